What follows belongs to an exercise in optimizing a design on an open flow for small area and a short achievable clock period; a production flow would make more cautious choices.
RTL that was checked went through simulation tests only; none was proved equivalent to the original.
Order is by start time. A run may have started before the one above it ended, and the first run may already hold edits.
The series may have gaps, and a smaller design here may also do less where the tests do not look.
For runs 8, 12 and 20, only the layout was checked, not whether the RTL still works.
Power and IR drop assume default switching activity.

==> design.v <==
`timescale 1ns / 1ps
module apb_master #(parameter DATA_WIDTH = 32, parameter ADDR_WIDTH = 32) (
		output 					PSEL,
		output 					PENABLE,
		output  [ADDR_WIDTH-1:0] PADDR,
		output  [DATA_WIDTH-1:0]	PWRDATA,
		output  					PWRITE,
		output  [DATA_WIDTH-1:0]	PRDATA_o,
		input  [DATA_WIDTH-1:0]	PRDATA,
		input  [DATA_WIDTH-1:0] data_i,
		input  [ADDR_WIDTH-1:0]	addr_i,
		input 					PCLK,
		input 					PRESETn,
		input 					PREADY,
		input 					evnt_trig_i,
		input 					pwrite_i
);
parameter IDLE = 2'd0;
parameter SETUP = 2'd1;
parameter ACCESS = 2'd2;
reg [1:0]	state, next_state;
always@(posedge PCLK) begin
	if(!PRESETn)
		state <= IDLE ;
	else
		state <= next_state ;
end
always@(*) begin
	case(state)
		IDLE : begin
			if (evnt_trig_i)
				next_state <= SETUP ;
			else 
				next_state <= IDLE;
		end
		SETUP : next_state <= ACCESS;
		ACCESS : begin
			if(PREADY)
				next_state <= IDLE ;
			else 
				next_state <= ACCESS ;
		end
		default : next_state <= IDLE ;
	endcase
end
assign PSEL = PRESETn ? (state != IDLE) : 1'b0;
assign PENABLE = (state == ACCESS) ;
assign PWRITE = pwrite_i;
assign PWRDATA = data_i;
assign PADDR = addr_i;
assign PRDATA_o = PRDATA;
endmodule
`timescale 1ns / 1ps
module APB_slave #( parameter DATA_WIDTH = 32, parameter ADDR_WIDTH = 32)(
    output  reg [DATA_WIDTH-1:0] PRDATA,
    output                       PREADY_o,
    input                    PREADY,
    input   [DATA_WIDTH-1:0] PWRDATA, 
    input   [ADDR_WIDTH-1:0] PADDR,
    input                    PCLK,
    input                    PRESETn,
    input                    PWRITE,
    input                    PENABLE,
    input                    PSEL
    );
    parameter  IDLE   = 2'd0, SETUP = 2'd1, ACCESS =2'd2;
    reg [DATA_WIDTH-1:0]    APB_MEM [ADDR_WIDTH-1:0];
    reg [1:0] prsnt_state , next_state ;
    always@(posedge PCLK , negedge PRESETn) begin   
        if(!PRESETn)
            prsnt_state <= IDLE ;
        else 
            prsnt_state <= next_state ;
    end
   always@(* ) begin
        next_state <= prsnt_state;
        case (prsnt_state)
            IDLE : begin
                if(PSEL )
                    next_state <= SETUP;        
                else 
                    next_state <= IDLE;
            end
            SETUP : begin
                if(PENABLE)
                    next_state <= ACCESS;
                else 
                    next_state <= IDLE;
            end
            ACCESS : begin
                if(PREADY) begin
                    if(!PSEL) 
                        next_state <= IDLE ;
                    else
                        next_state <= SETUP ;
                end
                else 
                    next_state <= ACCESS;
            end
            default : next_state <= IDLE;
        endcase
   end
   always@(*) begin
         if(!PRESETn)
            PRDATA = 32'd0;
         else begin
            if((next_state == ACCESS) && !PWRITE && (PADDR < ADDR_WIDTH))
                PRDATA = APB_MEM[PADDR];
            else 
                PRDATA = 32'd0;    
         end
   end
   always@(posedge PCLK) begin
         if((next_state == ACCESS) && PWRITE && (PADDR < ADDR_WIDTH))
            APB_MEM[PADDR] <= PWRDATA ;
   end
   assign PREADY_o = PREADY ;
endmodule
`timescale 1ns / 1ps
module apb_top #(parameter DATA_WIDTH = 32 , parameter ADDR_WIDTH = 32) (
		output [DATA_WIDTH-1:0]	PRDATA_o,
		input 					PCLK_i,
		input 					PRESETn_i,
		input [DATA_WIDTH-1:0]	PWRDATA_i,
		input [ADDR_WIDTH-1:0]	PADDR_i,
		input 					PWRITE_i,
		input 					PREADY_i,
		input 					EVENT_i
);
	wire [DATA_WIDTH-1:0]	p_rd_intr, pwrdata_intr, paddr_intr;
	wire 					p_ready_intr, psel_intr, pena_intr, pwrite_intr;				
	apb_master  #(.DATA_WIDTH(DATA_WIDTH), .ADDR_WIDTH(ADDR_WIDTH))  master_inst(
		.PCLK(PCLK_i),
		.PRESETn(PRESETn_i),
		.evnt_trig_i(EVENT_i),
		.data_i(PWRDATA_i),
		.addr_i(PADDR_i),
		.pwrite_i(PWRITE_i),
		.PRDATA(p_rd_intr),
		.PREADY(p_ready_intr),
		.PSEL(psel_intr),
		.PENABLE(pena_intr),
		.PADDR(paddr_intr),
		.PWRDATA(pwrdata_intr),
		.PWRITE(pwrite_intr),
		.PRDATA_o(PRDATA_o)
	);
	APB_slave #(.DATA_WIDTH(DATA_WIDTH), .ADDR_WIDTH(ADDR_WIDTH)) slave_inst(
		.PREADY(PREADY_i),
		.PWRDATA(pwrdata_intr), 
		.PADDR(paddr_intr),
		.PCLK(PCLK_i),
		.PRESETn(PRESETn_i),
		.PWRITE(pwrite_intr),
		.PENABLE(pena_intr),
		.PSEL(psel_intr),
		.PRDATA(p_rd_intr),
		.PREADY_o(p_ready_intr)
	);
endmodule
==> run.sh <==
#!/bin/bash
# synth_recipe.tcl (not shown) runs the flow's synth.tcl, then flattens the netlist and writes it again
# the make line also repeats each setting of config.mk as NAME=value (left out here)
make -C /OpenROAD-flow-scripts/flow DESIGN_CONFIG=/design/flow/config.mk WORK_HOME=/design/flow/orfs CLKGATE_MAP_FILE= SYNTH_SCRIPT=/design/flow/synth_recipe.tcl finish
==> config.mk <==
export PLATFORM = sky130hd
export DESIGN_NAME = apb_top
export DESIGN_NICKNAME = apb_top
export VERILOG_FILES = /design/flow/design.v
export SDC_FILE = /design/flow/constraint.sdc
export NUM_CORES = 4
export LEC_CHECK = 0
export CAP_MARGIN = 20
export CORE_MARGIN = 2
export CORE_UTILIZATION = 40
export SLEW_MARGIN = 20
==> constraint.sdc <==
create_clock -name core_clock -period 6.0 [get_ports {PCLK_i}]
set_input_delay 1.2000 -clock core_clock [delete_from_list [all_inputs] [get_ports {PCLK_i}]]
set_output_delay 1.2000 -clock core_clock [all_outputs]
set_load 0.01 [all_outputs]
==> impl_metrics.env, run 1 <==
export IMPL_nets=2125
export IMPL_ir_worst_vdd_uv=234
export IMPL_routed_via_density=5.75
export IMPL_die_x_um=320
export IMPL_dpl_worst_slack_ns=0.254
export IMPL_holdCritPathClass="reg2reg"
export IMPL_cts_num_sinks=1028
export IMPL_ff2ff_setup_slack_ns=3.47
export IMPL_drc=0
export IMPL_post_route_cells_drive_above_1_share_pct=22.4
export IMPL_initial_core_util_pct=40.5
export IMPL_setup_tns_ns=0
export IMPL_startpoint_type="input pin"
export IMPL_yosys_most_used_dff="edfxtp_1"
export IMPL_grt_pass1_vias=19700
export IMPL_antenna_found_initial=8
export IMPL_cts_buffers=95
export IMPL_synth_top_area_share_pct=77.0
export IMPL_yosysSeqAreaShare_pct=77.2
export IMPL_hold_buffers=0
export IMPL_max_slew_margin_pct=28.3
export IMPL_grt_ovfl_total=0
export IMPL_status="timing/DRC/antenna clean"
export IMPL_fin_cells=3419
export IMPL_synth_area_mm2=0.0399
export IMPL_cts_setup_buffers=0
export IMPL_clk_latency_ns=0.66
export IMPL_vias=19700
export IMPL_syn2layout_area_growth_pct=14.6
export IMPL_critPathArrivalTime_ns=4.62
export IMPL_worstHoldStart="slave_inst.prsnt_state[0]$_DFF_PN0_"
export IMPL_synth_async_reset_ratio_pct=0.195
export IMPL_die_area_mm2=0.102
export IMPL_yosys_top_cells_count="edfxtp_1, mux2i_1, a22oi_1, mux4_2, buf_2"
export IMPL_synth_area_leaders="edfxtp_1, mux2i_1, mux4_2, a22oi_1, nor4_2"
export IMPL_finalWorstSetupSlack_ns=0.177
export IMPL_dr_pass1_iters=6
export IMPL_groute_usage_overall_pct=19.0
export IMPL_critical_path_slowest_cell="a2111oi_2"
export IMPL_clock_root_buffer="clkbuf_16"
export IMPL_yosysMostFrequentCell="edfxtp_1"
export IMPL_antenna_left=0
export IMPL_crit_family="buffers and inverters"
export IMPL_clk_pin_slew_ns=0.07
export IMPL_drt_wl_total_um=97800
export IMPL_p_leak_nw=14.8
export IMPL_worstHoldPathCells=1
export IMPL_synth_edf_count=1024
export IMPL_port_buffers=100
export IMPL_whs_endpoint="slave_inst.prsnt_state[0]$_DFF_PN0_"
export IMPL_power_mw=14.5
export IMPL_rows=115
export IMPL_synth_nets=1943
export IMPL_crit_type="in2out"
export IMPL_ios=101
export IMPL_end_kind="output port"
export IMPL_dp_hpwl_um=55800
export IMPL_fin_util_pct=46.4
export IMPL_r2r_end="slave_inst.APB_MEM[7][12]$_DFFE_PP_"
export IMPL_rsz0062_at_grt="false"
export IMPL_drtIter0Drc=1937
export IMPL_gp_congestion=0.809
export IMPL_ys_warn_count=2
export IMPL_routedWlPerCell_um=28.6
export IMPL_slew_violations=0
export IMPL_power_density_mw_per_mm2=317
export IMPL_worst_pin_slew_ns=1.07
export IMPL_path_buf_inv=4
export IMPL_r2r_start="slave_inst.prsnt_state[1]$_DFF_PN0_"
export IMPL_h_tree_depth=3
export IMPL_fin_crit_ns=5.82
export IMPL_tritoncts="built"
export IMPL_clock_fmax_mhz=172
export IMPL_grt_pass1_wl_um=141000
export IMPL_cts_buffer_depth=3
export IMPL_crit_required_ns=4.80
export IMPL_hold_viol_final=0
export IMPL_yosysTopAreaCell="edfxtp_1"
export IMPL_finalCritPeriodShare_pct=97.1
export IMPL_syn_inst=1874
export IMPL_path_max_fanout=32
export IMPL_placed_cells=3246
export IMPL_maxCapViolations=0
export IMPL_rr_worst_depth=5
export IMPL_grt_max_degree=76
export IMPL_clock_skew_final_ns=0.0201
export IMPL_cts_resized=0
export IMPL_setup_viol=0
export IMPL_worst_path_largest_cell_delay_ns=0.70
export IMPL_synth_area_per_cell_um2=21.3
export IMPL_crit_chain="clkdlybuf4s50_1 -> buf_4 -> and4b_2 -> a22oi_4 -> o211ai_2 -> a2111oi_2 -> buf_4 -> clkdlybuf4s50_1"
export IMPL_fin_hold_ws_ns=0.471
export IMPL_synth_seq_cells=1028
export IMPL_insertedDiodeCount=0
export IMPL_die_h_um=320
export IMPL_placed_area_mm2=0.0428
export IMPL_stdcell_area_mm2=0.0458
export IMPL_core_mm2=0.0987
export IMPL_ys_types=47
==> final cells by class <==
type / instances / area (um2)
Fill cell: 8179 / 52900
Sequential cell: 1028 / 30800
Inverter: 1 / 3.75
Timing Repair Buffer: 202 / 1730
Clock buffer: 110 / 2480
Tap cell: 1287 / 1610
Multi-Input combinational cell: 728 / 8500
Clock inverter: 63 / 604
==> routing by layer <==
metal / up-vias / share of wire, % / track usage (%)
li1: 8328 / - / -
met2: 681 / 49 / 31.2
met1: 10500 / 43 / 26.4
met5: - / 0.074 / 0
met3: 118 / 6.4 / 3.13
met4: 12 / 1.7 / 4.79
==> state kept, by name (all words and copies together), names as in the netlist <==
name and count:
slave_inst.prsnt_state 2, master_inst.state 2, slave_inst.APB_MEM 1024
==> layout by cell type (no fill, tap or decap), types with 20 or more instances in the layout <==
| master | Yosys | layout |
|---|---|---|
| nor4_2 | 36 | 59 |
| buf_2 | 53 | 30 |
| clkinv_1 | 0 | 23 |
| clkdlybuf4s50_1 | 0 | 68 |
| buf_4 | 24 | 93 |
| edfxtp_1 | 1024 | 1024 |
| clkbuf_16 | 0 | 97 |
| mux4_2 | 109 | 109 |
| mux2i_1 | 263 | 263 |
| o22ai_1 | 50 | 50 |
| nand4_1 | 33 | 33 |
| a22oi_1 | 127 | 127 |
| clkinv_2 | 0 | 20 |
==> cell families after synthesis <==
kind of cell / after synthesis / synth area share [%]
DFF: 1028 / 77.2
muxes: 388 / 13.8
AOI/OAI and AO/OA: 194 / 3.72
and+or+nand+nor: 146 / 3.12
buffers and inverters: 118 / 2.14
==> worst max path at each step <==
stage | slack [ns] | cells after the start | end | start
6_report | 0.18 | 8 | PRDATA_o[30] | PADDR_i[2]
5_1_grt | 0.13 | 8 | PRDATA_o[30] | PADDR_i[2]
4_1_cts | 0.24 | 8 | PRDATA_o[24] | PADDR_i[3]
3_5_place_dp | 0.25 | 8 | PRDATA_o[30] | PADDR_i[2]
3_3_place_gp | 0.28 | 8 | PRDATA_o[30] | PADDR_i[2]
2_1_floorplan | 0.33 | 6 | slave_inst.APB_MEM[21][0]$_DFFE_PP_ | PADDR_i[1]
==> report_power, final <==
group	switching, mW	internal, mW
sequential	0.00125	7.89
combinational	0.363	0.208
clock	2.59	3.43
total	2.96	11.5
==> inputs of run 2 (changes only) <==
==> design.v (replaced) <==
module apb_master (
    input  wire PCLK,
    input  wire PRESETn,
    input  wire evnt_trig_i,
    input  wire PREADY,
    output wire m_setup,
    output wire m_access
);
    localparam [1:0] IDLE = 2'd0, SETUP = 2'd1, ACCESS = 2'd2;
    reg [1:0] state;
    reg [1:0] next_state;
    always @(*) begin
        case (state)
            IDLE:    next_state = evnt_trig_i ? SETUP : IDLE;
            SETUP:   next_state = ACCESS;
            ACCESS:  next_state = PREADY ? IDLE : ACCESS;
            default: next_state = IDLE;
        endcase
    end
    always @(posedge PCLK) begin
        if (!PRESETn) state <= IDLE;
        else          state <= next_state;
    end
    assign m_setup  = (state == SETUP);
    assign m_access = (state == ACCESS);
endmodule
module regbit (
    input  wire clk,
    input  wire we,
    input  wire hold,
    input  wire d,
    output reg  q
);
    always @(posedge clk)
        q <= (we & d) | (hold & q);
endmodule
module rd_and_or3 (
    input  wire [2:0] d,
    input  wire [2:0] s,
    output wire       y_n
);
    assign y_n = ~|(d & s);
endmodule
module rd_and_or2 (
    input  wire [1:0] d,
    input  wire [1:0] s,
    output wire       y_n
);
    assign y_n = ~|(d & s);
endmodule
module rd_bit (
    input  wire [31:0] d,
    input  wire [31:0] s,
    output wire        y
);
    wire [10:0] part_n;
    genvar g;
    generate
        for (g = 0; g < 10; g = g + 1) begin : g_part
            rd_and_or3 u_part (.d(d[3*g+2:3*g]), .s(s[3*g+2:3*g]), .y_n(part_n[g]));
        end
    endgenerate
    rd_and_or2 u_last (.d(d[31:30]), .s(s[31:30]), .y_n(part_n[10]));
    assign y = ~&part_n;
endmodule
module APB_slave (
    input  wire        PCLK,
    input  wire        PRESETn,
    input  wire        PREADY,
    input  wire        PWRITE,
    input  wire [31:0] PADDR,
    input  wire [31:0] PWRDATA,
    input  wire        m_setup,
    input  wire        m_access,
    output wire [31:0] PRDATA
);
    localparam [1:0] IDLE = 2'd0, SETUP = 2'd1, ACCESS = 2'd2;
    reg [1:0] state;
    reg [1:0] next_state;
    wire psel    = PRESETn & (m_setup | m_access);
    wire penable = m_access;
    always @(*) begin
        case (state)
            IDLE:    next_state = psel ? SETUP : IDLE;
            SETUP:   next_state = penable ? ACCESS : IDLE;
            ACCESS:  next_state = PREADY ? (psel ? SETUP : IDLE) : ACCESS;
            default: next_state = IDLE;
        endcase
    end
    always @(posedge PCLK or negedge PRESETn) begin
        if (!PRESETn) state <= IDLE;
        else          state <= next_state;
    end
    wire in_mem = PRESETn & (next_state == ACCESS) & ~|PADDR[31:5];
    wire rd_en  = in_mem & ~PWRITE;
    wire wr_en  = in_mem & PWRITE;
    wire [31:0] word_hit;
    genvar i, b;
    generate
        for (i = 0; i < 32; i = i + 1) begin : g_word_hit
            assign word_hit[i] = (PADDR[4:0] == i);
        end
    endgenerate
    wire [31:0] rd_sel = word_hit & {32{rd_en}};
    wire [31:0] wr_sel = word_hit & {32{wr_en}};
    wire [31:0] keep   = ~wr_sel;
    wire [31:0] bit_col [0:31];
    generate
        for (i = 0; i < 32; i = i + 1) begin : g_word
            for (b = 0; b < 32; b = b + 1) begin : g_bit
                regbit u_bit (.clk(PCLK), .we(wr_sel[i]), .hold(keep[i]),
                              .d(PWRDATA[b]), .q(bit_col[b][i]));
            end
        end
        for (b = 0; b < 32; b = b + 1) begin : g_rd
            rd_bit u_rd (.d(bit_col[b]), .s(rd_sel), .y(PRDATA[b]));
        end
    endgenerate
endmodule
module apb_top #(parameter DATA_WIDTH = 32, parameter ADDR_WIDTH = 32) (
    output [DATA_WIDTH-1:0] PRDATA_o,
    input                   PCLK_i,
    input                   PRESETn_i,
    input  [DATA_WIDTH-1:0] PWRDATA_i,
    input  [ADDR_WIDTH-1:0] PADDR_i,
    input                   PWRITE_i,
    input                   PREADY_i,
    input                   EVENT_i
);
    wire m_setup, m_access;
    apb_master master_inst (
        .PCLK(PCLK_i), .PRESETn(PRESETn_i), .evnt_trig_i(EVENT_i),
        .PREADY(PREADY_i), .m_setup(m_setup), .m_access(m_access)
    );
    APB_slave slave_inst (
        .PCLK(PCLK_i), .PRESETn(PRESETn_i), .PREADY(PREADY_i),
        .PWRITE(PWRITE_i), .PADDR(PADDR_i), .PWRDATA(PWRDATA_i),
        .m_setup(m_setup), .m_access(m_access), .PRDATA(PRDATA_o)
    );
endmodule
--- a/config.mk
+++ b/config.mk
@@ -9,3 +9,4 @@
 export CORE_MARGIN = 2
 export CORE_UTILIZATION = 40
 export SLEW_MARGIN = 20
+export SYNTH_HIERARCHICAL = 1
==> run 2 against run 1 <==
The layout now fails its checks (negative setup slack). Global-route usage is 11 points higher. Non-clock buffer count is 236 higher. Worst setup slack worse by 0.28 ns. Total power fell by 3.5%. Critical path depth increased by 2. Largest cell class unchanged. Final area is 0.80% lower.
==> impl_metrics.env, run 2 <==
export IMPL_post_route_cells_drive_above_1_share_pct=19.2
export IMPL_so_faults="negative setup slack"
export IMPL_yosysSeqAreaShare_pct=58.8
export IMPL_placed_cells=4210
export IMPL_grt_ovfl_total=0
export IMPL_setup_viol=5
export IMPL_synth_area_leaders="dfxtp_1, a22o_1, a222oi_1, nor4_1, nand4_1"
export IMPL_fin_hold_ws_ns=0.469
export IMPL_fin_util_pct=52.3
export IMPL_top_register="slave_inst.g_word.g_bit.u_bit.q"
export IMPL_most_common_layout_cells="dfxtp_1, a22o_1, a222oi_1"
export IMPL_dpl_worst_slack_ns=-0.232
export IMPL_gp_congestion=0.866
export IMPL_drtIter0Drc=5875
export IMPL_synth_top_area_share_pct=58.7
export IMPL_drt_wl_total_um=143000
export IMPL_switching_power_mw=3.02
export IMPL_yosysMostFrequentCell="dfxtp_1"
export IMPL_end_kind="output port"
export IMPL_biggestRegsByFlops="slave_inst.g_word.g_bit.u_bit.q: 1024 flops, master_inst.state: 2 flops, slave_inst.state: 2 flops"
export IMPL_h_tree_depth=3
export IMPL_syn_inst=2705
export IMPL_busiest_layer="met2"
export IMPL_grtUsageMet2_pct=46.0
export IMPL_yosys_top_cells_count="dfxtp_1, a22o_1, a222oi_1, nor4_1, nand4_1"
export IMPL_synth_area_mm2=0.0350
export IMPL_largest_reg_flops=1024
export IMPL_slew_violations=0
export IMPL_hold_viol_final=0
export IMPL_ys_types=28
export IMPL_fin_cells=4465
export IMPL_layout_commonest_cell="dfxtp_1"
export IMPL_ios=101
export IMPL_clock_root_buffer="clkbuf_16"
export IMPL_tritoncts="built"
export IMPL_clock_fmax_mhz=164
export IMPL_combPwrFrac_pct=2.0
export IMPL_synth_nets=2774
export IMPL_clk_latency_ns=0.71
export IMPL_seq_power_share_pct=48.8
export IMPL_fillers=7335
export IMPL_synth_async_reset_ratio_pct=0.195
export IMPL_finalWorstSetupSlack_ns=-0.105
export IMPL_dp_hpwl_um=81300
export IMPL_die_area_mm2=0.0899
export IMPL_drc=0
export IMPL_holdCritPathClass="reg2reg"
export IMPL_dr_pass1_iters=13
export IMPL_synth_area_per_cell_um2=12.9
export IMPL_yosys_most_used_dff="dfxtp_1"
export IMPL_routed_via_density=7.10
export IMPL_clk_pin_slew_ns=0.06
export IMPL_maxCapViolations=0
export IMPL_ys_warn_count=9
export IMPL_crit_type="in2out"
export IMPL_startpoint_type="input pin"
export IMPL_initial_core_util_pct=40.3
export IMPL_clock_skew_final_ns=0.0257
export IMPL_ff2ff_setup_slack_ns=2.45
export IMPL_path_max_fanout=19
export IMPL_max_slew_margin_pct=26.4
export IMPL_core_mm2=0.0868
export IMPL_grtUsageMet1_pct=39.3
export IMPL_p_clk_share_pct=49.2
export IMPL_cts_buffers=106
export IMPL_grt_pass1_vias=30600
export IMPL_synth_seq_cells=1028
export IMPL_hold_buffers=0
export IMPL_grt_max_degree=53
export IMPL_power_density_mw_per_mm2=308
export IMPL_finalCritPeriodShare_pct=102
export IMPL_critPathArrivalTime_ns=4.90
export IMPL_synth_edf_count=0
export IMPL_yosysTopAreaCell="dfxtp_1"
export IMPL_ir_worst_vdd_uv=247
export IMPL_routedWlPerCell_um=32.1
export IMPL_vias=31700
export IMPL_nets=3290
export IMPL_grt_pass1_wl_um=204000
export IMPL_setup_tns_ns=-0.316
export IMPL_syn2layout_area_growth_pct=29.7
export IMPL_crit_required_ns=4.80
export IMPL_cts_buffer_depth=3
export IMPL_worst_pin_slew_ns=1.10
export IMPL_fin_crit_ns=6.10
export IMPL_rows=108
export IMPL_switching_share_pct=21.6
export IMPL_antenna_found_initial=4
export IMPL_cts_num_sinks=1028
export IMPL_die_h_um=300
export IMPL_die_x_um=300
export IMPL_antenna_left=0
export IMPL_groute_usage_overall_pct=29.7
export IMPL_status="failed layout checks"
export IMPL_grt_util_met3_pct=6.69
export IMPL_rsz0062_at_grt="true"
export IMPL_p_leak_nw=17.8
export IMPL_port_buffers=100
export IMPL_internal_power_mw=11.0
## run 2: cell count changes after synthesis, sizes merged, moves of 31 or more
| cell | delta |
|---|---|
| buf | -90 |
| dfxtp | +1024 |
| nand3 | +34 |
| a222oi | +320 |
| a22o | +1024 |
| edfxtp | -1024 |
| a22oi | -97 |
| or4 | +35 |
| mux2i | -263 |
| nand4 | +33 |
| o22ai | -62 |
| mux4 | -125 |
| or3 | +31 |
## run 2: area by class of cell
cell class                      instances  area [um2]  share of cell area (%)
Multi-Input combinational cell       1647       15100                    33.2
Sequential cell                      1028       20600                    45.4
Antenna cell                            1        2.50                 0.00551
Tap cell                             1155        1450                    3.18
Clock buffer                          151        3100                    6.84
Clock inverter                         45         552                    1.22
Timing Repair Buffer                  438        4650                    10.2
## run 2: critical path, stage by stage
cell and delay (ns):
clkdlybuf4s50_1 0.40, or4_1 0.50, a2111o_2 0.61, clkbuf_16 0.27
nor4_4 0.36, buf_12 0.22, a222oi_1 0.12, nand4_1 0.43
or3_1 0.21, clkdlybuf4s50_1 0.54
## run 2: through the flow
step | total power [mW] | cell area, um2
after floorplan | 7.01 | 35200
after global placement | 7.25 | 40800
after detailed placement | 7.25 | 40800
after CTS | 14.0 | 44600
after global routing | 14.3 | 45400
final | 14.0 | 45400
## run 2: modules after synthesis, one instance, submodules excluded, excerpt
module	area [um2]	flip-flops and latches	times used
APB_slave	1080	2	1
apb_master	78.8	2	1
rd_and_or2	12.5	0	32
rd_and_or3	10.0	0	320
rd_bit	23.8	0	32
regbit	28.8	1	1024
## run 2: power by group through the flow
| stage | combinational (mW) | sequential (mW) | clock, mW |
|---|---|---|---|
| after floorplan | 0.0305 | 6.98 | 0 |
| after global placement | 0.268 | 6.98 | 0 |
| after detailed placement | 0.274 | 6.98 | 0 |
| after CTS | 0.276 | 6.83 | 6.92 |
| after global routing | 0.293 | 6.82 | 7.22 |
| final | 0.284 | 6.83 | 6.88 |
## run 2: final timing paths
| path | start | end | depth (start not counted) |
|---|---|---|---|
| setup / recovery | PADDR_i[19] | PRDATA_o[4] | 10 |
| hold / removal | slave_inst.state[0]$_DFF_PN0_ | slave_inst.state[0]$_DFF_PN0_ | 1 |
| setup reg to reg | slave_inst.state[0]$_DFF_PN0_ | slave_inst.g_word[14].g_bit[9].u_bit.q$_DFF_P_ | 8 |
| hold reg to reg | slave_inst.state[0]$_DFF_PN0_ | slave_inst.state[0]$_DFF_PN0_ | 1 |
| max in group asynchronous | PRESETn_i | slave_inst.state[0]$_DFF_PN0_ | 2 |
| min in group asynchronous | PRESETn_i | slave_inst.state[1]$_DFF_PN0_ | 2 |
## run 2: cell families after synthesis
| family | count (synthesis) | synth area share [%] |
|---|---|---|
| AO/OA/AOI/OAI | 1378 | 36.0 |
| flip-flops | 1028 | 58.8 |
| AND/OR/NAND/NOR | 269 | 4.72 |
| buffers and inverters | 30 | 0.465 |
## run 2: routing by layer
metal	wire length, um	vias up
li1	-	13100
met1	57400	16000
met2	63800	2206
met3	15600	337
met4	6400	0
met5	0	-
## run 2: what timing repair did
item | in CTS | in global routing
buffers inserted | 5 | 36
resized for setup | 12 | 52
cloned | 2 | 15
endpoints found under the setup margin | 32 | 32
pin swaps | 10 | 29
==> inputs of run 3 (changes only) <==
--- a/config.mk
+++ b/config.mk
@@ -8,5 +8,6 @@
 export CAP_MARGIN = 20
 export CORE_MARGIN = 2
 export CORE_UTILIZATION = 40
+export SETUP_SLACK_MARGIN = 2.5
 export SLEW_MARGIN = 20
 export SYNTH_HIERARCHICAL = 1
==> run 3 against run 2 <==
Now clean on timing, DRC and antenna. Routed wire length rose by 5.3%. Highest routed layer is now met5. Final area rose by 5.5%. Die area did not move. Hold slack got worse by 0.0039 ns. Critical path depth rose by 7. Maximum frequency rose by 8.8%. Total power fell by 2.2%. Combinational power barely moved. Sequential power barely moved. Via count rose by 4.6%. Clock skew fell by 0.0027 ns. Cell count rose by 3.8%.
==> impl_metrics.env, run 3 <==
export IMPL_synth_seq_cells=1028
export IMPL_startpoint_type="input pin"
export IMPL_fin_hold_ws_ns=0.465
export IMPL_synth_top_area_share_pct=58.7
export IMPL_syn2layout_area_growth_pct=36.9
export IMPL_top_register="slave_inst.g_word.g_bit.u_bit.q"
export IMPL_clock_fmax_mhz=178
export IMPL_die_x_um=300
export IMPL_biggestRegsByFlops="slave_inst.g_word.g_bit.u_bit.q: 1024 flops, master_inst.state: 2 flops, slave_inst.state: 2 flops"
export IMPL_yosysMostFrequentCell="dfxtp_1"
export IMPL_tritoncts="built"
export IMPL_die_h_um=300
export IMPL_routedWlPerCell_um=32.5
export IMPL_grt_pass1_vias=31500
export IMPL_fillers=7152
export IMPL_core_mm2=0.0868
export IMPL_yosys_most_used_dff="dfxtp_1"
export IMPL_rsz0062_at_grt="true"
export IMPL_finalCritPeriodShare_pct=93.5
export IMPL_dr_pass1_iters=14
export IMPL_synth_edf_count=0
export IMPL_syn_inst=2705
export IMPL_drtIter0Drc=5918
export IMPL_fin_crit_ns=5.61
export IMPL_post_route_cells_drive_above_1_share_pct=25.5
export IMPL_antenna_found_initial=3
export IMPL_placed_area_mm2=0.0413
export IMPL_ir_worst_vdd_uv=252
export IMPL_critPathLaunch="PADDR_i[30]"
export IMPL_yosysTopAreaCell="dfxtp_1"
export IMPL_slew_violations=0
export IMPL_grt_max_degree=33
export IMPL_synth_area_mm2=0.0350
export IMPL_clock_root_buffer="clkbuf_16"
export IMPL_initial_core_util_pct=40.3
export IMPL_critPathArrivalTime_ns=4.41
export IMPL_vias=33200
export IMPL_synth_area_leaders="dfxtp_1, a22o_1, a222oi_1, nor4_1, nand4_1"
export IMPL_clk_latency_ns=0.68
export IMPL_critical_path_slowest_cell="a2111o_2"
export IMPL_max_slew_margin_pct=44.9
export IMPL_layout_commonest_cell="dfxtp_1"
export IMPL_ys_warn_count=9
export IMPL_rr_worst_depth=12
export IMPL_rows=108
export IMPL_port_buffers=100
export IMPL_path_buf_inv=11
export IMPL_crit_type="in2out"
export IMPL_grt_pass1_wl_um=211000
export IMPL_ys_types=28
export IMPL_largest_reg_flops=1024
export IMPL_h_tree_depth=3
export IMPL_cts_buffers=104
export IMPL_routed_via_density=7.15
export IMPL_nets=3467
export IMPL_power_density_mw_per_mm2=286
export IMPL_yosys_top_cells_count="dfxtp_1, a22o_1, a222oi_1, nor4_1, nand4_1"
export IMPL_status="timing/DRC/antenna clean"
export IMPL_drt_wl_total_um=151000
export IMPL_dp_hpwl_um=83300
export IMPL_clock_skew_final_ns=0.0230
export IMPL_ff2ff_setup_slack_ns=2.53
export IMPL_drc=0
export IMPL_ios=101
export IMPL_worst_path_largest_cell_delay_ns=0.54
export IMPL_r2r_start="slave_inst.state[0]$_DFF_PN0_"
export IMPL_stdcell_area_mm2=0.0479
export IMPL_synth_area_per_cell_um2=12.9
export IMPL_yosysSeqAreaShare_pct=58.8
export IMPL_synth_nets=2774
export IMPL_synth_async_reset_ratio_pct=0.195
export IMPL_cts_num_sinks=1028
export IMPL_crit_chain="clkbuf_2 -> or4_1 -> a2111o_2 -> buf_12 -> buf_12 -> buf_12 -> nor4_4 -> buf_4 -> buf_6 -> buf_6 -> buf_16 -> a222oi_1 -> buf_4 -> nand4_1 -> buf_4 -> or3_4 -> buf_6"
export IMPL_fin_util_pct=55.2
export IMPL_power_mw=13.7
export IMPL_holdCritPathClass="in2async"
export IMPL_maxCapViolations=0
export IMPL_r2r_end="slave_inst.g_word[30].g_bit[16].u_bit.q$_DFF_P_"
export IMPL_grt_ovfl_total=0
export IMPL_crit_family="buffers and inverters"
export IMPL_hold_viol_final=0
export IMPL_groute_usage_overall_pct=31.0
export IMPL_end_kind="output port"
export IMPL_p_leak_nw=18.8
export IMPL_cts_buffer_depth=3
export IMPL_clk_pin_slew_ns=0.06
export IMPL_setup_viol=0
export IMPL_path_max_fanout=8
export IMPL_crit_required_ns=4.80
export IMPL_die_area_mm2=0.0899
export IMPL_gp_congestion=0.865
export IMPL_worst_pin_slew_ns=0.827
export IMPL_antenna_left=0
export IMPL_most_common_layout_cells="dfxtp_1, a22o_1, a222oi_1"
-- run 3: final cells by class --
type | count | area, um2 | share of cell area (%)
multi-input combinational | 1648 | 15300 | 31.9
clock buffer | 155 | 3100 | 6.47
clock inverter | 33 | 362 | 0.755
tap | 1155 | 1450 | 3.02
antenna | 1 | 2.50 | 0.00522
timing repair buffer | 616 | 7120 | 14.9
sequential | 1028 | 20600 | 43.0
-- run 3: worst max-delay path by stage --
stage / depth (start not counted) / to
floorplan: 8 / PRDATA_o[0]
global route: 17 / PRDATA_o[6]
detailed placement: 12 / PRDATA_o[30]
finish: 17 / PRDATA_o[6]
CTS: 13 / PRDATA_o[9]
global placement: 12 / PRDATA_o[30]
-- run 3: modules after synthesis, one instance, submodules excluded, a selection --
module | cells | copies in the design | cell area [um2] | flops+latches
rd_bit | 4 | 32 | 23.8 | 0
apb_master | 8 | 1 | 78.8 | 2
rd_and_or2 | 1 | 32 | 12.5 | 0
APB_slave | 169 | 1 | 1080 | 2
rd_and_or3 | 1 | 320 | 10.0 | 0
regbit | 2 | 1024 | 28.8 | 1
-- run 3: logic make-up after synthesis --
family	after synthesis	share of synthesized area [%]
AO/OA/AOI/OAI	1378	36.0
flip-flops	1028	58.8
AND/OR/NAND/NOR	269	4.72
buffers and inverters	30	0.465
-- run 3: stage by stage --
step / setup TNS [ns] / setup slack (ns) / instances
global placement: -3.76 / -0.226 / 4254
finish: 0 / 0.390 / 4636
floorplan: 0 / 0.425 / 2705
global route: 0 / 0.400 / 4635
detailed placement: -4.23 / -0.246 / 4254
CTS: 0 / 0.300 / 4567
-- run 3: where the power goes --
group	leakage, nW	internal (mW)	switching [mW]
Clock	1.70	3.82	2.76
Sequential	8.29	6.83	0.00118
Combinational	8.77	0.0701	0.214
Total	18.8	10.7	2.97
-- run 3: per-layer routing --
| layer | GRT usage (%) | up-vias | routed length, um |
|---|---|---|---|
| met2 | 47.5 | 2419 | 67100 |
| met3 | 6.41 | 417 | 16500 |
| met1 | 41.2 | 16800 | 59300 |
| li1 | - | 13500 | - |
| met4 | 16.1 | 2 | 7930 |
| met5 | 0 | - | 8 |
-- run 3: worst min-delay path: stages --
cell	delay, ns
buf_6	0.07
buf_4	0.09
buf_4	0.12
-- run 3: timing repair --
item,CTS,global route
gates cloned,21,22
gates resized for setup,338,129
pin swaps,89,107
endpoints found under the setup margin,992,480
hold buffers,0,0
buffers inserted,104,46
==> inputs of run 4 (changes only) <==
--- a/design.v
+++ b/design.v
@@ -48,9 +48,17 @@
 );
     assign y_n = ~|(d & s);
 endmodule
+module rd_out (
+    input  wire [10:0] part_n,
+    input  wire        en,
+    output wire        y
+);
+    assign y = en & ~&part_n;
+endmodule
 module rd_bit (
     input  wire [31:0] d,
     input  wire [31:0] s,
+    input  wire        en,
     output wire        y
 );
     wire [10:0] part_n;
@@ -61,7 +69,21 @@
         end
     endgenerate
     rd_and_or2 u_last (.d(d[31:30]), .s(s[31:30]), .y_n(part_n[10]));
-    assign y = ~&part_n;
+    rd_out u_out (.part_n(part_n), .en(en), .y(y));
+endmodule
+module line_and (
+    input  wire a,
+    input  wire b,
+    output wire y
+);
+    assign y = a & b;
+endmodule
+module line_nand (
+    input  wire a,
+    input  wire b,
+    output wire y
+);
+    assign y = ~(a & b);
 endmodule
 module APB_slave (
     input  wire        PCLK,
@@ -91,19 +113,30 @@
         if (!PRESETn) state <= IDLE;
         else          state <= next_state;
     end
-    wire in_mem = PRESETn & (next_state == ACCESS) & ~|PADDR[31:5];
+    wire in_mem = (next_state == ACCESS) & ~|PADDR[31:5];
     wire rd_en  = in_mem & ~PWRITE;
     wire wr_en  = in_mem & PWRITE;
-    wire [31:0] word_hit;
+    wire [3:0] lo;
+    wire [7:0] hi;
+    wire [7:0] hi_wr;
     genvar i, b;
     generate
-        for (i = 0; i < 32; i = i + 1) begin : g_word_hit
-            assign word_hit[i] = (PADDR[4:0] == i);
+        for (i = 0; i < 4; i = i + 1) begin : g_lo
+            assign lo[i] = (PADDR[1:0] == i);
+        end
+        for (i = 0; i < 8; i = i + 1) begin : g_hi
+            assign hi[i]    = (PADDR[4:2] == i);
+            assign hi_wr[i] = hi[i] & wr_en;
         end
     endgenerate
-    wire [31:0] rd_sel = word_hit & {32{rd_en}};
-    wire [31:0] wr_sel = word_hit & {32{wr_en}};
-    wire [31:0] keep   = ~wr_sel;
+    wire [31:0] rd_sel, wr_sel, keep;
+    generate
+        for (i = 0; i < 32; i = i + 1) begin : g_line
+            line_and  u_rs (.a(lo[i%4]), .b(hi[i/4]),    .y(rd_sel[i]));
+            line_and  u_ws (.a(lo[i%4]), .b(hi_wr[i/4]), .y(wr_sel[i]));
+            line_nand u_kp (.a(lo[i%4]), .b(hi_wr[i/4]), .y(keep[i]));
+        end
+    endgenerate
     wire [31:0] bit_col [0:31];
     generate
         for (i = 0; i < 32; i = i + 1) begin : g_word
@@ -113,7 +146,7 @@
             end
         end
         for (b = 0; b < 32; b = b + 1) begin : g_rd
-            rd_bit u_rd (.d(bit_col[b]), .s(rd_sel), .y(PRDATA[b]));
+            rd_bit u_rd (.d(bit_col[b]), .s(rd_sel), .en(rd_en), .y(PRDATA[b]));
         end
     endgenerate
 endmodule
==> flow/run.sh (new file) <==
#!/bin/bash
# Standard synthesis, then the standard ORFS layout with free cell sizing
# (no footprint matching) and plain buffers on the ports.
set -euo pipefail
bash standard.sh synth > synth.log 2>&1
bash standard.sh MATCH_CELL_FOOTPRINT=0 \
  "BUFFER_PORTS_ARGS=-buffer_cell sky130_fd_sc_hd__buf_2" \
  finish > layout.log 2>&1
==> standard.sh (new file) <==
#!/bin/bash
# synth_recipe.tcl (not shown) runs the flow's synth.tcl, then flattens the netlist and writes it again
# the make line also repeats each setting of config.mk as NAME=value (left out here)
make -C /OpenROAD-flow-scripts/flow DESIGN_CONFIG=/design/flow/config.mk WORK_HOME=/design/flow/orfs CLKGATE_MAP_FILE= SYNTH_SCRIPT=/design/flow/synth_recipe.tcl "${@:-finish}"
removed: run.sh
==> run 4 against run 3 <==
Cell count down 6.6%. Routed wire length down 4.7%. Still clean. Area after synthesis down 0.51%.
==> impl_metrics.env, run 4 <==
export IMPL_synth_area_leaders="dfxtp_1, a22o_1, a222oi_1, and2_1, nand4_1"
export IMPL_antenna_found_initial=4
export IMPL_clock_skew_final_ns=0.0261
export IMPL_yosysTopAreaCell="dfxtp_1"
export IMPL_drt_wl_total_um=144000
export IMPL_synth_nets=2747
export IMPL_dpl_worst_slack_ns=0.806
export IMPL_synth_area_mm2=0.0348
export IMPL_worst_path_largest_cell_delay_ns=0.54
export IMPL_largest_reg_flops=1024
export IMPL_die_x_um=299
export IMPL_ios=101
export IMPL_fin_cells=4329
export IMPL_initial_core_util_pct=40.3
export IMPL_crit_type="in2out"
export IMPL_slew_violations=0
export IMPL_crit_required_ns=4.80
export IMPL_path_buf_inv=5
export IMPL_stdcell_area_mm2=0.0429
export IMPL_die_h_um=299
export IMPL_rows=108
export IMPL_setup_tns_ns=0
export IMPL_drc=0
export IMPL_dp_hpwl_um=77900
export IMPL_yosys_top_cells_count="dfxtp_1, a22o_1, a222oi_1, and2_1, nand4_1"
export IMPL_setup_viol=0
export IMPL_cts_num_sinks=1028
export IMPL_groute_usage_overall_pct=30.4
export IMPL_clk_latency_ns=0.68
export IMPL_rr_worst_depth=7
export IMPL_port_buffers=100
export IMPL_holdCritPathClass="in2async"
export IMPL_status="timing/DRC/antenna clean"
export IMPL_tritoncts="built"
export IMPL_synth_async_reset_ratio_pct=0.195
export IMPL_synth_edf_count=0
export IMPL_top_register="slave_inst.g_word.g_bit.u_bit.q"
export IMPL_cts_buffer_depth=3
export IMPL_placed_cells=4043
export IMPL_critical_path_slowest_cell="a222oi_1"
export IMPL_core_mm2=0.0865
export IMPL_synth_seq_cells=1028
export IMPL_yosysMostFrequentCell="dfxtp_1"
export IMPL_syn2layout_area_growth_pct=23.3
export IMPL_ys_types=27
export IMPL_hold_viol_final=0
export IMPL_placed_area_mm2=0.0377
export IMPL_finalWorstSetupSlack_ns=1.22
export IMPL_finalCritPeriodShare_pct=79.7
export IMPL_drtIter0Drc=5461
export IMPL_cts_buffers=104
export IMPL_path_max_fanout=5
export IMPL_grt_pass1_vias=30200
export IMPL_path_depth=10
export IMPL_syn_inst=2678
export IMPL_max_slew_margin_pct=38.8
export IMPL_power_density_mw_per_mm2=325
export IMPL_crit_family="compound AO/OA/AOI/OAI gates"
export IMPL_most_common_layout_cells="dfxtp_1, a22o_1, a222oi_1"
export IMPL_synth_area_per_cell_um2=13.0
export IMPL_fin_util_pct=49.6
export IMPL_dr_pass1_iters=11
export IMPL_antenna_left=0
export IMPL_rsz0062_at_grt="true"
export IMPL_routedWlPerCell_um=33.2
export IMPL_gp_congestion=0.819
export IMPL_clk_pin_slew_ns=0.06
export IMPL_die_area_mm2=0.0894
export IMPL_busiest_layer="met2"
export IMPL_grtUsageMet2_pct=45.2
export IMPL_routed_via_density=7.19
export IMPL_grtUsageMet1_pct=41.7
export IMPL_grt_pass1_wl_um=206000
export IMPL_end_kind="output port"
export IMPL_crit_chain="buf_12 -> nor2b_4 -> buf_6 -> and2_4 -> buf_6 -> buf_6 -> a222oi_1 -> nand4_1 -> o31a_1 -> buf_2"
export IMPL_synth_top_area_share_pct=59.0
export IMPL_startpoint_type="input pin"
export IMPL_fin_crit_ns=4.78
export IMPL_ir_worst_vdd_uv=270
export IMPL_cpMostUsedCell="buf_6"
export IMPL_p_leak_nw=16.5
export IMPL_h_tree_depth=3
export IMPL_clock_fmax_mhz=209
export IMPL_nets=3156
export IMPL_grt_max_degree=33
export IMPL_grt_ovfl_total=0
export IMPL_biggestRegsByFlops="slave_inst.g_word.g_bit.u_bit.q: 1024 flops, master_inst.state: 2 flops, slave_inst.state: 2 flops"
export IMPL_clock_root_buffer="clkbuf_16"
export IMPL_grt_util_met3_pct=7.09
export IMPL_vias=31100
export IMPL_critPathArrivalTime_ns=3.58
export IMPL_worst_pin_slew_ns=0.918
export IMPL_post_route_cells_drive_above_1_share_pct=18.3
export IMPL_ys_warn_count=9
export IMPL_maxCapViolations=0
export IMPL_fillers=7503
export IMPL_layout_commonest_cell="dfxtp_1"
export IMPL_yosys_most_used_dff="dfxtp_1"
export IMPL_yosysSeqAreaShare_pct=59.1
run 4: worst paths after layout:
kind	end	slack (ns)	start
min	slave_inst.state[1]$_DFF_PN0_	0.31	PRESETn_i
min in group core_clock	slave_inst.state[0]$_DFF_PN0_	0.47	slave_inst.state[0]$_DFF_PN0_
max	PRDATA_o[6]	1.22	PADDR_i[1]
min reg2reg	slave_inst.state[0]$_DFF_PN0_	0.47	slave_inst.state[0]$_DFF_PN0_
max reg2reg	slave_inst.g_word[13].g_bit[25].u_bit.q$_DFF_P_	2.88	slave_inst.state[0]$_DFF_PN0_
max in group asynchronous	slave_inst.state[0]$_DFF_PN0_	5.57	PRESETn_i
run 4: cell type report:
type	instances	area, um2	area share (%)
timing repair buffer	298	2660	6.20
tap	1155	1450	3.37
multi-input combinational	1654	14600	34.1
inverter	1	8.76	0.0204
antenna	2	5.00	0.0117
clock inverter	24	399	0.930
clock buffer	167	3170	7.39
sequential	1028	20600	48.0
run 4: per-module statistics from Yosys (local to each module, per instance), a selection:
module | copies in the design | area, um2
rd_and_or2 | 32 | 12.5
apb_master | 1 | 78.8
line_nand | 32 | 3.75
line_and | 64 | 6.26
rd_and_or3 | 320 | 10.0
rd_out | 32 | 26.3
APB_slave | 1 | 305
regbit | 1024 | 28.8
run 4: per-stage QoR:
step | hold WS (ns) | total power, mW
after floorplan | 0.427 | 7.03
after global placement | 0.444 | 7.24
after detailed placement | 0.452 | 7.25
after CTS | 0.289 | 14.0
after global routing | 0.301 | 14.3
final | 0.314 | 13.9
run 4: cell families after synthesis:
logic type             count (synthesis)  synth area share (%)
and+or+nand+nor                      238                  3.85
buffers and inverters                  2                0.0431
AOI/OAI and AO/OA                   1410                  37.0
DFF                                 1028                  59.1
run 4: layer usage:
metal / vias to the layer above / part of all wire [%]
met1: 15800 / 40
met5: - / 0.044
li1: 12700 / -
met2: 2303 / 43
met3: 341 / 12
met4: 4 / 4.9
run 4: repair_timing:
item | in CTS | in global routing
resized for setup | 174 | 39
endpoints found under the hold margin | 0 | 0
gates cloned | 22 | 4
pin swaps | 111 | 53
setup endpoints to repair | 486 | 757
hold buffers | 0 | 0
setup buffers | 56 | 11
run 4: worst register-to-register path: stages, from the launching register on:
cell	delay, ns
dfrtp_1	0.39
or3b_1	0.38
a2111o_2	0.55
buf_4	0.24
nor4_4	0.42
buf_4	0.29
and2_4	0.52
a22o_1	0.27
run 4: power by group:
group | total, mW | internal, mW | switching (mW) | leakage [nW]
sequential | 6.83 | 6.83 | 0.00121 | 8.29
combinational | 0.341 | 0.0809 | 0.260 | 6.50
clock | 6.78 | 4.00 | 2.78 | 1.75
==> inputs of run 5 (changes only) <==
--- a/config.mk
+++ b/config.mk
@@ -7,7 +7,8 @@
 export LEC_CHECK = 0
 export CAP_MARGIN = 20
 export CORE_MARGIN = 2
-export CORE_UTILIZATION = 40
+export CORE_UTILIZATION = 65
+export PLACE_DENSITY = 0.72
 export SETUP_SLACK_MARGIN = 2.5
 export SLEW_MARGIN = 20
 export SYNTH_HIERARCHICAL = 1
==> run 5 against run 4 <==
First-iteration DRC count up 30%. Worst setup slack got worse by 0.017 ns. Critical path depth down 1. Sequential share of layout area grew 1.5 points. Combinational power shrank 6.2%. Cell count decreased by 12%. Die area is 38% lower. Final area decreased by 3.1%. Critical path type unchanged. Clock skew is 0.0076 ns lower. Critical endpoint is now PRDATA_o[3]. Total power decreased by 3.4%.
==> impl_metrics.env, run 5 <==
export IMPL_status="timing/DRC/antenna clean"
export IMPL_worst_path_largest_cell_delay_ns=0.72
export IMPL_stdcell_area_mm2=0.0416
export IMPL_post_route_cells_drive_above_1_share_pct=17.1
export IMPL_fin_crit_ns=4.80
export IMPL_grt_pass1_vias=30500
export IMPL_cts_num_sinks=1028
export IMPL_dp_hpwl_um=68900
export IMPL_crit_type="in2out"
export IMPL_clock_root_buffer="clkbuf_16"
export IMPL_finalWorstSetupSlack_ns=1.20
export IMPL_die_h_um=235
export IMPL_p_leak_nw=16.2
export IMPL_gp_congestion=0.921
export IMPL_hold_viol_final=0
export IMPL_initial_core_util_pct=66.0
export IMPL_rsz0062_at_grt="true"
export IMPL_clk_latency_ns=0.65
export IMPL_end_kind="output port"
export IMPL_top_register="slave_inst.g_word.g_bit.u_bit.q"
export IMPL_synth_top_area_share_pct=59.0
export IMPL_fillers=3265
export IMPL_placed_cells=3547
export IMPL_ys_warn_count=9
export IMPL_drt_wl_total_um=136000
export IMPL_combPwrFrac_pct=2.4
export IMPL_cts_buffers=99
export IMPL_ys_types=27
export IMPL_antenna_found_initial=2
export IMPL_nets=3114
export IMPL_finalCritPeriodShare_pct=80.0
export IMPL_yosysTopAreaCell="dfxtp_1"
export IMPL_met2RoutedLength_um=56300
export IMPL_maxCapViolations=0
export IMPL_largest_reg_flops=1024
export IMPL_grt_ovfl_total=0
export IMPL_ios=101
export IMPL_drc=0
export IMPL_critical_path_slowest_cell="a222oi_1"
export IMPL_power_density_mw_per_mm2=324
export IMPL_port_buffers=100
export IMPL_groute_usage_overall_pct=45.6
export IMPL_vias=32000
export IMPL_critPathArrivalTime_ns=3.60
export IMPL_holdCritPathClass="in2async"
export IMPL_core_mm2=0.0528
export IMPL_die_area_mm2=0.0554
export IMPL_synth_area_per_cell_um2=13.0
export IMPL_internal_power_mw=10.6
export IMPL_yosys_most_used_dff="dfxtp_1"
export IMPL_clock_skew_final_ns=0.0185
export IMPL_layout_commonest_cell="dfxtp_1"
export IMPL_tritoncts="built"
export IMPL_clock_fmax_mhz=208
export IMPL_synth_seq_cells=1028
export IMPL_max_slew_margin_pct=39.8
export IMPL_h_tree_depth=3
export IMPL_wl_met1_um=47600
export IMPL_setup_viol=0
export IMPL_yosysSeqAreaShare_pct=59.1
export IMPL_clk_pin_slew_ns=0.06
export IMPL_setup_tns_ns=0
export IMPL_antenna_left=0
export IMPL_die_x_um=235
export IMPL_worst_pin_slew_ns=0.902
export IMPL_placed_area_mm2=0.0369
export IMPL_crit_required_ns=4.80
export IMPL_critPathLaunch="PADDR_i[4]"
export IMPL_grt_pass1_wl_um=193000
export IMPL_cts_buffer_depth=3
export IMPL_slew_violations=0
export IMPL_fin_cells=3815
export IMPL_rows=84
export IMPL_yosys_top_cells_count="dfxtp_1, a22o_1, a222oi_1, and2_1, nand4_1"
export IMPL_switching_power_mw=2.90
export IMPL_startpoint_type="input pin"
export IMPL_yosysMostFrequentCell="dfxtp_1"
export IMPL_cpMostUsedCell="buf_2"
export IMPL_synth_area_leaders="dfxtp_1, a22o_1, a222oi_1, and2_1, nand4_1"
export IMPL_routedWlPerCell_um=35.7
export IMPL_syn_inst=2678
export IMPL_switching_share_pct=21.5
export IMPL_synth_area_mm2=0.0348
export IMPL_grt_max_degree=33
export IMPL_r2r_start="slave_inst.state[0]$_DFF_PN0_"
export IMPL_wl_met3_um=22800
export IMPL_syn2layout_area_growth_pct=19.4
export IMPL_p_clk_share_pct=47.0
export IMPL_synth_nets=2747
export IMPL_drtIter0Drc=7106
export IMPL_synth_edf_count=0
export IMPL_hold_buffers=0
export IMPL_dr_pass1_iters=13
export IMPL_path_max_fanout=6
export IMPL_biggestRegsByFlops="slave_inst.g_word.g_bit.u_bit.q: 1024 flops, master_inst.state: 2 flops, slave_inst.state: 2 flops"
export IMPL_most_common_layout_cells="dfxtp_1, a22o_1, a222oi_1"
export IMPL_dpl_worst_slack_ns=0.908
export IMPL_crit_chain="buf_2 -> inv_4 -> nor2_1 -> and2_4 -> buf_12 -> a222oi_1 -> nand4_1 -> o31a_1 -> buf_2"
export IMPL_synth_async_reset_ratio_pct=0.195
export IMPL_ir_worst_vdd_uv=265
export IMPL_top_layer="met5"
export IMPL_routed_via_density=8.39
export IMPL_seq_power_share_pct=50.6
run 5: layer usage:
metal / vias up / GRT usage [%]
li1: 12600 / -
met1: 15500 / 59.5
met2: 3211 / 64.9
met3: 662 / 15.3
met4: 4 / 29.1
met5: - / 0
run 5: modules after synthesis, one instance, submodules excluded, excerpt:
module / cells inside / times used / area (um2)
APB_slave: 46 / 1 / 305
apb_master: 8 / 1 / 78.8
line_and: 1 / 64 / 6.26
line_nand: 1 / 32 / 3.75
rd_and_or2: 1 / 32 / 12.5
rd_and_or3: 1 / 320 / 10.0
rd_out: 4 / 32 / 26.3
regbit: 2 / 1024 / 28.8
run 5: area by class of cell:
type	instances	area, um2	area share [%]
antenna	2	5.00	0.0120
tap	688	861	2.07
timing repair buffer	262	2250	5.40
inverter	1	6.26	0.0150
multi-input combinational	1653	14600	35.1
clock inverter	40	440	1.06
clock buffer	141	2840	6.83
sequential	1028	20600	49.5
run 5: critical path, delay by kind of cell:
| kind | cells | cell delay (ns) |
|---|---|---|
| AO/OA/AOI/OAI | 2 | 1.10 |
| buffers and inverters | 4 | 0.56 |
| AND/OR/NAND/NOR | 3 | 0.74 |
run 5: path summary, 6_finish.rpt:
| check | endpoint | slack, ns | depth (start not counted) |
|---|---|---|---|
| max | PRDATA_o[3] | 1.20 | 9 |
| min | slave_inst.state[1]$_DFF_PN0_ | 0.33 | 1 |
| max reg2reg | slave_inst.g_word[16].g_bit[23].u_bit.q$_DFF_P_ | 2.64 | 7 |
| min reg2reg | slave_inst.g_word[12].g_bit[18].u_bit.q$_DFF_P_ | 0.47 | 1 |
| max in group asynchronous | slave_inst.state[0]$_DFF_PN0_ | 5.55 | 1 |
| min in group core_clock | slave_inst.g_word[12].g_bit[18].u_bit.q$_DFF_P_ | 0.47 | 1 |
run 5: cell families after synthesis:
logic type / after synthesis / share of synthesized area [%]
and+or+nand+nor: 238 / 3.85
AOI/OAI and AO/OA: 1410 / 37.0
buffers and inverters: 2 / 0.0431
DFF: 1028 / 59.1
run 5: through the flow:
stage | utilization, % | power [mW] | hold WS [ns]
after floorplan | - | 7.03 | 0.427
after global placement | 69.8 | 7.22 | 0.442
after detailed placement | 69.9 | 7.23 | 0.452
after CTS | 77.4 | 13.4 | 0.322
after global routing | 78.8 | 13.7 | 0.324
final | 78.8 | 13.5 | 0.334
run 5: power groups by stage:
stage | combinational (mW) | sequential (mW) | clock, mW
after detailed placement | 0.246 | 6.98 | 0
after CTS | 0.273 | 6.83 | 6.31
final | 0.320 | 6.83 | 6.33
after global placement | 0.237 | 6.98 | 0
after floorplan | 0.0487 | 6.98 | 0
after global routing | 0.320 | 6.82 | 6.58
run 5: repair_timing:
action	4_1_cts	5_1_grt
endpoints found under the setup margin	433	541
setup buffers	25	38
pin swaps	60	61
gates resized for setup	113	72
endpoints found under the hold margin	0	0
cloned	13	9
==> inputs of run 6 (changes only) <==
==> flow/run.sh (replaced) <==
#!/bin/bash
# Standard synthesis, then the standard ORFS layout with free cell sizing
# (no footprint matching), plain buffers on the ports, and a clock tree of
# mid-size buffers without dummy loads.
set -euo pipefail
bash standard.sh synth > synth.log 2>&1
bash standard.sh MATCH_CELL_FOOTPRINT=0 \
  "BUFFER_PORTS_ARGS=-buffer_cell sky130_fd_sc_hd__buf_2" \
  "CTS_ARGS=-sink_clustering_enable -repair_clock_nets -dont_use_dummy_load -buf_list {sky130_fd_sc_hd__clkbuf_4 sky130_fd_sc_hd__clkbuf_8} -sink_clustering_size 16 -sink_clustering_max_diameter 50" \
  finish > layout.log 2>&1
--- a/config.mk
+++ b/config.mk
@@ -7,8 +7,7 @@
 export LEC_CHECK = 0
 export CAP_MARGIN = 20
 export CORE_MARGIN = 2
-export CORE_UTILIZATION = 65
-export PLACE_DENSITY = 0.72
+export CORE_UTILIZATION = 40
 export SETUP_SLACK_MARGIN = 2.5
 export SLEW_MARGIN = 20
 export SYNTH_HIERARCHICAL = 1
==> run 6 against run 5 <==
First-iteration DRC count decreased by 22%. Cell count up 12%. Critical path depth up 1. Hold slack got worse by 0.097 ns. Non-clock buffer count grew 60.
==> impl_metrics.env, run 6 <==
export IMPL_clock_root_buffer="clkbuf_8"
export IMPL_clk_latency_ns=0.78
export IMPL_internal_power_mw=8.37
export IMPL_hold_buffers=0
export IMPL_cts_buffers=99
export IMPL_ys_types=27
export IMPL_drc=0
export IMPL_maxCapViolations=0
export IMPL_p_clk_share_pct=34.2
export IMPL_biggestRegsByFlops="slave_inst.g_word.g_bit.u_bit.q: 1024 flops, master_inst.state: 2 flops, slave_inst.state: 2 flops"
export IMPL_top_register="slave_inst.g_word.g_bit.u_bit.q"
export IMPL_regArea_mm2=0.0206
export IMPL_switching_power_mw=2.53
export IMPL_crit_type="in2out"
export IMPL_yosysSeqAreaShare_pct=59.1
export IMPL_cts_buffer_depth=3
export IMPL_ir_worst_vdd_uv=171
export IMPL_path_max_fanout=5
export IMPL_seq_power_share_pct=62.5
export IMPL_antenna_found_initial=3
export IMPL_dr_pass1_iters=10
export IMPL_yosysTopAreaCell="dfxtp_1"
export IMPL_finalWorstSetupSlack_ns=1.26
export IMPL_die_h_um=299
export IMPL_status="timing/DRC/antenna clean"
export IMPL_rows=108
export IMPL_most_common_layout_cells="dfxtp_1, a22o_1, a222oi_1"
export IMPL_groute_usage_overall_pct=30.1
export IMPL_h_tree_depth=3
export IMPL_drtIter0Drc=5537
export IMPL_vias=31000
export IMPL_tritoncts="built"
export IMPL_layout_commonest_cell="dfxtp_1"
export IMPL_synth_area_mm2=0.0348
export IMPL_setup_tns_ns=0
export IMPL_worst_pin_slew_ns=0.949
export IMPL_dp_hpwl_um=77900
export IMPL_drt_wl_total_um=143000
export IMPL_syn2layout_area_growth_pct=17.9
export IMPL_multi_input_area_mm2=0.0146
export IMPL_port_buffers=100
export IMPL_clk_pin_slew_ns=0.10
export IMPL_max_slew_margin_pct=36.7
export IMPL_holdCritPathClass="in2async"
export IMPL_p_leak_nw=15.6
export IMPL_clock_skew_final_ns=0.0766
export IMPL_cts_num_sinks=1028
export IMPL_routedWlPerCell_um=33.6
export IMPL_die_area_mm2=0.0894
export IMPL_power_mw=10.9
export IMPL_synth_nets=2747
export IMPL_grt_pass1_vias=30000
export IMPL_routed_via_density=7.28
export IMPL_hold_viol_final=0
export IMPL_largest_reg_flops=1024
export IMPL_nets=3174
export IMPL_setup_viol=0
export IMPL_fin_util_pct=47.5
export IMPL_synth_async_reset_ratio_pct=0.195
export IMPL_fin_hold_ws_ns=0.237
export IMPL_end_kind="output port"
export IMPL_slew_violations=0
export IMPL_synth_seq_cells=1028
export IMPL_startpoint_type="input pin"
export IMPL_ios=101
export IMPL_synth_area_per_cell_um2=13.0
export IMPL_critPathArrivalTime_ns=3.54
export IMPL_synth_edf_count=0
export IMPL_ff2ff_setup_slack_ns=2.72
export IMPL_yosys_most_used_dff="dfxtp_1"
export IMPL_fillers=7686
export IMPL_power_density_mw_per_mm2=266
export IMPL_dpl_worst_slack_ns=0.806
export IMPL_crit_required_ns=4.80
export IMPL_grt_ovfl_total=0
export IMPL_grt_max_degree=33
export IMPL_antenna_left=0
export IMPL_grt_pass1_wl_um=204000
export IMPL_finalCritPeriodShare_pct=79.0
export IMPL_core_mm2=0.0865
export IMPL_combPwrFrac_pct=3.3
export IMPL_gp_congestion=0.819
export IMPL_ys_warn_count=9
export IMPL_synth_top_area_share_pct=59.0
export IMPL_switching_share_pct=23.2
export IMPL_initial_core_util_pct=40.3
export IMPL_post_route_cells_drive_above_1_share_pct=17.8
export IMPL_yosys_top_cells_count="dfxtp_1, a22o_1, a222oi_1, and2_1, nand4_1"
export IMPL_fin_crit_ns=4.74
export IMPL_synth_area_leaders="dfxtp_1, a22o_1, a222oi_1, and2_1, nand4_1"
export IMPL_clock_fmax_mhz=211
export IMPL_rsz0062_at_grt="true"
export IMPL_yosysMostFrequentCell="dfxtp_1"
export IMPL_syn_inst=2678
export IMPL_die_x_um=299
[run 6: cell type report]
cell class / instances / share of cell area (%)
sequential: 1028 / 50.1
multi-input combinational: 1653 / 35.6
timing repair buffer: 322 / 7.36
tap: 1155 / 3.52
clock buffer: 99 / 3.32
inverter: 1 / 0.0213
antenna: 2 / 0.0122
[run 6: cells by family (layout without fill, tap and decap cells)]
logic type | count (synthesis) | after routing | share of synthesized area, %
and+or+nand+nor | 238 | 243 | 3.85
AOI/OAI and AO/OA | 1410 | 1410 | 37.0
buffers and inverters | 2 | 422 | 0.0431
other | 0 | 2 | 0
DFF | 1028 | 1028 | 59.1
[run 6: worst max-delay path: stages]
cell and delay, ns:
buf_12 0.12, nor2b_4 0.12, buf_6 0.12, and2_4 0.20
buf_6 0.13, buf_6 0.11, a222oi_1 0.48, nand4_1 0.46
o31a_1 0.43, buf_2 0.16
[run 6: per-stage QoR]
step,std cells,cell area (um2)
floorplan,2678,34900
global placement,4043,37700
detailed placement,4043,37700
CTS,4224,40400
global route,4259,41100
finish,4260,41100
[run 6: worst paths after layout]
check | start | to | depth (start not counted)
min in group core_clock | slave_inst.g_word[23].g_bit[2].u_bit.q$_DFF_P_ | slave_inst.g_word[23].g_bit[2].u_bit.q$_DFF_P_ | 1
worst min-delay path | PRESETn_i | slave_inst.state[1]$_DFF_PN0_ | 1
worst max-delay path | PADDR_i[1] | PRDATA_o[6] | 10
worst max register to register | slave_inst.state[0]$_DFF_PN0_ | slave_inst.g_word[19].g_bit[20].u_bit.q$_DFF_P_ | 7
max in group asynchronous | PRESETn_i | slave_inst.state[0]$_DFF_PN0_ | 1
worst min register to register | slave_inst.g_word[23].g_bit[2].u_bit.q$_DFF_P_ | slave_inst.g_word[23].g_bit[2].u_bit.q$_DFF_P_ | 1
[run 6: repair_timing]
action | CTS | global route
endpoints found under the setup margin | 391 | 379
gates resized for setup | 183 | 70
gates cloned | 15 | 12
pin swaps | 118 | 80
buffers inserted | 67 | 22
[run 6: power by group through the flow]
stage          clock, mW  combinational, mW  sequential [mW]
2_1_floorplan          0             0.0487             6.98
3_3_place_gp           0              0.260             6.98
3_5_place_dp           0              0.268             6.98
4_1_cts             3.75              0.321             6.82
5_1_grt             4.03              0.361             6.82
6_report            3.73              0.355             6.82
[run 6: Yosys stat by module, one instance, submodules excluded, a selection]
| module | flip-flops and latches | area, um2 |
|---|---|---|
| APB_slave | 2 | 305 |
| apb_master | 2 | 78.8 |
| regbit | 1 | 28.8 |
| rd_out | 0 | 26.3 |
| rd_and_or2 | 0 | 12.5 |
| rd_and_or3 | 0 | 10.0 |
| line_and | 0 | 6.26 |
| line_nand | 0 | 3.75 |
[run 6: per-layer routing]
layer	global-route usage [%]	part of all wire [%]	wire length [um]	up-vias
met2	44.7	43	61700	2201
li1	-	-	-	12600
met5	0	0.018	26	-
met1	40.8	40	57400	15800
met3	8.15	12	17200	379
met4	13.7	4.8	6890	4
==> inputs of run 7 (changes only) <==
--- a/design.v
+++ b/design.v
@@ -34,56 +34,80 @@
     always @(posedge clk)
         q <= (we & d) | (hold & q);
 endmodule
-module rd_and_or3 (
-    input  wire [2:0] d,
-    input  wire [2:0] s,
-    output wire       y_n
+module rd_and_or8 (
+    input  wire [7:0] d,
+    input  wire [7:0] s,
+    output wire       y
 );
-    assign y_n = ~|(d & s);
+    assign y = |(d & s);
 endmodule
-module rd_and_or2 (
-    input  wire [1:0] d,
-    input  wire [1:0] s,
-    output wire       y_n
+module rd_or2_n (
+    input  wire a,
+    input  wire b,
+    output wire y_n
 );
-    assign y_n = ~|(d & s);
+    assign y_n = ~(a | b);
 endmodule
 module rd_out (
-    input  wire [10:0] part_n,
-    input  wire        en,
-    output wire        y
+    input  wire a_n,
+    input  wire b_n,
+    input  wire en_n,
+    output wire y
 );
-    assign y = en & ~&part_n;
+    assign y = ~((a_n & b_n) | en_n);
 endmodule
 module rd_bit (
     input  wire [31:0] d,
     input  wire [31:0] s,
-    input  wire        en,
+    input  wire        en_n,
     output wire        y
 );
-    wire [10:0] part_n;
+    wire [3:0] part;
+    wire [1:0] half_n;
     genvar g;
     generate
-        for (g = 0; g < 10; g = g + 1) begin : g_part
-            rd_and_or3 u_part (.d(d[3*g+2:3*g]), .s(s[3*g+2:3*g]), .y_n(part_n[g]));
+        for (g = 0; g < 4; g = g + 1) begin : g_part
+            rd_and_or8 u_part (.d(d[8*g+7:8*g]), .s(s[8*g+7:8*g]), .y(part[g]));
+        end
+        for (g = 0; g < 2; g = g + 1) begin : g_half
+            rd_or2_n u_half (.a(part[2*g]), .b(part[2*g+1]), .y_n(half_n[g]));
         end
     endgenerate
-    rd_and_or2 u_last (.d(d[31:30]), .s(s[31:30]), .y_n(part_n[10]));
-    rd_out u_out (.part_n(part_n), .en(en), .y(y));
+    rd_out u_out (.a_n(half_n[0]), .b_n(half_n[1]), .en_n(en_n), .y(y));
 endmodule
-module line_and (
-    input  wire a,
-    input  wire b,
+module predec2_n (
+    input  wire [1:0] a,
+    output wire [3:0] y_n
+);
+    assign y_n[0] = ~(~a[1] & ~a[0]);
+    assign y_n[1] = ~(~a[1] &  a[0]);
+    assign y_n[2] = ~( a[1] & ~a[0]);
+    assign y_n[3] = ~( a[1] &  a[0]);
+endmodule
+module predec3_n (
+    input  wire [2:0] a,
+    output wire [7:0] y_n
+);
+    genvar k;
+    generate
+        for (k = 0; k < 8; k = k + 1) begin : g_k
+            assign y_n[k] = ~(a == k);
+        end
+    endgenerate
+endmodule
+module line_nor (
+    input  wire a_n,
+    input  wire b_n,
     output wire y
 );
-    assign y = a & b;
+    assign y = ~(a_n | b_n);
 endmodule
-module line_nand (
-    input  wire a,
-    input  wire b,
+module line_or (
+    input  wire a_n,
+    input  wire b_n,
     output wire y
 );
-    assign y = ~(a & b);
+    assign y = a_n | b_n;
 endmodule
 module APB_slave (
     input  wire        PCLK,
@@ -113,28 +137,21 @@
         if (!PRESETn) state <= IDLE;
         else          state <= next_state;
     end
-    wire in_mem = (next_state == ACCESS) & ~|PADDR[31:5];
-    wire rd_en  = in_mem & ~PWRITE;
-    wire wr_en  = in_mem & PWRITE;
-    wire [3:0] lo;
-    wire [7:0] hi;
-    wire [7:0] hi_wr;
+    wire in_mem  = (next_state == ACCESS) & ~|PADDR[31:5];
+    wire rd_en_n = ~(in_mem & ~PWRITE);
+    wire wr_en   = in_mem & PWRITE;
+    wire [3:0] lo_n;
+    wire [7:0] hi_n;
+    wire [7:0] hi_wr_n = hi_n | {8{~wr_en}};
+    predec2_n u_pd_lo (.a(PADDR[1:0]), .y_n(lo_n));
+    predec3_n u_pd_hi (.a(PADDR[4:2]), .y_n(hi_n));
+    wire [31:0] rd_sel, wr_sel, keep;
     genvar i, b;
     generate
-        for (i = 0; i < 4; i = i + 1) begin : g_lo
-            assign lo[i] = (PADDR[1:0] == i);
-        end
-        for (i = 0; i < 8; i = i + 1) begin : g_hi
-            assign hi[i]    = (PADDR[4:2] == i);
-            assign hi_wr[i] = hi[i] & wr_en;
-        end
-    endgenerate
-    wire [31:0] rd_sel, wr_sel, keep;
-    generate
         for (i = 0; i < 32; i = i + 1) begin : g_line
-            line_and  u_rs (.a(lo[i%4]), .b(hi[i/4]),    .y(rd_sel[i]));
-            line_and  u_ws (.a(lo[i%4]), .b(hi_wr[i/4]), .y(wr_sel[i]));
-            line_nand u_kp (.a(lo[i%4]), .b(hi_wr[i/4]), .y(keep[i]));
+            line_nor u_rs (.a_n(lo_n[i%4]), .b_n(hi_n[i/4]),    .y(rd_sel[i]));
+            line_nor u_ws (.a_n(lo_n[i%4]), .b_n(hi_wr_n[i/4]), .y(wr_sel[i]));
+            line_or  u_kp (.a_n(lo_n[i%4]), .b_n(hi_wr_n[i/4]), .y(keep[i]));
         end
     endgenerate
     wire [31:0] bit_col [0:31];
@@ -146,7 +163,7 @@
             end
         end
         for (b = 0; b < 32; b = b + 1) begin : g_rd
-            rd_bit u_rd (.d(bit_col[b]), .s(rd_sel), .en(rd_en), .y(PRDATA[b]));
+            rd_bit u_rd (.d(bit_col[b]), .s(rd_sel), .en_n(rd_en_n), .y(PRDATA[b]));
         end
     endgenerate
 endmodule
--- a/config.mk
+++ b/config.mk
@@ -7,7 +7,8 @@
 export LEC_CHECK = 0
 export CAP_MARGIN = 20
 export CORE_MARGIN = 2
-export CORE_UTILIZATION = 40
+export CORE_UTILIZATION = 55
+export PLACE_DENSITY = 0.65
 export SETUP_SLACK_MARGIN = 2.5
 export SLEW_MARGIN = 20
 export SYNTH_HIERARCHICAL = 1
==> run 7 against run 6 <==
Critical endpoint is now PRDATA_o[16]. Critical path type unchanged. Worst setup slack gained 0.29 ns. Critical path depth unchanged. Register-to-register slack improved by 0.03 ns. Clock-buffer cell count down 7. Still clean. First-iteration DRC count decreased by 25%. Via count increased by 0.19%.
==> impl_metrics.env, run 7 <==
export IMPL_synth_edf_count=0
export IMPL_synth_area_mm2=0.0355
export IMPL_ir_worst_vdd_uv=184
export IMPL_clock_root_buffer="clkbuf_8"
export IMPL_power_mw=10.8
export IMPL_synth_area_leaders="dfxtp_1, a22o_1, a22oi_1, nand4_1, nor2_1"
export IMPL_worst_pin_slew_ns=1.01
export IMPL_yosysSeqAreaShare_pct=58.0
export IMPL_vias=31100
export IMPL_endpoint="PRDATA_o[16]"
export IMPL_synth_area_per_cell_um2=12.1
export IMPL_synth_async_reset_ratio_pct=0.195
export IMPL_synthMuxAreaShare_pct=0
export IMPL_path_max_fanout=8
export IMPL_end_kind="output port"
export IMPL_yosysMostFrequentCell="dfxtp_1"
export IMPL_syn2layout_area_growth_pct=15.7
export IMPL_layout_commonest_cell="dfxtp_1"
export IMPL_biggestRegsByFlops="slave_inst.g_word.g_bit.u_bit.q: 1024 flops, master_inst.state: 2 flops, slave_inst.state: 2 flops"
export IMPL_dp_hpwl_um=71400
export IMPL_die_h_um=258
export IMPL_yosys_top_cells_count="dfxtp_1, a22o_1, a22oi_1, nand4_1, nor2_1"
export IMPL_ff2ff_setup_slack_ns=2.75
export IMPL_r2r_start="master_inst.state[1]$_SDFF_PN0_"
export IMPL_rsz0062_at_grt="true"
export IMPL_grt_max_degree=33
export IMPL_clk_pin_slew_ns=0.09
export IMPL_max_slew_margin_pct=32.4
export IMPL_status="timing/DRC/antenna clean"
export IMPL_drc=0
export IMPL_cts_buffer_depth=3
export IMPL_critPathArrivalTime_ns=3.25
export IMPL_fillers=5014
export IMPL_cts_num_sinks=1028
export IMPL_gp_congestion=0.861
export IMPL_holdCritPathClass="in2async"
export IMPL_initial_core_util_pct=55.4
export IMPL_clock_fmax_mhz=225
export IMPL_power_density_mw_per_mm2=262
export IMPL_startpoint_type="input pin"
export IMPL_most_common_layout_cells="dfxtp_1, a22o_1, a22oi_1"
export IMPL_synth_compound_area_share_pct=37.0
export IMPL_fin_crit_ns=4.45
export IMPL_antenna_left=0
export IMPL_setup_tns_ns=0
export IMPL_routedWlPerCell_um=32.7
export IMPL_synthXorXnorAreaFrac_pct=0
export IMPL_port_buffers=100
export IMPL_dr_pass1_iters=6
export IMPL_routed_via_density=7.50
export IMPL_ios=101
export IMPL_groute_usage_overall_pct=39.0
export IMPL_rows=93
export IMPL_maxCapViolations=0
export IMPL_yosys_most_used_dff="dfxtp_1"
export IMPL_drt_wl_total_um=135000
export IMPL_largest_reg_flops=1024
export IMPL_fin_hold_ws_ns=0.240
export IMPL_drtIter0Drc=4159
export IMPL_grt_ovfl_total=0
export IMPL_top_register="slave_inst.g_word.g_bit.u_bit.q"
export IMPL_nets=3352
export IMPL_crit_required_ns=4.80
export IMPL_clock_skew_final_ns=0.0898
export IMPL_antenna_found_initial=10
export IMPL_syn_inst=2929
export IMPL_h_tree_depth=3
export IMPL_finalCritPeriodShare_pct=74.1
export IMPL_die_area_mm2=0.0666
export IMPL_crit_type="in2out"
export IMPL_synthAdderAreaFrac_pct=0
export IMPL_hold_viol_final=0
export IMPL_rr_worst_depth=7
export IMPL_die_x_um=258
export IMPL_clk_latency_ns=0.74
export IMPL_grt_pass1_wl_um=196000
export IMPL_hold_buffers=0
export IMPL_ys_types=31
export IMPL_slew_violations=0
export IMPL_synth_top_family_by_area="compound AO/OA/AOI/OAI gates"
export IMPL_cts_buffers=92
export IMPL_synth_simple_gate_area_share_pct=4.98
export IMPL_p_leak_nw=15.1
export IMPL_ys_warn_count=9
export IMPL_core_mm2=0.0641
export IMPL_synth_seq_cells=1028
export IMPL_yosysTopAreaCell="dfxtp_1"
export IMPL_r2r_end="slave_inst.g_word[3].g_bit[4].u_bit.q$_DFF_P_"
export IMPL_grt_pass1_vias=29700
export IMPL_critPathLaunch="PADDR_i[3]"
export IMPL_synth_nets=2998
export IMPL_tritoncts="built"
export IMPL_post_route_cells_drive_above_1_share_pct=16.5
export IMPL_setup_viol=0
export IMPL_synth_top_area_share_pct=57.9
==> run 7: report_power, final <==
part	internal [mW]	switching, mW	total, mW	leakage [nW]
sequential	6.82	0.00124	6.82	8.29
combinational	0.0787	0.266	0.344	6.15
clock	1.37	2.23	3.59	0.661
total	8.26	2.50	10.8	15.1
==> run 7: worst max-delay path: stages <==
cell	delay, ns
buf_6	0.11
or3b_4	0.38
nor2_4	0.12
buf_12	0.16
clkbuf_16	0.17
a22oi_1	0.20
nand4_1	0.34
nor2_4	0.31
a21oi_2	0.07
buf_2	0.17
==> run 7: Yosys stat by module, one instance, submodules excluded, a selection <==
module | copies in the design | flip-flops and latches
predec3_n | 1 | 0
rd_and_or8 | 128 | 0
regbit | 1024 | 1
predec2_n | 1 | 0
line_or | 32 | 0
line_nor | 64 | 0
rd_or2_n | 64 | 0
==> run 7: cell families after synthesis <==
group / Yosys count
buffers and inverters: 4
DFF: 1028
and+or+nand+nor: 326
AOI/OAI and AO/OA: 1571
==> run 7: layout make-up <==
class / count / area [um2] / share of cell area, %
well taps: 855 / 1070 / 2.60
repair buffers: 262 / 2540 / 6.19
flip-flops and latches: 1028 / 20600 / 50.1
inverters: 1 / 3.75 / 0.00914
clock buffers: 92 / 1270 / 3.08
diodes: 4 / 10.0 / 0.0244
multi-input cells: 1898 / 15600 / 38.0
==> run 7: metrics by stage <==
step | utilization, % | cell area, um2 | setup slack, ns | std cells
after global routing | 64.1 | 41100 | 1.57 | 4140
after detailed placement | 59.2 | 38000 | 0.970 | 3981
after CTS | 63.6 | 40800 | 1.66 | 4124
after floorplan | - | 35600 | 1.56 | 2929
after global placement | 59.2 | 38000 | 1.00 | 3981
final | 64.1 | 41100 | 1.55 | 4140
==> run 7: what timing repair did <==
action	in CTS	in global routing
gates resized for setup	214	38
gates cloned	20	1
endpoints found under the hold margin	0	0
pin swaps	118	31
setup buffers	31	11
setup endpoints to repair	32	32
==> run 7: worst min-delay path by stage <==
stage / to / slack, ns / start
floorplan: slave_inst.state[0]$_DFF_PN0_ / 0.42 / slave_inst.state[0]$_DFF_PN0_
global placement: slave_inst.state[0]$_DFF_PN0_ / 0.44 / slave_inst.state[0]$_DFF_PN0_
detailed placement: slave_inst.state[0]$_DFF_PN0_ / 0.45 / slave_inst.state[0]$_DFF_PN0_
CTS: slave_inst.state[0]$_DFF_PN0_ / 0.21 / PRESETn_i
global route: slave_inst.state[0]$_DFF_PN0_ / 0.22 / PRESETn_i
finish: slave_inst.state[0]$_DFF_PN0_ / 0.24 / PRESETn_i
==> run 7: routing by layer <==
| metal | up-vias | GRT usage, % | share of wire [%] |
|---|---|---|---|
| met5 | - | 0 | 0.031 |
| met4 | 6 | 20.3 | 5.0 |
| met3 | 345 | 11.7 | 13 |
| met2 | 2078 | 55.9 | 42 |
| met1 | 15700 | 53.1 | 40 |
| li1 | 13000 | - | - |
==> inputs of run 8 (changes only) <==
--- a/design.v
+++ b/design.v
@@ -75,25 +75,37 @@
     endgenerate
     rd_out u_out (.a_n(half_n[0]), .b_n(half_n[1]), .en_n(en_n), .y(y));
 endmodule
-module predec2_n (
-    input  wire [1:0] a,
-    output wire [3:0] y_n
-);
-    assign y_n[0] = ~(~a[1] & ~a[0]);
-    assign y_n[1] = ~(~a[1] &  a[0]);
-    assign y_n[2] = ~( a[1] & ~a[0]);
-    assign y_n[3] = ~( a[1] &  a[0]);
-endmodule
-module predec3_n (
-    input  wire [2:0] a,
-    output wire [7:0] y_n
-);
-    genvar k;
-    generate
-        for (k = 0; k < 8; k = k + 1) begin : g_k
-            assign y_n[k] = ~(a == k);
-        end
-    endgenerate
+module inv_cell (
+    input  wire a,
+    output wire y
+);
+    assign y = ~a;
+endmodule
+module nand2_cell (
+    input  wire a,
+    input  wire b,
+    output wire y
+);
+    assign y = ~(a & b);
+endmodule
+module nand3_cell (
+    input  wire a,
+    input  wire b,
+    input  wire c,
+    output wire y
+);
+    assign y = ~(a & b & c);
+endmodule
+module rd_en_gen (
+    input  wire [26:0] addr_hi,
+    input  wire        pwrite,
+    input  wire        pready,
+    input  wire        s_access,
+    input  wire        s_setup_m_access,
+    output wire        en_n
+);
+    wire access = s_setup_m_access | (s_access & ~pready);
+    assign en_n = ~(access & ~|addr_hi & ~pwrite);
 endmodule
 module line_nor (
     input  wire a_n,
@@ -138,15 +150,36 @@
         else          state <= next_state;
     end
     wire in_mem  = (next_state == ACCESS) & ~|PADDR[31:5];
-    wire rd_en_n = ~(in_mem & ~PWRITE);
     wire wr_en   = in_mem & PWRITE;
+    wire [1:0] rd_en_n;
+    genvar i, b;
+    generate
+        for (i = 0; i < 2; i = i + 1) begin : g_en
+            rd_en_gen u_en (.addr_hi(PADDR[31:5]), .pwrite(PWRITE), .pready(PREADY),
+                            .s_access(state == ACCESS),
+                            .s_setup_m_access((state == SETUP) & penable),
+                            .en_n(rd_en_n[i]));
+        end
+    endgenerate
+    wire [4:0] a_n;
     wire [3:0] lo_n;
     wire [7:0] hi_n;
+    generate
+        for (i = 0; i < 5; i = i + 1) begin : g_inv
+            inv_cell u_inv (.a(PADDR[i]), .y(a_n[i]));
+        end
+        for (i = 0; i < 4; i = i + 1) begin : g_lo
+            nand2_cell u_lo (.a(i[0] ? PADDR[0] : a_n[0]),
+                             .b(i[1] ? PADDR[1] : a_n[1]), .y(lo_n[i]));
+        end
+        for (i = 0; i < 8; i = i + 1) begin : g_hi
+            nand3_cell u_hi (.a(i[0] ? PADDR[2] : a_n[2]),
+                             .b(i[1] ? PADDR[3] : a_n[3]),
+                             .c(i[2] ? PADDR[4] : a_n[4]), .y(hi_n[i]));
+        end
+    endgenerate
     wire [7:0] hi_wr_n = hi_n | {8{~wr_en}};
-    predec2_n u_pd_lo (.a(PADDR[1:0]), .y_n(lo_n));
-    predec3_n u_pd_hi (.a(PADDR[4:2]), .y_n(hi_n));
     wire [31:0] rd_sel, wr_sel, keep;
-    genvar i, b;
     generate
         for (i = 0; i < 32; i = i + 1) begin : g_line
             line_nor u_rs (.a_n(lo_n[i%4]), .b_n(hi_n[i/4]),    .y(rd_sel[i]));
@@ -163,7 +196,7 @@
             end
         end
         for (b = 0; b < 32; b = b + 1) begin : g_rd
-            rd_bit u_rd (.d(bit_col[b]), .s(rd_sel), .en_n(rd_en_n), .y(PRDATA[b]));
+            rd_bit u_rd (.d(bit_col[b]), .s(rd_sel), .en_n(rd_en_n[b/16]), .y(PRDATA[b]));
         end
     endgenerate
 endmodule
==> run 8 against run 7 <==
Non-clock buffer count is 118 higher. Routed wire length is 3.9% higher. Sequential cell count stayed put. Cell count is 3.9% higher. First-iteration DRC count is 4.8% higher. Sequential power hardly changed. Maximum frequency is 1.1% lower. Clock power hardly changed. Sequential share of layout area is 2.5 points lower. Total power is 0.66% higher. Area after synthesis is 0.31% higher. Highest routed layer unchanged.
==> impl_metrics.env, run 8 <==
export IMPL_cpMostUsedCell="buf_12"
export IMPL_yosys_most_used_dff="dfxtp_1"
export IMPL_grt_max_degree=33
export IMPL_fin_util_pct=67.3
export IMPL_dpl_worst_slack_ns=0.849
export IMPL_dp_hpwl_um=76000
export IMPL_holdCritPathClass="in2async"
export IMPL_multi_input_area_mm2=0.0167
export IMPL_ff2ff_setup_slack_ns=3.03
export IMPL_worst_pin_slew_ns=1.06
export IMPL_fin_hold_ws_ns=0.276
export IMPL_path_max_fanout=8
export IMPL_ys_warn_count=9
export IMPL_h_tree_depth=3
export IMPL_cts_num_sinks=1028
export IMPL_synth_area_per_cell_um2=12.1
export IMPL_setup_tns_ns=0
export IMPL_yosys_top_cells_count="dfxtp_1, a22o_1, a22oi_1, nand4_1, nor2_1"
export IMPL_synth_area_mm2=0.0356
export IMPL_synth_async_reset_ratio_pct=0.195
export IMPL_die_h_um=258
export IMPL_yosysMostFrequentCell="dfxtp_1"
export IMPL_crit_type="in2out"
export IMPL_yosysSeqAreaShare_pct=57.8
export IMPL_biggestRegsByFlops="slave_inst.g_word.g_bit.u_bit.q: 1024 flops, master_inst.state: 2 flops, slave_inst.state: 2 flops"
export IMPL_dr_pass1_iters=8
export IMPL_critical_path_slowest_cell="nand4_1"
export IMPL_layout_commonest_cell="dfxtp_1"
export IMPL_finalWorstSetupSlack_ns=1.50
export IMPL_ios=101
export IMPL_regArea_mm2=0.0206
export IMPL_rows=93
export IMPL_rsz0062_at_grt="true"
export IMPL_fin_crit_ns=4.50
export IMPL_antenna_left=0
export IMPL_ys_types=26
export IMPL_cts_buffer_depth=3
export IMPL_top_register="slave_inst.g_word.g_bit.u_bit.q"
export IMPL_crit_family="buffers and inverters"
export IMPL_finalCritPeriodShare_pct=74.9
export IMPL_drtIter0Drc=4359
export IMPL_synth_nets=3024
export IMPL_post_route_cells_drive_above_1_share_pct=22.9
export IMPL_critPathArrivalTime_ns=3.30
export IMPL_die_area_mm2=0.0668
export IMPL_grt_pass1_vias=31300
export IMPL_clk_latency_ns=0.71
export IMPL_most_common_layout_cells="dfxtp_1, a22o_1, a22oi_1"
export IMPL_slew_violations=0
export IMPL_synth_area_leaders="dfxtp_1, a22o_1, a22oi_1, nand4_1, nor2_1"
export IMPL_power_mw=10.8
export IMPL_antenna_found_initial=2
export IMPL_crit_required_ns=4.80
export IMPL_clk_pin_slew_ns=0.09
export IMPL_die_x_um=258
export IMPL_setup_viol=0
export IMPL_syn2layout_area_growth_pct=21.4
export IMPL_largest_reg_flops=1024
export IMPL_drc=0
export IMPL_port_buffers=100
export IMPL_max_slew_margin_pct=29.5
export IMPL_gp_congestion=0.887
export IMPL_ir_worst_vdd_uv=215
export IMPL_synth_seq_cells=1028
export IMPL_cts_buffers=92
export IMPL_startpoint_type="input pin"
export IMPL_clock_fmax_mhz=222
export IMPL_grt_pass1_wl_um=205000
export IMPL_worst_path_largest_cell_delay_ns=0.32
export IMPL_clock_skew_final_ns=0.0467
export IMPL_groute_usage_overall_pct=40.8
export IMPL_synth_top_area_share_pct=57.7
export IMPL_synth_edf_count=0
export IMPL_syn_inst=2955
export IMPL_drt_wl_total_um=141000
export IMPL_fillers=4911
export IMPL_grt_ovfl_total=0
export IMPL_yosysTopAreaCell="dfxtp_1"
export IMPL_clock_root_buffer="clkbuf_8"
export IMPL_routedWlPerCell_um=32.7
export IMPL_maxCapViolations=0
export IMPL_nets=3515
export IMPL_initial_core_util_pct=55.4
export IMPL_status="timing/DRC/antenna clean"
export IMPL_p_leak_nw=15.9
export IMPL_routed_via_density=7.51
export IMPL_path_buf_inv=7
export IMPL_hold_viol_final=0
export IMPL_end_kind="output port"
export IMPL_core_mm2=0.0642
export IMPL_crit_chain="buf_12 -> clkinvlp_4 -> nand3_4 -> buf_6 -> nor2_4 -> buf_12 -> buf_12 -> buf_6 -> a22oi_2 -> nand4_1 -> nor2_1 -> a21oi_2 -> buf_2"
export IMPL_tritoncts="built"
export IMPL_vias=32300
export IMPL_power_density_mw_per_mm2=250
[run 8: cell count changes after synthesis, moves of 5 or more]
| cell | before | now |
|---|---|---|
| nand3_1 | 1 | 8 |
| nor4_1 | 4 | 15 |
| nand4b_1 | 8 | 0 |
| nand2_1 | 2 | 7 |
| inv_1 | 1 | 7 |
| or3_1 | 1 | 8 |
[run 8: timing repair]
item | 4_1_cts | 5_1_grt
hold buffers | 0 | 0
resized for setup | 309 | 61
cloned | 22 | 0
pin swaps | 191 | 92
buffers inserted | 133 | 18
setup endpoints to repair | 32 | 32
[run 8: final cells by class]
class	instances	area share [%]
sequential	1028	47.6
multi-input combinational	1937	38.5
timing repair buffer	380	8.34
clock buffer	92	2.93
tap	855	2.47
inverter	7	0.104
antenna	1	0.00579
[run 8: metrics by stage]
stage / instance area [um2] / cells
2_1_floorplan: 36000 / 2955
3_3_place_gp: 38600 / 4034
3_5_place_dp: 38600 / 4034
4_1_cts: 42800 / 4281
5_1_grt: 43200 / 4300
6_report: 43200 / 4300
[run 8: report_power, final]
group	internal, mW	total [mW]	switching (mW)
Combinational	0.114	0.432	0.318
Sequential	6.82	6.82	0.00141
Clock	1.37	3.58	2.21
[run 8: cell families (layout without fill, tap and decap cells)]
logic type,after synthesis,in the layout,share of synthesized area [%]
other,0,1,0
flip-flops,1028,1028,57.8
buffers and inverters,7,479,0.0738
AND/OR/NAND/NOR,348,365,5.25
AO/OA/AOI/OAI,1572,1572,36.9
[run 8: Yosys stat by module, one instance, submodules excluded, a selection]
| module | times used | cell area [um2] | flip-flops and latches | cells inside |
|---|---|---|---|---|
| nand3_cell | 8 | 5.00 | 0 | 1 |
| rd_out | 32 | 8.76 | 0 | 1 |
| inv_cell | 5 | 3.75 | 0 | 1 |
| APB_slave | 1 | 243 | 2 | 26 |
| nand2_cell | 4 | 3.75 | 0 | 1 |
| rd_en_gen | 2 | 71.3 | 0 | 12 |
| line_or | 32 | 6.26 | 0 | 1 |
| line_nor | 64 | 3.75 | 0 | 1 |
| rd_or2_n | 64 | 3.75 | 0 | 1 |
| apb_master | 1 | 78.8 | 2 | 8 |
| rd_and_or8 | 128 | 36.3 | 0 | 5 |
| regbit | 1024 | 28.8 | 1 | 2 |
[run 8: worst register-to-register path: stages (launching register included)]
cell,delay [ns]
dfxtp_1,0.39
nor2b_1,0.18
and3b_1,0.25
o2111ai_2,0.46
or3_1,0.68
or2_1,0.29
buf_4,0.29
a22o_1,0.30
[run 8: final timing paths]
check                                                                      end                                           from  cells after the start
worst max-delay path                                              PRDATA_o[23]                                     PADDR_i[4]                     13
worst min-delay path                             slave_inst.state[0]$_DFF_PN0_                                      PRESETn_i                      1
worst max register to register  slave_inst.g_word[3].g_bit[13].u_bit.q$_DFF_P_                master_inst.state[1]$_SDFF_PN0_                      7
worst min register to register   slave_inst.g_word[5].g_bit[7].u_bit.q$_DFF_P_  slave_inst.g_word[5].g_bit[7].u_bit.q$_DFF_P_                      1
max in group asynchronous                        slave_inst.state[1]$_DFF_PN0_                                      PRESETn_i                      1
min in group core_clock          slave_inst.g_word[5].g_bit[7].u_bit.q$_DFF_P_  slave_inst.g_word[5].g_bit[7].u_bit.q$_DFF_P_                      1
[run 8: per-layer routing]
layer | part of all wire, % | GRT usage [%] | up-vias
met4 | 4.5 | 18.6 | 2
met2 | 42 | 58.7 | 2211
met5 | 0.0078 | 0 | -
met1 | 40 | 55.6 | 16400
li1 | - | - | 13400
met3 | 13 | 13.6 | 317
==> inputs of run 9 (changes only) <==
==> design.v: back to that of run 7 <==
--- a/config.mk
+++ b/config.mk
@@ -9,6 +9,6 @@
 export CORE_MARGIN = 2
 export CORE_UTILIZATION = 55
 export PLACE_DENSITY = 0.65
-export SETUP_SLACK_MARGIN = 2.5
+export SETUP_SLACK_MARGIN = 1.8
 export SLEW_MARGIN = 20
 export SYNTH_HIERARCHICAL = 1
==> run 9 against run 8 <==
Still clean on timing, DRC and antenna. Global-route usage down 2.0 points. Clock-buffer cell count is the same. Die area fell by 0.31%. Clock power barely moved. Critical path depth decreased by 3.
==> impl_metrics.env, run 9 <==
export IMPL_initial_core_util_pct=55.4
export IMPL_post_route_cells_drive_above_1_share_pct=16.5
export IMPL_end_kind="output port"
export IMPL_stdcell_area_mm2=0.0410
export IMPL_layout_commonest_cell="dfxtp_1"
export IMPL_die_x_um=258
export IMPL_setup_viol=0
export IMPL_port_buffers=100
export IMPL_syn_inst=2929
export IMPL_cpMostUsedCell="nor2_4"
export IMPL_r2r_end="slave_inst.g_word[3].g_bit[4].u_bit.q$_DFF_P_"
export IMPL_ys_types=31
export IMPL_crit_chain="buf_6 -> or3b_4 -> nor2_4 -> buf_12 -> clkbuf_16 -> a22oi_1 -> nand4_1 -> nor2_4 -> a21oi_2 -> buf_2"
export IMPL_clock_fmax_mhz=224
export IMPL_p_leak_nw=15.0
export IMPL_nets=3345
export IMPL_ys_warn_count=9
export IMPL_multi_input_area_mm2=0.0156
export IMPL_yosys_top_cells_count="dfxtp_1, a22o_1, a22oi_1, nand4_1, nor2_1"
export IMPL_startpoint_type="input pin"
export IMPL_top_register="slave_inst.g_word.g_bit.u_bit.q"
export IMPL_setup_tns_ns=0
export IMPL_worst_pin_slew_ns=1.01
export IMPL_critical_path_slowest_cell="or3b_4"
export IMPL_hold_viol_final=0
export IMPL_drc=0
export IMPL_crit_required_ns=4.80
export IMPL_synthMuxAreaShare_pct=0
export IMPL_rows=93
export IMPL_h_tree_depth=3
export IMPL_synth_edf_count=0
export IMPL_cts_num_sinks=1028
export IMPL_fin_crit_ns=4.47
export IMPL_groute_usage_overall_pct=38.9
export IMPL_synth_top_family_by_area="compound AO/OA/AOI/OAI gates"
export IMPL_path_max_fanout=8
export IMPL_clk_pin_slew_ns=0.09
export IMPL_drtIter0Drc=4070
export IMPL_ff2ff_setup_slack_ns=2.72
export IMPL_maxCapViolations=0
export IMPL_yosysSeqAreaShare_pct=58.0
export IMPL_clock_skew_final_ns=0.0884
export IMPL_placed_cells=3981
export IMPL_power_mw=10.8
export IMPL_fin_cells=4134
export IMPL_drt_wl_total_um=135000
export IMPL_synth_simple_gate_area_share_pct=4.98
export IMPL_path_buf_inv=4
export IMPL_power_density_mw_per_mm2=262
export IMPL_dp_hpwl_um=71400
export IMPL_synth_compound_area_share_pct=37.0
export IMPL_synth_area_leaders="dfxtp_1, a22o_1, a22oi_1, nand4_1, nor2_1"
export IMPL_slew_violations=0
export IMPL_hold_buffers=0
export IMPL_synth_async_reset_ratio_pct=0.195
export IMPL_clock_root_buffer="clkbuf_8"
export IMPL_status="timing/DRC/antenna clean"
export IMPL_die_area_mm2=0.0666
export IMPL_regArea_mm2=0.0206
export IMPL_synthAdderAreaFrac_pct=0
export IMPL_synth_top_area_share_pct=57.9
export IMPL_crit_family="simple AND/OR/NAND/NOR gates"
export IMPL_yosysMostFrequentCell="dfxtp_1"
export IMPL_critPathLaunch="PADDR_i[3]"
export IMPL_routed_via_density=7.49
export IMPL_holdCritPathClass="in2async"
export IMPL_synthXorXnorAreaFrac_pct=0
export IMPL_syn2layout_area_growth_pct=15.5
export IMPL_critPathArrivalTime_ns=3.27
export IMPL_yosys_most_used_dff="dfxtp_1"
export IMPL_ir_worst_vdd_uv=183
export IMPL_biggestRegsByFlops="slave_inst.g_word.g_bit.u_bit.q: 1024 flops, master_inst.state: 2 flops, slave_inst.state: 2 flops"
export IMPL_routedWlPerCell_um=32.7
export IMPL_largest_reg_flops=1024
export IMPL_cts_buffers=92
export IMPL_crit_type="in2out"
export IMPL_ios=101
export IMPL_most_common_layout_cells="dfxtp_1, a22o_1, a22oi_1"
export IMPL_core_mm2=0.0641
export IMPL_grt_max_degree=33
export IMPL_antenna_left=0
export IMPL_die_h_um=258
export IMPL_finalCritPeriodShare_pct=74.4
export IMPL_antenna_found_initial=10
export IMPL_placed_area_mm2=0.0380
export IMPL_synth_nets=2998
export IMPL_gp_congestion=0.861
export IMPL_synth_seq_cells=1028
export IMPL_grt_pass1_vias=29600
export IMPL_yosysTopAreaCell="dfxtp_1"
export IMPL_r2r_start="master_inst.state[1]$_SDFF_PN0_"
export IMPL_synth_area_per_cell_um2=12.1
export IMPL_tritoncts="built"
export IMPL_clk_latency_ns=0.74
export IMPL_path_depth=10
export IMPL_dr_pass1_iters=6
export IMPL_max_slew_margin_pct=32.6
export IMPL_worst_path_largest_cell_delay_ns=0.39
export IMPL_cts_buffer_depth=3
export IMPL_fillers=5011
export IMPL_grt_ovfl_total=0
export IMPL_grt_pass1_wl_um=195000
export IMPL_rr_worst_depth=7
export IMPL_synth_area_mm2=0.0355
export IMPL_rsz0062_at_grt="true"
export IMPL_vias=31000
==> run 9: changes by cell type after synthesis, moves of 3 or more <==
cell / before / now
inv_1: 7 / 1
nor4_1: 15 / 4
nand3b_1: 0 / 4
or4_1: 4 / 0
nand3_1: 8 / 1
nand4b_1: 0 / 8
or3b_1: 0 / 3
nand2_1: 7 / 2
or3_1: 8 / 1
nand4_1: 131 / 128
==> run 9: cell type report <==
| class | instances | share of cell area (%) |
|---|---|---|
| diodes | 5 | 0.0305 |
| clock buffers | 92 | 3.09 |
| inverters | 1 | 0.00915 |
| multi-input cells | 1898 | 38.1 |
| flip-flops and latches | 1028 | 50.2 |
| well taps | 855 | 2.61 |
| repair buffers | 255 | 5.95 |
==> run 9: routing by layer <==
metal | wire length (um) | vias to the layer above | track usage (%) | share of wire [%]
met5 | 57 | - | 0 | 0.042
met4 | 6990 | 8 | 20.2 | 5.2
met3 | 17500 | 343 | 11.9 | 13
met2 | 56500 | 2021 | 55.8 | 42
met1 | 54100 | 15600 | 52.7 | 40
li1 | - | 13000 | - | -
==> run 9: per-stage QoR <==
step / utilization, % / worst slack, ns / hold slack (ns)
finish: 64.0 / 1.53 / 0.240
global route: 64.0 / 1.57 / 0.208
CTS: 63.5 / 1.66 / 0.209
detailed placement: 59.2 / 0.970 / 0.446
global placement: 59.2 / 1.00 / 0.440
floorplan: - / 1.56 / 0.423
==> run 9: logic make-up (layout without fill, tap and decap cells) <==
group | count (synthesis) | in the layout
AO/OA/AOI/OAI | 1571 | 1571
flip-flops | 1028 | 1028
AND/OR/NAND/NOR | 326 | 327
buffers and inverters | 4 | 348
other | 0 | 5
==> run 9: worst max path at each step <==
| stage | end |
|---|---|
| after floorplan | PRDATA_o[0] |
| after global placement | PRDATA_o[8] |
| after detailed placement | PRDATA_o[8] |
| after CTS | PRDATA_o[1] |
| after global routing | PRDATA_o[13] |
| final | PRDATA_o[14] |
==> run 9: modules after synthesis, one instance, submodules excluded, a selection <==
module,cells inside,cell area [um2]
rd_or2_n,1,3.75
APB_slave,29,265
line_nor,1,3.75
regbit,2,28.8
apb_master,8,78.8
line_or,1,6.26
predec3_n,8,60.1
rd_out,1,8.76
rd_and_or8,5,36.3
predec2_n,4,22.5
==> run 9: timing repair <==
action | in CTS | in global routing
buffers inserted | 28 | 7
setup endpoints to repair | 32 | 32
hold endpoints to repair | 0 | 0
pin swaps | 111 | 57
resized for setup | 208 | 49
cloned | 18 | 3
==> run 9: power by group <==
group	switching, mW	internal, mW
logic	0.266	0.0772
clock network	2.23	1.37
registers	0.00125	6.82
==> inputs of run 10 (changes only) <==
--- a/config.mk
+++ b/config.mk
@@ -9,6 +9,7 @@
 export CORE_MARGIN = 2
 export CORE_UTILIZATION = 55
 export PLACE_DENSITY = 0.65
-export SETUP_SLACK_MARGIN = 1.8
+export SETUP_SLACK_MARGIN = 1.5
 export SLEW_MARGIN = 20
 export SYNTH_HIERARCHICAL = 1
+export TNS_END_PERCENT = 5
==> run 10 against run 9 <==
Still clean. Sequential power hardly changed. Utilization is 1.7 points lower. First-iteration DRC count is 1.3% lower. Hold slack better by 0.050 ns. Critical path type unchanged. Critical endpoint is now PRDATA_o[13].
==> impl_metrics.env, run 10 <==
export IMPL_yosysMostFrequentCell="dfxtp_1"
export IMPL_drt_wl_total_um=130000
export IMPL_ios=101
export IMPL_rsz0062_at_grt="true"
export IMPL_top_register="slave_inst.g_word.g_bit.u_bit.q"
export IMPL_clock_skew_final_ns=0.0379
export IMPL_power_mw=10.7
export IMPL_drc=0
export IMPL_syn2layout_area_growth_pct=12.5
export IMPL_rr_worst_depth=7
export IMPL_setup_tns_ns=0
export IMPL_max_slew_margin_pct=33.5
export IMPL_p_leak_nw=14.7
export IMPL_ys_types=31
export IMPL_ff2ff_setup_slack_ns=2.73
export IMPL_post_route_cells_drive_above_1_share_pct=14.4
export IMPL_yosys_most_used_dff="dfxtp_1"
export IMPL_gp_congestion=0.856
export IMPL_antenna_left=0
export IMPL_yosys_top_cells_count="dfxtp_1, a22o_1, a22oi_1, nand4_1, nor2_1"
export IMPL_p_clk_share_pct=33.4
export IMPL_routed_via_density=7.43
export IMPL_crit_family="simple AND/OR/NAND/NOR gates"
export IMPL_placed_area_mm2=0.0381
export IMPL_cpMostUsedCell="buf_2"
export IMPL_routedWlPerCell_um=31.5
export IMPL_path_max_fanout=32
export IMPL_synth_top_area_share_pct=57.9
export IMPL_startpoint_type="input pin"
export IMPL_clock_fmax_mhz=218
export IMPL_worst_path_largest_cell_delay_ns=0.41
export IMPL_clk_pin_slew_ns=0.08
export IMPL_grt_pass1_vias=29500
export IMPL_cts_buffer_depth=3
export IMPL_slew_violations=0
export IMPL_fin_util_pct=62.3
export IMPL_core_mm2=0.0641
export IMPL_switching_power_mw=2.44
export IMPL_groute_usage_overall_pct=37.7
export IMPL_clock_root_buffer="clkbuf_8"
export IMPL_grt_ovfl_total=0
export IMPL_fin_crit_ns=4.58
export IMPL_synth_nets=2998
export IMPL_vias=30600
export IMPL_ys_warn_count=9
export IMPL_critical_path_slowest_cell="nand4_1"
export IMPL_holdCritPathClass="in2async"
export IMPL_internal_power_mw=8.27
export IMPL_biggestRegsByFlops="slave_inst.g_word.g_bit.u_bit.q: 1024 flops, master_inst.state: 2 flops, slave_inst.state: 2 flops"
export IMPL_end_kind="output port"
export IMPL_finalWorstSetupSlack_ns=1.42
export IMPL_worst_pin_slew_ns=0.997
export IMPL_finalCritPeriodShare_pct=76.4
export IMPL_critPathArrivalTime_ns=3.38
export IMPL_syn_inst=2929
export IMPL_synth_edf_count=0
export IMPL_synth_async_reset_ratio_pct=0.195
export IMPL_h_tree_depth=3
export IMPL_die_h_um=258
export IMPL_die_x_um=258
export IMPL_largest_reg_flops=1024
export IMPL_cts_num_sinks=1028
export IMPL_r2r_start="master_inst.state[1]$_SDFF_PN0_"
export IMPL_stdcell_area_mm2=0.0399
export IMPL_yosysSeqAreaShare_pct=58.0
export IMPL_layout_commonest_cell="dfxtp_1"
export IMPL_critPathLaunch="PADDR_i[1]"
export IMPL_grt_pass1_wl_um=190000
export IMPL_synth_area_mm2=0.0355
export IMPL_drtIter0Drc=4018
export IMPL_r2r_end="slave_inst.g_word[24].g_bit[19].u_bit.q$_DFF_P_"
export IMPL_dpl_worst_slack_ns=0.868
export IMPL_most_common_layout_cells="dfxtp_1, a22o_1, a22oi_1"
export IMPL_switching_share_pct=22.8
export IMPL_synth_area_per_cell_um2=12.1
export IMPL_nets=3329
export IMPL_synth_seq_cells=1028
export IMPL_hold_viol_final=0
export IMPL_antenna_found_initial=8
export IMPL_synth_area_leaders="dfxtp_1, a22o_1, a22oi_1, nand4_1, nor2_1"
export IMPL_crit_chain="buf_2 -> nand2b_2 -> buf_12 -> nor2_2 -> buf_4 -> a22oi_1 -> nand4_1 -> nor2_1 -> a21oi_2 -> buf_2"
export IMPL_ir_worst_vdd_uv=197
export IMPL_crit_required_ns=4.80
export IMPL_tritoncts="built"
export IMPL_fillers=5204
export IMPL_die_area_mm2=0.0666
export IMPL_cts_buffers=94
export IMPL_port_buffers=100
export IMPL_initial_core_util_pct=55.4
export IMPL_hold_buffers=0
export IMPL_status="timing/DRC/antenna clean"
export IMPL_dr_pass1_iters=6
export IMPL_maxCapViolations=0
export IMPL_crit_type="in2out"
export IMPL_dp_hpwl_um=72100
export IMPL_combPwrFrac_pct=2.9
export IMPL_path_buf_inv=4
export IMPL_yosysTopAreaCell="dfxtp_1"
export IMPL_rows=93
export IMPL_setup_viol=0
export IMPL_grt_max_degree=33
export IMPL_power_density_mw_per_mm2=268
export IMPL_seq_power_share_pct=63.7
export IMPL_clk_latency_ns=0.70
[run 10: routing by layer]
metal / GRT usage, % / share of wire, %
met5: 0 / 0.041
met4: 16.6 / 4.7
met3: 10.4 / 12
met2: 55.1 / 42
met1: 52.1 / 41
[run 10: worst max-delay path by stage]
stage | end | slack, ns | cells after the start
after floorplan | PRDATA_o[0] | 1.53 | 6
after global placement | PRDATA_o[6] | 0.86 | 9
after detailed placement | PRDATA_o[6] | 0.87 | 9
after CTS | PRDATA_o[9] | 1.46 | 9
after global routing | PRDATA_o[0] | 1.41 | 10
final | PRDATA_o[13] | 1.42 | 10
[run 10: what timing repair did]
action,CTS,global route
endpoints found under the setup margin,32,32
gates resized for setup,51,26
pin swaps,10,14
setup buffers,12,15
cloned,0,0
[run 10: area by class of cell]
class | instances | area (um2) | area share (%)
multi-input combinational | 1897 | 15200 | 38.1
tap | 855 | 1070 | 2.68
timing repair buffer | 238 | 1730 | 4.34
clock buffer | 94 | 1290 | 3.24
antenna | 3 | 7.51 | 0.0188
sequential | 1028 | 20600 | 51.6
inverter | 1 | 3.75 | 0.00940
[run 10: modules after synthesis, one instance, submodules excluded, a selection]
module      cell area [um2]  flops+latches  cells
line_nor               3.75              0      1
predec2_n              22.5              0      4
apb_master             78.8              2      8
APB_slave               265              2     29
predec3_n              60.1              0      8
regbit                 28.8              1      2
line_or                6.26              0      1
rd_out                 8.76              0      1
rd_or2_n               3.75              0      1
rd_and_or8             36.3              0      5
[run 10: kinds of logic after synthesis]
group / count (synthesis) / synth area share (%)
flip-flops: 1028 / 58.0
buffers and inverters: 4 / 0.0740
AO/OA/AOI/OAI: 1571 / 37.0
AND/OR/NAND/NOR: 326 / 4.98
[run 10: through the flow]
step                      std cells  hold WS [ns]
after global placement         3992         0.437
after global routing           4115         0.248
after CTS                      4098         0.239
after floorplan                2929         0.423
final                          4116         0.290
after detailed placement       3992         0.453
[run 10: worst reg2reg max path: stages, from the launching register on]
cell and delay (ns):
dfxtp_1 0.38, nor2b_1 0.18, and3b_1 0.19, o2111a_1 0.56, nand4b_1 0.47, nor2_2 0.79
buf_4 0.44, a22o_1 0.21
[run 10: power groups by stage]
stage	Combinational (mW)	Clock, mW	Sequential [mW]
final	0.308	3.58	6.82
after global routing	0.313	3.86	6.82
after CTS	0.284	3.61	6.82
after detailed placement	0.273	0	6.98
after global placement	0.266	0	6.98
after floorplan	0.0481	0	6.98
==> inputs of run 11 (changes only) <==
==> config.mk (replaced) <==
export PLATFORM = sky130hd
export DESIGN_NAME = apb_top
export DESIGN_NICKNAME = apb_top
export VERILOG_FILES = /design/flow/design.v
export SDC_FILE = /design/flow/constraint.sdc
export NUM_CORES = 4
export LEC_CHECK = 0
export CAP_MARGIN = 5
export CORE_MARGIN = 2
export CORE_UTILIZATION = 55
export PLACE_DENSITY = 0.65
export SETUP_SLACK_MARGIN = 1.5
export SLEW_MARGIN = 5
export SYNTH_HIERARCHICAL = 1
==> run 11 against run 10 <==
Still clean. Hold slack worse by 0.0042 ns. Via count down 0.20%. Routed wire length up 0.28%. Worst setup slack better by 0.12 ns. Die area unchanged. Largest cell class unchanged. Highest routed layer unchanged.
==> impl_metrics.env, run 11 <==
export IMPL_clk_pin_slew_ns=0.08
export IMPL_cts_buffers=94
export IMPL_slew_violations=0
export IMPL_routedWlPerCell_um=31.5
export IMPL_antenna_found_initial=8
export IMPL_max_slew_margin_pct=33.3
export IMPL_fin_crit_ns=4.47
export IMPL_die_x_um=258
export IMPL_hold_viol_final=0
export IMPL_grt_max_degree=33
export IMPL_critPathArrivalTime_ns=3.27
export IMPL_antenna_left=0
export IMPL_die_h_um=258
export IMPL_initial_core_util_pct=55.4
export IMPL_crit_required_ns=4.80
export IMPL_rows=93
export IMPL_h_tree_depth=3
export IMPL_rsz0062_at_grt="false"
export IMPL_clk_latency_ns=0.70
export IMPL_core_mm2=0.0641
export IMPL_synth_async_reset_ratio_pct=0.195
export IMPL_biggestRegsByFlops="slave_inst.g_word.g_bit.u_bit.q: 1024 flops, master_inst.state: 2 flops, slave_inst.state: 2 flops"
export IMPL_synth_area_leaders="dfxtp_1, a22o_1, a22oi_1, nand4_1, nor2_1"
export IMPL_synth_edf_count=0
export IMPL_clock_skew_final_ns=0.0372
export IMPL_layout_commonest_cell="dfxtp_1"
export IMPL_yosys_most_used_dff="dfxtp_1"
export IMPL_setup_tns_ns=0
export IMPL_largest_reg_flops=1024
export IMPL_ys_types=31
export IMPL_groute_usage_overall_pct=37.7
export IMPL_tritoncts="built"
export IMPL_crit_type="in2out"
export IMPL_cpMostUsedCell="buf_2"
export IMPL_vias=30500
export IMPL_grt_ovfl_total=0
export IMPL_yosysMostFrequentCell="dfxtp_1"
export IMPL_setup_viol=0
export IMPL_cts_buffer_depth=3
export IMPL_yosys_top_cells_count="dfxtp_1, a22o_1, a22oi_1, nand4_1, nor2_1"
export IMPL_synth_nets=2998
export IMPL_fin_hold_ws_ns=0.286
export IMPL_ys_warn_count=9
export IMPL_ios=101
export IMPL_worst_path_largest_cell_delay_ns=0.44
export IMPL_cts_num_sinks=1028
export IMPL_nets=3335
export IMPL_port_buffers=100
export IMPL_synth_area_mm2=0.0355
export IMPL_status="timing/DRC/antenna clean"
export IMPL_post_route_cells_drive_above_1_share_pct=14.6
export IMPL_dp_hpwl_um=72100
export IMPL_ir_worst_vdd_uv=196
export IMPL_power_density_mw_per_mm2=267
export IMPL_p_leak_nw=14.8
export IMPL_drt_wl_total_um=130000
export IMPL_top_register="slave_inst.g_word.g_bit.u_bit.q"
export IMPL_path_max_fanout=32
export IMPL_finalCritPeriodShare_pct=74.5
export IMPL_worst_pin_slew_ns=1.00
export IMPL_gp_congestion=0.856
export IMPL_most_common_layout_cells="dfxtp_1, a22o_1, a22oi_1"
export IMPL_grt_pass1_vias=29500
export IMPL_yosysTopAreaCell="dfxtp_1"
export IMPL_synth_area_per_cell_um2=12.1
export IMPL_end_kind="output port"
export IMPL_clock_fmax_mhz=224
export IMPL_clock_root_buffer="clkbuf_8"
export IMPL_synth_top_area_share_pct=57.9
export IMPL_critical_path_slowest_cell="nand4_1"
export IMPL_synth_seq_cells=1028
export IMPL_syn2layout_area_growth_pct=12.9
export IMPL_grt_pass1_wl_um=190000
export IMPL_dr_pass1_iters=6
export IMPL_crit_chain="buf_2 -> nand2b_4 -> buf_12 -> nor2_2 -> buf_8 -> a22oi_1 -> nand4_1 -> nor2_4 -> a21oi_2 -> buf_2"
export IMPL_drc=0
export IMPL_maxCapViolations=0
export IMPL_syn_inst=2929
export IMPL_startpoint_type="input pin"
export IMPL_die_area_mm2=0.0666
export IMPL_routed_via_density=7.40
export IMPL_drtIter0Drc=3991
export IMPL_holdCritPathClass="in2async"
export IMPL_yosysSeqAreaShare_pct=58.0
run 11: worst paths after layout:
check | from | to | slack (ns) | cells after the start
max in group asynchronous | PRESETn_i | slave_inst.state[0]$_DFF_PN0_ | 5.59 | 1
min | PRESETn_i | slave_inst.state[1]$_DFF_PN0_ | 0.29 | 1
min reg2reg | slave_inst.state[0]$_DFF_PN0_ | slave_inst.state[0]$_DFF_PN0_ | 0.47 | 1
max reg2reg | master_inst.state[1]$_SDFF_PN0_ | slave_inst.g_word[24].g_bit[19].u_bit.q$_DFF_P_ | 2.75 | 7
min in group core_clock | slave_inst.state[0]$_DFF_PN0_ | slave_inst.state[0]$_DFF_PN0_ | 0.47 | 1
max | PADDR_i[1] | PRDATA_o[1] | 1.53 | 10
run 11: worst max-delay path, delay by kind of cell:
kind | cells | cell delay (ns)
AO/OA/AOI/OAI | 2 | 0.34
buffers and inverters | 4 | 0.68
AND/OR/NAND/NOR | 4 | 1.01
run 11: modules after synthesis (local to each module, per instance), a selection:
module      flip-flops and latches  times used
rd_or2_n                         0          64
line_or                          0          32
APB_slave                        2           1
regbit                           1        1024
rd_out                           0          32
line_nor                         0          64
predec2_n                        0           1
rd_and_or8                       0         128
run 11: cell families (layout without fill, tap and decap cells):
family	Yosys count	in the layout	synth area share (%)
flops	1028	1028	58.0
other cells	0	3	0
simple gates	326	326	4.98
compound gates	1571	1571	37.0
buf+inv	4	339	0.0740
run 11: where the power goes:
group	internal [mW]	switching [mW]	leakage [nW]	total (mW)
logic	0.0622	0.252	5.83	0.314
clock network	1.39	2.19	0.676	3.58
registers	6.82	0.00119	8.29	6.82
total	8.28	2.44	14.8	10.7
run 11: final cells by class:
type | instances | area (um2)
inverter | 1 | 3.75
timing repair buffer | 244 | 1870
clock buffer | 94 | 1290
tap | 855 | 1070
antenna | 3 | 7.51
fill | 5183 | 24000
multi-input combinational | 1897 | 15200
sequential | 1028 | 20600
run 11: per-stage QoR:
stage	power [mW]	instances	area (um2)	setup WS (ns)	utilization, %
2_1_floorplan	7.03	2929	35500	1.53	-
3_3_place_gp	7.24	3992	38100	0.861	59.4
3_5_place_dp	7.25	3992	38100	0.868	59.4
4_1_cts	10.7	4101	39700	1.50	62.0
5_1_grt	11.0	4121	40100	1.50	62.5
6_report	10.7	4122	40100	1.53	62.5
run 11: repair_timing:
item,in CTS,in global routing
cloned,0,2
buffers inserted,15,16
pin swaps,13,18
setup endpoints to repair,32,29
hold buffers,0,0
resized for setup,60,39
run 11: layer usage:
| layer | track usage, % | up-vias | wire, um |
|---|---|---|---|
| met1 | 52.0 | 15500 | 53600 |
| met5 | 0 | - | 72 |
| li1 | - | 12900 | - |
| met3 | 10.6 | 296 | 15600 |
| met4 | 16.7 | 12 | 5850 |
| met2 | 55.1 | 1818 | 54900 |
==> inputs of run 12 (changes only) <==
--- a/design.v
+++ b/design.v
@@ -94,6 +94,17 @@
             assign y_n[k] = ~(a == k);
         end
     endgenerate
+endmodule
+module rd_en_gen (
+    input  wire [26:0] addr_hi,
+    input  wire        pwrite,
+    input  wire        pready,
+    input  wire        s_access,
+    input  wire        s_setup_m_access,
+    output wire        en_n
+);
+    wire access = s_setup_m_access | (s_access & ~pready);
+    assign en_n = ~(access & ~|addr_hi & ~pwrite);
 endmodule
 module line_nor (
     input  wire a_n,
@@ -138,18 +149,27 @@
         else          state <= next_state;
     end
     wire in_mem  = (next_state == ACCESS) & ~|PADDR[31:5];
-    wire rd_en_n = ~(in_mem & ~PWRITE);
     wire wr_en   = in_mem & PWRITE;
     wire [3:0] lo_n;
     wire [7:0] hi_n;
     wire [7:0] hi_wr_n = hi_n | {8{~wr_en}};
     predec2_n u_pd_lo (.a(PADDR[1:0]), .y_n(lo_n));
     predec3_n u_pd_hi (.a(PADDR[4:2]), .y_n(hi_n));
-    wire [31:0] rd_sel, wr_sel, keep;
+    wire [31:0] rd_sel [0:1];
+    wire [1:0]  rd_en_n;
+    wire [31:0] wr_sel, keep;
     genvar i, b;
     generate
+        for (i = 0; i < 2; i = i + 1) begin : g_bank
+            rd_en_gen u_en (.addr_hi(PADDR[31:5]), .pwrite(PWRITE), .pready(PREADY),
+                            .s_access(state == ACCESS),
+                            .s_setup_m_access((state == SETUP) & penable),
+                            .en_n(rd_en_n[i]));
+            for (b = 0; b < 32; b = b + 1) begin : g_rs
+                line_nor u_rs (.a_n(lo_n[b%4]), .b_n(hi_n[b/4]), .y(rd_sel[i][b]));
+            end
+        end
         for (i = 0; i < 32; i = i + 1) begin : g_line
-            line_nor u_rs (.a_n(lo_n[i%4]), .b_n(hi_n[i/4]),    .y(rd_sel[i]));
             line_nor u_ws (.a_n(lo_n[i%4]), .b_n(hi_wr_n[i/4]), .y(wr_sel[i]));
             line_or  u_kp (.a_n(lo_n[i%4]), .b_n(hi_wr_n[i/4]), .y(keep[i]));
         end
@@ -163,7 +183,7 @@
             end
         end
         for (b = 0; b < 32; b = b + 1) begin : g_rd
-            rd_bit u_rd (.d(bit_col[b]), .s(rd_sel), .en_n(rd_en_n), .y(PRDATA[b]));
+            rd_bit u_rd (.d(bit_col[b]), .s(rd_sel[b/16]), .en_n(rd_en_n[b/16]), .y(PRDATA[b]));
         end
     endgenerate
 endmodule
--- a/config.mk
+++ b/config.mk
@@ -5,10 +5,10 @@
 export SDC_FILE = /design/flow/constraint.sdc
 export NUM_CORES = 4
 export LEC_CHECK = 0
-export CAP_MARGIN = 5
+export CAP_MARGIN = 20
 export CORE_MARGIN = 2
 export CORE_UTILIZATION = 55
 export PLACE_DENSITY = 0.65
 export SETUP_SLACK_MARGIN = 1.5
-export SLEW_MARGIN = 5
+export SLEW_MARGIN = 20
 export SYNTH_HIERARCHICAL = 1
==> run 12 against run 11 <==
Still clean. Sequential power barely moved. Clock power increased by 2%. Combinational power grew 12%. Utilization up 0.19 points. Maximum frequency fell by 2.3%. Sequential share of layout area decreased by 0.34 points. Routed wire length increased by 5.6%. Die area rose by 0.66%. Clock-buffer cell count up 1. Non-clock buffer count up 13. Sequential cell count stayed put. Largest power group unchanged.
==> impl_metrics.env, run 12 <==
export IMPL_largest_reg_flops=1024
export IMPL_finalWorstSetupSlack_ns=1.43
export IMPL_path_max_fanout=11
export IMPL_critical_path_slowest_cell="nand4_1"
export IMPL_hold_viol_final=0
export IMPL_drc=0
export IMPL_finalCritPeriodShare_pct=76.2
export IMPL_rr_worst_depth=7
export IMPL_slew_violations=0
export IMPL_vias=31400
export IMPL_setup_tns_ns=0
export IMPL_max_slew_margin_pct=28.0
export IMPL_routed_via_density=7.49
export IMPL_r2r_start="master_inst.state[1]$_SDFF_PN0_"
export IMPL_die_area_mm2=0.0670
export IMPL_post_route_cells_drive_above_1_share_pct=14.3
export IMPL_ff2ff_setup_slack_ns=2.39
export IMPL_dr_pass1_iters=6
export IMPL_synth_edf_count=0
export IMPL_grt_max_degree=33
export IMPL_worst_path_largest_cell_delay_ns=0.49
export IMPL_ys_warn_count=9
export IMPL_layout_commonest_cell="dfxtp_1"
export IMPL_synth_area_mm2=0.0357
export IMPL_fin_crit_ns=4.57
export IMPL_initial_core_util_pct=55.5
export IMPL_die_x_um=259
export IMPL_h_tree_depth=3
export IMPL_drt_wl_total_um=137000
export IMPL_startpoint_type="input pin"
export IMPL_crit_type="in2out"
export IMPL_routedWlPerCell_um=32.7
export IMPL_synth_area_per_cell_um2=12.0
export IMPL_cpMostUsedCell="buf_4"
export IMPL_holdCritPathClass="in2async"
export IMPL_clock_root_buffer="clkbuf_8"
export IMPL_port_buffers=100
export IMPL_ys_types=29
export IMPL_top_register="slave_inst.g_word.g_bit.u_bit.q"
export IMPL_dp_hpwl_um=83500
export IMPL_busiest_layer="met2"
export IMPL_rsz0062_at_grt="true"
export IMPL_path_depth=10
export IMPL_r2r_end="slave_inst.g_word[28].g_bit[26].u_bit.q$_DFF_P_"
export IMPL_power_mw=10.8
export IMPL_fillers=5151
export IMPL_crit_required_ns=4.80
export IMPL_grtUsageMet1_pct=54.7
export IMPL_hold_buffers=0
export IMPL_tritoncts="built"
export IMPL_cts_num_sinks=1028
export IMPL_yosys_top_cells_count="dfxtp_1, a22o_1, a22oi_1, nor2_1, nand4_1"
export IMPL_crit_family="simple AND/OR/NAND/NOR gates"
export IMPL_grtUsageMet2_pct=57.0
export IMPL_syn_inst=2982
export IMPL_power_density_mw_per_mm2=268
export IMPL_rows=93
export IMPL_syn2layout_area_growth_pct=12.9
export IMPL_path_buf_inv=4
export IMPL_yosys_most_used_dff="dfxtp_1"
export IMPL_p_leak_nw=14.9
export IMPL_end_kind="output port"
export IMPL_synth_seq_cells=1028
export IMPL_die_h_um=259
export IMPL_multi_input_area_mm2=0.0155
export IMPL_setup_viol=0
export IMPL_groute_usage_overall_pct=39.5
export IMPL_cts_buffer_depth=3
export IMPL_synth_nets=3051
export IMPL_crit_chain="buf_4 -> nand2b_4 -> buf_12 -> nor2_1 -> buf_4 -> a22oi_1 -> nand4_1 -> nor2_2 -> a21oi_2 -> buf_2"
export IMPL_critPathArrivalTime_ns=3.37
export IMPL_clk_latency_ns=0.74
export IMPL_ios=101
export IMPL_nets=3405
export IMPL_clk_pin_slew_ns=0.05
export IMPL_synth_area_leaders="dfxtp_1, a22o_1, a22oi_1, nand4_1, nor2_1"
export IMPL_grt_pass1_wl_um=199000
export IMPL_biggestRegsByFlops="slave_inst.g_word.g_bit.u_bit.q: 1024 flops, master_inst.state: 2 flops, slave_inst.state: 2 flops"
export IMPL_worst_pin_slew_ns=1.08
export IMPL_yosysMostFrequentCell="dfxtp_1"
export IMPL_dpl_worst_slack_ns=0.846
export IMPL_clock_skew_final_ns=0.0460
export IMPL_synth_top_area_share_pct=57.5
export IMPL_most_common_layout_cells="dfxtp_1, a22o_1, a22oi_1"
export IMPL_maxCapViolations=0
export IMPL_cts_buffers=95
export IMPL_ir_worst_vdd_uv=228
export IMPL_synth_async_reset_ratio_pct=0.195
export IMPL_clock_fmax_mhz=219
export IMPL_yosysTopAreaCell="dfxtp_1"
export IMPL_antenna_found_initial=8
export IMPL_drtIter0Drc=4138
export IMPL_gp_congestion=0.942
export IMPL_yosysSeqAreaShare_pct=57.6
export IMPL_grt_ovfl_total=0
export IMPL_antenna_left=0
export IMPL_core_mm2=0.0643
export IMPL_status="timing/DRC/antenna clean"
export IMPL_regArea_mm2=0.0206
export IMPL_grt_util_met3_pct=11.2
export IMPL_grt_pass1_vias=29900
[run 12: changes by cell type in the layout (fill, tap and decap cells not counted), moves of 3 or more]
cell      previous run  this run
buf_12              13         9
buf_4              109       135
buf_8                4         0
nand4_1            128       131
nand4b_1             8         0
nor2_1              39        88
nor2_2              73        55
nor4_1               4        15
or3_1                0         8
or4_1                0         3
[run 12: area by class of cell]
cell class                 instances  share of cell area, %
sequential                      1028                   51.0
multi-input combinational       1952                   38.4
clock buffer                      95                   3.24
antenna                            3                 0.0186
timing repair buffer             257                   4.66
tap                              855                   2.65
inverter                           2                 0.0186
[run 12: worst register-to-register path, stage by stage (launching register included)]
cell	delay (ns)
dfxtp_1	0.37
nor2b_1	0.17
and3b_1	0.26
o2111ai_2	0.56
or3_1	0.71
nor2_2	0.85
buf_4	0.42
a22o_1	0.18
[run 12: cell families after synthesis]
family          after synthesis  synth area share [%]
buf+inv                       2                0.0210
simple gates                380                  5.65
compound gates             1572                  36.7
flops                      1028                  57.6
[run 12: power by group]
group          switching, mW  total [mW]  internal [mW]
clock network           2.24        3.65           1.41
logic                  0.284       0.353         0.0687
registers            0.00134        6.82           6.82
total                   2.52        10.8           8.30
[run 12: timing repair]
item,in CTS,in global routing
endpoints found under the setup margin,32,32
buffers inserted,15,3
pin swaps,16,21
resized for setup,66,39
hold endpoints to repair,0,0
cloned,2,0
[run 12: worst max path at each step]
| stage | start | to |
|---|---|---|
| 2_1_floorplan | PADDR_i[1] | PRDATA_o[0] |
| 3_3_place_gp | PADDR_i[1] | PRDATA_o[16] |
| 3_5_place_dp | PADDR_i[3] | PRDATA_o[16] |
| 4_1_cts | PADDR_i[0] | PRDATA_o[15] |
| 5_1_grt | PADDR_i[2] | PRDATA_o[6] |
| 6_report | PADDR_i[1] | PRDATA_o[3] |
[run 12: modules after synthesis, one instance, submodules excluded, excerpt]
module      times used  flip-flops and latches  area [um2]  cells
APB_slave            1                       2         243     26
apb_master           1                       2        78.8      8
line_nor            96                       0        3.75      1
line_or             32                       0        6.26      1
predec2_n            1                       0        22.5      4
predec3_n            1                       0        60.1      8
rd_and_or8         128                       0        36.3      5
rd_en_gen            2                       0        71.3     12
rd_or2_n            64                       0        3.75      1
rd_out              32                       0        8.76      1
regbit            1024                       1        28.8      2
[run 12: per-stage QoR]
step	hold slack [ns]	instances	cell area (um2)	util (%)
5_1_grt	0.279	4191	40400	62.7
3_5_place_dp	0.453	4074	38400	59.7
3_3_place_gp	0.450	4074	38400	59.7
2_1_floorplan	0.435	2982	35700	-
4_1_cts	0.263	4186	40200	62.4
6_report	0.303	4192	40400	62.7
[run 12: per-layer routing]
layer | vias up | wire length (um)
li1 | 13200 | -
met4 | 8 | 7070
met1 | 15800 | 55500
met5 | - | 40
met3 | 374 | 16900
met2 | 2037 | 57700
==> inputs of run 13 (changes only) <==
--- a/design.v
+++ b/design.v
@@ -95,17 +95,6 @@
         end
     endgenerate
 endmodule
-module rd_en_gen (
-    input  wire [26:0] addr_hi,
-    input  wire        pwrite,
-    input  wire        pready,
-    input  wire        s_access,
-    input  wire        s_setup_m_access,
-    output wire        en_n
-);
-    wire access = s_setup_m_access | (s_access & ~pready);
-    assign en_n = ~(access & ~|addr_hi & ~pwrite);
-endmodule
 module line_nor (
     input  wire a_n,
     input  wire b_n,
@@ -149,27 +138,18 @@
         else          state <= next_state;
     end
     wire in_mem  = (next_state == ACCESS) & ~|PADDR[31:5];
+    wire rd_en_n = ~(in_mem & ~PWRITE);
     wire wr_en   = in_mem & PWRITE;
     wire [3:0] lo_n;
     wire [7:0] hi_n;
     wire [7:0] hi_wr_n = hi_n | {8{~wr_en}};
     predec2_n u_pd_lo (.a(PADDR[1:0]), .y_n(lo_n));
     predec3_n u_pd_hi (.a(PADDR[4:2]), .y_n(hi_n));
-    wire [31:0] rd_sel [0:1];
-    wire [1:0]  rd_en_n;
-    wire [31:0] wr_sel, keep;
+    wire [31:0] rd_sel, wr_sel, keep;
     genvar i, b;
     generate
-        for (i = 0; i < 2; i = i + 1) begin : g_bank
-            rd_en_gen u_en (.addr_hi(PADDR[31:5]), .pwrite(PWRITE), .pready(PREADY),
-                            .s_access(state == ACCESS),
-                            .s_setup_m_access((state == SETUP) & penable),
-                            .en_n(rd_en_n[i]));
-            for (b = 0; b < 32; b = b + 1) begin : g_rs
-                line_nor u_rs (.a_n(lo_n[b%4]), .b_n(hi_n[b/4]), .y(rd_sel[i][b]));
-            end
-        end
         for (i = 0; i < 32; i = i + 1) begin : g_line
+            line_nor u_rs (.a_n(lo_n[i%4]), .b_n(hi_n[i/4]),    .y(rd_sel[i]));
             line_nor u_ws (.a_n(lo_n[i%4]), .b_n(hi_wr_n[i/4]), .y(wr_sel[i]));
             line_or  u_kp (.a_n(lo_n[i%4]), .b_n(hi_wr_n[i/4]), .y(keep[i]));
         end
@@ -183,7 +163,7 @@
             end
         end
         for (b = 0; b < 32; b = b + 1) begin : g_rd
-            rd_bit u_rd (.d(bit_col[b]), .s(rd_sel[b/16]), .en_n(rd_en_n[b/16]), .y(PRDATA[b]));
+            rd_bit u_rd (.d(bit_col[b]), .s(rd_sel), .en_n(rd_en_n), .y(PRDATA[b]));
         end
     endgenerate
 endmodule
--- a/config.mk
+++ b/config.mk
@@ -8,6 +8,7 @@
 export CAP_MARGIN = 20
 export CORE_MARGIN = 2
 export CORE_UTILIZATION = 55
+export GPL_TIMING_DRIVEN = 0
 export PLACE_DENSITY = 0.65
 export SETUP_SLACK_MARGIN = 1.5
 export SLEW_MARGIN = 20
==> run 13 against run 12 <==
Non-clock buffer count up 25. Clock power about the same. Via count up 0.60%. Synthesized cell count down 1.8%. Critical path type unchanged. Combinational power down 1%. Area after synthesis down 0.67%. Clock skew up 0.0085 ns. Critical endpoint is now PRDATA_o[23].
==> impl_metrics.env, run 13 <==
export IMPL_status="timing/DRC/antenna clean"
export IMPL_drtIter0Drc=4470
export IMPL_synth_nets=2998
export IMPL_clock_root_buffer="clkbuf_8"
export IMPL_drt_wl_total_um=138000
export IMPL_yosys_top_cells_count="dfxtp_1, a22o_1, a22oi_1, nand4_1, nor2_1"
export IMPL_core_mm2=0.0641
export IMPL_routedWlPerCell_um=33.2
export IMPL_placed_cells=3982
export IMPL_grt_pass1_vias=30900
export IMPL_dr_pass1_iters=8
export IMPL_drc=0
export IMPL_rows=93
export IMPL_synth_area_per_cell_um2=12.1
export IMPL_synth_async_reset_ratio_pct=0.195
export IMPL_holdCritPathClass="in2async"
export IMPL_routed_via_density=7.58
export IMPL_critPathArrivalTime_ns=3.37
export IMPL_ios=101
export IMPL_ir_worst_vdd_uv=179
export IMPL_finalWorstSetupSlack_ns=1.43
export IMPL_finalCritPeriodShare_pct=76.2
export IMPL_clk_latency_ns=0.77
export IMPL_die_x_um=258
export IMPL_top_register="slave_inst.g_word.g_bit.u_bit.q"
export IMPL_dpl_worst_slack_ns=0.837
export IMPL_worst_pin_slew_ns=0.945
export IMPL_rsz0062_at_grt="true"
export IMPL_initial_core_util_pct=55.4
export IMPL_crit_chain="buf_4 -> nand2b_4 -> buf_4 -> nor2_4 -> buf_4 -> a22oi_1 -> nand4_1 -> nor2_1 -> a21oi_2 -> buf_2"
export IMPL_fin_hold_ws_ns=0.257
export IMPL_power_density_mw_per_mm2=254
export IMPL_clock_skew_final_ns=0.0545
export IMPL_yosysMostFrequentCell="dfxtp_1"
export IMPL_multi_input_area_mm2=0.0155
export IMPL_max_slew_margin_pct=37.0
export IMPL_antenna_found_initial=11
export IMPL_synth_seq_cells=1028
export IMPL_crit_type="in2out"
export IMPL_startpoint_type="input pin"
export IMPL_nets=3379
export IMPL_setup_viol=0
export IMPL_post_route_cells_drive_above_1_share_pct=16.4
export IMPL_path_buf_inv=4
export IMPL_critical_path_slowest_cell="nor2_1"
export IMPL_port_buffers=99
export IMPL_antenna_left=0
export IMPL_crit_family="simple AND/OR/NAND/NOR gates"
export IMPL_syn2layout_area_growth_pct=19.8
export IMPL_stdcell_area_mm2=0.0425
export IMPL_vias=31600
export IMPL_layout_commonest_cell="dfxtp_1"
export IMPL_cts_buffers=95
export IMPL_path_max_fanout=14
export IMPL_clock_fmax_mhz=219
export IMPL_gp_congestion=0.863
export IMPL_cpMostUsedCell="buf_4"
export IMPL_regArea_mm2=0.0206
export IMPL_crit_required_ns=4.80
export IMPL_slew_violations=0
export IMPL_tritoncts="built"
export IMPL_groute_usage_overall_pct=39.5
export IMPL_ys_types=31
export IMPL_fin_crit_ns=4.57
export IMPL_biggestRegsByFlops="slave_inst.g_word.g_bit.u_bit.q: 1024 flops, master_inst.state: 2 flops, slave_inst.state: 2 flops"
export IMPL_h_tree_depth=3
export IMPL_yosys_most_used_dff="dfxtp_1"
export IMPL_synth_area_mm2=0.0355
export IMPL_grt_ovfl_total=0
export IMPL_synth_top_area_share_pct=57.9
export IMPL_syn_inst=2929
export IMPL_maxCapViolations=0
export IMPL_most_common_layout_cells="dfxtp_1, a22o_1, a22oi_1"
export IMPL_cts_buffer_depth=3
export IMPL_worst_path_largest_cell_delay_ns=0.54
export IMPL_placed_area_mm2=0.0401
export IMPL_grt_max_degree=33
export IMPL_setup_tns_ns=0
export IMPL_hold_viol_final=0
export IMPL_yosysSeqAreaShare_pct=58.0
export IMPL_largest_reg_flops=1024
export IMPL_clk_pin_slew_ns=0.10
export IMPL_ys_warn_count=9
export IMPL_fillers=4707
export IMPL_end_kind="output port"
export IMPL_die_h_um=258
export IMPL_dp_hpwl_um=83400
export IMPL_fin_cells=4171
export IMPL_synth_area_leaders="dfxtp_1, a22o_1, a22oi_1, nand4_1, nor2_1"
export IMPL_synth_edf_count=0
export IMPL_cts_num_sinks=1028
export IMPL_die_area_mm2=0.0666
export IMPL_grt_pass1_wl_um=198000
export IMPL_yosysTopAreaCell="dfxtp_1"
export IMPL_p_leak_nw=15.7
run 13: cell types whose count changed after synthesis, moves of 2 or more:
cell	change
nor2_1	-33
nor4_1	-11
nand4b_1	+8
or3_1	-8
or4_1	-4
nand4_1	-3
a21oi_1	-2
nand2_1	-2
nor2b_1	-2
nor4b_1	-2
run 13: layout make-up:
type / instances / area share [%]
Timing Repair Buffer: 279 / 9.34
Multi-Input combinational cell: 1902 / 36.5
Antenna cell: 8 / 0.0471
Clock buffer: 95 / 3.08
Buffer: 3 / 0.0530
Tap cell: 855 / 2.52
Sequential cell: 1028 / 48.4
Inverter: 1 / 0.00883
run 13: cells by family (layout without fill, tap and decap cells):
kind of cell	Yosys count	after routing	share of synthesized area [%]
other	0	8	0
DFF	1028	1028	58.0
AOI/OAI and AO/OA	1571	1571	37.0
and+or+nand+nor	326	331	4.98
buffers and inverters	4	378	0.0740
run 13: worst paths after layout:
path	start	to	slack [ns]	cells after the start
worst max-delay path	PADDR_i[1]	PRDATA_o[23]	1.43	10
max in group asynchronous	PRESETn_i	slave_inst.state[1]$_DFF_PN0_	5.60	1
worst max register to register	master_inst.state[1]$_SDFF_PN0_	slave_inst.g_word[10].g_bit[31].u_bit.q$_DFF_P_	2.63	8
worst min register to register	slave_inst.state[0]$_DFF_PN0_	slave_inst.state[0]$_DFF_PN0_	0.47	1
worst min-delay path	PRESETn_i	slave_inst.state[0]$_DFF_PN0_	0.26	1
min in group core_clock	slave_inst.state[0]$_DFF_PN0_	slave_inst.state[0]$_DFF_PN0_	0.47	1
run 13: worst reg2reg max path, stage by stage, from the launching register on:
cell and delay (ns):
dfxtp_1 0.38, nor2b_1 0.19, and3b_1 0.20, o2111a_1 0.39, buf_6 0.21, nand4b_1 0.62
or2_2 0.80, buf_16 0.26, a22o_1 0.21
run 13: power by group:
| part | internal (mW) | total [mW] | switching, mW |
|---|---|---|---|
| clock network | 1.41 | 3.65 | 2.24 |
| logic | 0.0789 | 0.348 | 0.269 |
| registers | 6.82 | 6.82 | 0.00111 |
| total | 8.31 | 10.8 | 2.51 |
run 13: modules after synthesis (local to each module, per instance), excerpt:
module | cells inside | flip-flops and latches
APB_slave | 29 | 2
regbit | 2 | 1
predec2_n | 4 | 0
rd_out | 1 | 0
predec3_n | 8 | 0
rd_and_or8 | 5 | 0
run 13: repair_timing:
action | in CTS | in global routing
cloned | 3 | 2
setup buffers | 62 | 19
hold endpoints to repair | 0 | 0
endpoints found under the setup margin | 32 | 31
pin swaps | 32 | 12
hold buffers | 0 | 0
resized for setup | 24 | 18
run 13: stage by stage:
step	util [%]	total power, mW
2_1_floorplan	-	7.03
3_3_place_gp	57.8	7.22
3_5_place_dp	62.6	7.27
4_1_cts	65.9	10.8
5_1_grt	66.3	11.1
6_report	66.3	10.8
run 13: metal layers:
| layer | part of all wire, % | global-route usage, % | vias up |
|---|---|---|---|
| met5 | 0.035 | 0 | - |
| met4 | 5.6 | 22.0 | 8 |
| met3 | 14 | 14.2 | 468 |
| met2 | 42 | 57.1 | 2359 |
| met1 | 38 | 51.2 | 15700 |
| li1 | - | - | 13100 |
==> inputs of run 14 (changes only) <==
--- a/config.mk
+++ b/config.mk
@@ -8,7 +8,6 @@
 export CAP_MARGIN = 20
 export CORE_MARGIN = 2
 export CORE_UTILIZATION = 55
-export GPL_TIMING_DRIVEN = 0
 export PLACE_DENSITY = 0.65
 export SETUP_SLACK_MARGIN = 1.5
 export SLEW_MARGIN = 20
==> run 14 against run 13 <==
Critical path depth is the same. Critical endpoint is now PRDATA_o[1]. Maximum frequency grew 2.3%. Still clean. Worst setup slack gained 0.10 ns. Combinational power shrank 9.8%. Critical path type unchanged. Sequential power is essentially flat. Routed wire length shrank 6.1%. Global-route usage shrank 1.8 points. First-iteration DRC count shrank 11%.
==> impl_metrics.env, run 14 <==
export IMPL_die_area_mm2=0.0666
export IMPL_most_common_layout_cells="dfxtp_1, a22o_1, a22oi_1"
export IMPL_ys_types=31
export IMPL_synth_area_leaders="dfxtp_1, a22o_1, a22oi_1, nand4_1, nor2_1"
export IMPL_synth_async_reset_ratio_pct=0.195
export IMPL_gp_congestion=0.856
export IMPL_synth_nets=2998
export IMPL_nets=3335
export IMPL_ff2ff_setup_slack_ns=2.75
export IMPL_h_tree_depth=3
export IMPL_rows=93
export IMPL_ys_warn_count=9
export IMPL_yosysSeqAreaShare_pct=58.0
export IMPL_fin_util_pct=62.5
export IMPL_port_buffers=100
export IMPL_fin_cells=4122
export IMPL_top_register="slave_inst.g_word.g_bit.u_bit.q"
export IMPL_worst_path_largest_cell_delay_ns=0.44
export IMPL_ir_worst_vdd_uv=196
export IMPL_die_x_um=258
export IMPL_grt_pass1_vias=29500
export IMPL_cts_buffer_depth=3
export IMPL_rr_worst_depth=7
export IMPL_crit_type="in2out"
export IMPL_fillers=5183
export IMPL_power_mw=10.7
export IMPL_path_max_fanout=32
export IMPL_rsz0062_at_grt="false"
export IMPL_clk_pin_slew_ns=0.08
export IMPL_syn_inst=2929
export IMPL_startpoint_type="input pin"
export IMPL_routedWlPerCell_um=31.5
export IMPL_power_density_mw_per_mm2=267
export IMPL_drc=0
export IMPL_layout_commonest_cell="dfxtp_1"
export IMPL_cpMostUsedCell="buf_2"
export IMPL_clk_latency_ns=0.70
export IMPL_vias=30500
export IMPL_end_kind="output port"
export IMPL_maxCapViolations=0
export IMPL_critPathArrivalTime_ns=3.27
export IMPL_yosysTopAreaCell="dfxtp_1"
export IMPL_hold_viol_final=0
export IMPL_yosysMostFrequentCell="dfxtp_1"
export IMPL_synth_area_per_cell_um2=12.1
export IMPL_finalCritPeriodShare_pct=74.5
export IMPL_largest_reg_flops=1024
export IMPL_synth_top_area_share_pct=57.9
export IMPL_yosys_most_used_dff="dfxtp_1"
export IMPL_regArea_mm2=0.0206
export IMPL_core_mm2=0.0641
export IMPL_groute_usage_overall_pct=37.7
export IMPL_yosys_top_cells_count="dfxtp_1, a22o_1, a22oi_1, nand4_1, nor2_1"
export IMPL_antenna_left=0
export IMPL_fin_crit_ns=4.47
export IMPL_synth_area_mm2=0.0355
export IMPL_crit_required_ns=4.80
export IMPL_die_h_um=258
export IMPL_grt_pass1_wl_um=190000
export IMPL_setup_viol=0
export IMPL_clock_root_buffer="clkbuf_8"
export IMPL_cts_num_sinks=1028
export IMPL_setup_tns_ns=0
export IMPL_grt_ovfl_total=0
export IMPL_clock_fmax_mhz=224
export IMPL_tritoncts="built"
export IMPL_ios=101
export IMPL_initial_core_util_pct=55.4
export IMPL_grt_max_degree=33
export IMPL_multi_input_area_mm2=0.0152
export IMPL_clock_skew_final_ns=0.0372
export IMPL_max_slew_margin_pct=33.3
export IMPL_synth_edf_count=0
export IMPL_dp_hpwl_um=72100
export IMPL_crit_chain="buf_2 -> nand2b_4 -> buf_12 -> nor2_2 -> buf_8 -> a22oi_1 -> nand4_1 -> nor2_4 -> a21oi_2 -> buf_2"
export IMPL_syn2layout_area_growth_pct=12.9
export IMPL_placed_cells=3992
export IMPL_antenna_found_initial=8
export IMPL_r2r_end="slave_inst.g_word[24].g_bit[19].u_bit.q$_DFF_P_"
export IMPL_p_leak_nw=14.8
export IMPL_synth_seq_cells=1028
export IMPL_critical_path_slowest_cell="nand4_1"
export IMPL_cts_buffers=94
export IMPL_dr_pass1_iters=6
export IMPL_drt_wl_total_um=130000
export IMPL_drtIter0Drc=3991
export IMPL_hold_buffers=0
export IMPL_holdCritPathClass="in2async"
export IMPL_biggestRegsByFlops="slave_inst.g_word.g_bit.u_bit.q: 1024 flops, master_inst.state: 2 flops, slave_inst.state: 2 flops"
export IMPL_worst_pin_slew_ns=1.00
export IMPL_routed_via_density=7.40
export IMPL_slew_violations=0
export IMPL_post_route_cells_drive_above_1_share_pct=14.6
export IMPL_status="timing/DRC/antenna clean"
export IMPL_r2r_start="master_inst.state[1]$_SDFF_PN0_"
run 14: cells by family (layout without fill, tap and decap cells):
| family | after synthesis | count (layout) | synth area share [%] |
|---|---|---|---|
| AOI/OAI and AO/OA | 1571 | 1571 | 37.0 |
| DFF | 1028 | 1028 | 58.0 |
| and+or+nand+nor | 326 | 326 | 4.98 |
| buffers and inverters | 4 | 339 | 0.0740 |
| other | 0 | 3 | 0 |
run 14: per-stage QoR:
step / area [um2] / setup slack [ns] / hold slack [ns]
2_1_floorplan: 35500 / 1.53 / 0.423
3_3_place_gp: 38100 / 0.861 / 0.437
3_5_place_dp: 38100 / 0.868 / 0.453
4_1_cts: 39700 / 1.50 / 0.239
5_1_grt: 40100 / 1.50 / 0.248
6_report: 40100 / 1.53 / 0.286
run 14: worst max-delay path by stage:
| stage | from | end | cells past startpoint |
|---|---|---|---|
| floorplan | PADDR_i[1] | PRDATA_o[0] | 6 |
| global placement | PADDR_i[2] | PRDATA_o[6] | 9 |
| detailed placement | PADDR_i[2] | PRDATA_o[6] | 9 |
| CTS | PADDR_i[4] | PRDATA_o[4] | 9 |
| global route | PADDR_i[0] | PRDATA_o[0] | 11 |
| finish | PADDR_i[1] | PRDATA_o[1] | 10 |
run 14: critical path: cells and delay by family:
kind / cells / cell delay (ns)
AND/OR/NAND/NOR: 4 / 1.01
AO/OA/AOI/OAI: 2 / 0.34
buffers and inverters: 4 / 0.68
run 14: where the power goes:
group / leakage [nW] / total (mW) / internal [mW] / switching (mW)
clock: 0.676 / 3.58 / 1.39 / 2.19
sequential: 8.29 / 6.82 / 6.82 / 0.00119
combinational: 5.83 / 0.314 / 0.0622 / 0.252
total: 14.8 / 10.7 / 8.28 / 2.44
run 14: metal layers:
layer / vias up / global-route usage, % / routed length [um]
li1: 12900 / - / -
met1: 15500 / 52.0 / 53600
met2: 1818 / 55.1 / 54900
met3: 296 / 10.6 / 15600
met4: 12 / 16.7 / 5850
met5: - / 0 / 72
run 14: final cells by class:
cell class	instances	area share (%)
repair buffers	244	4.68
inverters	1	0.00936
flip-flops and latches	1028	51.4
diodes	3	0.0187
clock buffers	94	3.23
multi-input cells	1897	38.0
well taps	855	2.67
run 14: modules after synthesis, one instance, submodules excluded, a selection:
module	area (um2)	times used	flops+latches	cells
line_nor	3.75	64	0	1
regbit	28.8	1024	1	2
line_or	6.26	32	0	1
apb_master	78.8	1	2	8
predec3_n	60.1	1	0	8
rd_or2_n	3.75	64	0	1
APB_slave	265	1	2	29
rd_and_or8	36.3	128	0	5
run 14: what timing repair did:
action / CTS / global route
cloned: 0 / 2
buffers inserted: 15 / 16
setup endpoints to repair: 32 / 29
pin swaps: 13 / 18
gates resized for setup: 60 / 39
endpoints found under the hold margin: 0 / 0
==> inputs of run 15 (changes only) <==
--- a/config.mk
+++ b/config.mk
@@ -7,8 +7,8 @@
 export LEC_CHECK = 0
 export CAP_MARGIN = 20
 export CORE_MARGIN = 2
-export CORE_UTILIZATION = 55
-export PLACE_DENSITY = 0.65
+export CORE_UTILIZATION = 62
+export PLACE_DENSITY = 0.72
 export SETUP_SLACK_MARGIN = 1.5
 export SLEW_MARGIN = 20
 export SYNTH_HIERARCHICAL = 1
==> run 15 against run 14 <==
Still clean. Register-to-register slack lost 0.45 ns. Global-route usage grew 4.4 points. Final area shrank 1.1%. Sequential power is essentially flat. Sequential share of layout area grew 0.55 points. Synthesized cell count is the same. Routed wire length shrank 0.39%. Maximum frequency shrank 1.3%. Die area shrank 11%. Non-clock buffer count shrank 14. Critical endpoint is now PRDATA_o[31].
==> impl_metrics.env, run 15 <==
export IMPL_critPathArrivalTime_ns=3.33
export IMPL_synth_async_reset_ratio_pct=0.195
export IMPL_antenna_found_initial=12
export IMPL_hold_viol_final=0
export IMPL_critPathLaunch="PADDR_i[1]"
export IMPL_path_depth=9
export IMPL_rows=87
export IMPL_path_max_fanout=32
export IMPL_clock_fmax_mhz=221
export IMPL_top_register="slave_inst.g_word.g_bit.u_bit.q"
export IMPL_grt_ovfl_total=0
export IMPL_port_buffers=100
export IMPL_core_mm2=0.0565
export IMPL_rsz0062_at_grt="true"
export IMPL_max_slew_margin_pct=27.5
export IMPL_gp_congestion=0.885
export IMPL_groute_usage_overall_pct=42.1
export IMPL_synth_area_per_cell_um2=12.1
export IMPL_power_density_mw_per_mm2=266
export IMPL_finalCritPeriodShare_pct=75.5
export IMPL_path_buf_inv=3
export IMPL_status="timing/DRC/antenna clean"
export IMPL_die_x_um=243
export IMPL_yosysTopAreaCell="dfxtp_1"
export IMPL_fin_crit_ns=4.53
export IMPL_fin_hold_ws_ns=0.297
export IMPL_crit_type="in2out"
export IMPL_tritoncts="built"
export IMPL_ff2ff_setup_slack_ns=2.30
export IMPL_r2r_end="slave_inst.g_word[5].g_bit[8].u_bit.q$_DFF_P_"
export IMPL_cts_num_sinks=1028
export IMPL_dp_hpwl_um=72400
export IMPL_layout_commonest_cell="dfxtp_1"
export IMPL_drtIter0Drc=4399
export IMPL_grt_pass1_wl_um=190000
export IMPL_maxCapViolations=0
export IMPL_synth_top_area_share_pct=57.9
export IMPL_grt_max_degree=33
export IMPL_crit_family="simple AND/OR/NAND/NOR gates"
export IMPL_syn2layout_area_growth_pct=11.7
export IMPL_biggestRegsByFlops="slave_inst.g_word.g_bit.u_bit.q: 1024 flops, master_inst.state: 2 flops, slave_inst.state: 2 flops"
export IMPL_syn_inst=2929
export IMPL_yosysMostFrequentCell="dfxtp_1"
export IMPL_clock_skew_final_ns=0.0388
export IMPL_synth_area_mm2=0.0355
export IMPL_clk_latency_ns=0.72
export IMPL_worst_pin_slew_ns=1.09
export IMPL_startpoint_type="input pin"
export IMPL_yosys_top_cells_count="dfxtp_1, a22o_1, a22oi_1, nand4_1, nor2_1"
export IMPL_die_h_um=243
export IMPL_slew_violations=0
export IMPL_antenna_left=0
export IMPL_h_tree_depth=3
export IMPL_fillers=4139
export IMPL_r2r_start="master_inst.state[1]$_SDFF_PN0_"
export IMPL_ir_worst_vdd_uv=234
export IMPL_crit_chain="buf_2 -> nand2b_4 -> nor2_2 -> buf_4 -> a22oi_1 -> nand4_1 -> nor2_1 -> a21oi_2 -> buf_2"
export IMPL_cts_buffer_depth=3
export IMPL_ys_types=31
export IMPL_routed_via_density=7.73
export IMPL_drt_wl_total_um=129000
export IMPL_routedWlPerCell_um=32.3
export IMPL_drc=0
export IMPL_synth_seq_cells=1028
export IMPL_clk_pin_slew_ns=0.08
export IMPL_cts_buffers=85
export IMPL_yosysSeqAreaShare_pct=58.0
export IMPL_yosys_most_used_dff="dfxtp_1"
export IMPL_setup_viol=0
export IMPL_ios=101
export IMPL_cpMostUsedCell="buf_2"
export IMPL_crit_required_ns=4.80
export IMPL_most_common_layout_cells="dfxtp_1, a22o_1, a22oi_1"
export IMPL_grt_pass1_vias=30000
export IMPL_vias=31000
export IMPL_endpoint="PRDATA_o[31]"
export IMPL_holdCritPathClass="in2async"
export IMPL_placed_area_mm2=0.0379
export IMPL_synth_nets=2998
export IMPL_initial_core_util_pct=62.8
export IMPL_dr_pass1_iters=8
export IMPL_hold_buffers=0
export IMPL_stdcell_area_mm2=0.0397
export IMPL_die_area_mm2=0.0592
export IMPL_clock_root_buffer="clkbuf_8"
export IMPL_post_route_cells_drive_above_1_share_pct=13.8
export IMPL_p_leak_nw=14.6
export IMPL_end_kind="output port"
export IMPL_worst_path_largest_cell_delay_ns=0.44
export IMPL_largest_reg_flops=1024
export IMPL_power_mw=10.6
export IMPL_synth_area_leaders="dfxtp_1, a22o_1, a22oi_1, nand4_1, nor2_1"
export IMPL_rr_worst_depth=7
export IMPL_synth_edf_count=0
export IMPL_critical_path_slowest_cell="nor2_1"
export IMPL_ys_warn_count=9
export IMPL_nets=3314
export IMPL_setup_tns_ns=0
-- run 15: cell counts after synthesis --
Identical to the previous run, type by type.
-- run 15: cell families (layout without fill, tap and decap cells) --
| family | count (synthesis) | count (layout) | synth area share, % |
|---|---|---|---|
| compound gates | 1571 | 1571 | 37.0 |
| flops | 1028 | 1028 | 58.0 |
| simple gates | 326 | 328 | 4.98 |
| buf+inv | 4 | 316 | 0.0740 |
| other cells | 0 | 6 | 0 |
-- run 15: repair_timing --
item                                    in CTS  in global routing
resized for setup                           39                 54
setup buffers                               17                  6
pin swaps                                   10                 18
endpoints found under the setup margin      32                 32
gates cloned                                 2                  3
-- run 15: report_power, final --
group / internal (mW) / switching [mW] / total [mW]
logic: 0.0596 / 0.250 / 0.310
registers: 6.82 / 0.00131 / 6.82
clock network: 1.27 / 2.17 / 3.44
total: 8.15 / 2.42 / 10.6
-- run 15: how the worst min path moves through the flow --
stage / end / depth (start not counted) / from
finish: slave_inst.state[0]$_DFF_PN0_ / 1 / PRESETn_i
global route: slave_inst.state[0]$_DFF_PN0_ / 1 / PRESETn_i
global placement: slave_inst.state[0]$_DFF_PN0_ / 1 / slave_inst.state[0]$_DFF_PN0_
detailed placement: slave_inst.g_word[31].g_bit[16].u_bit.q$_DFF_P_ / 1 / slave_inst.g_word[31].g_bit[16].u_bit.q$_DFF_P_
floorplan: slave_inst.state[0]$_DFF_PN0_ / 1 / slave_inst.state[0]$_DFF_PN0_
CTS: slave_inst.state[0]$_DFF_PN0_ / 1 / PRESETn_i
-- run 15: Yosys stat by module (local to each module, per instance), a selection --
module      cells  flip-flops and latches
APB_slave      29                       2
apb_master      8                       2
line_nor        1                       0
line_or         1                       0
predec2_n       4                       0
predec3_n       8                       0
rd_and_or8      5                       0
rd_or2_n        1                       0
rd_out          1                       0
regbit          2                       1
-- run 15: final cells by class --
class                   count  area (um2)  share of cell area, %
clock buffers              85        1170                   2.95
repair buffers            230        1740                   4.39
multi-input cells        1899       15200                   38.3
diodes                      6        15.0                 0.0379
flip-flops and latches   1028       20600                   51.9
well taps                 756         946                   2.38
inverters                   1        3.75                0.00946
-- run 15: worst register-to-register path, delay by kind of cell (launching register included) --
family | cells | cell delay [ns]
AOI/OAI and AO/OA | 2 | 0.93
buffers and inverters | 1 | 0.39
DFF | 1 | 0.38
and+or+nand+nor | 4 | 1.92
-- run 15: per-stage QoR --
stage / cells / setup slack, ns / utilization (%)
final: 4005 / 1.47 / 70.2
after global routing: 4000 / 1.48 / 70.2
after CTS: 3990 / 1.50 / 69.6
after detailed placement: 3886 / 0.882 / 67.0
after global placement: 3886 / 0.895 / 67.0
after floorplan: 2929 / 1.53 / -
-- run 15: metal layers --
layer	up-vias	global-route usage [%]	share of wire, %
li1	12900	-	-
met1	15300	57.0	39
met2	2379	60.5	41
met3	360	14.8	15
met4	20	19.2	4.7
met5	-	0	0.13
==> inputs of run 16 (changes only) <==
--- a/config.mk
+++ b/config.mk
@@ -7,8 +7,8 @@
 export LEC_CHECK = 0
 export CAP_MARGIN = 20
 export CORE_MARGIN = 2
-export CORE_UTILIZATION = 62
-export PLACE_DENSITY = 0.72
-export SETUP_SLACK_MARGIN = 1.5
+export CORE_UTILIZATION = 55
+export PLACE_DENSITY = 0.65
+export SETUP_SLACK_MARGIN = 1.6
 export SLEW_MARGIN = 20
 export SYNTH_HIERARCHICAL = 1
==> run 16 against run 15 <==
Still clean on timing, DRC and antenna. Combinational power is 1% higher. Sequential share of layout area decreased by 0.70 points. Sequential power about the same. Critical path type unchanged. Largest cell class unchanged. Highest routed layer unchanged.
==> impl_metrics.env, run 16 <==
export IMPL_status="timing/DRC/antenna clean"
export IMPL_layout_commonest_cell="dfxtp_1"
export IMPL_p_clk_share_pct=33.4
export IMPL_grt_ovfl_total=0
export IMPL_grt_pass1_vias=29400
export IMPL_dp_hpwl_um=71400
export IMPL_synth_async_reset_ratio_pct=0.195
export IMPL_die_x_um=258
export IMPL_slew_violations=0
export IMPL_clock_fmax_mhz=223
export IMPL_fin_crit_ns=4.48
export IMPL_clock_root_buffer="clkbuf_8"
export IMPL_die_h_um=258
export IMPL_crit_family="buffers and inverters"
export IMPL_rows=93
export IMPL_maxCapViolations=0
export IMPL_antenna_found_initial=10
export IMPL_clock_skew_final_ns=0.0802
export IMPL_cts_buffer_depth=3
export IMPL_synth_area_per_cell_um2=12.1
export IMPL_nets=3316
export IMPL_clk_latency_ns=0.73
export IMPL_biggestRegsByFlops="slave_inst.g_word.g_bit.u_bit.q: 1024 flops, master_inst.state: 2 flops, slave_inst.state: 2 flops"
export IMPL_ys_types=31
export IMPL_critical_path_slowest_cell="buf_6"
export IMPL_drtIter0Drc=4148
export IMPL_switching_share_pct=23.1
export IMPL_worst_pin_slew_ns=1.01
export IMPL_switching_power_mw=2.47
export IMPL_fin_util_pct=62.7
export IMPL_cts_buffers=92
export IMPL_drc=0
export IMPL_groute_usage_overall_pct=37.9
export IMPL_startpoint_type="input pin"
export IMPL_synth_top_area_share_pct=57.9
export IMPL_cts_num_sinks=1028
export IMPL_crit_type="in2out"
export IMPL_ios=101
export IMPL_yosysTopAreaCell="dfxtp_1"
export IMPL_seq_power_share_pct=63.6
export IMPL_crit_chain="buf_2 -> nand2_4 -> buf_4 -> nor2_2 -> buf_6 -> a22oi_1 -> nand4_1 -> nor2_2 -> a21oi_4 -> buf_2"
export IMPL_die_area_mm2=0.0666
export IMPL_syn_inst=2929
export IMPL_tritoncts="built"
export IMPL_synth_seq_cells=1028
export IMPL_dr_pass1_iters=5
export IMPL_end_kind="output port"
export IMPL_top_register="slave_inst.g_word.g_bit.u_bit.q"
export IMPL_routed_via_density=7.48
export IMPL_rr_worst_depth=7
export IMPL_path_buf_inv=4
export IMPL_rsz0062_at_grt="true"
export IMPL_max_slew_margin_pct=32.6
export IMPL_setup_viol=0
export IMPL_combPwrFrac_pct=2.9
export IMPL_grt_max_degree=33
export IMPL_routedWlPerCell_um=32.2
export IMPL_setup_tns_ns=0
export IMPL_internal_power_mw=8.25
export IMPL_synth_edf_count=0
export IMPL_finalCritPeriodShare_pct=74.7
export IMPL_path_depth=10
export IMPL_grt_pass1_wl_um=191000
export IMPL_post_route_cells_drive_above_1_share_pct=14.9
export IMPL_clk_pin_slew_ns=0.09
export IMPL_core_mm2=0.0641
export IMPL_power_density_mw_per_mm2=267
export IMPL_yosys_most_used_dff="dfxtp_1"
export IMPL_port_buffers=100
export IMPL_most_common_layout_cells="dfxtp_1, a22o_1, a22oi_1"
export IMPL_synth_area_mm2=0.0355
export IMPL_worst_path_largest_cell_delay_ns=0.32
export IMPL_gp_congestion=0.861
export IMPL_synth_nets=2998
export IMPL_holdCritPathClass="in2async"
export IMPL_synth_area_leaders="dfxtp_1, a22o_1, a22oi_1, nand4_1, nor2_1"
export IMPL_antenna_left=0
export IMPL_critPathArrivalTime_ns=3.28
export IMPL_crit_required_ns=4.80
export IMPL_h_tree_depth=3
export IMPL_yosysMostFrequentCell="dfxtp_1"
export IMPL_power_mw=10.7
export IMPL_ys_warn_count=9
export IMPL_yosys_top_cells_count="dfxtp_1, a22o_1, a22oi_1, nand4_1, nor2_1"
export IMPL_syn2layout_area_growth_pct=13.3
export IMPL_yosysSeqAreaShare_pct=58.0
export IMPL_vias=30700
export IMPL_drt_wl_total_um=132000
export IMPL_largest_reg_flops=1024
export IMPL_hold_viol_final=0
export IMPL_path_max_fanout=32
export IMPL_initial_core_util_pct=55.4
export IMPL_p_leak_nw=14.8
export IMPL_ir_worst_vdd_uv=180
-- run 16: changes by cell type in the layout (fill, tap and decap cells not counted), sizes merged --
cell / delta
buf: -3
clkbuf: +7
diode: -2
nor2: -2
-- run 16: power by group through the flow --
stage	Combinational, mW	Clock [mW]	Sequential (mW)
after floorplan	0.0507	0	6.98
after global placement	0.264	0	6.98
after detailed placement	0.271	0	6.98
after CTS	0.289	3.60	6.82
after global routing	0.317	3.85	6.82
final	0.314	3.58	6.82
-- run 16: metrics by stage --
stage	hold WS (ns)	area [um2]	worst slack (ns)	instances
final	0.252	40200	1.52	4104
after global routing	0.221	40200	1.54	4104
after CTS	0.209	39800	1.58	4086
after detailed placement	0.446	38000	0.970	3981
after global placement	0.440	38000	1.00	3981
after floorplan	0.423	35600	1.56	2929
-- run 16: routing by layer --
metal  vias up  global-route usage, %  part of all wire (%)
li1      12900                      -                     -
met1     15600                   52.0                    41
met2      1943                   54.6                    43
met3       266                   10.7                    12
met4         4                   19.1                   4.1
met5         -                      0                 0.021
-- run 16: worst paths after layout --
kind | slack, ns | end | startpoint
worst max-delay path | 1.52 | PRDATA_o[1] | PADDR_i[1]
worst min-delay path | 0.25 | slave_inst.state[0]$_DFF_PN0_ | PRESETn_i
worst max register to register | 2.70 | slave_inst.g_word[3].g_bit[4].u_bit.q$_DFF_P_ | master_inst.state[1]$_SDFF_PN0_
worst min register to register | 0.46 | slave_inst.state[0]$_DFF_PN0_ | slave_inst.state[0]$_DFF_PN0_
max in group asynchronous | 5.63 | slave_inst.state[1]$_DFF_PN0_ | PRESETn_i
min in group core_clock | 0.46 | slave_inst.state[0]$_DFF_PN0_ | slave_inst.state[0]$_DFF_PN0_
-- run 16: timing repair --
item	CTS	global route
setup endpoints to repair	32	32
resized for setup	110	64
buffers inserted	10	11
hold buffers	0	0
gates cloned	3	3
pin swaps	15	48
-- run 16: cell type report --
type                    instances  area, um2
multi-input cells            1897      15400
inverters                       1       3.75
clock buffers                  92       1270
diodes                          4       10.0
fillers                      5121      23900
flip-flops and latches       1028      20600
repair buffers                227       1900
well taps                     855       1070
-- run 16: cell families (layout without fill, tap and decap cells) --
group / Yosys count / after routing / synth area share, %
DFF: 1028 / 1028 / 58.0
AOI/OAI and AO/OA: 1571 / 1571 / 37.0
buffers and inverters: 4 / 320 / 0.0740
and+or+nand+nor: 326 / 326 / 4.98
other: 0 / 4 / 0
-- run 16: Yosys stat by module (local to each module, per instance), a selection --
module,cells inside,cell area (um2),times used,flip-flops and latches
rd_out,1,8.76,32,0
predec2_n,4,22.5,1,0
line_nor,1,3.75,64,0
APB_slave,29,265,1,2
predec3_n,8,60.1,1,0
apb_master,8,78.8,1,2
rd_or2_n,1,3.75,64,0
regbit,2,28.8,1024,1
rd_and_or8,5,36.3,128,0
line_or,1,6.26,32,0
==> inputs of run 17 (changes only) <==
--- a/flow/run.sh
+++ b/flow/run.sh
@@ -7,4 +7,5 @@
 bash standard.sh MATCH_CELL_FOOTPRINT=0 \
   "BUFFER_PORTS_ARGS=-buffer_cell sky130_fd_sc_hd__buf_2" \
   "CTS_ARGS=-sink_clustering_enable -repair_clock_nets -dont_use_dummy_load -buf_list {sky130_fd_sc_hd__clkbuf_4 sky130_fd_sc_hd__clkbuf_8} -sink_clustering_size 16 -sink_clustering_max_diameter 50" \
+  RECOVER_POWER=30 \
   finish > layout.log 2>&1
--- a/config.mk
+++ b/config.mk
@@ -9,6 +9,6 @@
 export CORE_MARGIN = 2
 export CORE_UTILIZATION = 55
 export PLACE_DENSITY = 0.65
-export SETUP_SLACK_MARGIN = 1.6
+export SETUP_SLACK_MARGIN = 1.5
 export SLEW_MARGIN = 20
 export SYNTH_HIERARCHICAL = 1
==> run 17 against run 16 <==
Area after synthesis unchanged. Utilization decreased by 0.30 points. Routed wire length decreased by 1.4%. Register-to-register slack got worse by 0.45 ns. The layout now fails its checks (max-capacitance violations, max-slew violations). Die area unchanged. Sequential share of layout area increased by 0.25 points. First-iteration DRC count decreased by 3.3%. Total power about the same.
==> impl_metrics.env, run 17 <==
export IMPL_dp_hpwl_um=72100
export IMPL_ys_types=31
export IMPL_end_kind="output port"
export IMPL_cts_num_sinks=1028
export IMPL_yosysMostFrequentCell="dfxtp_1"
export IMPL_worst_path_largest_cell_delay_ns=0.42
export IMPL_rsz0062_at_grt="false"
export IMPL_dr_pass1_iters=6
export IMPL_rows=93
export IMPL_rr_worst_depth=7
export IMPL_tritoncts="built"
export IMPL_r2r_start="master_inst.state[1]$_SDFF_PN0_"
export IMPL_r2r_end="slave_inst.g_word[14].g_bit[28].u_bit.q$_DFF_P_"
export IMPL_gp_congestion=0.856
export IMPL_power_density_mw_per_mm2=268
export IMPL_die_h_um=258
export IMPL_holdCritPathClass="in2async"
export IMPL_hold_buffers=0
export IMPL_fillers=5211
export IMPL_yosys_most_used_dff="dfxtp_1"
export IMPL_antenna_left=0
export IMPL_worst_pin_slew_ns=2.24
export IMPL_status="failed layout checks"
export IMPL_critPathArrivalTime_ns=3.29
export IMPL_initial_core_util_pct=55.4
export IMPL_crit_family="simple AND/OR/NAND/NOR gates"
export IMPL_clock_skew_final_ns=0.0329
export IMPL_drt_wl_total_um=130000
export IMPL_fin_crit_ns=4.49
export IMPL_drc=0
export IMPL_synth_area_per_cell_um2=12.1
export IMPL_die_x_um=258
export IMPL_synth_edf_count=0
export IMPL_most_common_layout_cells="dfxtp_1, a22o_1, a22oi_1"
export IMPL_syn2layout_area_growth_pct=12.7
export IMPL_port_buffers=100
export IMPL_ys_warn_count=9
export IMPL_crit_type="in2out"
export IMPL_h_tree_depth=3
export IMPL_yosysSeqAreaShare_pct=58.0
export IMPL_cts_buffer_depth=3
export IMPL_ir_worst_vdd_uv=196
export IMPL_grt_max_degree=33
export IMPL_syn_inst=2929
export IMPL_power_mw=10.7
export IMPL_synth_seq_cells=1028
export IMPL_nets=3335
export IMPL_finalCritPeriodShare_pct=74.8
export IMPL_crit_required_ns=4.80
export IMPL_max_slew_margin_pct=-49.3
export IMPL_path_max_fanout=10
export IMPL_synth_area_leaders="dfxtp_1, a22o_1, a22oi_1, nand4_1, nor2_1"
export IMPL_die_area_mm2=0.0666
export IMPL_yosys_top_cells_count="dfxtp_1, a22o_1, a22oi_1, nand4_1, nor2_1"
export IMPL_p_leak_nw=14.7
export IMPL_placed_area_mm2=0.0381
export IMPL_clock_fmax_mhz=223
export IMPL_clock_root_buffer="clkbuf_8"
export IMPL_antenna_found_initial=8
export IMPL_routed_via_density=7.43
export IMPL_clk_pin_slew_ns=0.09
export IMPL_drtIter0Drc=4010
export IMPL_biggestRegsByFlops="slave_inst.g_word.g_bit.u_bit.q: 1024 flops, master_inst.state: 2 flops, slave_inst.state: 2 flops"
export IMPL_post_route_cells_drive_above_1_share_pct=13.9
export IMPL_largest_reg_flops=1024
export IMPL_grt_pass1_vias=29500
export IMPL_layout_commonest_cell="dfxtp_1"
export IMPL_path_buf_inv=6
export IMPL_fin_hold_ws_ns=0.319
export IMPL_stdcell_area_mm2=0.0400
export IMPL_synth_async_reset_ratio_pct=0.195
export IMPL_grt_ovfl_total=0
export IMPL_startpoint_type="input pin"
export IMPL_synth_top_area_share_pct=57.9
export IMPL_core_mm2=0.0641
export IMPL_critical_path_slowest_cell="nand4_1"
export IMPL_cts_buffers=94
export IMPL_maxCapViolations=20
export IMPL_crit_chain="clkbuf_4 -> nand3b_1 -> buf_6 -> buf_4 -> nor2_4 -> buf_12 -> buf_4 -> a22oi_2 -> nand4_1 -> nor2_4 -> a21oi_2 -> buf_2"
export IMPL_vias=30600
export IMPL_hold_viol_final=0
export IMPL_clk_latency_ns=0.70
export IMPL_ff2ff_setup_slack_ns=2.25
export IMPL_synth_nets=2998
export IMPL_setup_tns_ns=0
export IMPL_slew_violations=660
export IMPL_setup_viol=0
export IMPL_so_faults="max-capacitance violations, max-slew violations"
export IMPL_routedWlPerCell_um=31.6
export IMPL_top_register="slave_inst.g_word.g_bit.u_bit.q"
export IMPL_ios=101
export IMPL_synth_area_mm2=0.0355
export IMPL_grt_pass1_wl_um=190000
export IMPL_groute_usage_overall_pct=37.7
export IMPL_yosysTopAreaCell="dfxtp_1"
## run 17: stage by stage
| stage | setup slack, ns | std cells | utilization (%) |
|---|---|---|---|
| after CTS | 1.50 | 4101 | 62.0 |
| after global placement | 0.861 | 3992 | 59.4 |
| after floorplan | 1.53 | 2929 | - |
| after global routing | 1.50 | 4121 | 62.4 |
| after detailed placement | 0.868 | 3992 | 59.4 |
| final | 1.51 | 4123 | 62.4 |
## run 17: cell families after synthesis
| kind of cell | after synthesis | share of synthesized area, % |
|---|---|---|
| buf+inv | 4 | 0.0740 |
| compound gates | 1571 | 37.0 |
| simple gates | 326 | 4.98 |
| flops | 1028 | 58.0 |
## run 17: area by class of cell
class                           instances  area, um2  area share (%)
Timing Repair Buffer                  244       1800            4.49
Sequential cell                      1028      20600            51.5
Multi-Input combinational cell       1897      15200            38.1
Clock buffer                           94       1290            3.23
Tap cell                              855       1070            2.67
Antenna cell                            4       10.0          0.0250
Inverter                                1       3.75         0.00938
## run 17: how the worst max path moves through the flow
| stage | start | cells after the start | to | slack (ns) |
|---|---|---|---|---|
| after global routing | PADDR_i[0] | 11 | PRDATA_o[0] | 1.50 |
| after floorplan | PADDR_i[1] | 6 | PRDATA_o[0] | 1.53 |
| after CTS | PADDR_i[4] | 9 | PRDATA_o[4] | 1.50 |
| after global placement | PADDR_i[2] | 9 | PRDATA_o[6] | 0.86 |
| final | PADDR_i[2] | 12 | PRDATA_o[6] | 1.51 |
| after detailed placement | PADDR_i[2] | 9 | PRDATA_o[6] | 0.87 |
## run 17: power breakdown
| part | switching (mW) | total (mW) | internal, mW |
|---|---|---|---|
| Clock | 2.19 | 3.58 | 1.39 |
| Sequential | 0.00119 | 6.82 | 6.82 |
| Combinational | 0.253 | 0.315 | 0.0620 |
## run 17: modules after synthesis (local to each module, per instance), a selection
module      area, um2  flip-flops and latches  cells  times used
line_nor         3.75                       0      1          64
regbit           28.8                       1      2        1024
apb_master       78.8                       2      8           1
APB_slave         265                       2     29           1
predec2_n        22.5                       0      4           1
rd_and_or8       36.3                       0      5         128
predec3_n        60.1                       0      8           1
rd_out           8.76                       0      1          32
rd_or2_n         3.75                       0      1          64
line_or          6.26                       0      1          32
## run 17: metal layers
| layer | part of all wire [%] | global-route usage, % |
|---|---|---|
| met1 | 41 | 52.0 |
| met4 | 4.4 | 16.7 |
| met3 | 12 | 10.6 |
| met2 | 42 | 55.1 |
| met5 | 0.055 | 0 |
## run 17: what timing repair did
| item | CTS | global route |
|---|---|---|
| gates cloned | 0 | 2 |
| resized for setup | 60 | 39 |
| buffers inserted | 15 | 16 |
| pin swaps | 13 | 18 |
| setup endpoints to repair | 32 | 29 |
==> inputs of run 18 (changes only) <==
--- a/flow/run.sh
+++ b/flow/run.sh
@@ -7,5 +7,4 @@
 bash standard.sh MATCH_CELL_FOOTPRINT=0 \
   "BUFFER_PORTS_ARGS=-buffer_cell sky130_fd_sc_hd__buf_2" \
   "CTS_ARGS=-sink_clustering_enable -repair_clock_nets -dont_use_dummy_load -buf_list {sky130_fd_sc_hd__clkbuf_4 sky130_fd_sc_hd__clkbuf_8} -sink_clustering_size 16 -sink_clustering_max_diameter 50" \
-  RECOVER_POWER=30 \
   finish > layout.log 2>&1
--- a/config.mk
+++ b/config.mk
@@ -8,7 +8,7 @@
 export CAP_MARGIN = 20
 export CORE_MARGIN = 2
 export CORE_UTILIZATION = 55
-export PLACE_DENSITY = 0.65
+export PLACE_DENSITY = 0.75
 export SETUP_SLACK_MARGIN = 1.5
 export SLEW_MARGIN = 20
 export SYNTH_HIERARCHICAL = 1
==> run 18 against run 17 <==
The run now finishes clean. Maximum frequency is 1.1% lower. Area after synthesis stayed put. Synthesized cell count stayed put. Total power is 0.70% lower. Register-to-register slack better by 0.35 ns. Clock power is 2% lower. Cell count is 0.49% lower. Die area stayed put. Sequential power hardly changed. Combinational power is 2% lower. Hold slack worse by 0.074 ns. Utilization is 0.16 points lower. Critical path type unchanged. Largest cell class unchanged. Highest routed layer unchanged.
==> impl_metrics.env, run 18 <==
export IMPL_ir_worst_vdd_uv=208
export IMPL_hold_viol_final=0
export IMPL_yosys_top_cells_count="dfxtp_1, a22o_1, a22oi_1, nand4_1, nor2_1"
export IMPL_yosysSeqAreaShare_pct=58.0
export IMPL_yosysTopAreaCell="dfxtp_1"
export IMPL_rsz0062_at_grt="true"
export IMPL_status="timing/DRC/antenna clean"
export IMPL_synth_seq_cells=1028
export IMPL_syn2layout_area_growth_pct=12.4
export IMPL_synth_area_leaders="dfxtp_1, a22o_1, a22oi_1, nand4_1, nor2_1"
export IMPL_dr_pass1_iters=6
export IMPL_die_area_mm2=0.0666
export IMPL_path_max_fanout=23
export IMPL_largest_reg_flops=1024
export IMPL_drt_wl_total_um=131000
export IMPL_ios=101
export IMPL_dp_hpwl_um=74000
export IMPL_synth_async_reset_ratio_pct=0.195
export IMPL_nets=3315
export IMPL_holdCritPathClass="in2async"
export IMPL_power_density_mw_per_mm2=267
export IMPL_h_tree_depth=3
export IMPL_placed_area_mm2=0.0380
export IMPL_top_register="slave_inst.g_word.g_bit.u_bit.q"
export IMPL_yosys_most_used_dff="dfxtp_1"
export IMPL_antenna_found_initial=12
export IMPL_fin_crit_ns=4.54
export IMPL_clk_latency_ns=0.73
export IMPL_drtIter0Drc=4372
export IMPL_die_h_um=258
export IMPL_most_common_layout_cells="dfxtp_1, a22o_1, a22oi_1"
export IMPL_grt_max_degree=33
export IMPL_layout_commonest_cell="dfxtp_1"
export IMPL_setup_viol=0
export IMPL_maxCapViolations=0
export IMPL_syn_inst=2929
export IMPL_grt_ovfl_total=0
export IMPL_p_leak_nw=14.7
export IMPL_clock_root_buffer="clkbuf_8"
export IMPL_max_slew_margin_pct=27.5
export IMPL_end_kind="output port"
export IMPL_ys_types=31
export IMPL_fillers=5048
export IMPL_critPathArrivalTime_ns=3.34
export IMPL_synth_top_area_share_pct=57.9
export IMPL_ys_warn_count=9
export IMPL_crit_type="in2out"
export IMPL_antenna_left=0
export IMPL_post_route_cells_drive_above_1_share_pct=14.1
export IMPL_routed_via_density=7.64
export IMPL_finalCritPeriodShare_pct=75.7
export IMPL_crit_required_ns=4.80
export IMPL_core_mm2=0.0641
export IMPL_port_buffers=100
export IMPL_hold_buffers=0
export IMPL_multi_input_area_mm2=0.0152
export IMPL_synth_area_mm2=0.0355
export IMPL_synth_area_per_cell_um2=12.1
export IMPL_die_x_um=258
export IMPL_slew_violations=0
export IMPL_cts_num_sinks=1028
export IMPL_regArea_mm2=0.0206
export IMPL_startpoint_type="input pin"
export IMPL_synth_edf_count=0
export IMPL_clock_skew_final_ns=0.0662
export IMPL_yosysMostFrequentCell="dfxtp_1"
export IMPL_synth_nets=2998
export IMPL_cts_buffer_depth=3
export IMPL_worst_pin_slew_ns=1.09
export IMPL_clock_fmax_mhz=220
export IMPL_clk_pin_slew_ns=0.10
export IMPL_drc=0
export IMPL_tritoncts="built"
export IMPL_routedWlPerCell_um=31.8
export IMPL_stdcell_area_mm2=0.0399
export IMPL_gp_congestion=0.901
export IMPL_vias=31300
export IMPL_grt_pass1_wl_um=190000
export IMPL_biggestRegsByFlops="slave_inst.g_word.g_bit.u_bit.q: 1024 flops, master_inst.state: 2 flops, slave_inst.state: 2 flops"
export IMPL_grt_pass1_vias=29800
export IMPL_rows=93
export IMPL_initial_core_util_pct=55.4
export IMPL_cts_buffers=90
export IMPL_setup_tns_ns=0
export IMPL_groute_usage_overall_pct=37.3
## run 18: cell counts after synthesis
No cell type changed its count.
## run 18: power by group
group | internal, mW | leakage (nW) | total [mW] | switching [mW]
clock network | 1.34 | 0.647 | 3.52 | 2.18
registers | 6.82 | 8.29 | 6.82 | 0.00120
logic | 0.0580 | 5.74 | 0.308 | 0.250
total | 8.21 | 14.7 | 10.6 | 2.43
## run 18: cell families after synthesis
group	share of synthesized area, %
flops	58.0
simple gates	4.98
compound gates	37.0
buf+inv	0.0740
## run 18: final cells by class
type | count | area share, %
Multi-Input combinational cell | 1898 | 38.2
Antenna cell | 4 | 0.0251
Sequential cell | 1028 | 51.6
Inverter | 1 | 0.00940
Timing Repair Buffer | 227 | 4.43
Tap cell | 855 | 2.68
Clock buffer | 90 | 3.10
## run 18: routing by layer
metal | vias to the layer above | global-route usage (%) | part of all wire (%)
li1 | 12900 | - | -
met3 | 420 | 13.5 | 14
met5 | - | 0 | 0.066
met2 | 2326 | 52.9 | 41
met4 | 16 | 19.8 | 5.5
met1 | 15700 | 49.6 | 39
## run 18: worst paths after layout
| check | start | end | slack, ns | depth (start not counted) |
|---|---|---|---|---|
| worst min register to register | slave_inst.state[0]$_DFF_PN0_ | slave_inst.state[0]$_DFF_PN0_ | 0.46 | 1 |
| worst max register to register | master_inst.state[1]$_SDFF_PN0_ | slave_inst.g_word[19].g_bit[27].u_bit.q$_DFF_P_ | 2.60 | 7 |
| min in group core_clock | slave_inst.state[0]$_DFF_PN0_ | slave_inst.state[0]$_DFF_PN0_ | 0.46 | 1 |
| worst max-delay path | PADDR_i[2] | PRDATA_o[3] | 1.46 | 9 |
| max in group asynchronous | PRESETn_i | slave_inst.state[0]$_DFF_PN0_ | 5.61 | 1 |
| worst min-delay path | PRESETn_i | slave_inst.state[1]$_DFF_PN0_ | 0.24 | 1 |
## run 18: timing repair
action	4_1_cts	5_1_grt
hold endpoints to repair	0	0
endpoints found under the setup margin	32	32
setup buffers	3	20
gates cloned	0	2
resized for setup	50	59
pin swaps	9	22
## run 18: per-module statistics from Yosys (local to each module, per instance), excerpt
module      cells  flops+latches  area [um2]  copies in the design
APB_slave      29              2         265                     1
apb_master      8              2        78.8                     1
predec3_n       8              0        60.1                     1
rd_and_or8      5              0        36.3                   128
regbit          2              1        28.8                  1024
predec2_n       4              0        22.5                     1
rd_out          1              0        8.76                    32
line_or         1              0        6.26                    32
line_nor        1              0        3.75                    64
rd_or2_n        1              0        3.75                    64
## run 18: stage by stage
stage	utilization (%)	worst slack, ns	std cells	power, mW	hold WS [ns]
floorplan	-	1.53	2929	7.03	0.423
global placement	59.3	1.06	3984	7.24	0.436
detailed placement	59.3	0.993	3984	7.25	0.453
CTS	61.6	1.46	4077	10.6	0.226
global route	62.2	1.44	4100	10.9	0.221
finish	62.3	1.46	4103	10.6	0.245
## run 18: critical path, cell delays in order
cell and delay (ns):
buf_2 0.17, nand3b_1 0.37, nor2_4 0.10, buf_12 0.19
a22oi_1 0.37, nand4_1 0.28, nor2_1 0.38, a21oi_2 0.11
buf_2 0.16
==> inputs of run 19 (changes only) <==
==> flow/run.sh (replaced) <==
#!/bin/bash
# Standard synthesis, then the standard ORFS layout with free cell sizing
# (no footprint matching), plain buffers on the ports, and a clock tree of
# mid-size buffers without dummy loads.
set -euo pipefail
bash standard.sh synth > synth.log 2>&1
bash standard.sh MATCH_CELL_FOOTPRINT=0 \
  "BUFFER_PORTS_ARGS=-buffer_cell sky130_fd_sc_hd__buf_2" \
  "CTS_ARGS=-sink_clustering_enable -repair_clock_nets -dont_use_dummy_load -buf_list {sky130_fd_sc_hd__clkbuf_4 sky130_fd_sc_hd__clkbuf_8} -sink_clustering_buffer sky130_fd_sc_hd__clkbuf_4 -sink_clustering_size 10 -sink_clustering_max_diameter 40" \
  finish > layout.log 2>&1
--- a/config.mk
+++ b/config.mk
@@ -8,7 +8,7 @@
 export CAP_MARGIN = 20
 export CORE_MARGIN = 2
 export CORE_UTILIZATION = 55
-export PLACE_DENSITY = 0.75
+export PLACE_DENSITY = 0.65
 export SETUP_SLACK_MARGIN = 1.5
 export SLEW_MARGIN = 20
 export SYNTH_HIERARCHICAL = 1
==> run 19 against run 18 <==
Final area fell by 0.23%. Total power is 1.0% lower. Synthesized cell count stayed put. Register-to-register slack better by 0.14 ns. Maximum frequency is 1.3% higher. Clock-buffer cell count increased by 47. Highest routed layer unchanged. Critical endpoint is now PRDATA_o[1]. Non-clock buffer count increased by 10. Sequential share of layout area rose by 0.12 points.
==> impl_metrics.env, run 19 <==
export IMPL_initial_core_util_pct=55.4
export IMPL_maxCapViolations=0
export IMPL_worst_pin_slew_ns=1.02
export IMPL_path_max_fanout=32
export IMPL_r2r_end="slave_inst.g_word[24].g_bit[30].u_bit.q$_DFF_P_"
export IMPL_layout_commonest_cell="dfxtp_1"
export IMPL_synth_area_per_cell_um2=12.1
export IMPL_end_kind="output port"
export IMPL_placed_area_mm2=0.0381
export IMPL_hold_buffers=0
export IMPL_fillers=5252
export IMPL_path_buf_inv=4
export IMPL_die_h_um=258
export IMPL_setup_viol=0
export IMPL_groute_usage_overall_pct=38.1
export IMPL_synth_async_reset_ratio_pct=0.195
export IMPL_biggestRegsByFlops="slave_inst.g_word.g_bit.u_bit.q: 1024 flops, master_inst.state: 2 flops, slave_inst.state: 2 flops"
export IMPL_clk_latency_ns=0.77
export IMPL_cpMostUsedCell="buf_2"
export IMPL_rows=93
export IMPL_die_area_mm2=0.0666
export IMPL_synth_edf_count=0
export IMPL_post_route_cells_drive_above_1_share_pct=15.6
export IMPL_largest_reg_flops=1024
export IMPL_setup_tns_ns=0
export IMPL_yosysMostFrequentCell="dfxtp_1"
export IMPL_top_register="slave_inst.g_word.g_bit.u_bit.q"
export IMPL_critical_path_slowest_cell="nand4_1"
export IMPL_combPwrFrac_pct=2.9
export IMPL_crit_required_ns=4.80
export IMPL_port_buffers=100
export IMPL_cts_buffer_depth=3
export IMPL_drc=0
export IMPL_synth_top_family_by_area="compound AO/OA/AOI/OAI gates"
export IMPL_synth_seq_cells=1028
export IMPL_die_x_um=258
export IMPL_ir_worst_vdd_uv=188
export IMPL_syn2layout_area_growth_pct=12.2
export IMPL_startpoint_type="input pin"
export IMPL_clk_pin_slew_ns=0.11
export IMPL_yosysTopAreaCell="dfxtp_1"
export IMPL_clock_skew_final_ns=0.0449
export IMPL_yosysSeqAreaShare_pct=58.0
export IMPL_crit_chain="buf_2 -> nand2b_4 -> buf_12 -> nor2_2 -> buf_8 -> a22oi_1 -> nand4_1 -> nor2_4 -> a21oi_2 -> buf_2"
export IMPL_gp_congestion=0.856
export IMPL_finalCritPeriodShare_pct=74.7
export IMPL_ff2ff_setup_slack_ns=2.74
export IMPL_core_mm2=0.0641
export IMPL_grt_max_degree=33
export IMPL_vias=30700
export IMPL_synth_area_mm2=0.0355
export IMPL_grt_pass1_vias=30000
export IMPL_synth_compound_area_share_pct=37.0
export IMPL_seq_power_share_pct=64.7
export IMPL_grt_ovfl_total=0
export IMPL_fin_crit_ns=4.48
export IMPL_most_common_layout_cells="dfxtp_1, a22o_1, a22oi_1"
export IMPL_crit_family="simple AND/OR/NAND/NOR gates"
export IMPL_rr_worst_depth=7
export IMPL_routed_via_density=7.39
export IMPL_yosys_top_cells_count="dfxtp_1, a22o_1, a22oi_1, nand4_1, nor2_1"
export IMPL_dp_hpwl_um=72100
export IMPL_stdcell_area_mm2=0.0398
export IMPL_switching_share_pct=23.5
export IMPL_synth_area_leaders="dfxtp_1, a22o_1, a22oi_1, nand4_1, nor2_1"
export IMPL_crit_type="in2out"
export IMPL_critPathLaunch="PADDR_i[1]"
export IMPL_ys_types=31
export IMPL_drtIter0Drc=3835
export IMPL_status="timing/DRC/antenna clean"
export IMPL_slew_violations=0
export IMPL_rsz0062_at_grt="true"
export IMPL_critPathArrivalTime_ns=3.28
export IMPL_yosys_most_used_dff="dfxtp_1"
export IMPL_holdCritPathClass="in2async"
export IMPL_p_clk_share_pct=32.3
export IMPL_antenna_found_initial=5
export IMPL_worst_path_largest_cell_delay_ns=0.45
export IMPL_routedWlPerCell_um=31.3
export IMPL_syn_inst=2929
export IMPL_tritoncts="built"
export IMPL_internal_power_mw=8.06
export IMPL_antenna_left=0
export IMPL_fin_hold_ws_ns=0.209
export IMPL_clock_fmax_mhz=223
export IMPL_dr_pass1_iters=6
export IMPL_synthXorXnorAreaFrac_pct=0
export IMPL_p_leak_nw=14.7
export IMPL_grt_pass1_wl_um=191000
export IMPL_nets=3371
export IMPL_power_mw=10.5
export IMPL_synthMuxAreaShare_pct=0
export IMPL_drt_wl_total_um=130000
export IMPL_clock_root_buffer="clkbuf_8"
export IMPL_power_density_mw_per_mm2=265
export IMPL_synth_nets=2998
export IMPL_h_tree_depth=4
export IMPL_cts_buffers=137
export IMPL_fin_util_pct=62.1
export IMPL_synthAdderAreaFrac_pct=0
export IMPL_cts_num_sinks=1028
export IMPL_r2r_start="master_inst.state[1]$_SDFF_PN0_"
export IMPL_ios=101
export IMPL_hold_viol_final=0
export IMPL_max_slew_margin_pct=32.3
export IMPL_synth_simple_gate_area_share_pct=4.98
export IMPL_ys_warn_count=9
export IMPL_synth_top_area_share_pct=57.9
export IMPL_switching_power_mw=2.48
## run 19: cell count changes in the layout (fill, tap and decap cells not counted), sizes merged
cell,before,now
nor2,129,128
clkbuf,92,138
buf,225,236
## run 19: modules after synthesis (local to each module, per instance), excerpt
module | times used | area (um2) | flops+latches | cells inside
predec2_n | 1 | 22.5 | 0 | 4
apb_master | 1 | 78.8 | 2 | 8
rd_out | 32 | 8.76 | 0 | 1
regbit | 1024 | 28.8 | 1 | 2
APB_slave | 1 | 265 | 2 | 29
line_or | 32 | 6.26 | 0 | 1
rd_or2_n | 64 | 3.75 | 0 | 1
rd_and_or8 | 128 | 36.3 | 0 | 5
line_nor | 64 | 3.75 | 0 | 1
predec3_n | 1 | 60.1 | 0 | 8
## run 19: metal layers
metal	GRT usage [%]	vias to the layer above	share of wire, %
li1	-	13000	-
met1	51.6	15500	41
met2	54.4	1862	42
met3	11.8	318	12
met4	20.4	4	4.9
met5	0	-	0.018
## run 19: logic make-up (layout without fill, tap and decap cells)
family,count (synthesis),count (layout)
flip-flops,1028,1028
AO/OA/AOI/OAI,1571,1571
AND/OR/NAND/NOR,326,326
buffers and inverters,4,375
other,0,4
## run 19: worst max path at each step
stage / endpoint / slack [ns] / depth (start not counted)
5_1_grt: PRDATA_o[30] / 1.46 / 9
3_3_place_gp: PRDATA_o[6] / 0.86 / 9
6_report: PRDATA_o[1] / 1.52 / 10
3_5_place_dp: PRDATA_o[6] / 0.87 / 9
4_1_cts: PRDATA_o[6] / 1.49 / 10
2_1_floorplan: PRDATA_o[0] / 1.53 / 6
## run 19: area by class of cell
| type | count | area, um2 | area share [%] |
|---|---|---|---|
| flip-flops and latches | 1028 | 20600 | 51.7 |
| multi-input cells | 1897 | 15300 | 38.3 |
| repair buffers | 237 | 1750 | 4.40 |
| clock buffers | 137 | 1130 | 2.85 |
| well taps | 855 | 1070 | 2.69 |
| diodes | 4 | 10.0 | 0.0251 |
| inverters | 1 | 3.75 | 0.00943 |
## run 19: stage by stage
stage               instances  setup slack, ns
floorplan                2929             1.53
global placement         3992            0.861
detailed placement       3992            0.868
CTS                      4142             1.49
global route             4157             1.46
finish                   4159             1.52
## run 19: worst register-to-register path, stage by stage, from the launching register on
cell	delay, ns
dfxtp_1	0.39
nor2b_1	0.19
and3b_1	0.19
o2111a_1	0.55
nand4b_1	0.46
nor2_2	0.78
buf_4	0.43
a22o_1	0.20
## run 19: power groups by stage
stage               sequential (mW)  combinational [mW]  clock [mW]
global placement               6.98               0.266           0
global route                   6.82               0.313        3.72
CTS                            6.82               0.284        3.44
finish                         6.82               0.308        3.41
floorplan                      6.98              0.0481           0
detailed placement             6.98               0.273           0
## run 19: timing repair
action | 4_1_cts | 5_1_grt
pin swaps | 14 | 15
gates resized for setup | 65 | 35
buffers inserted | 13 | 13
endpoints found under the setup margin | 32 | 28
hold endpoints to repair | 0 | 0
cloned | 0 | 0
==> inputs of run 20 (changes only) <==
--- a/design.v
+++ b/design.v
@@ -145,25 +145,29 @@
     wire [7:0] hi_wr_n = hi_n | {8{~wr_en}};
     predec2_n u_pd_lo (.a(PADDR[1:0]), .y_n(lo_n));
     predec3_n u_pd_hi (.a(PADDR[4:2]), .y_n(hi_n));
-    wire [31:0] rd_sel, wr_sel, keep;
-    genvar i, b;
+    wire [31:0] rd_sel [0:1];
+    wire [31:0] wr_sel [0:1];
+    wire [31:0] keep   [0:1];
+    genvar i, b, h;
     generate
-        for (i = 0; i < 32; i = i + 1) begin : g_line
-            line_nor u_rs (.a_n(lo_n[i%4]), .b_n(hi_n[i/4]),    .y(rd_sel[i]));
-            line_nor u_ws (.a_n(lo_n[i%4]), .b_n(hi_wr_n[i/4]), .y(wr_sel[i]));
-            line_or  u_kp (.a_n(lo_n[i%4]), .b_n(hi_wr_n[i/4]), .y(keep[i]));
+        for (h = 0; h < 2; h = h + 1) begin : g_half
+            for (i = 0; i < 32; i = i + 1) begin : g_line
+                line_nor u_rs (.a_n(lo_n[i%4]), .b_n(hi_n[i/4]),    .y(rd_sel[h][i]));
+                line_nor u_ws (.a_n(lo_n[i%4]), .b_n(hi_wr_n[i/4]), .y(wr_sel[h][i]));
+                line_or  u_kp (.a_n(lo_n[i%4]), .b_n(hi_wr_n[i/4]), .y(keep[h][i]));
+            end
         end
     endgenerate
     wire [31:0] bit_col [0:31];
     generate
         for (i = 0; i < 32; i = i + 1) begin : g_word
             for (b = 0; b < 32; b = b + 1) begin : g_bit
-                regbit u_bit (.clk(PCLK), .we(wr_sel[i]), .hold(keep[i]),
+                regbit u_bit (.clk(PCLK), .we(wr_sel[b/16][i]), .hold(keep[b/16][i]),
                               .d(PWRDATA[b]), .q(bit_col[b][i]));
             end
         end
         for (b = 0; b < 32; b = b + 1) begin : g_rd
-            rd_bit u_rd (.d(bit_col[b]), .s(rd_sel), .en_n(rd_en_n), .y(PRDATA[b]));
+            rd_bit u_rd (.d(bit_col[b]), .s(rd_sel[b/16]), .en_n(rd_en_n), .y(PRDATA[b]));
         end
     endgenerate
 endmodule
==> run 20 against run 19 <==
Critical endpoint is now PRDATA_o[22]. Via count rose by 3.3%. Still clean on timing, DRC and antenna. Clock skew rose by 0.0066 ns. Sequential share of layout area fell by 0.93 points. Routed wire length barely moved. Global-route usage fell by 0.68 points.
==> impl_metrics.env, run 20 <==
export IMPL_dp_hpwl_um=81100
export IMPL_yosysTopAreaCell="dfxtp_1"
export IMPL_crit_type="in2out"
export IMPL_maxCapViolations=0
export IMPL_synth_area_per_cell_um2=11.9
export IMPL_yosysMostFrequentCell="dfxtp_1"
export IMPL_top_register="slave_inst.g_word.g_bit.u_bit.q"
export IMPL_antenna_found_initial=6
export IMPL_worst_pin_slew_ns=1.06
export IMPL_end_kind="output port"
export IMPL_ir_worst_vdd_uv=201
export IMPL_drtIter0Drc=4813
export IMPL_setup_tns_ns=0
export IMPL_clock_root_buffer="clkbuf_8"
export IMPL_port_buffers=100
export IMPL_placed_cells=4082
export IMPL_die_area_mm2=0.0674
export IMPL_placed_area_mm2=0.0383
export IMPL_setup_viol=0
export IMPL_power_mw=10.6
export IMPL_ys_warn_count=9
export IMPL_synth_seq_cells=1028
export IMPL_cts_buffer_depth=3
export IMPL_fin_hold_ws_ns=0.200
export IMPL_p_leak_nw=15.0
export IMPL_fin_cells=4273
export IMPL_holdCritPathClass="in2async"
export IMPL_grt_pass1_vias=29200
export IMPL_synth_top_area_share_pct=57.1
export IMPL_ys_types=31
export IMPL_crit_required_ns=4.80
export IMPL_hold_viol_final=0
export IMPL_syn_inst=3025
export IMPL_h_tree_depth=4
export IMPL_dr_pass1_iters=7
export IMPL_max_slew_margin_pct=29.1
export IMPL_post_route_cells_drive_above_1_share_pct=14.7
export IMPL_largest_reg_flops=1024
export IMPL_path_buf_inv=6
export IMPL_biggestRegsByFlops="slave_inst.g_word.g_bit.u_bit.q: 1024 flops, master_inst.state: 2 flops, slave_inst.state: 2 flops"
export IMPL_routedWlPerCell_um=30.4
export IMPL_ios=101
export IMPL_worst_path_largest_cell_delay_ns=0.41
export IMPL_ff2ff_setup_slack_ns=2.53
export IMPL_routed_via_density=7.44
export IMPL_yosys_top_cells_count="dfxtp_1, a22o_1, a22oi_1, nor2_1, nand4_1"
export IMPL_drc=0
export IMPL_synth_async_reset_ratio_pct=0.195
export IMPL_drt_wl_total_um=130000
export IMPL_path_max_fanout=16
export IMPL_r2r_end="slave_inst.g_word[0].g_bit[6].u_bit.q$_DFF_P_"
export IMPL_core_mm2=0.0646
export IMPL_clk_pin_slew_ns=0.10
export IMPL_clock_fmax_mhz=219
export IMPL_slew_violations=0
export IMPL_critPathArrivalTime_ns=3.37
export IMPL_critical_path_slowest_cell="a22oi_1"
export IMPL_startpoint_type="input pin"
export IMPL_status="timing/DRC/antenna clean"
export IMPL_rr_worst_depth=6
export IMPL_groute_usage_overall_pct=37.4
export IMPL_most_common_layout_cells="dfxtp_1, a22o_1, a22oi_1"
export IMPL_gp_congestion=0.944
export IMPL_finalCritPeriodShare_pct=76.2
export IMPL_tritoncts="built"
export IMPL_cts_num_sinks=1028
export IMPL_cts_buffers=140
export IMPL_die_x_um=260
export IMPL_rsz0062_at_grt="true"
export IMPL_fin_crit_ns=4.57
export IMPL_synth_area_mm2=0.0359
export IMPL_synth_edf_count=0
export IMPL_r2r_start="master_inst.state[1]$_SDFF_PN0_"
export IMPL_power_density_mw_per_mm2=262
export IMPL_layout_commonest_cell="dfxtp_1"
export IMPL_die_h_um=260
export IMPL_synth_nets=3094
export IMPL_initial_core_util_pct=55.7
export IMPL_yosysSeqAreaShare_pct=57.3
export IMPL_synth_area_leaders="dfxtp_1, a22o_1, a22oi_1, nand4_1, nor2_1"
export IMPL_clock_skew_final_ns=0.0516
export IMPL_grt_pass1_wl_um=191000
export IMPL_rows=93
export IMPL_cpMostUsedCell="buf_4"
export IMPL_grt_max_degree=33
export IMPL_antenna_left=0
export IMPL_syn2layout_area_growth_pct=12.8
export IMPL_stdcell_area_mm2=0.0406
export IMPL_nets=3488
export IMPL_crit_family="buffers and inverters"
export IMPL_vias=31800
export IMPL_crit_chain="buf_2 -> nand3b_1 -> buf_12 -> buf_4 -> buf_4 -> nor2_1 -> buf_4 -> a22oi_1 -> nand4_1 -> nor2_1 -> a21oi_2 -> buf_2"
export IMPL_yosys_most_used_dff="dfxtp_1"
export IMPL_grt_ovfl_total=0
export IMPL_clk_latency_ns=0.78
[run 20: report_power, final]
group	switching, mW	internal (mW)	total (mW)
clock	2.25	1.21	3.45
sequential	0.00122	6.82	6.82
combinational	0.293	0.0694	0.363
total	2.54	8.09	10.6
[run 20: cells by family after synthesis]
logic type / synth area share [%]
AOI/OAI and AO/OA: 36.5
buffers and inverters: 0.0731
DFF: 57.3
and+or+nand+nor: 6.14
[run 20: area by class of cell]
type                            instances  area, um2
Tap cell                              855       1070
Inverter                                1       3.75
Timing Repair Buffer                  249       1900
Clock buffer                          140       1160
Multi-Input combinational cell       1999      15800
Antenna cell                            1       2.50
Sequential cell                      1028      20600
Fill cell                            5158      24000
[run 20: how the worst max path moves through the flow]
stage,to,depth (start not counted),startpoint,slack (ns)
final,PRDATA_o[22],12,PADDR_i[2],1.43
after detailed placement,PRDATA_o[17],9,PADDR_i[0],0.62
after global routing,PRDATA_o[22],12,PADDR_i[2],1.49
after CTS,PRDATA_o[27],10,PADDR_i[1],1.49
after global placement,PRDATA_o[7],8,PADDR_i[1],0.65
after floorplan,PRDATA_o[0],5,PADDR_i[20],1.55
[run 20: routing by layer]
metal	GRT usage (%)	share of wire (%)	wire length (um)	up-vias
li1	-	-	-	13400
met1	56.5	44	56800	16000
met2	51.6	41	53700	2107
met3	9.48	12	15800	262
met4	12.3	2.8	3700	6
met5	0	0.024	31	-
[run 20: Yosys stat by module, one instance, submodules excluded, excerpt]
module	cell area, um2	cells	flops+latches
APB_slave	265	29	2
apb_master	78.8	8	2
line_nor	3.75	1	0
line_or	6.26	1	0
predec2_n	22.5	4	0
predec3_n	60.1	8	0
rd_and_or8	36.3	5	0
rd_or2_n	3.75	1	0
rd_out	8.76	1	0
regbit	28.8	2	1
[run 20: stage by stage]
| step | util [%] | setup slack [ns] |
|---|---|---|
| floorplan | - | 1.55 |
| global placement | 59.3 | 0.647 |
| detailed placement | 59.3 | 0.624 |
| CTS | 62.6 | 1.49 |
| global route | 62.8 | 1.49 |
| finish | 62.8 | 1.43 |
[run 20: what timing repair did]
| action | in CTS | in global routing |
|---|---|---|
| setup endpoints to repair | 32 | 32 |
| gates resized for setup | 107 | 20 |
| hold buffers | 0 | 0 |
| buffers inserted | 40 | 4 |
| pin swaps | 24 | 8 |
| gates cloned | 5 | 1 |

what the ideal ports hide:
The results above use ideal ports. As a check the final layouts listed here were re-extracted and re-timed, cells and wires unchanged. Step 1: set_driving_cell puts a clkbuf_16 on PCLK_i and a buf_2 on each other input, an assumption about the parent block. Step 2, shift: input delay + t, output delay - t, t = (earliest + latest rising clock arrival at the registers) / 2. This alone moves slack from input paths to output paths. Slacks: ideal / step 1 / step 2; pairs: ideal / step 1.
| run | shift t [ns] | slack for setup (ns) | hold WS [ns] |
|---|---|---|---|
| run 1 | 0.715 | 0.177 / 0.058 / 0.058 | 0.471 / 0.471 / 0.471 |
| run 2 | 0.764 | -0.105 / -0.137 / -0.137 | 0.469 / 0.469 / 0.469 |
| run 3 | 0.751 | 0.390 / 0.367 / 0.367 | 0.465 / 0.434 / 0.467 |
| run 4 | 0.734 | 1.218 / 1.166 / 1.166 | 0.314 / 0.295 / 0.469 |
| run 5 | 0.714 | 1.200 / 1.148 / 1.148 | 0.334 / 0.290 / 0.471 |
| run 6 | 0.802 | 1.261 / 1.210 / 1.210 | 0.237 / 0.214 / 0.472 |
| run 7 | 0.767 | 1.553 / 1.478 / 1.478 | 0.240 / 0.197 / 0.460 |
| run 8 | 0.762 | 1.503 / 1.439 / 1.439 | 0.276 / 0.248 / 0.470 |
| run 9 | 0.768 | 1.535 / 1.501 / 1.501 | 0.240 / 0.195 / 0.460 |
| run 10 | 0.760 | 1.416 / 1.302 / 1.302 | 0.290 / 0.246 / 0.470 |
| run 11 | 0.768 | 1.531 / 1.413 / 1.413 | 0.286 / 0.238 / 0.469 |
| run 12 | 0.766 | 1.428 / 1.380 / 1.235 | 0.303 / 0.263 / 0.470 |
| run 13 | 0.791 | 1.428 / 1.307 / 1.307 | 0.257 / 0.211 / 0.469 |
| run 14 | 0.768 | 1.531 / 1.413 / 1.413 | 0.286 / 0.238 / 0.469 |
| run 15 | 0.758 | 1.470 / 1.443 / 1.443 | 0.297 / 0.258 / 0.473 |
| run 16 | 0.764 | 1.519 / 1.459 / 1.459 | 0.252 / 0.208 / 0.461 |
| run 17 | 0.764 | 1.510 / 1.407 / 1.407 | 0.319 / 0.274 / 0.469 |
| run 18 | 0.758 | 1.461 / 1.336 / 1.336 | 0.245 / 0.213 / 0.465 |
| run 19 | 0.825 | 1.520 / 1.379 / 1.379 | 0.209 / 0.164 / 0.466 |
| run 20 | 0.828 | 1.426 / 1.370 / 1.370 | 0.200 / 0.158 / 0.466 |
The setup slack of run 12, which loses most, moves by -0.048 ns with the drivers and by -0.193 ns with both steps.
